What follows belongs to an exercise in optimizing a design on an open flow for small area; a production flow would make more cautious choices.
RTL that was checked went through simulation tests only; none was proved equivalent to the original.
The runs stand in the order in which they began. Some may have run side by side, so a run need not build on the results above it, and the first need not be the original design.
Some runs may be left out. An edit can pass the tests and still lose a function that they never use.
The RTL of runs 2 to 6 and 9 to 11 was laid out without a check of its function.
The clock cells of runs 7 to 18 come from the design's own scripts or RTL, not from TritonCTS.
The clock port is modelled as an ideal driver, which makes a skipped or thinned clock tree look cheaper than it is; a real chip needs a root buffer or a tree.

==> flow/design.v <==
module game_logic (
    input wire clk,                
    input wire reset,              
    input wire up_btn,             
    input wire down_btn,           
    input wire left_btn,           
    input wire right_btn,          
    input wire select_btn,         
    output reg [3:0] cursor_pos,   
    output reg [15:0] card_values, 
    output reg [15:0] card_states, 
    output reg [7:0] move_count,   
    output reg game_won,           
    output reg card_matched        
);
    localparam CARD_HIDDEN   = 2'b00;
    localparam CARD_FLIPPED  = 2'b01;
    localparam CARD_MATCHED  = 2'b10;
    reg [3:0] first_card_pos;
    reg first_card_selected;
    reg [3:0] selected_cards_count;
    always @(posedge clk or posedge reset) begin
        if (reset) begin
            cursor_pos <= 4'b0000;
            card_states <= 16'h0000;
            card_values <= 16'h0000;
            move_count <= 8'h00;
            game_won <= 1'b0;
            card_matched <= 1'b0;
            first_card_selected <= 1'b0;
            selected_cards_count <= 4'h0;
            card_values <= 16'b0101_0101_1010_1010;
        end else begin
            card_matched <= 1'b0;
            if (up_btn && cursor_pos[3:2] > 0)
                cursor_pos[3:2] <= cursor_pos[3:2] - 1;
            else if (down_btn && cursor_pos[3:2] < 3)
                cursor_pos[3:2] <= cursor_pos[3:2] + 1;
            else if (left_btn && cursor_pos[1:0] > 0)
                cursor_pos[1:0] <= cursor_pos[1:0] - 1;
            else if (right_btn && cursor_pos[1:0] < 3)
                cursor_pos[1:0] <= cursor_pos[1:0] + 1;
            if (select_btn) begin
                if (!first_card_selected) begin
                    if (card_states[cursor_pos] == CARD_HIDDEN) begin
                        card_states[cursor_pos] <= CARD_FLIPPED;
                        first_card_pos <= cursor_pos;
                        first_card_selected <= 1'b1;
                        selected_cards_count <= selected_cards_count + 1;
                    end
                end
                else begin
                    if (card_states[cursor_pos] == CARD_HIDDEN && cursor_pos != first_card_pos) begin
                        card_states[cursor_pos] <= CARD_FLIPPED;
                        selected_cards_count <= selected_cards_count + 1;
                        move_count <= move_count + 1;
                        if (card_values[first_card_pos] == card_values[cursor_pos]) begin
                            card_states[first_card_pos] <= CARD_MATCHED;
                            card_states[cursor_pos] <= CARD_MATCHED;
                            card_matched <= 1'b1;
                        end
                        first_card_selected <= 1'b0;
                    end
                end
            end
            if (&card_states[15:0]) begin
                game_won <= 1'b1;
            end
        end
    end
endmodule
module vga_display (
    input wire clk,               
    input wire reset,              
    input wire [15:0] card_states,  
    input wire [3:0] cursor_pos,   
    output wire hsync,             
    output wire vsync,             
    output wire [3:0] red,         
    output wire [3:0] green,       
    output wire [3:0] blue         
);
    localparam H_ACTIVE = 640;
    localparam H_FRONT_PORCH = 16;
    localparam H_SYNC = 96;
    localparam H_BACK_PORCH = 48;
    localparam V_ACTIVE = 480;
    localparam V_FRONT_PORCH = 10;
    localparam V_SYNC = 2;
    localparam V_BACK_PORCH = 33;
    reg [9:0] h_count;   
    reg [9:0] v_count;   
    reg video_on;        
    assign hsync = (h_count >= (H_ACTIVE + H_FRONT_PORCH)) && 
                   (h_count < (H_ACTIVE + H_FRONT_PORCH + H_SYNC));
    assign vsync = (v_count >= (V_ACTIVE + V_FRONT_PORCH)) && 
                   (v_count < (V_ACTIVE + V_FRONT_PORCH + V_SYNC));
    always @(posedge clk or posedge reset) begin
        if (reset) begin
            h_count <= 0;
        end else begin
            if (h_count < (H_ACTIVE + H_FRONT_PORCH + H_SYNC + H_BACK_PORCH - 1)) begin
                h_count <= h_count + 1;
            end else begin
                h_count <= 0;
            end
        end
    end
    always @(posedge clk or posedge reset) begin
        if (reset) begin
            v_count <= 0;
        end else begin
            if (h_count == (H_ACTIVE + H_FRONT_PORCH + H_SYNC + H_BACK_PORCH - 1)) begin
                if (v_count < (V_ACTIVE + V_FRONT_PORCH + V_SYNC + V_BACK_PORCH - 1)) begin
                    v_count <= v_count + 1;
                end else begin
                    v_count <= 0;
                end
            end
        end
    end
    always @(posedge clk) begin
        video_on <= (h_count < H_ACTIVE) && (v_count < V_ACTIVE);
    end
    wire [3:0] card_x, card_y;
    assign card_x = h_count[9:6];   
    assign card_y = v_count[9:6];   
    reg [3:0] r, g, b;
    always @(*) begin
        if (!video_on) begin
            {r, g, b} = 12'h000;
        end else begin
            case (card_states[{card_y[1:0], card_x[1:0]}])
                2'b00: begin   
                    {r, g, b} = 12'h555;   
                end
                2'b01: begin   
                    {r, g, b} = 12'hAAA;   
                end
                2'b10: begin   
                    {r, g, b} = 12'h0F0;   
                end
                default: begin
                    {r, g, b} = 12'h000;   
                end
            endcase
            if ({card_y[1:0], card_x[1:0]} == cursor_pos) begin
                {r, g, b} = 12'hF00;   
            end
        end
    end
    assign red = r;
    assign green = g;
    assign blue = b;
endmodule
module uart_logger (
    input wire clk,                
    input wire reset,              
    input wire [3:0] card_pos,     
    input wire card_flipped,       
    input wire card_matched,       
    input wire game_won,           
    input wire [7:0] move_count,   
    output reg uart_tx,            
    output wire tx_done            
);
    localparam BAUD_RATE = 115200;
    localparam CLOCK_FREQ = 100_000_000;   
    localparam BAUD_DIV = CLOCK_FREQ / BAUD_RATE;
    reg [3:0] tx_state;
    reg [7:0] tx_data;
    reg [15:0] baud_counter;
    reg [3:0] bit_count;
    localparam IDLE = 4'b0000;
    localparam START = 4'b0001;
    localparam DATA = 4'b0010;
    localparam STOP = 4'b0011;
    always @(posedge clk or posedge reset) begin
        if (reset) begin
            uart_tx <= 1'b1;   
            tx_state <= IDLE;
            tx_data <= 8'h00;
            baud_counter <= 16'h0000;
            bit_count <= 4'h0;
        end else begin
            case (tx_state)
                IDLE: begin
                    uart_tx <= 1'b1;   
                    if (card_flipped) begin
                        tx_data <= {4'h0, card_pos};   
                        tx_state <= START;
                    end else if (card_matched) begin
                        tx_data <= 8'hAA;   
                        tx_state <= START;
                    end else if (game_won) begin
                        tx_data <= move_count;   
                        tx_state <= START;
                    end
                end
                START: begin
                    uart_tx <= 1'b0;
                    bit_count <= 4'h0;
                    if (baud_counter < BAUD_DIV) begin
                        baud_counter <= baud_counter + 1;
                    end else begin
                        baud_counter <= 16'h0000;
                        tx_state <= DATA;
                    end
                end
                DATA: begin
                    uart_tx <= tx_data[bit_count];
                    if (baud_counter < BAUD_DIV) begin
                        baud_counter <= baud_counter + 1;
                    end else begin
                        baud_counter <= 16'h0000;
                        if (bit_count < 4'd7) begin
                            bit_count <= bit_count + 1;
                        end else begin
                            tx_state <= STOP;
                        end
                    end
                end
                STOP: begin
                    uart_tx <= 1'b1;
                    if (baud_counter < BAUD_DIV) begin
                        baud_counter <= baud_counter + 1;
                    end else begin
                        baud_counter <= 16'h0000;
                        tx_state <= IDLE;
                    end
                end
                default: tx_state <= IDLE;
            endcase
        end
    end
    assign tx_done = (tx_state == IDLE);
endmodule
module card_flip_game_top (
    input wire clk,            
    input wire reset,          
    input wire up_btn,
    input wire down_btn,
    input wire left_btn,
    input wire right_btn,
    input wire select_btn,
    output wire hsync,
    output wire vsync,
    output wire [3:0] red,
    output wire [3:0] green,
    output wire [3:0] blue,
    output wire [6:0] seg_display,
    output wire [3:0] seg_select,
    output wire uart_tx
);
    wire [3:0] cursor_pos;
    wire [15:0] card_values;
    wire [15:0] card_states;
    wire [7:0] move_count;
    wire game_won;
    wire card_matched;
    game_logic game_controller (
        .clk(clk),
        .reset(reset),
        .up_btn(up_btn),
        .down_btn(down_btn),
        .left_btn(left_btn),
        .right_btn(right_btn),
        .select_btn(select_btn),
        .cursor_pos(cursor_pos),
        .card_values(card_values),
        .card_states(card_states),
        .move_count(move_count),
        .game_won(game_won),
        .card_matched(card_matched)
    );
    vga_display display (
        .clk(clk),
        .reset(reset),
        .card_states(card_states),
        .cursor_pos(cursor_pos),
        .hsync(hsync),
        .vsync(vsync),
        .red(red),
        .green(green),
        .blue(blue)
    );
    seven_segment_driver seg_driver (
        .clk(clk),
        .reset(reset),
        .move_count(move_count),
        .game_won(game_won),
        .seg_display(seg_display),
        .seg_select(seg_select)
    );
    uart_logger game_logger (
        .clk(clk),
        .reset(reset),
        .card_pos(cursor_pos),
        .card_flipped(select_btn),
        .card_matched(card_matched),
        .game_won(game_won),
        .move_count(move_count),
        .uart_tx(uart_tx)
    );
endmodule
module seven_segment_driver (
    input wire clk,
    input wire reset,
    input wire [7:0] move_count,
    input wire game_won,
    output reg [6:0] seg_display,
    output reg [3:0] seg_select
);
    always @(posedge clk or posedge reset) begin
        if (reset) begin
            seg_display <= 7'b1111111;   
            seg_select <= 4'b1110;       
        end else begin
            if (game_won) begin
                seg_display <= 7'b0010101;
            end else begin
                case (move_count[3:0])
                    4'h0: seg_display <= 7'b1000000;  
                    4'h1: seg_display <= 7'b1111001;  
                    4'h2: seg_display <= 7'b0100100;  
                    4'h3: seg_display <= 7'b0110000;  
                    4'h4: seg_display <= 7'b0011001;  
                    4'h5: seg_display <= 7'b0010010;  
                    4'h6: seg_display <= 7'b0000010;  
                    4'h7: seg_display <= 7'b1111000;  
                    4'h8: seg_display <= 7'b0000000;  
                    4'h9: seg_display <= 7'b0010000;  
                    default: seg_display <= 7'b1111111;  
                endcase
            end
        end
    end
endmodule
==> flow/run.sh <==
#!/bin/bash
# synth_recipe.tcl (not shown) runs the flow's synth.tcl, then flattens the netlist and writes it again
# the make line also repeats each setting of config.mk as NAME=value (left out here)
make -C /OpenROAD-flow-scripts/flow DESIGN_CONFIG=/design/flow/config.mk WORK_HOME=/design/flow/orfs CLKGATE_MAP_FILE= SYNTH_SCRIPT=/design/flow/synth_recipe.tcl finish
==> flow/config.mk <==
export PLATFORM = sky130hd
export DESIGN_NAME = card_flip_game_top
export DESIGN_NICKNAME = card_flip_game_top
export VERILOG_FILES = /design/flow/design.v
export SDC_FILE = /design/flow/constraint.sdc
export NUM_CORES = 4
export LEC_CHECK = 0
export CAP_MARGIN = 20
export CORE_MARGIN = 2
export CORE_UTILIZATION = 40
export SLEW_MARGIN = 20
==> flow/constraint.sdc <==
create_clock -name core_clock -period 10.0 [get_ports {clk}]
set_input_delay 2.0000 -clock core_clock [delete_from_list [all_inputs] [get_ports {clk}]]
set_output_delay 2.0000 -clock core_clock [all_outputs]
set_load 0.01 [all_outputs]
==> metrics.md, run 1 <==
| Metric | Value |
|---|---|
| Yosys warnings | 4 |
| Worst setup SP type | flop |
| Die W | 122 um |
| # rows | 43 |
| Total negative slack | 0 ns |
| Layout cells sized above 1 | 7.00% |
| CTS tree | yes |
| Status | complete, no violations |
| Setup CP Type | reg2out |
| DIE AREA | 14800 um^2 |
| HP Class | reg2reg |
| DR pass1 iterations | 4 |
| Yosys cell types | 60 |
| Crit Path Max Fanout | 9 |
| FF+latch count, synth | 94 |
| RSZ-0062 raised after global routing | no |
| Final HPWL DP | 8.41 mm |
| Least-Margin Pin Slew | 1.03 ns |
| Highest Signal Layer | met4 |
| Die height | 122 um |
| Routed WL per cell | 15.4 um |
| Flop-to-flop setup slack | 6.94 ns |
| Gr usage total | 17.3% |
| Clk Latency, worst-skew pair | 0.34 ns |
| Area Growth Syn to Fin | 11.0% |
| Count of final setup violators | 0 |
| Synthesized cell area | 5550 um^2 |
| Final Hold Vio Count | 0 |
| CTS resizes | 0 |
| Placer Congestion | 0.810 |
| FILL cells | 1306 |
| Vias per std cell | 5.56 |
| DR iter-0 viols | 406 |
| Post-synth top flop | dfrtp_1 |
| Register cell area after layout | 2380 um^2 |
| First-pass GRT wire length | 20.5 mm |
| Final period utilization | 48.7% |
| DR WL met2 | 5.81 mm |
| Async S/R FF share, synth | 94.7% |
| CP Data Arrival Time | 2.87 ns |
| Initial Util | 40.5% |
| Fin crit period | 4.87 ns |
| Grt ovf | 0 |
| Max-slew violations | 0 |
| Post-synth EDFFs | 4 |
| Antenna violations before repair | 0 |
| # IOs | 33 |
| Clock-pin slew on the worst setup and hold paths | 0.06 ns |
| Worst Skew | 0.00611 ns |
| Worst relative slew slack | 30.6% |
| # port buffers | 28 |
| DRC viols | 0 |
| Met1 Routed Length | 5.61 mm |
| WL met3 | 377 um |
| Cts bufs inserted | 9 |
| Antenna viol nets, final | 0 |
| Sequential element share of the synthesized area | 42.8% |
| Via count | 4336 |
| Highest clock rate | 0.205 GHz |
| Core area | 13700 um^2 |
| Layout Nets | 626 |
| # hold bufs at CTS | 0 |
| Postcts setup bufs | 0 |
| Clk sinks | 94 |
| Vias in the first global route | 4131 |
| Root Driver | clkbuf_16 |
| ANT cells | 0 |
| Synthesized instance count | 591 |
| Largest net degree at the start of global routing | 66 |
| H-Tree Depth | 3 |
| Critical path required time | 8.00 ns |
| Clock Tree Buf Depth | 2 |
| Syn avg cell area | 9.40 um^2 |
| Kind of end point of the critical path | primary output |
| Routed WL | 12.0 mm |
| Max cap viols | 0 |
| Multi-input gate area | 2870 um^2 |
-- final timing paths --
kind,endpoint,cells after the start,startpoint
max,blue[2],6,display.h_count[6]$_DFF_PP0_
min,game_logger.uart_tx$_DFFE_PP1P_,2,game_logger.uart_tx$_DFFE_PP1P_
max reg2reg,game_controller.card_states[13]$_DFFE_PP0P_,6,game_controller.cursor_pos[3]$_DFFE_PP0N_
min reg2reg,game_logger.uart_tx$_DFFE_PP1P_,2,game_logger.uart_tx$_DFFE_PP1P_
max in group asynchronous,game_controller.card_matched$_DFF_PP0_,3,reset
min in group asynchronous,game_controller.cursor_pos[1]$_DFFE_PP0P_,2,reset
-- state kept, by name, summed over array words and instances (netlist names), 7 cells and up --
| register | count |
|---|---|
| game_controller.move_count | 8 |
| game_logger.tx_data | 8 |
| game_logger.baud_counter | 16 |
| seg_driver.seg_display | 7 |
| game_controller.card_states | 16 |
| display.h_count | 10 |
| display.v_count | 10 |
-- layout make-up --
cell class	instances	share of cell area, %
clock buffers	13	4.22
clock inverters	3	0.710
inverters	20	1.24
multi-input cells	438	46.6
flip-flops and latches	94	38.5
well taps	180	3.65
repair buffers	32	5.03
-- synthesized netlist by cell type, types with 6 or more instances --
library cell | instances | share of area, %
dfrtp_1 | 81 | 36
nor2_1 | 64 | 4.3
nand2_1 | 52 | 3.5
nand3_1 | 32 | 2.9
o21ai_1 | 26 | 2.3
a21oi_1 | 25 | 2.3
ha_1 | 24 | 5.4
xnor2_1 | 22 | 3.5
a22o_1 | 17 | 2.7
clkbuf_1 | 16 | 1.1
inv_1 | 16 | 1.1
nor2b_1 | 15 | 1.7
a32o_1 | 14 | 2.5
buf_4 | 14 | 1.9
nand4_1 | 13 | 1.5
o21ai_0 | 13 | 1.2
and3_1 | 11 | 1.2
nor3_1 | 11 | 0.99
mux2i_1 | 9 | 1.6
o31ai_1 | 9 | 1.2
xor2_1 | 9 | 1.4
dfstp_2 | 8 | 3.8
nand2b_1 | 8 | 0.90
mux4_2 | 7 | 2.8
o22ai_1 | 6 | 0.68
-- layer usage --
metal  up-vias  global-route usage [%]
met1      2129                    23.2
met3        14                    2.95
met5         -                       0
li1       2114                       -
met4         0                    6.54
met2        79                    28.0
-- logic make-up (layout without fill, tap and decap cells) --
| family | Yosys count | in the layout | synth area share (%) |
|---|---|---|---|
| AND/OR/NAND/NOR | 226 | 226 | 19.6 |
| XOR/XNOR | 31 | 31 | 4.89 |
| adder cells (fa/ha/maj) | 24 | 24 | 5.41 |
| other | 2 | 4 | 0.135 |
| buffers and inverters | 61 | 68 | 5.59 |
| multiplexers | 19 | 19 | 5.07 |
| flip-flops | 94 | 94 | 42.8 |
| AO/OA/AOI/OAI | 134 | 134 | 16.5 |
-- cell usage in the layout (no fill, tap or decap), drive strengths merged, types with 17 or more instances in the layout --
| master | n |
|---|---|
| nand2 | 52 |
| ha | 24 |
| nand3 | 32 |
| o21ai | 39 |
| clkdlybuf4s50 | 28 |
| dfrtp | 81 |
| xnor2 | 22 |
| inv | 18 |
| a21oi | 26 |
| a22o | 17 |
| nor2 | 64 |
-- worst max-delay path: stages, from the launching register on --
cell and delay (ns):
dfrtp_1 0.59, mux4_2 0.54, nor2b_1 0.14, a211oi_1 0.22
a21oi_1 0.11, nor2_1 0.32, clkdlybuf4s50_1 0.61
-- metrics by stage --
stage          instance area [um^2]  util [%]  hold WS (ns)  instances  setup slack [ns]
2_1_floorplan                  5560         -         0.409        593              5.71
3_3_place_gp                   5860      42.7         0.453        764              5.35
3_5_place_dp                   5860      42.7         0.455        764              5.27
4_1_cts                        6170      45.0         0.464        780              5.12
5_1_grt                        6170      45.0         0.495        780              4.92
6_report                       6170      45.0         0.461        780              5.13
Power of run 1 is not shown: the default activity estimate is doubtful for this run.
==> run 2, diff against run 1 <==
==> flow/design.v (replaced) <==
module game_logic (
    input wire clk,
    input wire reset,
    input wire up_btn,
    input wire down_btn,
    input wire left_btn,
    input wire right_btn,
    input wire select_btn,
    output reg [3:0] cursor_pos,    
    output reg [15:0] card_states,  
    output reg [7:0] move_count_d,  
    output wire game_won,           
    output reg game_won_d,          
    output reg card_matched,        
    output reg first_cycle          
);
    reg [3:0] first_card_pos;
    reg first_card_selected;
    reg move_inc;
    wire [1:0] row = cursor_pos[3:2];
    wire [1:0] col = cursor_pos[1:0];
    wire cur_up = card_states[cursor_pos];
    wire same_value = (first_card_pos[0] ^ first_card_pos[3]) == (cursor_pos[0] ^ cursor_pos[3]);
    wire pick = select_btn && !cur_up;
    wire second = pick && first_card_selected;
    wire is_match = second && same_value;
    assign game_won = (&card_states) && !move_inc;
    always @(posedge clk) begin
        first_cycle <= reset;
        if (reset) begin
            cursor_pos <= 4'b0000;
            card_states <= 16'h0000;
            move_count_d <= 8'h00;
            move_inc <= 1'b0;
            game_won_d <= 1'b0;
            card_matched <= 1'b0;
            first_card_selected <= 1'b0;
        end else begin
            if (up_btn && row != 2'd0)
                cursor_pos[3:2] <= row - 2'd1;
            else if (down_btn && row != 2'd3)
                cursor_pos[3:2] <= row + 2'd1;
            else if (left_btn && col != 2'd0)
                cursor_pos[1:0] <= col - 2'd1;
            else if (right_btn && col != 2'd3)
                cursor_pos[1:0] <= col + 2'd1;
            move_count_d <= move_count_d + {7'd0, move_inc};
            move_inc <= second;
            card_matched <= is_match;
            game_won_d <= game_won;
            if (pick) begin
                first_card_selected <= !first_card_selected;
                if (is_match)
                    card_states[first_card_pos] <= 1'b0;
                else
                    card_states[cursor_pos] <= 1'b1;
            end
        end
        if (pick && !first_card_selected)
            first_card_pos <= cursor_pos;
    end
endmodule
module vga_display (
    input wire clk,
    input wire reset,
    input wire [15:0] card_states,
    input wire [3:0] cursor_pos,
    output wire hsync,
    output wire vsync,
    output wire [3:0] red,
    output wire [3:0] green,
    output wire [3:0] blue
);
    reg [9:0] h_count;   
    reg [9:0] v_count;   
    reg video_on;
    wire h_end = h_count[9] & h_count[8] & (&h_count[4:0]);            
    wire v_end = v_count[9] & v_count[3] & v_count[2];                 
    assign hsync = h_count[9] & !h_count[8] & h_count[7] &
                   (h_count[6:4] != 3'b000) & (h_count[6:4] != 3'b111);
    assign vsync = (v_count[8:1] == 8'b11110101);
    wire h_act = !(h_count[9] & (h_count[8] | h_count[7]));            
    wire v_act = !v_count[9] & !(&v_count[8:5]);                       
    always @(posedge clk) begin
        if (reset || h_end)
            h_count <= 10'd0;
        else
            h_count <= h_count + 10'd1;
        if (reset || (h_end && v_end))
            v_count <= 10'd0;
        else if (h_end)
            v_count <= v_count + 10'd1;
        video_on <= h_act && v_act;
    end
    wire [3:0] grid_cell = {v_count[7:6], h_count[7:6]};
    wire hit = (grid_cell == cursor_pos);
    wire up = card_states[grid_cell];
    wire a = video_on & (hit | up);    
    wire b = video_on & (hit | !up);   
    wire c = video_on & !hit & up;     
    wire d = video_on & !hit & !up;    
    assign red = {a, b, a, b};
    assign green = {c, d, c, d};
    assign blue = {c, d, c, d};
endmodule
module uart_logger (
    input wire clk,
    input wire reset,
    input wire [3:0] card_pos,
    input wire card_flipped,
    input wire card_matched,
    input wire game_won,
    input wire [7:0] move_count,
    output reg uart_tx
);
    reg [3:0] phase;
    reg [9:0] baud;
    reg src_pos;         
    reg src_match;       
    reg [3:0] pos;
    wire idle = !phase[3] && !phase[1] && phase[0];
    wire event_in = card_flipped || card_matched || game_won;
    wire load = idle && event_in;
    wire bit_end = baud[9] & (&baud[6:0]);
    wire [2:0] k = phase[2:0];
    wire data_bit = src_pos ? (!k[2] && pos[k[1:0]]) :
                    src_match ? k[0] : move_count[k];
    always @(posedge clk) begin
        if (reset || idle || bit_end)
            baud <= 10'd0;
        else
            baud <= {baud[8:0], !(baud[9] ^ baud[0])};
        if (reset) begin
            phase <= 4'b0001;
            uart_tx <= 1'b1;
        end else begin
            if (load)
                phase <= 4'b0111;
            else if (bit_end) begin
                phase[2:0] <= phase[2:0] + 3'd1;
                phase[3] <= phase[3] ? !(&phase[2:0]) : phase[2];
            end
            uart_tx <= phase[3] ? data_bit : !phase[2];
        end
        if (load) begin
            src_pos <= card_flipped;
            src_match <= !card_flipped && card_matched;
            pos <= card_pos;
        end
    end
endmodule
module card_flip_game_top (
    input wire clk,            
    input wire reset,          
    input wire up_btn,
    input wire down_btn,
    input wire left_btn,
    input wire right_btn,
    input wire select_btn,
    output wire hsync,
    output wire vsync,
    output wire [3:0] red,
    output wire [3:0] green,
    output wire [3:0] blue,
    output wire [6:0] seg_display,
    output wire [3:0] seg_select,
    output wire uart_tx
);
    wire [3:0] cursor_pos;
    wire [15:0] card_states;
    wire [7:0] move_count_d;
    wire game_won;
    wire game_won_d;
    wire card_matched;
    wire first_cycle;
    game_logic game_controller (
        .clk(clk),
        .reset(reset),
        .up_btn(up_btn),
        .down_btn(down_btn),
        .left_btn(left_btn),
        .right_btn(right_btn),
        .select_btn(select_btn),
        .cursor_pos(cursor_pos),
        .card_states(card_states),
        .move_count_d(move_count_d),
        .game_won(game_won),
        .game_won_d(game_won_d),
        .card_matched(card_matched),
        .first_cycle(first_cycle)
    );
    vga_display display (
        .clk(clk),
        .reset(reset),
        .card_states(card_states),
        .cursor_pos(cursor_pos),
        .hsync(hsync),
        .vsync(vsync),
        .red(red),
        .green(green),
        .blue(blue)
    );
    seven_segment_driver seg_driver (
        .move_count_d(move_count_d[3:0]),
        .game_won_d(game_won_d),
        .first_cycle(first_cycle),
        .seg_display(seg_display),
        .seg_select(seg_select)
    );
    uart_logger game_logger (
        .clk(clk),
        .reset(reset),
        .card_pos(cursor_pos),
        .card_flipped(select_btn),
        .card_matched(card_matched),
        .game_won(game_won),
        .move_count(move_count_d),
        .uart_tx(uart_tx)
    );
endmodule
module seven_segment_driver (
    input wire [3:0] move_count_d,
    input wire game_won_d,
    input wire first_cycle,
    output reg [6:0] seg_display,
    output wire [3:0] seg_select
);
    assign seg_select = 4'b1110;
    always @(*) begin
        if (first_cycle)
            seg_display = 7'b1111111;
        else if (game_won_d)
            seg_display = 7'b0010101;
        else begin
            case (move_count_d)
                4'h0: seg_display = 7'b1000000;
                4'h1: seg_display = 7'b1111001;
                4'h2: seg_display = 7'b0100100;
                4'h3: seg_display = 7'b0110000;
                4'h4: seg_display = 7'b0011001;
                4'h5: seg_display = 7'b0010010;
                4'h6: seg_display = 7'b0000010;
                4'h7: seg_display = 7'b1111000;
                4'h8: seg_display = 7'b0000000;
                4'h9: seg_display = 7'b0010000;
                default: seg_display = 7'b1111111;
            endcase
        end
    end
endmodule
==> run 2 against run 1 <==
Effect of this change:
- still clean on timing, DRC and antenna
- sequential share of layout area decreased by 3.1 points
- utilization increased by 0.27 points
- fmax increased by 1.5%
- via count decreased by 17%
- register-to-register slack improved by 0.50 ns
- non-clock buffer count decreased by 1
- wire length decreased by 18%
- die area decreased by 16%
- highest routed layer unchanged
==> metrics.md, run 2 <==
| Metric | Value |
|---|---|
| Commonest non-fill, non-tap cells in the layout | dfxtp_1 (76), nor2_1 (39), inv_1 (31), nand2_1 (28), clkdlybuf4s50_1 (28) |
| Final Hold Vio Count | 0 |
| Vias in the first global route | 3335 |
| Post-synth EDFFs | 10 |
| Top-count cell post-synth | dfxtp_1 |
| Final period utilization | 48.0% |
| FILL cells | 1111 |
| ANT cells | 0 |
| Worst Skew | 0.00316 ns |
| Placer Congestion | 0.887 |
| # hold bufs at CTS | 0 |
| Postcts setup bufs | 0 |
| Least-Margin Pin Slew | 0.901 ns |
| Synth top area share | 32.7% |
| Clock Tree Buf Depth | 2 |
| Cts bufs inserted | 9 |
| Max reg flops | 16 |
| Sequential element share of the synthesized area | 39.2% |
| Clk Latency, worst-skew pair | 0.34 ns |
| DR pass1 iterations | 5 |
| Final HPWL DP | 7.01 mm |
| Kind of end point of the critical path | primary output |
| Die height | 112 um |
| Core area | 11400 um^2 |
| Synth area leaders | dfxtp_1 (33%), edfxtp_1 (6.5%), ha_1 (5.7%), xor2_1 (4.3%), mux4_2 (3.9%) |
| H-Tree Depth | 3 |
| Synthesized cell area | 4650 um^2 |
| Crit Path Max Fanout | 8 |
| Hold Slack | 0.432 ns |
| Setup CP Type | reg2out |
| CTS resizes | 0 |
| Via count | 3581 |
| Vias per std cell | 5.54 |
| Worst setup SP type | flop |
| DR iter-0 viols | 263 |
| Hold path endpoint | game_logger.baud[9]$_SDFF_PP0_ |
| Most common cell after layout, fill and taps aside | dfxtp_1 |
| Async S/R FF share, synth | 0% |
| Highest clock rate | 0.208 GHz |
| Cells on Worst Hold Path | 1 |
| # IOs | 33 |
| Synth area leader | dfxtp_1 |
| Flop-to-flop setup slack | 7.44 ns |
| Hold path start | game_logger.baud[8]$_SDFF_PP0_ |
| Die W | 112 um |
| CTS tree | yes |
| Commonest cells in the netlist | dfxtp_1 (76), nor2_1 (39), inv_1 (31) |
| FF+latch count, synth | 86 |
| Total negative slack | 0 ns |
| Initial Util | 40.9% |
| Antenna violations before repair | 0 |
| RSZ-0062 raised after global routing | no |
| HP Class | reg2reg |
| CP Data Arrival Time | 2.80 ns |
| Critical path required time | 8.00 ns |
| Post-synth top flop | dfxtp_1 |
| Routed WL | 9.91 mm |
| Antenna viol nets, final | 0 |
| Routed WL per cell | 15.3 um |
| Area Growth Syn to Fin | 10.6% |
| Worst r2r dst | game_controller.card_states[6]$_SDFFE_PP0N_ |
| Count of final setup violators | 0 |
| Status | complete, no violations |
| Worst relative slew slack | 39.6% |
| # port buffers | 28 |
| Largest net degree at the start of global routing | 42 |
| DIE AREA | 12500 um^2 |
| FF-to-FF Start | game_controller.cursor_pos[1]$_SDFFE_PP0P_ |
| Grt ovf | 0 |
| DRC viols | 0 |
| Clock-pin slew on the worst setup and hold paths | 0.06 ns |
| # rows | 39 |
| Clk sinks | 86 |
| Area post-placement | 4870 um^2 |
| Max cap viols | 0 |
| Register-to-Register Path Depth | 7 |
| Max-slew violations | 0 |
| Fin crit period | 4.80 ns |
| First-pass GRT wire length | 16.4 mm |
| Synthesized instance count | 490 |
| Layout cells sized above 1 | 7.95% |
| Yosys warnings | 4 |
| Yosys cell types | 61 |
| Largest reg by FF count | game_controller.card_states |
| Root Driver | clkbuf_16 |
| Gr usage total | 16.2% |
| Layout Nets | 526 |
| Syn avg cell area | 9.48 um^2 |
| Design area | 5140 um^2 |
==> run 2: per-stage QoR <==
stage	util, %	setup slack [ns]	std cells
2_1_floorplan	-	5.99	492
3_3_place_gp	42.8	5.63	630
3_5_place_dp	42.8	5.54	630
4_1_cts	45.2	5.17	646
5_1_grt	45.2	5.08	646
6_report	45.2	5.20	646
==> run 2: area by class of cell <==
cell class	instances	area [um^2]	area share, %
multi-input cells	338	2440	47.6
flip-flops and latches	86	1820	35.4
repair buffers	31	303	5.89
clock buffers	10	229	4.45
well taps	143	179	3.48
inverters	32	120	2.34
clock inverters	6	43.8	0.852
==> run 2: routing by layer <==
metal  track usage, %  vias to the layer above  part of all wire (%)
li1                 -                     1751                     -
met1             21.5                     1716                    48
met2             25.1                       98                    46
met3             4.46                       16                   4.3
met4             6.50                        0                   1.7
met5                0                        -                     0
==> run 2: worst max-delay path, cell delays in order (launching register included) <==
cell	delay, ns
dfxtp_1	0.57
mux4_2	0.55
mux4_2	0.51
a21boi_0	0.24
clkdlybuf4s50_1	0.59
==> run 2: worst max path at each step <==
stage | start | to | slack, ns
final | display.h_count[6]$_SDFF_PP0_ | red[0] | 5.20
after global placement | display.h_count[6]$_SDFF_PP0_ | red[0] | 5.63
after CTS | display.h_count[6]$_SDFF_PP0_ | red[0] | 5.17
after floorplan | display.h_count[6]$_SDFF_PP0_ | red[0] | 5.99
after global routing | display.h_count[6]$_SDFF_PP0_ | red[0] | 5.08
after detailed placement | display.h_count[6]$_SDFF_PP0_ | red[0] | 5.54
==> run 2: cell families (layout without fill, tap and decap cells) <==
logic type / Yosys count / count (layout) / synth area share, %
AO/OA/AOI/OAI: 82 / 82 / 12.6
XOR/XNOR: 37 / 37 / 7.54
adder cells (fa/ha/maj): 21 / 21 / 5.65
buffers and inverters: 68 / 79 / 8.35
flip-flops: 86 / 86 / 39.2
multiplexers: 21 / 21 / 7.11
other: 2 / 4 / 0.162
AND/OR/NAND/NOR: 173 / 173 / 19.4
Power of run 2 is not shown: the default activity estimate is doubtful for this run.
==> run 3, diff against run 2 <==
--- a/flow/design.v
+++ b/flow/design.v
@@ -227,4 +227,14 @@
 );
     assign seg_select = 4'b1110;
+    localparam [15:0] SEG0 = 16'hfc12;
+    localparam [15:0] SEG1 = 16'hfc60;
+    localparam [15:0] SEG2 = 16'hfc04;
+    localparam [15:0] SEG3 = 16'hfc92;
+    localparam [15:0] SEG4 = 16'hfeba;
+    localparam [15:0] SEG5 = 16'hfc8e;
+    localparam [15:0] SEG6 = 16'hfc83;
+    wire [6:0] digit = {SEG6[move_count_d], SEG5[move_count_d], SEG4[move_count_d],
+                        SEG3[move_count_d], SEG2[move_count_d], SEG1[move_count_d],
+                        SEG0[move_count_d]};
     always @(*) begin
         if (first_cycle)
@@ -232,19 +242,6 @@
         else if (game_won_d)
             seg_display = 7'b0010101;
-        else begin
-            case (move_count_d)
-                4'h0: seg_display = 7'b1000000;
-                4'h1: seg_display = 7'b1111001;
-                4'h2: seg_display = 7'b0100100;
-                4'h3: seg_display = 7'b0110000;
-                4'h4: seg_display = 7'b0011001;
-                4'h5: seg_display = 7'b0010010;
-                4'h6: seg_display = 7'b0000010;
-                4'h7: seg_display = 7'b1111000;
-                4'h8: seg_display = 7'b0000000;
-                4'h9: seg_display = 7'b0010000;
-                default: seg_display = 7'b1111111;
-            endcase
-        end
-    end
-endmodule
+        else
+            seg_display = digit;
+    end
+endmodule
--- a/flow/config.mk
+++ b/flow/config.mk
@@ -9,3 +9,4 @@
 export CORE_MARGIN = 2
 export CORE_UTILIZATION = 40
+export CTS_BUF_LIST = sky130_fd_sc_hd__clkbuf_8
 export SLEW_MARGIN = 20
==> run 3 against run 2 <==
Effect of this change:
- still clean on timing, DRC and antenna
- fmax decreased by 1.9%
- via count decreased by 3.1%
- critical path depth unchanged
- final cell count decreased by 1.4%
- global-route usage increased by 1.5 points
- clock-buffer cell count unchanged
- clock skew increased by 0.0050 ns
- die area decreased by 5.1%
- register-to-register slack got worse by 0.35 ns
- worst hold slack improved by 0.014 ns
- critical endpoint unchanged
==> metrics.md, run 3 <==
| Metric | Value |
|---|---|
| HP Class | reg2reg |
| Kind of end point of the critical path | primary output |
| Async S/R FF share, synth | 0% |
| Final period utilization | 48.9% |
| Area Growth Syn to Fin | 10.2% |
| Grt ovf | 0 |
| Pre-CTS setup slack | 5.44 ns |
| Total negative slack | 0 ns |
| Final setup margin | 5.11 ns |
| # rows | 38 |
| Critical path's largest stage delay | 0.60 ns |
| # port buffers | 28 |
| Postcts setup bufs | 0 |
| CP Depth | 4 |
| Sequential element share of the synthesized area | 38.2% |
| Register-to-Register Path Depth | 6 |
| Multiplexer share of the synthesized area | 6.94% |
| Commonest non-fill, non-tap cells in the layout | dfxtp_1 (69), nor2_1 (46), inv_1 (30), nand2_1 (28), clkdlybuf4s50_1 (28) |
| Clock Tree Buf Depth | 2 |
| Die height | 109 um |
| Crit Path Max Fanout | 10 |
| Routed WL per cell | 15.4 um |
| Placer Congestion | 0.849 |
| Critical path required time | 8.00 ns |
| Synth top area share | 31.4% |
| DR pass1 iterations | 5 |
| Synth Area in Compound Gates | 12.0% |
| First-pass GRT wire length | 16.3 mm |
| Final Hold Vio Count | 0 |
| # IOs | 33 |
| Status | complete, no violations |
| Largest net degree at the start of global routing | 38 |
| Worst setup SP type | flop |
| RSZ-0062 raised after global routing | no |
| Post-synth top flop | dfxtp_1 |
| CP Data Arrival Time | 2.89 ns |
| Synthesized instance count | 487 |
| CP max-delay cell | clkdlybuf4s50_1 |
| ANT cells | 0 |
| Max cap viols | 0 |
| Critical path cell sequence | mux4_2 -> mux4_2 -> a21boi_0 -> clkdlybuf4s50_1 |
| Placed instance count | 621 |
| DRC viols | 0 |
| Synthesized cell area | 4400 um^2 |
| Max-slew violations | 0 |
| Largest family of logic cells by synthesized area | simple AND/OR/NAND/NOR gates |
| Final HPWL DP | 7.04 mm |
| Vias in the first global route | 3345 |
| Setup CP Type | reg2out |
| Vias per std cell | 5.45 |
| Clock-pin slew on the worst setup and hold paths | 0.08 ns |
| DIE AREA | 11900 um^2 |
| Commonest cells in the netlist | dfxtp_1 (69), nor2_1 (47), inv_1 (29) |
| Layout cells sized above 1 | 7.44% |
| Cell Count, Final, Fillers Out | 637 |
| Buf+Inv Stages, Crit Path | 1 |
| Yosys cell types | 56 |
| CTS resizes | 0 |
| Antenna violations before repair | 0 |
| Least-Margin Pin Slew | 0.740 ns |
| Cts bufs inserted | 9 |
| Post-Synth Simple-Gate Area | 22.2% |
| Largest reg by FF count | game_controller.card_states |
| Cells on Worst Hold Path | 1 |
| FF+latch count, synth | 79 |
| Via count | 3471 |
| Core area | 10800 um^2 |
| Clk Latency, worst-skew pair | 0.35 ns |
| Yosys warnings | 4 |
| DR iter-0 viols | 231 |
| Highest clock rate | 0.204 GHz |
| Post-Synth XOR/XNOR Area | 7.08% |
| Post-synth EDFFs | 10 |
| CTS tree | yes |
| Synth Area in Adders | 5.69% |
| Synth area leaders | dfxtp_1 (31%), edfxtp_1 (6.8%), ha_1 (5.7%), mux4_2 (5.1%), nor2_1 (4.0%) |
| # hold bufs at CTS | 0 |
| Antenna viol nets, final | 0 |
| Root Driver | clkbuf_8 |
| Syn avg cell area | 9.04 um^2 |
| Worst path top cell family by delay | multiplexers |
| Worst Skew | 0.00815 ns |
| Die W | 109 um |
| Count of final setup violators | 0 |
| Clk sinks | 79 |
| Synth area leader | dfxtp_1 |
| Gr usage total | 17.7% |
| Most used cell, CP | mux4_2 |
| Routed WL | 9.82 mm |
| Max reg flops | 16 |
| Worst relative slew slack | 50.6% |
| Hold Slack | 0.447 ns |
| Top-count cell post-synth | dfxtp_1 |
| Initial Util | 40.8% |
| Fin crit period | 4.89 ns |
| H-Tree Depth | 3 |
| Layout Nets | 519 |
| Most common cell after layout, fill and taps aside | dfxtp_1 |
-- run 3: cells by family (layout without fill, tap and decap cells) --
| kind of cell | after synthesis | count (layout) |
|---|---|---|
| flip-flops | 79 | 79 |
| AO/OA/AOI/OAI | 78 | 78 |
| multiplexers | 18 | 18 |
| buffers and inverters | 70 | 78 |
| AND/OR/NAND/NOR | 186 | 186 |
| other | 2 | 4 |
| XOR/XNOR | 34 | 34 |
| adder cells (fa/ha/maj) | 20 | 20 |
-- run 3: per-layer routing --
metal | track usage (%) | vias to the layer above | wire, um
met4 | 7.97 | 0 | 286
met3 | 4.00 | 27 | 506
met2 | 28.7 | 115 | 4460
met5 | 0 | - | 0
li1 | - | 1722 | -
met1 | 22.5 | 1607 | 4570
-- run 3: cell type report --
type                    count  area [um^2]
inverters                  30          113
multi-input cells         340         2390
clock inverters             6         43.8
fillers                  1012         5940
well taps                 140          175
clock buffers              10          138
flip-flops and latches     79         1680
repair buffers             32          310
-- run 3: worst register-to-register path, cell delays in order (launching register included) --
cell	delay, ns
dfxtp_1	0.41
buf_4	0.29
mux4_2	0.56
and3_4	0.20
or3_1	0.57
or3_1	0.43
inv_1	0.15
-- run 3: worst paths after layout --
path	to	slack, ns	from
max	red[0]	5.11	display.h_count[6]$_SDFF_PP0_
max reg2reg	game_controller.first_card_pos[3]$_DFFE_PP_	7.09	game_controller.cursor_pos[0]$_SDFFE_PP0P_
min reg2reg	display.h_count[0]$_SDFF_PP0_	0.45	display.h_count[0]$_SDFF_PP0_
min	display.h_count[0]$_SDFF_PP0_	0.45	display.h_count[0]$_SDFF_PP0_
-- run 3: through the flow --
| stage | util, % | cell area [um^2] |
|---|---|---|
| 2_1_floorplan | - | 4410 |
| 3_3_place_gp | 43.2 | 4670 |
| 3_5_place_dp | 43.2 | 4670 |
| 4_1_cts | 44.9 | 4850 |
| 5_1_grt | 44.9 | 4850 |
| 6_report | 44.9 | 4850 |
Power of run 3 is not shown: the default activity estimate is doubtful for this run.
==> run 4, diff against run 3 <==
--- a/flow/config.mk
+++ b/flow/config.mk
@@ -9,4 +9,5 @@
 export CORE_MARGIN = 2
 export CORE_UTILIZATION = 40
-export CTS_BUF_LIST = sky130_fd_sc_hd__clkbuf_8
+export CTS_BUF_LIST = sky130_fd_sc_hd__clkbuf_4 sky130_fd_sc_hd__clkbuf_8
+export CTS_CLUSTER_SIZE = 20
 export SLEW_MARGIN = 20
==> run 4 against run 3 <==
Effect of this change:
- worst setup slack about the same
- non-clock buffer count unchanged
- clock-buffer cell count increased by 1
- die area unchanged
- fmax about the same
- synthesized cell count unchanged
- utilization about the same
- worst hold slack unchanged
- sequential share of layout area about the same
- critical endpoint unchanged
- critical path depth unchanged
- global-route usage unchanged
- still clean on timing, DRC and antenna
==> metrics.md, run 4 <==
| Metric | Value |
|---|---|
| Commonest non-fill, non-tap cells in the layout | dfxtp_1 (69), nor2_1 (46), inv_1 (29), nand2_1 (28), clkdlybuf4s50_1 (28) |
| Critical path's largest stage delay | 0.60 ns |
| Routed WL | 9.83 mm |
| Critical path cell sequence | mux4_2 -> mux4_2 -> a21boi_0 -> clkdlybuf4s50_1 |
| Status | complete, no violations |
| Largest net degree at the start of global routing | 38 |
| Synth top area share | 31.4% |
| FF-to-FF Start | game_controller.cursor_pos[0]$_SDFFE_PP0P_ |
| Setup CP Type | reg2out |
| Synthesized cell area | 4400 um^2 |
| Antenna violations before repair | 0 |
| Max reg flops | 16 |
| Sequential element share of the synthesized area | 38.2% |
| H-Tree Depth | 3 |
| Area Growth Syn to Fin | 10.3% |
| Final Hold Vio Count | 0 |
| Die height | 109 um |
| HP Class | reg2reg |
| Async S/R FF share, synth | 0% |
| Antenna viol nets, final | 0 |
| Layout Nets | 519 |
| ANT cells | 0 |
| Postcts setup bufs | 0 |
| Placer Congestion | 0.849 |
| RSZ-0062 raised after global routing | no |
| Worst Skew | 0.00815 ns |
| Via count | 3481 |
| Die W | 109 um |
| Synthesized instance count | 487 |
| Crit Path Max Fanout | 10 |
| Cts bufs inserted | 9 |
| Clk sinks | 79 |
| Final HPWL DP | 7.04 mm |
| Total negative slack | 0 ns |
| Worst setup SP type | flop |
| Syn avg cell area | 9.04 um^2 |
| FF+latch count, synth | 79 |
| Fin crit period | 4.89 ns |
| Commonest cells in the netlist | dfxtp_1 (69), nor2_1 (47), inv_1 (29) |
| Top-count cell post-synth | dfxtp_1 |
| CP Data Arrival Time | 2.89 ns |
| Grt ovf | 0 |
| Hold Slack | 0.447 ns |
| Most common cell after layout, fill and taps aside | dfxtp_1 |
| # hold bufs at CTS | 0 |
| Yosys cell types | 56 |
| Gr usage total | 17.7% |
| Root Driver | clkbuf_8 |
| Most used cell, CP | mux4_2 |
| CP max-delay cell | clkdlybuf4s50_1 |
| First-pass GRT wire length | 16.3 mm |
| Yosys warnings | 4 |
| Core area | 10800 um^2 |
| Critical path required time | 8.00 ns |
| Worst relative slew slack | 51.5% |
| Vias in the first global route | 3345 |
| Post-synth EDFFs | 10 |
| # IOs | 33 |
| Routed WL per cell | 15.4 um |
| CTS tree | yes |
| Least-Margin Pin Slew | 0.722 ns |
| DR iter-0 viols | 231 |
| Hold path start | display.h_count[0]$_SDFF_PP0_ |
| Count of final setup violators | 0 |
| Highest clock rate | 0.204 GHz |
| Max-slew violations | 0 |
| # rows | 38 |
| Max cap viols | 0 |
| Vias per std cell | 5.46 |
| DIE AREA | 11900 um^2 |
| CP Launch Point | display.h_count[6]$_SDFF_PP0_ |
| DRC viols | 0 |
| Largest reg by FF count | game_controller.card_states |
| CTS resizes | 0 |
| Synth area leaders | dfxtp_1 (31%), edfxtp_1 (6.8%), ha_1 (5.7%), mux4_2 (5.1%), nor2_1 (4.0%) |
| # port buffers | 28 |
| DR pass1 iterations | 5 |
| Final period utilization | 48.9% |
| Post-synth top flop | dfxtp_1 |
| FILL cells | 1011 |
| Clk Latency, worst-skew pair | 0.35 ns |
| Layout cells sized above 1 | 7.65% |
| Clock-pin slew on the worst setup and hold paths | 0.08 ns |
| Clock Tree Buf Depth | 2 |
| Kind of end point of the critical path | primary output |
| Synth area leader | dfxtp_1 |
| Initial Util | 40.8% |
==> run 4: cell types whose count changed in the layout (fill, tap and decap cells not counted) <==
cell	change
clkbuf_4	+1
inv_1	-1
==> run 4: metal layers <==
layer	part of all wire (%)	vias to the layer above	global-route usage, %	wire length, um
met5	0	-	0	0
met4	3.1	0	7.97	301
met3	4.8	30	4.00	471
met2	45	115	28.7	4450
met1	47	1615	22.5	4610
li1	-	1721	-	-
==> run 4: cell type report <==
class                           count  area (um^2)  share of cell area, %
Clock buffer                       11          145                   2.99
Clock inverter                      5         40.0                  0.825
Inverter                           30          113                   2.32
Multi-Input combinational cell    340         2390                   49.2
Sequential cell                    79         1680                   34.6
Tap cell                          140          175                   3.61
Timing Repair Buffer               32          310                   6.39
==> run 4: critical path, delay by kind of cell, from the launching register on <==
kind | cells | cell delay (ns)
flip-flops | 1 | 0.59
buffers and inverters | 1 | 0.60
AO/OA/AOI/OAI | 1 | 0.30
multiplexers | 2 | 1.05
==> run 4: path summary, 6_finish.rpt <==
kind / slack (ns) / to / cells past startpoint
setup / recovery: 5.11 / red[0] / 4
hold / removal: 0.45 / display.h_count[0]$_SDFF_PP0_ / 1
setup reg to reg: 7.10 / game_controller.first_card_pos[3]$_DFFE_PP_ / 6
hold reg to reg: 0.45 / display.h_count[0]$_SDFF_PP0_ / 1
==> run 4: cells by family after synthesis <==
family | count (synthesis) | synth area share (%)
DFF | 79 | 38.2
adders and majority gates | 20 | 5.69
and+or+nand+nor | 186 | 22.2
other | 2 | 0.171
AOI/OAI and AO/OA | 78 | 12.0
buffers and inverters | 70 | 7.76
muxes | 18 | 6.94
xor gates and xnor gates | 34 | 7.08
==> run 4: through the flow <==
step | util (%) | area [um^2] | worst slack [ns] | std cells
6_report | 45.0 | 4850 | 5.11 | 637
3_5_place_dp | 43.2 | 4670 | 5.44 | 621
4_1_cts | 44.9 | 4850 | 5.04 | 637
3_3_place_gp | 43.2 | 4670 | 5.49 | 621
5_1_grt | 45.0 | 4850 | 4.94 | 637
2_1_floorplan | - | 4410 | 5.93 | 489
Power of run 4 is not shown: the default activity estimate is doubtful for this run.
==> run 5, diff against run 4 <==
--- a/flow/config.mk
+++ b/flow/config.mk
@@ -8,6 +8,7 @@
 export CAP_MARGIN = 20
 export CORE_MARGIN = 2
-export CORE_UTILIZATION = 40
-export CTS_BUF_LIST = sky130_fd_sc_hd__clkbuf_4 sky130_fd_sc_hd__clkbuf_8
-export CTS_CLUSTER_SIZE = 20
+export CORE_UTILIZATION = 60
+export CTS_BUF_LIST = sky130_fd_sc_hd__clkbuf_8
+export CTS_CLUSTER_DIAMETER = 100
+export CTS_CLUSTER_SIZE = 30
 export SLEW_MARGIN = 20
==> run 5 against run 4 <==
Effect of this change:
- still clean on timing, DRC and antenna
- fmax up 0.53%
- design area down 0.44%
- clock skew up 0.0097 ns
- via count up 0.14%
- non-clock buffer count unchanged
- utilization up 22 points
- die area down 32%
==> metrics.md, run 5 <==
| Metric | Value |
|---|---|
| Synth top area share | 31.4% |
| Highest clock rate | 0.205 GHz |
| Utilization after layout | 67.3% |
| Initial Util | 61.3% |
| Clock Tree Buf Depth | 2 |
| CP Data Arrival Time | 2.87 ns |
| HP Class | reg2reg |
| DIE AREA | 8040 um^2 |
| Synth area leader | dfxtp_1 |
| Routed WL | 9.32 mm |
| Final period utilization | 48.7% |
| # IOs | 33 |
| Largest net degree at the start of global routing | 38 |
| Clk sinks | 79 |
| Postcts setup bufs | 0 |
| Multi-input gate area | 2390 um^2 |
| Worst relative slew slack | 52.9% |
| Root Driver | clkbuf_8 |
| Most common cell after layout, fill and taps aside | dfxtp_1 |
| Status | complete, no violations |
| Die W | 89.7 um |
| Worst Skew | 0.0178 ns |
| # port buffers | 28 |
| Max reg flops | 16 |
| Hold path start | display.h_count[0]$_SDFF_PP0_ |
| Die height | 89.7 um |
| Final HPWL DP | 6.61 mm |
| Worst r2r dst | game_controller.card_states[4]$_SDFFE_PP0N_ |
| Cell Count, Final, Fillers Out | 596 |
| Via count | 3486 |
| H-Tree Depth | 3 |
| Largest reg by FF count | game_controller.card_states |
| Antenna violations before repair | 0 |
| Antenna viol nets, final | 0 |
| Fin crit period | 4.87 ns |
| ANT cells | 0 |
| First-pass GRT wire length | 15.3 mm |
| Synth area leaders | dfxtp_1 (31%), edfxtp_1 (6.8%), ha_1 (5.7%), mux4_2 (5.1%), nor2_1 (4.0%) |
| Hold path endpoint | display.h_count[0]$_SDFF_PP0_ |
| FF+latch count, synth | 79 |
| Cts bufs inserted | 9 |
| Worst setup SP type | flop |
| Placed instance count | 580 |
| Cells on Worst Hold Path | 1 |
| Kind of end point of the critical path | primary output |
| Least-Margin Pin Slew | 0.706 ns |
| Total negative slack | 0 ns |
| Vias per std cell | 5.85 |
| Grt ovf | 0 |
| Critical path required time | 8.00 ns |
| Syn avg cell area | 9.04 um^2 |
| Post-synth EDFFs | 10 |
| Register-to-Register Path Depth | 6 |
| Commonest non-fill, non-tap cells in the layout | dfxtp_1 (69), nor2_1 (47), inv_1 (30), nand2_1 (28), clkdlybuf4s50_1 (28) |
| DR pass1 iterations | 4 |
| Layout cells sized above 1 | 7.24% |
| Commonest cells in the netlist | dfxtp_1 (69), nor2_1 (47), inv_1 (29) |
| CTS resizes | 0 |
| Register cell area after layout | 1680 um^2 |
| Vias in the first global route | 3221 |
| Routed WL per cell | 15.6 um |
| Sequential element share of the synthesized area | 38.2% |
| RSZ-0062 raised after global routing | no |
| DRC viols | 0 |
| Core area | 7180 um^2 |
| Final Hold Vio Count | 0 |
| Area Growth Syn to Fin | 9.78% |
| Synthesized instance count | 487 |
| FILL cells | 599 |
| # rows | 31 |
| Synthesized cell area | 4400 um^2 |
| Crit Path Max Fanout | 10 |
| Max cap viols | 0 |
| Clock-pin slew on the worst setup and hold paths | 0.09 ns |
| DR iter-0 viols | 282 |
| Setup CP Type | reg2out |
| Max-slew violations | 0 |
| Layout Nets | 519 |
| Post-synth top flop | dfxtp_1 |
| Yosys warnings | 4 |
| FF-to-FF Start | game_controller.cursor_pos[1]$_SDFFE_PP0P_ |
| Count of final setup violators | 0 |
| Clk Latency, worst-skew pair | 0.35 ns |
| Async S/R FF share, synth | 0% |
| Top-count cell post-synth | dfxtp_1 |
| Gr usage total | 24.7% |
| Flop-to-flop setup slack | 7.07 ns |
| Placer Congestion | 0.870 |
| Yosys cell types | 56 |
| # hold bufs at CTS | 0 |
| CTS tree | yes |
==> run 5: critical path, stage by stage (launching register included) <==
cell and delay, ns:
dfxtp_1 0.62, mux4_2 0.57, mux4_2 0.52, a21boi_0 0.23, clkdlybuf4s50_1 0.58
==> run 5: kinds of logic (layout without fill, tap and decap cells) <==
| kind of cell | after synthesis | count (layout) | synth area share [%] |
|---|---|---|---|
| adder cells (fa/ha/maj) | 20 | 20 | 5.69 |
| buffers and inverters | 70 | 78 | 7.76 |
| flip-flops | 79 | 79 | 38.2 |
| multiplexers | 18 | 18 | 6.94 |
| XOR/XNOR | 34 | 34 | 7.08 |
| AND/OR/NAND/NOR | 186 | 186 | 22.2 |
| AO/OA/AOI/OAI | 78 | 78 | 12.0 |
| other | 2 | 4 | 0.171 |
==> run 5: layout make-up <==
cell class | count | area share, %
clock buffer | 9 | 2.56
clock inverter | 7 | 1.94
inverter | 30 | 2.33
multi-input combinational | 340 | 49.4
sequential | 79 | 34.8
tap | 99 | 2.56
timing repair buffer | 32 | 6.42
==> run 5: worst max path at each step <==
stage | start | to | slack [ns]
floorplan | display.h_count[6]$_SDFF_PP0_ | red[0] | 5.93
global placement | display.h_count[6]$_SDFF_PP0_ | red[0] | 5.57
detailed placement | display.h_count[6]$_SDFF_PP0_ | red[2] | 5.49
CTS | display.h_count[6]$_SDFF_PP0_ | red[2] | 5.10
global route | display.h_count[6]$_SDFF_PP0_ | red[0] | 4.92
finish | display.h_count[6]$_SDFF_PP0_ | red[2] | 5.13
==> run 5: routing by layer <==
layer	GRT usage [%]	share of wire, %	vias up
met5	0	0	-
met4	7.19	1.2	0
met3	5.21	5.9	12
met2	38.8	47	89
met1	34.7	46	1657
li1	-	-	1728
==> run 5: through the flow <==
stage	worst slack (ns)	instance area, um^2	hold WS (ns)
after floorplan	5.93	4410	0.406
after global placement	5.57	4610	0.413
after detailed placement	5.49	4610	0.438
after CTS	5.10	4830	0.453
after global routing	4.92	4830	0.476
final	5.13	4830	0.449
Power of run 5 is not shown: the default activity estimate is doubtful for this run.
==> run 6, diff against run 5 <==
==> flow/flow/run.sh (new file) <==
#!/bin/bash
# Layout flow: the standard ORFS flow, with 1x port buffers and a
# clock tree without dummy loads. Each tool's output goes to a log here.
set -euo pipefail
CTS="-sink_clustering_enable -repair_clock_nets -dont_use_dummy_load"
CTS="$CTS -buf_list ${CTS_BUFS:-sky130_fd_sc_hd__clkbuf_8}"
CTS="$CTS -sink_clustering_size ${CTS_SIZE:-30} -sink_clustering_max_diameter ${CTS_DIAM:-100}"
bash standard.sh "BUFFER_PORTS_ARGS=-buffer_cell sky130_fd_sc_hd__buf_1" "CTS_ARGS=$CTS" finish > standard_flow.log 2>&1
==> flow/standard.sh (new file) <==
#!/bin/bash
# synth_recipe.tcl (not shown) runs the flow's synth.tcl, then flattens the netlist and writes it again
# the make line also repeats each setting of config.mk as NAME=value (left out here)
make -C /OpenROAD-flow-scripts/flow DESIGN_CONFIG=/design/flow/config.mk WORK_HOME=/design/flow/orfs CLKGATE_MAP_FILE= SYNTH_SCRIPT=/design/flow/synth_recipe.tcl "${@:-finish}"
--- a/flow/config.mk
+++ b/flow/config.mk
@@ -9,6 +9,3 @@
 export CORE_MARGIN = 2
 export CORE_UTILIZATION = 60
-export CTS_BUF_LIST = sky130_fd_sc_hd__clkbuf_8
-export CTS_CLUSTER_DIAMETER = 100
-export CTS_CLUSTER_SIZE = 30
 export SLEW_MARGIN = 20
removed: flow/run.sh
==> run 6 against run 5 <==
Effect of this change:
- fmax is 10% higher
- sequential share of layout area is 2.1 points higher
- critical endpoint unchanged
- still clean
- first-iteration DRC count is 17% lower
==> metrics.md, run 6 <==
| Metric | Value |
|---|---|
| Largest family of logic cells by synthesized area | simple AND/OR/NAND/NOR gates |
| Status | complete, no violations |
| Worst setup SP type | flop |
| Highest Signal Layer | met4 |
| Met1 Routed Length | 4.37 mm |
| Die W | 89.7 um |
| DR iter-0 viols | 234 |
| Max reg flops | 16 |
| Top-count cell post-synth | dfxtp_1 |
| Register-to-Register Path Depth | 6 |
| Utilization after layout | 63.6% |
| Hold path start | game_logger.baud[8]$_SDFF_PP0_ |
| Clk sinks | 79 |
| Grt ovf | 0 |
| CP max-delay cell | dfxtp_1 |
| Cts bufs inserted | 9 |
| First-pass GRT wire length | 15.1 mm |
| Final Hold Vio Count | 0 |
| CTS tree | yes |
| Largest net degree at the start of global routing | 38 |
| Synth Area in Adders | 5.69% |
| Layout Nets | 519 |
| Max-slew violations | 0 |
| Post-synth top flop | dfxtp_1 |
| Critical path cell sequence | mux4_2 -> mux4_2 -> a21boi_0 -> buf_1 |
| Synth Area in Compound Gates | 12.0% |
| Commonest non-fill, non-tap cells in the layout | dfxtp_1 (69), nor2_1 (47), inv_1 (29), nand2_1 (28), buf_1 (28) |
| Clock Tree Buf Depth | 2 |
| Post-synth EDFFs | 10 |
| H-Tree Depth | 3 |
| Hold path endpoint | game_logger.baud[9]$_SDFF_PP0_ |
| Crit Path Max Fanout | 10 |
| # hold bufs at CTS | 0 |
| Via count | 3459 |
| CP Data Arrival Time | 2.42 ns |
| Synth top area share | 31.4% |
| Async S/R FF share, synth | 0% |
| Postcts setup bufs | 0 |
| Routed WL | 9.14 mm |
| Flop-to-flop setup slack | 7.02 ns |
| Synth area leader | dfxtp_1 |
| Synth area leaders | dfxtp_1 (31%), edfxtp_1 (6.8%), ha_1 (5.7%), mux4_2 (5.1%), nor2_1 (4.0%) |
| Kind of end point of the critical path | primary output |
| ANT cells | 0 |
| Least-Margin Pin Slew | 0.680 ns |
| # IOs | 33 |
| Clock-pin slew on the worst setup and hold paths | 0.08 ns |
| Largest reg by FF count | game_controller.card_states |
| Syn avg cell area | 9.04 um^2 |
| Highest clock rate | 0.226 GHz |
| Fin crit period | 4.42 ns |
| RSZ-0062 raised after global routing | no |
| CTS resizes | 0 |
| Most common cell after layout, fill and taps aside | dfxtp_1 |
| DIE AREA | 8040 um^2 |
| Initial Util | 61.3% |
| Yosys warnings | 4 |
| FF+latch count, synth | 79 |
| Sequential element share of the synthesized area | 38.2% |
| Max cap viols | 0 |
| Antenna viol nets, final | 0 |
| DR WL met2 | 4.21 mm |
| Total negative slack | 0 ns |
| Setup CP Type | reg2out |
| DRC viols | 0 |
| Post-Synth Simple-Gate Area | 22.2% |
| Worst Skew | 0.0280 ns |
| Synthesized instance count | 487 |
| Placer Congestion | 0.842 |
| Gr usage total | 24.4% |
| Critical path required time | 8.00 ns |
| Yosys cell types | 56 |
| Vias per std cell | 5.87 |
| Most used cell, CP | mux4_2 |
| Commonest cells in the netlist | dfxtp_1 (69), nor2_1 (47), inv_1 (29) |
| HP Class | reg2reg |
| Cells on Worst Hold Path | 1 |
| DR pass1 iterations | 5 |
| Worst relative slew slack | 54.6% |
| Clk Latency, worst-skew pair | 0.35 ns |
| Synthesized cell area | 4400 um^2 |
| Count of final setup violators | 0 |
| Multiplexer share of the synthesized area | 6.94% |
| Layout cells sized above 1 | 6.12% |
| Final HPWL DP | 6.58 mm |
| # rows | 31 |
| Worst r2r dst | game_controller.first_card_pos[2]$_DFFE_PP_ |
| Post-Synth XOR/XNOR Area | 7.08% |
| Vias in the first global route | 3062 |
| WL met3 | 434 um |
| # port buffers | 28 |
| Routed WL per cell | 15.5 um |
| Area Growth Syn to Fin | 3.67% |
| Die height | 89.7 um |
| Final period utilization | 44.2% |
| Critical path's largest stage delay | 0.61 ns |
| Core area | 7180 um^2 |
| Root Driver | clkbuf_8 |
| FF-to-FF Start | game_controller.cursor_pos[1]$_SDFFE_PP0P_ |
| Antenna violations before repair | 0 |
run 6: changes by cell type in the layout (fill, tap and decap cells not counted):
cell	delta
bufinv_16	-2
clkdlybuf4s50_1	-28
inv_4	-2
buf_1	+28
inv_1	-1
inv_6	-2
run 6: worst max-delay path by stage:
stage / start / end / slack [ns] / depth (start not counted)
2_1_floorplan: display.h_count[6]$_SDFF_PP0_ / red[0] / 5.93 / 5
6_report: display.h_count[6]$_SDFF_PP0_ / red[2] / 5.58 / 4
3_5_place_dp: display.h_count[6]$_SDFF_PP0_ / red[2] / 5.94 / 4
4_1_cts: display.h_count[6]$_SDFF_PP0_ / red[2] / 5.55 / 4
5_1_grt: display.h_count[6]$_SDFF_PP0_ / red[0] / 5.38 / 4
3_3_place_gp: display.h_count[6]$_SDFF_PP0_ / red[0] / 5.97 / 4
run 6: final cells by class:
class	count	area [um^2]
Multi-Input combinational cell	340	2390
Sequential cell	79	1680
Clock buffer	9	124
Inverter	30	113
Tap cell	99	124
Fill cell	648	2610
Timing Repair Buffer	32	135
run 6: cell families (layout without fill, tap and decap cells):
group	after synthesis	in the layout
multiplexers	18	18
flip-flops	79	79
AND/OR/NAND/NOR	186	186
XOR/XNOR	34	34
AO/OA/AOI/OAI	78	78
other	2	4
buffers and inverters	70	71
adder cells (fa/ha/maj)	20	20
run 6: layer usage:
metal | vias to the layer above | global-route usage [%]
met2 | 92 | 37.2
met4 | 0 | 8.68
met3 | 12 | 3.84
met5 | - | 0
li1 | 1716 | -
met1 | 1639 | 35.3
run 6: critical path: cells and delay by family (launching register included):
family / cells / cell delay [ns]
DFF: 1 / 0.61
muxes: 2 / 1.07
buffers and inverters: 1 / 0.18
AOI/OAI and AO/OA: 1 / 0.22
run 6: stage by stage:
stage,setup slack [ns],std cells,cell area [um^2],hold WS [ns]
after floorplan,5.93,489,4410,0.406
after global placement,5.97,579,4430,0.412
after detailed placement,5.94,580,4440,0.427
after CTS,5.55,589,4560,0.452
after global routing,5.38,589,4560,0.454
final,5.58,589,4560,0.445
Power of run 6 is not shown: the default activity estimate is doubtful for this run.
==> run 7, diff against run 6 <==
--- a/flow/design.v
+++ b/flow/design.v
@@ -12,6 +12,5 @@
     output wire game_won,           
     output reg game_won_d,          
-    output reg card_matched,        
-    output reg first_cycle          
+    output reg card_matched         
 );
     reg [3:0] first_card_pos;
@@ -26,11 +25,23 @@
     wire is_match = second && same_value;
     assign game_won = (&card_states) && !move_inc;
+    wire turn_up = pick && !is_match;
+    wire [3:0] up_row = turn_up ? (4'b0001 << cursor_pos[3:2]) : 4'b0000;
+    wire [3:0] up_col = 4'b0001 << cursor_pos[1:0];
+    wire [3:0] dn_row = is_match ? (4'b0001 << first_card_pos[3:2]) : 4'b0000;
+    wire [3:0] dn_col = 4'b0001 << first_card_pos[1:0];
+    wire [15:0] card_states_next;
+    genvar i;
+    generate
+        for (i = 0; i < 16; i = i + 1) begin : card
+            assign card_states_next[i] = !(reset || (dn_row[i / 4] && dn_col[i % 4])) &&
+                                         (card_states[i] || (up_row[i / 4] && up_col[i % 4]));
+        end
+    endgenerate
     always @(posedge clk) begin
-        first_cycle <= reset;
+        card_states <= card_states_next;
         if (reset) begin
             cursor_pos <= 4'b0000;
-            card_states <= 16'h0000;
-            move_count_d <= 8'h00;
-            move_inc <= 1'b0;
+            move_count_d <= 8'hFF;
+            move_inc <= 1'b1;
             game_won_d <= 1'b0;
             card_matched <= 1'b0;
@@ -49,11 +60,6 @@
             card_matched <= is_match;
             game_won_d <= game_won;
-            if (pick) begin
+            if (pick)
                 first_card_selected <= !first_card_selected;
-                if (is_match)
-                    card_states[first_card_pos] <= 1'b0;
-                else
-                    card_states[cursor_pos] <= 1'b1;
-            end
         end
         if (pick && !first_card_selected)
@@ -173,5 +179,4 @@
     wire game_won_d;
     wire card_matched;
-    wire first_cycle;
     game_logic game_controller (
         .clk(clk),
@@ -187,6 +192,5 @@
         .game_won(game_won),
         .game_won_d(game_won_d),
-        .card_matched(card_matched),
-        .first_cycle(first_cycle)
+        .card_matched(card_matched)
     );
     vga_display display (
@@ -204,5 +208,4 @@
         .move_count_d(move_count_d[3:0]),
         .game_won_d(game_won_d),
-        .first_cycle(first_cycle),
         .seg_display(seg_display),
         .seg_select(seg_select)
@@ -222,5 +225,4 @@
     input wire [3:0] move_count_d,
     input wire game_won_d,
-    input wire first_cycle,
     output reg [6:0] seg_display,
     output wire [3:0] seg_select
@@ -238,7 +240,5 @@
                         SEG0[move_count_d]};
     always @(*) begin
-        if (first_cycle)
-            seg_display = 7'b1111111;
-        else if (game_won_d)
+        if (game_won_d)
             seg_display = 7'b0010101;
         else
==> flow/flow/run.sh (replaced) <==
#!/bin/bash
# Layout flow: the standard ORFS flow (standard.sh) with
#  - synthesis: synth_recipe.tcl, but abc maps with an area script and no
#    adder cells (same registers, names and cell types);
#  - 1x buffers on the ports;
#  - a one-level clock tree: CTS_NBUF clock buffers fed by the clock port,
#    each driving one cluster of registers, built before global placement
#    (flow/gpl_hook.tcl, flow/clock_tree.tcl, flow/cts_hook.tcl).
# Each tool's output goes to standard_flow.log here (ORFS's own logs are
# under orfs/logs).
set -euo pipefail
F=$PWD/flow
export FLOW_ABC_SCRIPT=$F/area.script
export CTS_NBUF=${CTS_NBUF:-4}
export CTS_MASTER=${CTS_MASTER:-sky130_fd_sc_hd__clkbuf_8}
bash standard.sh \
  "SYNTH_SCRIPT=$F/synth_area.tcl" \
  "ADDER_MAP_FILE=" \
  "BUFFER_PORTS_ARGS=-buffer_cell sky130_fd_sc_hd__buf_1" \
  "PRE_GLOBAL_PLACE_TCL=$F/gpl_hook.tcl" \
  "PRE_CTS_TCL=$F/cts_hook.tcl" \
  finish > standard_flow.log 2>&1
==> flow/flow/area.script (new file) <==
strash
dch
map -a
&get -n
&st
&dch
&nf -R 1000 -p
&put
==> flow/flow/clock_tree.tcl (new file) <==
proc manual_clock_tree {nbuf master} {
  set block [ord::get_db_block]
  set clk [$block findNet clk]
  set sinks [$clk getITerms]
  set pts {}
  foreach it $sinks {
    set box [[$it getInst] getBBox]
    lappend pts [list [expr {([$box xMin] + [$box xMax]) / 2}] [expr {([$box yMin] + [$box yMax]) / 2}]]
  }
  set n [llength $pts]
  # k-means, seeded along the sinks sorted by x then y
  set order [lsort -integer -indices [lmap p $pts {expr {[lindex $p 0] * 4 + [lindex $p 1]}}]]
  set cent {}
  for {set k 0} {$k < $nbuf} {incr k} {
    lappend cent [lindex $pts [lindex $order [expr {($k * 2 + 1) * $n / (2 * $nbuf)}]]]
  }
  for {set iter 0} {$iter < 50} {incr iter} {
    set asg {}
    foreach p $pts {
      set best 0; set bd -1
      for {set k 0} {$k < $nbuf} {incr k} {
        set c [lindex $cent $k]
        set d [expr {abs([lindex $p 0] - [lindex $c 0]) + abs([lindex $p 1] - [lindex $c 1])}]
        if {$bd < 0 || $d < $bd} { set bd $d; set best $k }
      }
      lappend asg $best
    }
    set new {}
    for {set k 0} {$k < $nbuf} {incr k} {
      set sx 0; set sy 0; set m 0
      foreach p $pts a $asg { if {$a == $k} { incr sx [lindex $p 0]; incr sy [lindex $p 1]; incr m } }
      if {$m == 0} { lappend new [lindex $cent $k] } else { lappend new [list [expr {$sx / $m}] [expr {$sy / $m}]] }
    }
    set cent $new
  }
  set mst [[ord::get_db] findMaster $master]
  for {set k 0} {$k < $nbuf} {incr k} {
    set inst [odb::dbInst_create $block $mst "clkbuf_leaf_$k"]
    set onet [odb::dbNet_create $block "clknet_leaf_$k"]
    $onet setSigType CLOCK
    [$inst findITerm A] connect $clk
    [$inst findITerm X] connect $onet
    set c [lindex $cent $k]
    $inst setLocation [lindex $c 0] [lindex $c 1]
    $inst setPlacementStatus PLACED
    set cnt 0
    foreach it $sinks a $asg {
      if {$a == $k} { $it disconnect; $it connect $onet; incr cnt }
    }
    puts "manual clock tree: $master clkbuf_leaf_$k at $c drives $cnt registers"
  }
}

==> flow/flow/cts_hook.tcl (new file) <==
# PRE_CTS hook: the clock tree was built before global placement
# (flow/gpl_hook.tcl), so clock_tree_synthesis only propagates the clock.
rename clock_tree_synthesis orfs_clock_tree_synthesis
proc clock_tree_synthesis {args} {
  set_propagated_clock [all_clocks]
}
==> flow/flow/gpl_hook.tcl (new file) <==
# PRE_GLOBAL_PLACE hook: builds the clock tree (flow/clock_tree.tcl) right
# after the ports are buffered, from the positions of the placement that
# skipped the IOs, so global placement pulls each cluster to its buffer.
source [file join [file dirname [info script]] clock_tree.tcl]
rename buffer_ports orfs_buffer_ports
proc buffer_ports {args} {
  orfs_buffer_ports {*}$args
  manual_clock_tree $::env(CTS_NBUF) $::env(CTS_MASTER)
}
==> flow/flow/synth_area.tcl (new file) <==
# synth_recipe.tcl with one change: abc maps with the area script named by FLOW_ABC_SCRIPT.
proc synth {args} { yosys synth -nofsm -noshare {*}$args }
proc abc {args} {
  set i [lsearch -exact $args -script]
  if {$i >= 0 && [info exists ::env(FLOW_ABC_SCRIPT)]} { lset args [expr {$i + 1}] $::env(FLOW_ABC_SCRIPT) }
  yosys abc {*}$args
}
source $::env(SCRIPTS_DIR)/synth.tcl
# left out here: clear keep_hierarchy, flatten, clean up, hide names made inside functions, write 1_2_yosys.v
==> run 7 against run 6 <==
Effect of this change:
- utilization is 1.8 points higher
- register-to-register slack worse by 0.22 ns
- synthesized cell count is 21% lower
- still clean
- wire length is 26% lower
- die area is 20% lower
- largest cell class unchanged
- fmax is 7.9% higher
==> metrics.md, run 7 <==
| Metric | Value |
|---|---|
| Status | complete, no violations |
| FF+latch count, synth | 78 |
| Final Hold Vio Count | 0 |
| # rows | 27 |
| Largest reg by FF count | game_controller.card_states |
| Synth area leader | dfxtp_1 |
| DR iter-0 viols | 168 |
| Max-slew violations | 0 |
| Commonest non-fill, non-tap cells in the layout | dfxtp_1 (68), nor2_1 (46), a21oi_1 (42), nor3_1 (36), buf_1 (28) |
| Critical path required time | 8.00 ns |
| Kind of end point of the critical path | primary output |
| Register cell area after layout | 1660 um^2 |
| Area Growth Syn to Fin | 4.15% |
| Routed WL per cell | 14.3 um |
| CTS resizes | 0 |
| Post-synth EDFFs | 10 |
| Grt ovf | 0 |
| Clock-pin slew on the worst setup and hold paths | 0.11 ns |
| Antenna violations before repair | 0 |
| Worst Skew | 0.0240 ns |
| Synth area leaders | dfxtp_1 (39%), edfxtp_1 (8.6%), a21oi_1 (6.0%), nor3_1 (5.2%), nor2_1 (4.9%) |
| Postcts setup bufs | 0 |
| Initial Util | 62.8% |
| Yosys warnings | 4 |
| Area post-placement | 3640 um^2 |
| Die W | 80.4 um |
| Synth top area share | 38.9% |
| # hold bufs at CTS | 0 |
| HP Class | reg2reg |
| DIE AREA | 6460 um^2 |
| Vias per std cell | 5.87 |
| Flop-to-flop setup slack | 6.80 ns |
| Register-to-Register Path Depth | 10 |
| Final period utilization | 41.0% |
| Highest clock rate | 0.244 GHz |
| Clk Latency, worst-skew pair | 0.18 ns |
| First-pass GRT wire length | 11.6 mm |
| Post-synth top flop | dfxtp_1 |
| Routed WL | 6.81 mm |
| DR pass1 iterations | 5 |
| Count of final setup violators | 0 |
| Top-count cell post-synth | dfxtp_1 |
| Yosys cell types | 40 |
| Async S/R FF share, synth | 0% |
| RSZ-0062 raised after global routing | no |
| Die height | 80.4 um |
| Sequential element share of the synthesized area | 47.5% |
| Gr usage total | 21.7% |
| Max cap viols | 0 |
| # port buffers | 28 |
| FILL cells | 485 |
| Design area | 3640 um^2 |
| Most common cell after layout, fill and taps aside | dfxtp_1 |
| CP Launch Point | display.h_count[7]$_SDFF_PP0_ |
| Largest net degree at the start of global routing | 43 |
| Commonest cells in the netlist | dfxtp_1 (68), nor2_1 (46), a21oi_1 (42) |
| ANT cells | 0 |
| DRC viols | 0 |
| Layout Nets | 413 |
| Crit Path Max Fanout | 9 |
| Worst setup SP type | flop |
| Multi-input gate area | 1710 um^2 |
| CP Data Arrival Time | 2.10 ns |
| Syn avg cell area | 9.09 um^2 |
| Fin crit period | 4.10 ns |
| Synthesized cell area | 3500 um^2 |
| Via count | 2793 |
| Synthesized instance count | 385 |
| Layout cells sized above 1 | 2.72% |
| Core area | 5570 um^2 |
| Setup CP Type | reg2out |
| FF-to-FF Start | game_controller.cursor_pos[0]$_SDFFE_PP0P_ |
| Max reg flops | 16 |
| Antenna viol nets, final | 0 |
| Vias in the first global route | 2467 |
| Worst relative slew slack | 53.1% |
| Placer Congestion | 0.840 |
| CP Capture Point | green[0] |
| # IOs | 33 |
| Total negative slack | 0 ns |
| Worst r2r dst | game_controller.card_states[9]$_DFF_P_ |
| Least-Margin Pin Slew | 0.701 ns |
| Final HPWL DP | 5.03 mm |
-- run 7: cell type report --
cell class | count | area share [%]
multi-input combinational | 289 | 46.9
buffer | 4 | 1.51
timing repair buffer | 29 | 3.09
sequential | 78 | 45.6
inverter | 4 | 0.412
tap | 72 | 2.47
-- run 7: per-layer routing --
metal / vias to the layer above / global-route usage (%) / wire length, um
li1: 1412 / - / -
met1: 1285 / 31.6 / 3240
met2: 89 / 37.3 / 3150
met3: 7 / 1.12 / 362
met4: 0 / 1.53 / 55
met5: - / 0 / 0
-- run 7: stage by stage --
step	std cells	hold WS (ns)	setup slack, ns	util, %
finish	476	0.463	5.90	65.4
global route	476	0.481	5.67	65.4
CTS	476	0.468	5.89	65.4
detailed placement	476	0.446	6.10	65.4
global placement	476	0.438	6.14	65.4
floorplan	387	0.413	6.31	-
-- run 7: kinds of logic after synthesis --
| group | Yosys count | share of synthesized area, % |
|---|---|---|
| buf+inv | 20 | 3.86 |
| xor+xnor | 16 | 4.01 |
| flops | 78 | 47.5 |
| compound gates | 81 | 14.0 |
| mux | 7 | 4.15 |
| simple gates | 181 | 26.3 |
| other cells | 2 | 0.215 |
-- run 7: how the worst min path moves through the flow --
stage | startpoint | to | slack (ns) | depth (start not counted)
floorplan | display.v_count[9]$_SDFFE_PP0P_ | display.video_on$_DFF_P_ | 0.41 | 1
global placement | game_logger.baud[8]$_SDFF_PP0_ | game_logger.baud[9]$_SDFF_PP0_ | 0.44 | 1
detailed placement | display.v_count[9]$_SDFFE_PP0P_ | display.video_on$_DFF_P_ | 0.45 | 1
CTS | game_controller.first_card_selected$_SDFFE_PP0N_ | game_controller.first_card_selected$_SDFFE_PP0N_ | 0.47 | 2
global route | game_logger.baud[7]$_SDFF_PP0_ | game_logger.baud[8]$_SDFF_PP0_ | 0.48 | 1
finish | game_logger.baud[7]$_SDFF_PP0_ | game_logger.baud[8]$_SDFF_PP0_ | 0.46 | 1
-- run 7: critical path, stage by stage, from the launching register on --
cell	delay (ns)
dfxtp_1	0.59
mux4_2	0.55
mux2i_1	0.17
o211ai_1	0.17
clkinv_1	0.09
and3_1	0.19
buf_1	0.16
Power of run 7 is not shown: the default activity estimate is doubtful for this run.
==> run 8, diff against run 7 <==
--- a/flow/flow/run.sh
+++ b/flow/flow/run.sh
@@ -6,5 +6,6 @@
 #  - a one-level clock tree: CTS_NBUF clock buffers fed by the clock port,
 #    each driving one cluster of registers, built before global placement
-#    (flow/gpl_hook.tcl, flow/clock_tree.tcl, flow/cts_hook.tcl).
+#    (flow/gpl_hook.tcl, flow/clock_tree.tcl) and sized after placement
+#    (flow/cts_hook.tcl).
 # Each tool's output goes to standard_flow.log here (ORFS's own logs are
 # under orfs/logs).
@@ -14,4 +15,6 @@
 export CTS_NBUF=${CTS_NBUF:-4}
 export CTS_MASTER=${CTS_MASTER:-sky130_fd_sc_hd__clkbuf_8}
+export CTS_SIZES=${CTS_SIZES:-"sky130_fd_sc_hd__clkbuf_8 sky130_fd_sc_hd__buf_8 sky130_fd_sc_hd__buf_12 sky130_fd_sc_hd__clkbuf_16"}
+export CTS_SLEW_NS=${CTS_SLEW_NS:-0.105}
 bash standard.sh \
   "SYNTH_SCRIPT=$F/synth_area.tcl" \
==> flow/flow/cts_hook.tcl (replaced) <==
# PRE_CTS hook: the clock tree was built before global placement
# (flow/gpl_hook.tcl), so clock_tree_synthesis only propagates the clock
# and sizes each clock buffer: the smallest of CTS_SIZES whose output slew,
# estimated from the placement, is under CTS_SLEW_NS.
rename clock_tree_synthesis orfs_clock_tree_synthesis
proc clock_tree_synthesis {args} {
  set_propagated_clock [all_clocks]
  estimate_parasitics -placement
  foreach inst [get_cells clkbuf_leaf_*] {
    foreach m $::env(CTS_SIZES) {
      replace_cell $inst $m
      estimate_parasitics -placement
      set out [get_pins -of_objects $inst -filter "direction==output"]
      set s [get_property $out slew_max]
      if {$s < $::env(CTS_SLEW_NS)} { break }
    }
    puts "clock buffer [get_property $inst name]: $m, estimated slew $s"
  }
}
==> run 8 against run 7 <==
Effect of this change:
- clock skew grew 0.012 ns
- area after synthesis stayed put
- worst hold slack worse by 0.024 ns
- critical path depth unchanged
- wire length shrank 0.19%
- highest routed layer unchanged
- critical path type unchanged
- final cell count unchanged
- register-to-register slack about the same
- utilization up 0.25 points
- first-iteration DRC count fell by 3.6%
- synthesized cell count is the same
- sequential share of layout area shrank 0.17 points
==> metrics.md, run 8 <==
| Metric | Value |
|---|---|
| Most common cell after layout, fill and taps aside | dfxtp_1 |
| Grt ovf | 0 |
| Antenna viol nets, final | 0 |
| HP Class | reg2reg |
| Postcts setup bufs | 0 |
| Worst setup SP type | flop |
| Placer Congestion | 0.840 |
| Max-slew violations | 0 |
| DR pass1 iterations | 5 |
| Layout Nets | 413 |
| Final Hold Vio Count | 0 |
| CP Data Arrival Time | 2.07 ns |
| # rows | 27 |
| Post-synth top flop | dfxtp_1 |
| Clk Latency, worst-skew pair | 0.15 ns |
| Vias in the first global route | 2478 |
| Initial Util | 62.8% |
| Vias per std cell | 5.86 |
| Antenna violations before repair | 0 |
| Area Growth Syn to Fin | 4.54% |
| Fin crit period | 4.07 ns |
| Routed WL per cell | 14.3 um |
| First-pass GRT wire length | 11.6 mm |
| Count of final setup violators | 0 |
| Max cap viols | 0 |
| Commonest cells in the netlist | dfxtp_1 (68), nor2_1 (46), a21oi_1 (42) |
| Synthesized instance count | 385 |
| Routed WL | 6.79 mm |
| Layout cells sized above 1 | 2.72% |
| Critical path required time | 8.00 ns |
| Synth top area share | 38.9% |
| Worst Skew | 0.0356 ns |
| Crit Path Max Fanout | 9 |
| Least-Margin Pin Slew | 0.713 ns |
| Kind of end point of the critical path | primary output |
| Top-count cell post-synth | dfxtp_1 |
| Sequential element share of the synthesized area | 47.5% |
| Synthesized cell area | 3500 um^2 |
| Total negative slack | 0 ns |
| Largest net degree at the start of global routing | 43 |
| Status | complete, no violations |
| # IOs | 33 |
| Yosys warnings | 4 |
| Final HPWL DP | 5.03 mm |
| Synth area leaders | dfxtp_1 (39%), edfxtp_1 (8.6%), a21oi_1 (6.0%), nor3_1 (5.2%), nor2_1 (4.9%) |
| # port buffers | 28 |
| Max reg flops | 16 |
| FF+latch count, synth | 78 |
| Die W | 80.4 um |
| Clock-pin slew on the worst setup and hold paths | 0.10 ns |
| CTS resizes | 0 |
| Setup CP Type | reg2out |
| Core area | 5570 um^2 |
| DR iter-0 viols | 162 |
| Worst relative slew slack | 52.3% |
| RSZ-0062 raised after global routing | no |
| Async S/R FF share, synth | 0% |
| Yosys cell types | 40 |
| Highest clock rate | 0.246 GHz |
| Via count | 2790 |
| Hold Slack | 0.440 ns |
| Post-synth EDFFs | 10 |
| ANT cells | 0 |
| Synth area leader | dfxtp_1 |
| Die height | 80.4 um |
| # hold bufs at CTS | 0 |
| Final period utilization | 40.7% |
| DRC viols | 0 |
| Gr usage total | 21.7% |
| DIE AREA | 6460 um^2 |
| Commonest non-fill, non-tap cells in the layout | dfxtp_1 (68), nor2_1 (46), a21oi_1 (42), nor3_1 (36), buf_1 (28) |
| Syn avg cell area | 9.09 um^2 |
| Largest reg by FF count | game_controller.card_states |
run 8: through the flow:
| stage | area (um^2) | instances | utilization [%] | setup WS (ns) |
|---|---|---|---|---|
| 2_1_floorplan | 3510 | 387 | - | 6.31 |
| 3_3_place_gp | 3640 | 476 | 65.4 | 6.14 |
| 3_5_place_dp | 3640 | 476 | 65.4 | 6.10 |
| 4_1_cts | 3660 | 476 | 65.6 | 5.93 |
| 5_1_grt | 3660 | 476 | 65.6 | 5.71 |
| 6_report | 3660 | 476 | 65.6 | 5.93 |
run 8: final cells by class:
class / instances / area (um^2)
multi-input combinational: 289 / 1710
tap: 72 / 90.1
sequential: 78 / 1660
buffer: 4 / 68.8
timing repair buffer: 29 / 113
inverter: 4 / 15.0
fill: 482 / 1920
run 8: logic make-up (layout without fill, tap and decap cells):
group,after synthesis,after routing,share of synthesized area [%]
AOI/OAI and AO/OA,81,81,14.0
xor gates and xnor gates,16,16,4.01
buffers and inverters,20,37,3.86
DFF,78,78,47.5
muxes,7,7,4.15
other,2,4,0.215
and+or+nand+nor,181,181,26.3
run 8: layer usage:
layer	track usage, %	vias to the layer above	part of all wire [%]
li1	-	1409	-
met1	31.6	1302	48
met2	37.3	73	47
met3	1.12	6	4.3
met4	1.53	0	0.75
met5	0	-	0
run 8: path summary, 6_finish.rpt:
path / startpoint / endpoint / slack (ns) / cells after the start
worst max-delay path: display.h_count[7]$_SDFF_PP0_ / green[0] / 5.93 / 6
worst min-delay path: display.v_count[9]$_SDFFE_PP0P_ / display.video_on$_DFF_P_ / 0.44 / 1
worst max register to register: game_controller.cursor_pos[0]$_SDFFE_PP0P_ / game_controller.card_states[7]$_DFF_P_ / 6.80 / 10
worst min register to register: display.v_count[9]$_SDFFE_PP0P_ / display.video_on$_DFF_P_ / 0.44 / 1
run 8: critical path, stage by stage, from the launching register on:
cell and delay, ns:
dfxtp_1 0.59, mux4_2 0.55, mux2i_1 0.17, o211ai_1 0.18, clkinv_1 0.09, and3_1 0.19, buf_1 0.16
Power of run 8 is not shown: the default activity estimate is doubtful for this run.
==> run 9, diff against run 8 <==
--- a/flow/design.v
+++ b/flow/design.v
@@ -19,4 +19,8 @@
     wire [1:0] row = cursor_pos[3:2];
     wire [1:0] col = cursor_pos[1:0];
+    wire go_up = up_btn && (row != 2'd0);
+    wire go_row = go_up || (down_btn && (row != 2'd3));
+    wire go_left = !go_row && left_btn && (col != 2'd0);
+    wire go_col = go_left || (!go_row && right_btn && (col != 2'd3));
     wire cur_up = card_states[cursor_pos];
     wire same_value = (first_card_pos[0] ^ first_card_pos[3]) == (cursor_pos[0] ^ cursor_pos[3]);
@@ -48,12 +52,5 @@
             first_card_selected <= 1'b0;
         end else begin
-            if (up_btn && row != 2'd0)
-                cursor_pos[3:2] <= row - 2'd1;
-            else if (down_btn && row != 2'd3)
-                cursor_pos[3:2] <= row + 2'd1;
-            else if (left_btn && col != 2'd0)
-                cursor_pos[1:0] <= col - 2'd1;
-            else if (right_btn && col != 2'd3)
-                cursor_pos[1:0] <= col + 2'd1;
+            cursor_pos <= {row + {go_up, go_row}, col + {go_left, go_col}};
             move_count_d <= move_count_d + {7'd0, move_inc};
             move_inc <= second;
--- a/flow/config.mk
+++ b/flow/config.mk
@@ -8,4 +8,4 @@
 export CAP_MARGIN = 20
 export CORE_MARGIN = 2
-export CORE_UTILIZATION = 60
+export CORE_UTILIZATION = 80
 export SLEW_MARGIN = 20
==> run 9 against run 8 <==
Effect of this change:
- global-route usage up 7.8 points
- worst hold slack better by 0.014 ns
- clock skew grew 0.0023 ns
- worst setup slack lost 0.037 ns
- wire length grew 4.8%
- via count increased by 4.7%
- highest routed layer unchanged
- area after synthesis down 0.25%
- design area decreased by 0.96%
- critical path type unchanged
==> metrics.md, run 9 <==
| Metric | Value |
|---|---|
| Die W | 70.0 um |
| Least-Margin Pin Slew | 0.832 ns |
| Synthesized instance count | 381 |
| Design area | 3620 um^2 |
| CP max-delay cell | dfxtp_1 |
| Layout Nets | 409 |
| Synth area leader | dfxtp_1 |
| Flop-to-flop setup slack | 6.90 ns |
| Area post-placement | 3610 um^2 |
| Worst r2r dst | game_controller.card_states[11]$_DFF_P_ |
| Register-to-Register Path Depth | 9 |
| Crit Path Max Fanout | 8 |
| Largest net degree at the start of global routing | 43 |
| DR iter-0 viols | 255 |
| DIE AREA | 4910 um^2 |
| Worst Skew | 0.0379 ns |
| Highest clock rate | 0.243 GHz |
| Area Growth Syn to Fin | 3.80% |
| Async S/R FF share, synth | 0% |
| HP Class | reg2reg |
| Final period utilization | 41.1% |
| Synthesized cell area | 3490 um^2 |
| Buf+Inv Stages, Crit Path | 1 |
| Top-count cell post-synth | dfxtp_1 |
| Fin crit period | 4.11 ns |
| # port buffers | 28 |
| Grt ovf | 0 |
| DR pass1 iterations | 5 |
| Hold path start | display.v_count[9]$_SDFFE_PP0P_ |
| Critical path required time | 8.00 ns |
| Vias per std cell | 6.46 |
| First-pass GRT wire length | 12.2 mm |
| Clk Latency, worst-skew pair | 0.16 ns |
| Clock-pin slew on the worst setup and hold paths | 0.09 ns |
| Via count | 2920 |
| # hold bufs at CTS | 0 |
| Syn avg cell area | 9.16 um^2 |
| Die height | 70.0 um |
| Final HPWL DP | 5.28 mm |
| DRC viols | 0 |
| Synth area leaders | dfxtp_1 (39%), edfxtp_1 (8.6%), a21oi_1 (5.7%), nor2_1 (5.4%), nor3_1 (5.0%) |
| Placer Congestion | 0.914 |
| Yosys warnings | 4 |
| Initial Util | 81.8% |
| Cells on Worst Hold Path | 1 |
| Vias in the first global route | 2727 |
| Commonest cells in the netlist | dfxtp_1 (68), nor2_1 (50), a21oi_1 (40) |
| Routed WL | 7.12 mm |
| FF+latch count, synth | 78 |
| Setup CP Type | reg2out |
| Largest reg by FF count | game_controller.card_states |
| Status | complete, no violations |
| Most common cell after layout, fill and taps aside | dfxtp_1 |
| Total negative slack | 0 ns |
| Post-synth top flop | dfxtp_1 |
| RSZ-0062 raised after global routing | no |
| Sequential element share of the synthesized area | 47.6% |
| Critical path's largest stage delay | 0.55 ns |
| Max cap viols | 0 |
| Critical path cell sequence | mux4_2 -> nand2_1 -> nor2_1 -> a31oi_1 -> o21ai_0 -> a21boi_0 -> buf_1 |
| ANT cells | 0 |
| Count of final setup violators | 0 |
| # IOs | 33 |
| # rows | 24 |
| Post-synth EDFFs | 10 |
| Hold Slack | 0.454 ns |
| Synth top area share | 39.0% |
| Max reg flops | 16 |
| Layout cells sized above 1 | 2.75% |
| Core area | 4260 um^2 |
| Yosys cell types | 43 |
| Final Hold Vio Count | 0 |
| Postcts setup bufs | 0 |
| CTS resizes | 0 |
| CP Data Arrival Time | 2.11 ns |
| FILL cells | 246 |
| Max-slew violations | 0 |
| Gr usage total | 29.5% |
| Worst relative slew slack | 44.5% |
| Commonest non-fill, non-tap cells in the layout | dfxtp_1 (68), nor2_1 (50), a21oi_1 (40), nor3_1 (35), buf_1 (28) |
| Worst path top cell family by delay | compound AO/OA/AOI/OAI gates |
| Antenna viol nets, final | 0 |
| Worst setup SP type | flop |
| Hold path endpoint | display.video_on$_DFF_P_ |
| Kind of end point of the critical path | primary output |
| FF-to-FF Start | game_controller.cursor_pos[1]$_SDFF_PP0_ |
| Routed WL per cell | 15.8 um |
| Antenna violations before repair | 0 |
## run 9: cell count changes in the layout (fill, tap and decap cells not counted), sizes merged, moves of 3 or more
cell,before,now
and3,12,25
nor2b,17,7
nand2,25,20
nor2,46,50
a211oi,4,1
o21ai,8,5
## run 9: how the worst max path moves through the flow
stage / startpoint / to / slack, ns / cells past startpoint
5_1_grt: display.h_count[7]$_SDFF_PP0_ / red[0] / 5.70 / 7
3_3_place_gp: display.h_count[7]$_SDFF_PP0_ / green[0] / 6.10 / 8
2_1_floorplan: display.h_count[7]$_SDFF_PP0_ / blue[0] / 6.25 / 8
3_5_place_dp: display.h_count[7]$_SDFF_PP0_ / red[0] / 6.04 / 7
4_1_cts: display.h_count[7]$_SDFF_PP0_ / red[0] / 5.89 / 7
6_report: display.h_count[7]$_SDFF_PP0_ / red[0] / 5.89 / 7
## run 9: through the flow
stage,utilization [%],setup slack (ns),cells
after floorplan,-,6.25,383
after global placement,84.7,6.10,452
after detailed placement,84.7,6.04,452
after CTS,84.9,5.89,452
after global routing,84.9,5.70,452
final,84.9,5.89,452
## run 9: worst reg2reg max path, delay by kind of cell (launching register included)
kind | cells | cell delay (ns)
compound gates | 4 | 0.90
flops | 1 | 0.57
simple gates | 5 | 1.55
## run 9: layout make-up
type                    instances  area, um^2  area share [%]
flip-flops and latches         78        1660            45.9
multi-input cells             285        1700            46.9
inverters                       4        15.0           0.415
well taps                      52        65.1            1.80
plain buffers                   4        67.6            1.87
repair buffers                 29         113            3.11
## run 9: cell families (layout without fill, tap and decap cells)
| group | after synthesis | count (layout) | share of synthesized area (%) |
|---|---|---|---|
| AOI/OAI and AO/OA | 79 | 79 | 14.2 |
| xor gates and xnor gates | 17 | 17 | 4.27 |
| buffers and inverters | 20 | 37 | 3.87 |
| DFF | 78 | 78 | 47.6 |
| muxes | 7 | 7 | 4.16 |
| other | 2 | 4 | 0.215 |
| and+or+nand+nor | 178 | 178 | 25.7 |
## run 9: layer usage
layer  share of wire (%)  GRT usage, %  vias up
met4                 2.7          8.55        0
met1                  42          39.5     1366
met2                  49          51.9      117
li1                    -             -     1413
met5                   0             0        -
met3                 6.0          2.02       24
Power of run 9 is not shown: the default activity estimate is doubtful for this run.
==> run 10, diff against run 9 <==
--- a/flow/config.mk
+++ b/flow/config.mk
@@ -8,4 +8,4 @@
 export CAP_MARGIN = 20
 export CORE_MARGIN = 2
-export CORE_UTILIZATION = 80
+export CORE_UTILIZATION = 70
 export SLEW_MARGIN = 20
==> run 10 against run 9 <==
Effect of this change:
- fmax fell by 0.77%
- worst setup slack got worse by 0.032 ns
- worst hold slack got worse by 0.0023 ns
- utilization fell by 8.4 points
- critical path depth did not move
- final cell count rose by 3.3%
- largest cell class unchanged
- clock skew barely moved
- critical path type unchanged
- wire length fell by 3.5%
- still clean on timing, DRC and antenna
- area after synthesis did not move
- register-to-register slack barely moved
- die area rose by 13%
==> metrics.md, run 10 <==
| Metric | Value |
|---|---|
| Status | complete, no violations |
| Synthesized cell area | 3490 um^2 |
| Hold path start | game_logger.baud[8]$_SDFF_PP0_ |
| DRC viols | 0 |
| Final HPWL DP | 5.23 mm |
| Count of final setup violators | 0 |
| Die height | 74.6 um |
| DR iter-0 viols | 146 |
| DR pass1 iterations | 4 |
| Post-synth EDFFs | 10 |
| Vias in the first global route | 2482 |
| Synth area leader | dfxtp_1 |
| Setup CP Type | reg2out |
| Die W | 74.6 um |
| Clk Latency, worst-skew pair | 0.16 ns |
| Commonest non-fill, non-tap cells in the layout | dfxtp_1 (68), nor2_1 (50), a21oi_1 (40), nor3_1 (35), buf_1 (28) |
| Layout cells sized above 1 | 2.75% |
| RSZ-0062 raised after global routing | no |
| FF-to-FF Start | game_controller.cursor_pos[0]$_SDFF_PP0_ |
| Cells on Worst Hold Path | 1 |
| Yosys cell types | 43 |
| Core area | 4750 um^2 |
| Worst r2r dst | game_controller.card_states[11]$_DFF_P_ |
| Vias per std cell | 6.05 |
| Top-count cell post-synth | dfxtp_1 |
| DIE AREA | 5570 um^2 |
| Sequential element share of the synthesized area | 47.6% |
| Post-synth top flop | dfxtp_1 |
| # rows | 25 |
| Worst relative slew slack | 44.5% |
| Worst Skew | 0.0378 ns |
| Total negative slack | 0 ns |
| Routed WL per cell | 14.7 um |
| Synth area leaders | dfxtp_1 (39%), edfxtp_1 (8.6%), a21oi_1 (5.7%), nor2_1 (5.4%), nor3_1 (5.0%) |
| Async S/R FF share, synth | 0% |
| Commonest cells in the netlist | dfxtp_1 (68), nor2_1 (50), a21oi_1 (40) |
| Routed WL | 6.87 mm |
| Kind of end point of the critical path | primary output |
| Yosys warnings | 4 |
| Placer Congestion | 0.911 |
| # hold bufs at CTS | 0 |
| Syn avg cell area | 9.16 um^2 |
| # port buffers | 28 |
| Most common cell after layout, fill and taps aside | dfxtp_1 |
| Via count | 2827 |
| Area Growth Syn to Fin | 4.34% |
| Register-to-Register Path Depth | 9 |
| Hold Slack | 0.451 ns |
| Postcts setup bufs | 0 |
| CTS resizes | 0 |
| Final period utilization | 41.4% |
| Largest reg by FF count | game_controller.card_states |
| FILL cells | 380 |
| ANT cells | 0 |
| Initial Util | 73.4% |
| Critical path required time | 8.00 ns |
| Worst setup SP type | flop |
| Highest clock rate | 0.242 GHz |
| Largest net degree at the start of global routing | 43 |
| Max reg flops | 16 |
| Max cap viols | 0 |
| Layout Nets | 409 |
| Least-Margin Pin Slew | 0.832 ns |
| # IOs | 33 |
| Hold path endpoint | game_logger.baud[9]$_SDFF_PP0_ |
| Final Hold Vio Count | 0 |
| Synthesized instance count | 381 |
| FF+latch count, synth | 78 |
| Clock-pin slew on the worst setup and hold paths | 0.09 ns |
| First-pass GRT wire length | 11.4 mm |
| Antenna viol nets, final | 0 |
| Flop-to-flop setup slack | 6.91 ns |
| Fin crit period | 4.14 ns |
| Gr usage total | 25.4% |
| Grt ovf | 0 |
| CP Data Arrival Time | 2.14 ns |
| Crit Path Max Fanout | 8 |
| Max-slew violations | 0 |
| Antenna violations before repair | 0 |
| Synth top area share | 39.0% |
| HP Class | reg2reg |
[run 10: cell families after synthesis]
logic type                Yosys count  share of synthesized area (%)
AOI/OAI and AO/OA                  79                           14.2
xor gates and xnor gates           17                           4.27
buffers and inverters              20                           3.87
DFF                                78                           47.6
muxes                               7                           4.16
other                               2                          0.215
and+or+nand+nor                   178                           25.7
[run 10: stage by stage]
step	setup WS (ns)	std cells	area, um^2	util [%]
after detailed placement	6.02	467	3630	76.3
after global routing	5.65	467	3640	76.6
after CTS	5.86	467	3640	76.6
after floorplan	6.25	383	3500	-
after global placement	6.13	467	3630	76.3
final	5.86	467	3640	76.6
[run 10: routing by layer]
layer  vias to the layer above  share of wire [%]  GRT usage (%)
met5                         -                  0              0
met4                         0               0.96           2.98
met3                         8                3.7           1.36
met2                        77                 50           44.9
met1                      1329                 45           35.9
li1                       1413                  -              -
[run 10: worst max path at each step]
stage                                             start       to  slack [ns]  cells after the start
after CTS                 display.h_count[7]$_SDFF_PP0_   red[0]        5.86                      7
after detailed placement  display.h_count[7]$_SDFF_PP0_   red[0]        6.02                      7
final                     display.h_count[7]$_SDFF_PP0_   red[0]        5.86                      7
after global placement    display.h_count[7]$_SDFF_PP0_  blue[0]        6.13                      8
after floorplan           display.h_count[7]$_SDFF_PP0_  blue[0]        6.25                      8
after global routing      display.h_count[7]$_SDFF_PP0_   red[0]        5.65                      7
[run 10: area by class of cell]
type / count / area [um^2] / share of cell area (%)
buffer: 4 / 67.6 / 1.86
inverter: 4 / 15.0 / 0.412
multi-input combinational: 285 / 1700 / 46.7
sequential: 78 / 1660 / 45.6
tap: 67 / 83.8 / 2.30
timing repair buffer: 29 / 113 / 3.09
[run 10: worst max-delay path: stages, from the launching register on]
cell,delay [ns]
dfxtp_1,0.55
mux4_2,0.54
nand2_1,0.07
nor2_1,0.04
a31oi_1,0.13
o21ai_0,0.15
a21boi_0,0.31
buf_1,0.21
Power of run 10 is not shown: the default activity estimate is doubtful for this run.
==> run 11, diff against run 10 <==
--- a/flow/design.v
+++ b/flow/design.v
@@ -48,6 +48,4 @@
             move_count_d <= 8'hFF;
             move_inc <= 1'b1;
-            game_won_d <= 1'b0;
-            card_matched <= 1'b0;
             first_card_selected <= 1'b0;
         end else begin
@@ -55,9 +53,9 @@
             move_count_d <= move_count_d + {7'd0, move_inc};
             move_inc <= second;
-            card_matched <= is_match;
-            game_won_d <= game_won;
             if (pick)
                 first_card_selected <= !first_card_selected;
         end
+        card_matched <= is_match;
+        game_won_d <= game_won;
         if (pick && !first_card_selected)
             first_card_pos <= cursor_pos;
@@ -130,20 +128,17 @@
                     src_match ? k[0] : move_count[k];
     always @(posedge clk) begin
-        if (reset || idle || bit_end)
+        if (idle || bit_end)
             baud <= 10'd0;
         else
             baud <= {baud[8:0], !(baud[9] ^ baud[0])};
-        if (reset) begin
+        if (reset)
             phase <= 4'b0001;
-            uart_tx <= 1'b1;
-        end else begin
-            if (load)
-                phase <= 4'b0111;
-            else if (bit_end) begin
-                phase[2:0] <= phase[2:0] + 3'd1;
-                phase[3] <= phase[3] ? !(&phase[2:0]) : phase[2];
-            end
-            uart_tx <= phase[3] ? data_bit : !phase[2];
-        end
+        else if (load)
+            phase <= 4'b0111;
+        else if (bit_end) begin
+            phase[2:0] <= phase[2:0] + 3'd1;
+            phase[3] <= phase[3] ? !(&phase[2:0]) : phase[2];
+        end
+        uart_tx <= phase[3] ? data_bit : !phase[2];
         if (load) begin
             src_pos <= card_flipped;
--- a/flow/flow/run.sh
+++ b/flow/flow/run.sh
@@ -16,5 +16,5 @@
 export CTS_MASTER=${CTS_MASTER:-sky130_fd_sc_hd__clkbuf_8}
 export CTS_SIZES=${CTS_SIZES:-"sky130_fd_sc_hd__clkbuf_8 sky130_fd_sc_hd__buf_8 sky130_fd_sc_hd__buf_12 sky130_fd_sc_hd__clkbuf_16"}
-export CTS_SLEW_NS=${CTS_SLEW_NS:-0.105}
+export CTS_SLEW_NS=${CTS_SLEW_NS:-0.112}
 bash standard.sh \
   "SYNTH_SCRIPT=$F/synth_area.tcl" \
==> flow/flow/area.script (replaced) <==
strash
balance
rewrite
refactor
balance
rewrite
rewrite -z
balance
refactor -z
rewrite -z
balance
&get -n
&st
&dch
&nf -R 1000 -p
&put
==> run 11 against run 10 <==
Effect of this change:
- worst setup slack worse by 0.12 ns
- final cell count decreased by 4.5%
- wire length shrank 2.4%
- synthesized cell count is 5.5% lower
- sequential cell count unchanged
==> metrics.md, run 11 <==
| Metric | Value |
|---|---|
| Grt ovf | 0 |
| Highest Signal Layer | met4 |
| Routed WL | 6.71 mm |
| Final HPWL DP | 4.94 mm |
| Gr usage total | 24.3% |
| Final period utilization | 42.6% |
| DIE AREA | 5510 um^2 |
| Multi-input gate area | 1660 um^2 |
| WL met3 | 381 um |
| Vias per std cell | 6.21 |
| FF+latch count, synth | 78 |
| Yosys warnings | 4 |
| Synth top area share | 39.4% |
| Clk Latency, worst-skew pair | 0.16 ns |
| Synthesized cell area | 3450 um^2 |
| Initial Util | 72.6% |
| Hold path start | game_logger.baud[7]$_SDFF_PP0_ |
| Antenna violations before repair | 0 |
| CP Launch Point | display.h_count[7]$_SDFF_PP0_ |
| Setup CP Type | reg2out |
| # port buffers | 28 |
| RSZ-0062 raised after global routing | no |
| Post-synth top flop | dfxtp_1 |
| Postcts setup bufs | 0 |
| Post-synth EDFFs | 10 |
| Top-count cell post-synth | dfxtp_1 |
| Status | complete, no violations |
| Synth area leader | dfxtp_1 |
| Die W | 74.2 um |
| Critical path required time | 8.00 ns |
| Least-Margin Pin Slew | 0.952 ns |
| Clock-pin slew on the worst setup and hold paths | 0.11 ns |
| # IOs | 33 |
| Sequential element share of the synthesized area | 48.1% |
| Commonest cells in the netlist | dfxtp_1 (68), a21oi_1 (45), nor2_1 (38) |
| Routed WL per cell | 15.0 um |
| # hold bufs at CTS | 0 |
| Core area | 4750 um^2 |
| Layout Nets | 388 |
| Count of final setup violators | 0 |
| Worst setup SP type | flop |
| Register cell area after layout | 1660 um^2 |
| Placer Congestion | 0.898 |
| Syn avg cell area | 9.59 um^2 |
| Async S/R FF share, synth | 0% |
| Max reg flops | 16 |
| Final Hold Vio Count | 0 |
| Worst Skew | 0.0347 ns |
| Crit Path Max Fanout | 10 |
| Commonest non-fill, non-tap cells in the layout | dfxtp_1 (68), a21oi_1 (45), nor2_1 (38), buf_1 (28), nor2b_1 (18) |
| Hold path endpoint | game_logger.baud[8]$_SDFF_PP0_ |
| Max cap viols | 0 |
| DRC viols | 0 |
| Largest net degree at the start of global routing | 40 |
| Register-to-Register Path Depth | 10 |
| Layout cells sized above 1 | 3.17% |
| Synth area leaders | dfxtp_1 (39%), edfxtp_1 (8.7%), a21oi_1 (6.5%), mux4_2 (4.6%), nor2_1 (4.1%) |
| DR iter-0 viols | 171 |
| Most common cell after layout, fill and taps aside | dfxtp_1 |
| Yosys cell types | 43 |
| Cells on Worst Hold Path | 1 |
| # rows | 25 |
| Antenna viol nets, final | 0 |
| HP Class | reg2reg |
| Vias in the first global route | 2355 |
| FF-to-FF Start | game_controller.cursor_pos[0]$_SDFF_PP0_ |
| DR WL met2 | 3.02 mm |
| Worst relative slew slack | 35.9% |
| First-pass GRT wire length | 10.8 mm |
| Synthesized instance count | 360 |
| ANT cells | 0 |
| DR pass1 iterations | 5 |
| Total negative slack | 0 ns |
| Flop-to-flop setup slack | 6.63 ns |
| Area Growth Syn to Fin | 4.06% |
| FILL cells | 355 |
| CP Data Arrival Time | 2.26 ns |
| Fin crit period | 4.26 ns |
| Largest reg by FF count | game_controller.card_states |
| Via count | 2769 |
| Kind of end point of the critical path | primary output |
| Worst r2r dst | game_controller.card_states[11]$_DFF_P_ |
| CTS resizes | 0 |
| Die height | 74.2 um |
| Highest clock rate | 0.235 GHz |
| Max-slew violations | 0 |
| Met1 Routed Length | 3.16 mm |
==> run 11: cell types whose count changed after synthesis, sizes merged, moves of 4 or more <==
cell and delta:
nor2b +11, a222oi +4, nand2 -4, a311oi +4, a211oi +15, nor3 -19, nor2 -12, a21oi +5
o21ai +4, and3 -12
==> run 11: worst max path at each step <==
| stage | to | slack, ns | cells past startpoint |
|---|---|---|---|
| detailed placement | green[0] | 5.92 | 6 |
| global placement | green[2] | 6.05 | 6 |
| finish | green[0] | 5.74 | 6 |
| global route | blue[0] | 5.55 | 6 |
| CTS | green[0] | 5.71 | 6 |
| floorplan | blue[0] | 6.16 | 6 |
==> run 11: cells by family after synthesis <==
group	Yosys count	synth area share, %
flip-flops	78	48.1
AND/OR/NAND/NOR	136	20.6
multiplexers	7	4.57
XOR/XNOR	17	4.31
AO/OA/AOI/OAI	98	18.1
buffers and inverters	22	4.13
other	2	0.218
==> run 11: stage by stage <==
stage | util, % | instances | cell area (um^2) | hold WS, ns | worst slack [ns]
global placement | 75.5 | 446 | 3590 | 0.419 | 6.05
floorplan | - | 362 | 3460 | 0.414 | 6.16
detailed placement | 75.5 | 446 | 3590 | 0.436 | 5.92
finish | 75.6 | 446 | 3590 | 0.457 | 5.74
CTS | 75.6 | 446 | 3590 | 0.463 | 5.71
global route | 75.6 | 446 | 3590 | 0.474 | 5.55
==> run 11: layout make-up <==
type | count | area share, %
multi-input cells | 262 | 46.1
plain buffers | 4 | 1.57
repair buffers | 29 | 3.13
inverters | 6 | 0.627
flip-flops and latches | 78 | 46.3
well taps | 67 | 2.33
==> run 11: per-layer routing <==
metal / vias up / global-route usage, %
li1: 1353 / -
met1: 1291 / 37.0
met2: 111 / 39.2
met3: 14 / 0.542
met4: 0 / 5.75
met5: - / 0
==> run 11: worst max-delay path, stage by stage, from the launching register on <==
cell and delay [ns]:
dfxtp_1 0.61, mux4_2 0.57, a21oi_1 0.18, a32o_1 0.19, nor2b_1 0.16, and2_0 0.21
buf_1 0.17
Power of run 11 is not shown: the default activity estimate is doubtful for this run.
==> run 12, diff against run 11 <==
--- a/flow/design.v
+++ b/flow/design.v
@@ -118,6 +118,5 @@
     reg [9:0] baud;
     reg src_pos;         
-    reg src_match;       
-    reg [3:0] pos;
+    reg [3:0] pos;       
     wire idle = !phase[3] && !phase[1] && phase[0];
     wire event_in = card_flipped || card_matched || game_won;
@@ -126,5 +125,5 @@
     wire [2:0] k = phase[2:0];
     wire data_bit = src_pos ? (!k[2] && pos[k[1:0]]) :
-                    src_match ? k[0] : move_count[k];
+                    pos[0] ? k[0] : move_count[k];
     always @(posedge clk) begin
         if (idle || bit_end)
@@ -143,6 +142,5 @@
         if (load) begin
             src_pos <= card_flipped;
-            src_match <= !card_flipped && card_matched;
-            pos <= card_pos;
+            pos <= {card_pos[3:1], card_flipped ? card_pos[0] : card_matched};
         end
     end
==> run 12 against run 11 <==
Effect of this change:
- final cell count up 1.3%
- first-iteration DRC count unchanged
- via count down 0.58%
- worst hold slack barely moved
- register-to-register slack about the same
- utilization grew 0.24 points
- fmax rose by 3.1%
- die area shrank 0.66%
- critical path type unchanged
==> metrics.md, run 12 <==
| Metric | Value |
|---|---|
| Status | complete, no violations |
| Largest reg by FF count | game_controller.card_states |
| Kind of end point of the critical path | primary output |
| Clock-pin slew on the worst setup and hold paths | 0.08 ns |
| Worst relative slew slack | 44.0% |
| CTS resizes | 0 |
| Crit Path Max Fanout | 10 |
| # IOs | 33 |
| Clk Latency, worst-skew pair | 0.16 ns |
| Final Hold Vio Count | 0 |
| Placed instance count | 452 |
| FF+latch count, synth | 77 |
| Area post-placement | 3570 um^2 |
| Post-synth EDFFs | 9 |
| HP Class | reg2reg |
| Antenna violations before repair | 0 |
| Commonest non-fill, non-tap cells in the layout | dfxtp_1 (68), a21oi_1 (48), nor2_1 (42), buf_1 (28), a211oi_1 (17) |
| # port buffers | 28 |
| Top-count cell post-synth | dfxtp_1 |
| Gr usage total | 24.5% |
| Multi-input gate area | 1660 um^2 |
| FILL cells | 361 |
| Yosys warnings | 4 |
| Final period utilization | 41.3% |
| Worst setup SP type | flop |
| RSZ-0062 raised after global routing | no |
| Syn avg cell area | 9.37 um^2 |
| Synth top area share | 39.7% |
| Vias per std cell | 6.09 |
| Max cap viols | 0 |
| Synthesized cell area | 3430 um^2 |
| DR pass1 iterations | 4 |
| Post-synth top flop | dfxtp_1 |
| DRC viols | 0 |
| Postcts setup bufs | 0 |
| Routed WL per cell | 14.4 um |
| Worst Skew | 0.0465 ns |
| Die W | 74.0 um |
| Layout cells sized above 1 | 2.60% |
| Sequential element share of the synthesized area | 47.6% |
| Max reg flops | 16 |
| Synthesized instance count | 366 |
| # hold bufs at CTS | 0 |
| Async S/R FF share, synth | 0% |
| Initial Util | 72.6% |
| Synth area leaders | dfxtp_1 (40%), edfxtp_1 (7.9%), a21oi_1 (7.0%), nor2_1 (4.6%), a211oi_1 (3.7%) |
| Routed WL | 6.52 mm |
| Yosys cell types | 44 |
| Grt ovf | 0 |
| CP Data Arrival Time | 2.13 ns |
| Layout Nets | 394 |
| Max-slew violations | 0 |
| Die height | 74.0 um |
| Count of final setup violators | 0 |
| FF-to-FF Start | game_controller.cursor_pos[0]$_SDFF_PP0_ |
| Largest net degree at the start of global routing | 40 |
| Via count | 2753 |
| Design area | 3580 um^2 |
| Critical path required time | 8.00 ns |
| Placer Congestion | 1.00 |
| CP Launch Point | display.h_count[7]$_SDFF_PP0_ |
| Core area | 4720 um^2 |
| Setup CP Type | reg2out |
| Hold path start | game_logger.baud[7]$_SDFF_PP0_ |
| Synth area leader | dfxtp_1 |
| Area Growth Syn to Fin | 4.42% |
| Fin crit period | 4.13 ns |
| # rows | 25 |
| Most common cell after layout, fill and taps aside | dfxtp_1 |
| DR iter-0 viols | 171 |
| Least-Margin Pin Slew | 0.828 ns |
| DIE AREA | 5470 um^2 |
| Vias in the first global route | 2358 |
| Register cell area after layout | 1630 um^2 |
| First-pass GRT wire length | 10.9 mm |
| ANT cells | 0 |
| Highest clock rate | 0.242 GHz |
| Final HPWL DP | 4.89 mm |
| Total negative slack | 0 ns |
| Antenna viol nets, final | 0 |
| Cell Count, Final, Fillers Out | 452 |
| Commonest cells in the netlist | dfxtp_1 (68), a21oi_1 (48), nor2_1 (42) |
[run 12: cell types whose count changed in the layout (fill, tap and decap cells not counted), sizes merged, moves of 2 or more]
cell and change:
a21oi +3, nor2 +4, mux2i +2, mux4 -2
nor2b -2, nand2b +2
[run 12: logic make-up (layout without fill, tap and decap cells)]
logic type | Yosys count | after routing | share of synthesized area (%)
muxes | 7 | 7 | 3.87
xor gates and xnor gates | 16 | 16 | 4.09
AOI/OAI and AO/OA | 102 | 102 | 18.8
DFF | 77 | 77 | 47.6
and+or+nand+nor | 140 | 140 | 21.3
buffers and inverters | 22 | 39 | 4.16
other | 2 | 4 | 0.219
[run 12: metrics by stage]
stage | worst slack [ns] | util, % | hold WS (ns)
2_1_floorplan | 6.17 | - | 0.414
3_3_place_gp | 6.11 | 75.5 | 0.419
3_5_place_dp | 6.01 | 75.5 | 0.439
4_1_cts | 5.86 | 75.8 | 0.463
5_1_grt | 5.66 | 75.8 | 0.470
6_report | 5.87 | 75.8 | 0.457
[run 12: final timing paths]
kind	cells past startpoint	slack [ns]	to
max	8	5.87	blue[3]
min	1	0.46	game_logger.baud[8]$_SDFF_PP0_
max reg2reg	11	6.64	game_controller.card_states[9]$_DFF_P_
min reg2reg	1	0.46	game_logger.baud[8]$_SDFF_PP0_
[run 12: per-layer routing]
metal | vias to the layer above | part of all wire (%) | GRT usage (%)
met4 | 0 | 0.92 | 2.83
met1 | 1306 | 50 | 37.5
met3 | 4 | 3.2 | 0.407
met5 | - | 0 | 0
met2 | 71 | 46 | 41.0
li1 | 1372 | - | -
[run 12: layout make-up]
| class | count | share of cell area [%] |
|---|---|---|
| buffer | 4 | 1.89 |
| inverter | 6 | 0.629 |
| multi-input combinational | 269 | 46.4 |
| sequential | 77 | 45.6 |
| tap | 67 | 2.34 |
| timing repair buffer | 29 | 3.15 |
[run 12: critical path: stages, from the launching register on]
cell and delay (ns):
dfxtp_1 0.61, mux4_2 0.56, nand2_1 0.08, nand2_1 0.05
a21oi_1 0.13, a21oi_1 0.08, nor2b_1 0.15, and2_0 0.22
buf_1 0.14
Power of run 12 is not shown: the default activity estimate is doubtful for this run.
==> run 13, diff against run 12 <==
--- a/flow/flow/area.script
+++ b/flow/flow/area.script
@@ -15,2 +15,3 @@
 &nf -R 1000 -p
 &put
+mfs3 -a
==> run 13 against run 12 <==
Effect of this change:
- still clean
- register-to-register slack barely moved
- critical path type unchanged
- critical path depth unchanged
- global-route usage rose by 0.29 points
- die area shrank 0.51%
- wire length hardly changed
- area after synthesis is 0.55% lower
- highest routed layer unchanged
- design area shrank 0.66%
- worst hold slack got worse by 0.0072 ns
- clock skew down 0.0093 ns
==> metrics.md, run 13 <==
| Metric | Value |
|---|---|
| Synth area leader | dfxtp_1 |
| Highest Signal Layer | met4 |
| Setup CP Type | reg2out |
| Final period utilization | 41.3% |
| Gr usage total | 24.8% |
| Fin crit period | 4.13 ns |
| Highest clock rate | 0.242 GHz |
| Least-Margin Pin Slew | 0.776 ns |
| Most common cell after layout, fill and taps aside | dfxtp_1 |
| Worst setup SP type | flop |
| FILL cells | 344 |
| Synthesized instance count | 366 |
| DIE AREA | 5440 um^2 |
| Antenna violations before repair | 0 |
| Via count | 2735 |
| Die W | 73.8 um |
| Worst Skew | 0.0372 ns |
| Final Hold Vio Count | 0 |
| Count of final setup violators | 0 |
| Post-synth top flop | dfxtp_1 |
| CP Capture Point | blue[1] |
| Routed WL | 6.52 mm |
| Clk Latency, worst-skew pair | 0.16 ns |
| First-pass GRT wire length | 11.0 mm |
| Synth area leaders | dfxtp_1 (40%), edfxtp_1 (7.9%), a21oi_1 (6.9%), nor2_1 (4.6%), a211oi_1 (3.7%) |
| Postcts setup bufs | 0 |
| Layout cells sized above 1 | 2.60% |
| CP Depth | 8 |
| # IOs | 33 |
| Register-to-Register Path Depth | 11 |
| Sequential element share of the synthesized area | 47.9% |
| Placer Congestion | 0.927 |
| Pre-CTS setup slack | 6.04 ns |
| Vias per std cell | 6.05 |
| Largest net degree at the start of global routing | 40 |
| Antenna viol nets, final | 0 |
| Initial Util | 72.2% |
| Worst r2r dst | game_controller.card_states[3]$_DFF_P_ |
| Max-slew violations | 0 |
| Final setup margin | 5.87 ns |
| Commonest cells in the netlist | dfxtp_1 (68), a21oi_1 (47), nor2_1 (42) |
| WL met3 | 469 um |
| Status | complete, no violations |
| CP Launch Point | display.h_count[7]$_SDFF_PP0_ |
| Routed WL per cell | 14.4 um |
| FF-to-FF Start | game_controller.cursor_pos[0]$_SDFF_PP0_ |
| Max reg flops | 16 |
| Commonest non-fill, non-tap cells in the layout | dfxtp_1 (68), a21oi_1 (47), nor2_1 (42), buf_1 (28) |
| ANT cells | 0 |
| DR WL met2 | 2.87 mm |
| FF+latch count, synth | 77 |
| Kind of end point of the critical path | primary output |
| Async S/R FF share, synth | 0% |
| Die height | 73.8 um |
| CP Data Arrival Time | 2.13 ns |
| Total negative slack | 0 ns |
| # rows | 25 |
| Critical path required time | 8.00 ns |
| Yosys cell types | 41 |
| Met1 Routed Length | 3.12 mm |
| # hold bufs at CTS | 0 |
| # port buffers | 28 |
| Area Growth Syn to Fin | 4.29% |
| Core area | 4720 um^2 |
| Critical path cell sequence | mux4_2 -> nand2_1 -> nand2_1 -> a21oi_1 -> a21oi_1 -> nor2b_1 -> and2_0 -> buf_1 |
| DR iter-0 viols | 188 |
| Synthesized cell area | 3410 um^2 |
| Synth top area share | 39.9% |
| Final HPWL DP | 4.82 mm |
| Crit Path Max Fanout | 10 |
| Max cap viols | 0 |
| CP max-delay cell | dfxtp_1 |
| Clock-pin slew on the worst setup and hold paths | 0.10 ns |
| Flop-to-flop setup slack | 6.63 ns |
| Vias in the first global route | 2414 |
| Grt ovf | 0 |
| RSZ-0062 raised after global routing | no |
| Syn avg cell area | 9.32 um^2 |
| Largest reg by FF count | game_controller.card_states |
| DR pass1 iterations | 8 |
| Buf+Inv Stages, Crit Path | 1 |
| Top-count cell post-synth | dfxtp_1 |
| CTS resizes | 0 |
| Worst path top cell family by delay | flip-flops |
| Layout Nets | 394 |
| Yosys warnings | 4 |
| Post-synth EDFFs | 9 |
| HP Class | reg2reg |
| DRC viols | 0 |
| Worst relative slew slack | 47.5% |
| Critical path's largest stage delay | 0.61 ns |
[run 13: routing by layer]
metal	vias to the layer above	GRT usage [%]
met5	-	0
met4	0	3.23
met3	6	1.78
met2	119	39.6
met1	1236	38.1
li1	1374	-
[run 13: worst min path at each step]
stage	start	endpoint	slack, ns	cells past startpoint
final	game_logger.baud[8]$_SDFF_PP0_	game_logger.baud[9]$_SDFF_PP0_	0.45	1
after global routing	game_logger.baud[8]$_SDFF_PP0_	game_logger.baud[9]$_SDFF_PP0_	0.47	1
after CTS	game_logger.baud[8]$_SDFF_PP0_	game_logger.baud[9]$_SDFF_PP0_	0.45	1
after detailed placement	game_logger.baud[8]$_SDFF_PP0_	game_logger.baud[9]$_SDFF_PP0_	0.43	1
after global placement	game_logger.baud[8]$_SDFF_PP0_	game_logger.baud[9]$_SDFF_PP0_	0.42	1
after floorplan	game_logger.baud[7]$_SDFF_PP0_	game_logger.baud[8]$_SDFF_PP0_	0.41	1
[run 13: layout make-up]
type	instances	area, um^2	area share (%)
Sequential cell	77	1630	45.9
Buffer	4	62.6	1.76
Tap cell	67	83.8	2.36
Inverter	7	26.3	0.739
Multi-Input combinational cell	268	1640	46.1
Timing Repair Buffer	29	113	3.17
[run 13: cell families (layout without fill, tap and decap cells)]
| group | after synthesis | in the layout | synth area share, % |
|---|---|---|---|
| and+or+nand+nor | 138 | 138 | 20.6 |
| AOI/OAI and AO/OA | 103 | 103 | 19.0 |
| DFF | 77 | 77 | 47.9 |
| buffers and inverters | 23 | 40 | 4.29 |
| xor gates and xnor gates | 16 | 16 | 4.11 |
| muxes | 7 | 7 | 3.89 |
| other | 2 | 4 | 0.220 |
[run 13: stage by stage]
step | instance area, um^2 | std cells | hold WS, ns | utilization [%]
after detailed placement | 3550 | 452 | 0.430 | 75.1
after global placement | 3550 | 452 | 0.424 | 75.1
after CTS | 3560 | 452 | 0.454 | 75.3
final | 3560 | 452 | 0.450 | 75.3
after global routing | 3560 | 452 | 0.465 | 75.3
after floorplan | 3420 | 368 | 0.414 | -
Power of run 13 is not shown: the default activity estimate is doubtful for this run.
==> run 14, diff against run 13 <==
--- a/flow/flow/run.sh
+++ b/flow/flow/run.sh
@@ -3,5 +3,5 @@
 #  - synthesis: synth_recipe.tcl, but abc maps with an area script and no
 #    adder cells (same registers, names and cell types);
-#  - 1x buffers on the ports;
+#  - 1x buffers on the ports, and one tie cell for all constant outputs;
 #  - a one-level clock tree: CTS_NBUF clock buffers fed by the clock port,
 #    each driving one cluster of registers, built before global placement
==> flow/flow/gpl_hook.tcl (replaced) <==
# PRE_GLOBAL_PLACE hook: merges the tie cells (flow/ties.tcl) and builds the
# clock tree (flow/clock_tree.tcl) right after the ports are buffered, from the positions of the placement that
# skipped the IOs, so global placement pulls each cluster to its buffer.
source [file join [file dirname [info script]] clock_tree.tcl]
source [file join [file dirname [info script]] ties.tcl]
rename buffer_ports orfs_buffer_ports
proc buffer_ports {args} {
  orfs_buffer_ports {*}$args
  merge_tie_cells
  manual_clock_tree $::env(CTS_NBUF) $::env(CTS_MASTER)
}
==> flow/flow/ties.tcl (new file) <==
# Merge the tie cells: one conb_1 drives every constant output, its HI pin
# the outputs tied high and its LO pin those tied low.
proc merge_tie_cells {} {
  set block [ord::get_db_block]
  set ties {}
  foreach inst [$block getInsts] {
    if {[[$inst getMaster] getName] eq "sky130_fd_sc_hd__conb_1"} { lappend ties $inst }
  }
  if {[llength $ties] < 2} { return }
  set keep [lindex $ties 0]
  foreach inst [lrange $ties 1 end] {
    foreach pin {HI LO} {
      set net [[$inst findITerm $pin] getNet]
      if {$net eq "NULL"} { continue }
      set knet [[$keep findITerm $pin] getNet]
      [$inst findITerm $pin] disconnect
      if {$knet eq "NULL"} {
        [$keep findITerm $pin] connect $net
        continue
      }
      foreach bt [$net getBTerms] { $bt disconnect; $bt connect $knet }
      foreach it [$net getITerms] { $it disconnect; $it connect $knet }
      odb::dbNet_destroy $net
    }
    odb::dbInst_destroy $inst
  }
  puts "merged [llength $ties] tie cells into [$keep getName]"
}
==> run 14 against run 13 <==
Effect of this change:
- largest cell class is now sequential cells
- worst hold slack improved by 0.0078 ns
- still clean
- final cell count shrank 0.66%
- register-to-register slack worse by 0.06 ns
- highest routed layer unchanged
==> metrics.md, run 14 <==
| Metric | Value |
|---|---|
| Area post-placement | 3540 um^2 |
| Commonest non-fill, non-tap cells in the layout | dfxtp_1 (68), a21oi_1 (47), nor2_1 (42), buf_1 (28) |
| Initial Util | 72.2% |
| DIE AREA | 5440 um^2 |
| Synthesized instance count | 366 |
| RSZ-0062 raised after global routing | no |
| ANT cells | 0 |
| CTS resizes | 0 |
| CP Data Arrival Time | 2.16 ns |
| Kind of end point of the critical path | primary output |
| Final HPWL DP | 4.94 mm |
| Final Hold Vio Count | 0 |
| Largest net degree at the start of global routing | 40 |
| Count of final setup violators | 0 |
| Clock-pin slew on the worst setup and hold paths | 0.11 ns |
| Critical path required time | 8.00 ns |
| Synthesized cell area | 3410 um^2 |
| Gr usage total | 24.9% |
| Status | complete, no violations |
| Highest clock rate | 0.240 GHz |
| Placer Congestion | 0.939 |
| Max cap viols | 0 |
| Layout Nets | 392 |
| Routed WL per cell | 14.6 um |
| FF-to-FF Start | game_controller.cursor_pos[0]$_SDFF_PP0_ |
| # rows | 25 |
| Vias per std cell | 6.04 |
| CP Launch Point | display.h_count[7]$_SDFF_PP0_ |
| Design area | 3540 um^2 |
| HP Class | reg2reg |
| DRC viols | 0 |
| Most common cell after layout, fill and taps aside | dfxtp_1 |
| Via count | 2713 |
| Worst r2r dst | game_controller.card_states[3]$_DFF_P_ |
| Max reg flops | 16 |
| CP Depth | 8 |
| Yosys warnings | 4 |
| Yosys cell types | 41 |
| Vias in the first global route | 2411 |
| Synth area leader | dfxtp_1 |
| First-pass GRT wire length | 11.0 mm |
| Commonest cells in the netlist | dfxtp_1 (68), a21oi_1 (47), nor2_1 (42) |
| Flop-to-flop setup slack | 6.57 ns |
| Critical path's largest stage delay | 0.61 ns |
| Final period utilization | 41.6% |
| # hold bufs at CTS | 0 |
| Hold path start | game_logger.baud[8]$_SDFF_PP0_ |
| Core area | 4720 um^2 |
| DR pass1 iterations | 5 |
| Synth top area share | 39.9% |
| Syn avg cell area | 9.32 um^2 |
| Least-Margin Pin Slew | 0.931 ns |
| Max-slew violations | 0 |
| Worst relative slew slack | 37.3% |
| Crit Path Max Fanout | 10 |
| Routed WL | 6.57 mm |
| CP max-delay cell | dfxtp_1 |
| Die height | 73.8 um |
| Clk Latency, worst-skew pair | 0.16 ns |
| Buf+Inv Stages, Crit Path | 1 |
| CP Capture Point | blue[1] |
| # port buffers | 28 |
| Top-count cell post-synth | dfxtp_1 |
| FF+latch count, synth | 77 |
| Grt ovf | 0 |
| Die W | 73.8 um |
| Post-synth EDFFs | 9 |
| Antenna viol nets, final | 0 |
| Async S/R FF share, synth | 0% |
| Largest reg by FF count | game_controller.card_states |
| Postcts setup bufs | 0 |
| Synth area leaders | dfxtp_1 (40%), edfxtp_1 (7.9%), a21oi_1 (6.9%), nor2_1 (4.6%), a211oi_1 (3.7%) |
| Fin crit period | 4.16 ns |
| Worst setup SP type | flop |
| Worst Skew | 0.0411 ns |
| Layout cells sized above 1 | 2.62% |
| Register-to-Register Path Depth | 11 |
| Worst path top cell family by delay | flip-flops |
| Post-synth top flop | dfxtp_1 |
| Critical path cell sequence | mux4_2 -> nand2_1 -> nand2_1 -> a21oi_1 -> a21oi_1 -> nor2b_1 -> and2_0 -> buf_1 |
| DR iter-0 viols | 149 |
| Total negative slack | 0 ns |
| Antenna violations before repair | 0 |
| # IOs | 33 |
| Setup CP Type | reg2out |
| Sequential element share of the synthesized area | 47.9% |
| Area Growth Syn to Fin | 3.93% |
-- run 14: changes by cell type in the layout (fill, tap and decap cells not counted), sizes merged --
cell    change
buf         -1
clkbuf      +1
conb        -3
-- run 14: cell families (layout without fill, tap and decap cells) --
logic type | after synthesis | count (layout) | share of synthesized area [%]
other cells | 2 | 1 | 0.220
simple gates | 138 | 138 | 20.6
mux | 7 | 7 | 3.89
buf+inv | 23 | 40 | 4.29
flops | 77 | 77 | 47.9
compound gates | 103 | 103 | 19.0
xor+xnor | 16 | 16 | 4.11
-- run 14: worst min path at each step --
stage | endpoint | cells past startpoint
CTS | game_logger.baud[9]$_SDFF_PP0_ | 1
floorplan | game_logger.baud[8]$_SDFF_PP0_ | 1
global route | game_logger.baud[8]$_SDFF_PP0_ | 1
global placement | game_logger.baud[9]$_SDFF_PP0_ | 1
finish | game_logger.baud[9]$_SDFF_PP0_ | 1
detailed placement | game_logger.baud[9]$_SDFF_PP0_ | 1
-- run 14: routing by layer --
metal | global-route usage [%] | wire length [um] | vias to the layer above
met4 | 5.25 | 89 | 0
met5 | 0 | 0 | -
li1 | - | - | 1361
met3 | 1.78 | 375 | 10
met2 | 40.5 | 2960 | 99
met1 | 36.7 | 3150 | 1243
-- run 14: worst register-to-register path: cells and delay by family, from the launching register on --
family                 cells  cell delay [ns]
AND/OR/NAND/NOR            4             1.20
buffers and inverters      1             0.17
AO/OA/AOI/OAI              6             1.33
flip-flops                 1             0.61
-- run 14: stage by stage --
stage	hold slack [ns]	instances	setup slack (ns)	util, %
6_report	0.458	449	5.84	75.0
5_1_grt	0.482	449	5.63	75.0
4_1_cts	0.462	449	5.83	75.0
3_5_place_dp	0.429	449	6.02	74.9
3_3_place_gp	0.424	449	6.11	74.9
2_1_floorplan	0.414	368	6.17	-
-- run 14: cell type report --
type,count,area (um^2)
inverter,7,26.3
tap,67,83.8
multi-input combinational,265,1630
fill,359,1180
buffer,4,61.3
timing repair buffer,29,113
sequential,77,1630
Power of run 14 is not shown: the default activity estimate is doubtful for this run.
==> run 15, diff against run 14 <==
--- a/flow/flow/clock_tree.tcl
+++ b/flow/flow/clock_tree.tcl
@@ -34,4 +34,31 @@
     set cent $new
   }
+  # balance: assign registers to centres nearest first, at most
+  # ceil(n / nbuf) per centre, then move each centre to its cluster's middle
+  set cap [expr {($n + $nbuf - 1) / $nbuf}]
+  set pairs {}
+  set i 0
+  foreach p $pts {
+    for {set k 0} {$k < $nbuf} {incr k} {
+      set c [lindex $cent $k]
+      lappend pairs [list [expr {abs([lindex $p 0] - [lindex $c 0]) + abs([lindex $p 1] - [lindex $c 1])}] $i $k]
+    }
+    incr i
+  }
+  set asg [lrepeat $n -1]
+  set fill [lrepeat $nbuf 0]
+  foreach pr [lsort -integer -index 0 $pairs] {
+    lassign $pr d i k
+    if {[lindex $asg $i] >= 0 || [lindex $fill $k] >= $cap} { continue }
+    lset asg $i $k
+    lset fill $k [expr {[lindex $fill $k] + 1}]
+  }
+  set new {}
+  for {set k 0} {$k < $nbuf} {incr k} {
+    set sx 0; set sy 0; set m 0
+    foreach p $pts a $asg { if {$a == $k} { incr sx [lindex $p 0]; incr sy [lindex $p 1]; incr m } }
+    if {$m == 0} { lappend new [lindex $cent $k] } else { lappend new [list [expr {$sx / $m}] [expr {$sy / $m}]] }
+  }
+  set cent $new
   set mst [[ord::get_db] findMaster $master]
   for {set k 0} {$k < $nbuf} {incr k} {
==> run 15 against run 14 <==
Effect of this change:
- area after synthesis stayed put
- sequential share of layout area about the same
- via count increased by 1.0%
- die area did not move
- sequential cell count unchanged
- register-to-register slack improved by 0.17 ns
- first-iteration DRC count up 11%
- worst setup slack improved by 0.064 ns
- still clean on timing, DRC and antenna
==> metrics.md, run 15 <==
| Metric | Value |
|---|---|
| Max reg flops | 16 |
| Worst Skew | 0.0344 ns |
| Hold path endpoint | game_logger.baud[8]$_SDFF_PP0_ |
| Layout Nets | 393 |
| Post-Synth XOR/XNOR Area | 4.11% |
| Clock-pin slew on the worst setup and hold paths | 0.11 ns |
| Final period utilization | 41.0% |
| Synth Area in Adders | 0% |
| Max-slew violations | 0 |
| Multiplexer share of the synthesized area | 3.89% |
| Post-Synth Simple-Gate Area | 20.6% |
| Setup CP Type | reg2out |
| # rows | 25 |
| Critical path required time | 8.00 ns |
| Count of final setup violators | 0 |
| Die W | 73.8 um |
| Critical path cell sequence | mux4_2 -> nand2_1 -> nand2_1 -> a21oi_1 -> a21oi_1 -> nor2_1 -> and2_0 -> buf_1 |
| Critical path's largest stage delay | 0.60 ns |
| Worst path top cell family by delay | flip-flops |
| Vias in the first global route | 2397 |
| Kind of end point of the critical path | primary output |
| Routed WL per cell | 14.6 um |
| Final Hold Vio Count | 0 |
| Clk Latency, worst-skew pair | 0.17 ns |
| Hold path start | game_logger.baud[7]$_SDFF_PP0_ |
| Routed WL | 6.57 mm |
| Commonest non-fill, non-tap cells in the layout | dfxtp_1 (68), a21oi_1 (47), nor2_1 (42), buf_1 (28) |
| RSZ-0062 raised after global routing | no |
| Largest net degree at the start of global routing | 40 |
| Top-count cell post-synth | dfxtp_1 |
| Gr usage total | 24.5% |
| Post-synth top flop | dfxtp_1 |
| Final HPWL DP | 4.93 mm |
| Vias per std cell | 6.09 |
| Antenna viol nets, final | 0 |
| Core area | 4720 um^2 |
| Worst relative slew slack | 44.0% |
| M1 GR Usage | 35.9% |
| Synth top area share | 39.9% |
| Yosys warnings | 4 |
| ANT cells | 0 |
| Buf+Inv Stages, Crit Path | 1 |
| # IOs | 33 |
| Met2 Use GR | 40.5% |
| CP max-delay cell | dfxtp_1 |
| Syn avg cell area | 9.32 um^2 |
| # port buffers | 28 |
| Die height | 73.8 um |
| First-pass GRT wire length | 10.9 mm |
| Area Growth Syn to Fin | 3.96% |
| Total negative slack | 0 ns |
| Least-Margin Pin Slew | 0.828 ns |
| Synth Area in Compound Gates | 19.0% |
| Synth area leader | dfxtp_1 |
| # hold bufs at CTS | 0 |
| Synthesized cell area | 3410 um^2 |
| Most common cell after layout, fill and taps aside | dfxtp_1 |
| Postcts setup bufs | 0 |
| FF+latch count, synth | 77 |
| Register-to-Register Path Depth | 11 |
| Flop-to-flop setup slack | 6.74 ns |
| Via count | 2740 |
| Largest family of logic cells by synthesized area | simple AND/OR/NAND/NOR gates |
| Worst r2r dst | game_controller.card_states[3]$_DFF_P_ |
| Grt peak-use layer | met2 |
| DIE AREA | 5440 um^2 |
| Synth area leaders | dfxtp_1 (40%), edfxtp_1 (7.9%), a21oi_1 (6.9%), nor2_1 (4.6%), a211oi_1 (3.7%) |
| Highest clock rate | 0.244 GHz |
| CP Data Arrival Time | 2.10 ns |
| DR iter-0 viols | 165 |
| FF-to-FF Start | game_controller.cursor_pos[0]$_SDFF_PP0_ |
| Status | complete, no violations |
| Max cap viols | 0 |
| Fin crit period | 4.10 ns |
| CP Depth | 8 |
| GR Util met3 | 1.65% |
| Synthesized instance count | 366 |
| Cells on Worst Hold Path | 1 |
| Layout cells sized above 1 | 2.87% |
| Antenna violations before repair | 0 |
| Async S/R FF share, synth | 0% |
| Worst setup SP type | flop |
| Placer Congestion | 0.894 |
| Initial Util | 72.2% |
| Yosys cell types | 41 |
| Sequential element share of the synthesized area | 47.9% |
| Commonest cells in the netlist | dfxtp_1 (68), a21oi_1 (47), nor2_1 (42) |
| HP Class | reg2reg |
| Post-synth EDFFs | 9 |
| Largest reg by FF count | game_controller.card_states |
| DR pass1 iterations | 4 |
| DRC viols | 0 |
| Crit Path Max Fanout | 10 |
| Grt ovf | 0 |
| CTS resizes | 0 |
run 15: cell counts after synthesis:
Identical to the previous run, type by type.
run 15: metal layers:
layer	routed length (um)	vias up	part of all wire [%]
met1	3080	1270	47
met3	382	4	5.8
li1	-	1370	-
met5	0	-	0
met4	61	0	0.93
met2	3040	96	46
run 15: logic make-up after synthesis:
kind of cell | count (synthesis)
AO/OA/AOI/OAI | 103
XOR/XNOR | 16
buffers and inverters | 23
flip-flops | 77
multiplexers | 7
other | 2
AND/OR/NAND/NOR | 138
run 15: cell type report:
cell class,count,area [um^2]
buffer,4,57.6
tap,67,83.8
sequential,77,1630
inverter,7,26.3
fill,364,1180
timing repair buffer,30,118
multi-input combinational,265,1630
run 15: worst max path at each step:
stage,startpoint,to,slack (ns)
2_1_floorplan,display.h_count[7]$_SDFF_PP0_,blue[1],6.17
3_3_place_gp,display.h_count[7]$_SDFF_PP0_,blue[1],6.10
3_5_place_dp,display.h_count[7]$_SDFF_PP0_,green[0],6.06
4_1_cts,display.h_count[7]$_SDFF_PP0_,green[0],5.89
5_1_grt,display.h_count[7]$_SDFF_PP0_,green[2],5.66
6_report,display.h_count[7]$_SDFF_PP0_,green[0],5.90
run 15: stage by stage:
step	utilization, %	worst slack [ns]	area (um^2)	instances	hold slack [ns]
floorplan	-	6.17	3420	368	0.414
global placement	74.9	6.10	3540	449	0.424
detailed placement	74.9	6.06	3540	449	0.431
CTS	74.9	5.89	3540	449	0.463
global route	75.0	5.66	3540	450	0.473
finish	75.0	5.90	3540	450	0.461
Power of run 15 is not shown: the default activity estimate is doubtful for this run.
==> run 16, diff against run 15 <==
--- a/flow/design.v
+++ b/flow/design.v
@@ -32,11 +32,11 @@
     wire [3:0] up_row = turn_up ? (4'b0001 << cursor_pos[3:2]) : 4'b0000;
     wire [3:0] up_col = 4'b0001 << cursor_pos[1:0];
-    wire [3:0] dn_row = is_match ? (4'b0001 << first_card_pos[3:2]) : 4'b0000;
-    wire [3:0] dn_col = 4'b0001 << first_card_pos[1:0];
+    wire [3:0] dn_row = (is_match ? (4'b0001 << first_card_pos[3:2]) : 4'b0000) | {4{reset}};
+    wire [3:0] dn_col = (4'b0001 << first_card_pos[1:0]) | {4{reset}};
     wire [15:0] card_states_next;
     genvar i;
     generate
         for (i = 0; i < 16; i = i + 1) begin : card
-            assign card_states_next[i] = !(reset || (dn_row[i / 4] && dn_col[i % 4])) &&
+            assign card_states_next[i] = !(dn_row[i / 4] && dn_col[i % 4]) &&
                                          (card_states[i] || (up_row[i / 4] && up_col[i % 4]));
         end
--- a/flow/flow/clock_tree.tcl
+++ b/flow/flow/clock_tree.tcl
@@ -34,31 +34,4 @@
     set cent $new
   }
-  # balance: assign registers to centres nearest first, at most
-  # ceil(n / nbuf) per centre, then move each centre to its cluster's middle
-  set cap [expr {($n + $nbuf - 1) / $nbuf}]
-  set pairs {}
-  set i 0
-  foreach p $pts {
-    for {set k 0} {$k < $nbuf} {incr k} {
-      set c [lindex $cent $k]
-      lappend pairs [list [expr {abs([lindex $p 0] - [lindex $c 0]) + abs([lindex $p 1] - [lindex $c 1])}] $i $k]
-    }
-    incr i
-  }
-  set asg [lrepeat $n -1]
-  set fill [lrepeat $nbuf 0]
-  foreach pr [lsort -integer -index 0 $pairs] {
-    lassign $pr d i k
-    if {[lindex $asg $i] >= 0 || [lindex $fill $k] >= $cap} { continue }
-    lset asg $i $k
-    lset fill $k [expr {[lindex $fill $k] + 1}]
-  }
-  set new {}
-  for {set k 0} {$k < $nbuf} {incr k} {
-    set sx 0; set sy 0; set m 0
-    foreach p $pts a $asg { if {$a == $k} { incr sx [lindex $p 0]; incr sy [lindex $p 1]; incr m } }
-    if {$m == 0} { lappend new [lindex $cent $k] } else { lappend new [list [expr {$sx / $m}] [expr {$sy / $m}]] }
-  }
-  set cent $new
   set mst [[ord::get_db] findMaster $master]
   for {set k 0} {$k < $nbuf} {incr k} {
==> run 16 against run 15 <==
Effect of this change:
- final cell count fell by 2.4%
- wire length fell by 3.0%
- die area fell by 1.1%
- global-route usage fell by 0.28 points
- clock skew fell by 0.0081 ns
- worst hold slack got worse by 0.0033 ns
- first-iteration DRC count fell by 31%
- critical path depth fell by 2
- via count fell by 1.1%
- worst setup slack improved by 0.048 ns
- sequential share of layout area rose by 0.83 points
- sequential cell count did not move
==> metrics.md, run 16 <==
| Metric | Value |
|---|---|
| Final HPWL DP | 4.88 mm |
| Critical path's largest stage delay | 0.56 ns |
| Postcts setup bufs | 0 |
| Register cell area after layout | 1630 um^2 |
| Post-synth top flop | dfxtp_1 |
| RSZ-0062 raised after global routing | no |
| Pre-CTS setup slack | 6.13 ns |
| CP Data Arrival Time | 2.05 ns |
| Commonest cells in the netlist | dfxtp_1 (68), a21oi_1 (62), nor2_1 (40) |
| Area Growth Syn to Fin | 3.38% |
| Yosys cell types | 39 |
| Die W | 73.4 um |
| Gr usage total | 24.3% |
| FF+latch count, synth | 77 |
| Status | complete, no violations |
| Grt ovf | 0 |
| Crit Path Max Fanout | 9 |
| Hold path start | game_logger.baud[8]$_SDFF_PP0_ |
| Syn avg cell area | 9.13 um^2 |
| Final setup margin | 5.95 ns |
| Largest reg by FF count | game_controller.card_states |
| Vias in the first global route | 2398 |
| Antenna viol nets, final | 0 |
| Multi-input gate area | 1580 um^2 |
| Vias per std cell | 6.17 |
| Initial Util | 71.8% |
| CP Launch Point | display.h_count[7]$_SDFF_PP0_ |
| Synth top area share | 40.4% |
| Top-count cell post-synth | dfxtp_1 |
| HP Class | reg2reg |
| Critical path cell sequence | mux4_2 -> a21oi_1 -> a32oi_1 -> nor2_1 -> and2_0 -> buf_1 |
| Fin crit period | 4.05 ns |
| DIE AREA | 5380 um^2 |
| DRC viols | 0 |
| Layout cells sized above 1 | 2.60% |
| Antenna violations before repair | 0 |
| CTS resizes | 0 |
| DR pass1 iterations | 4 |
| Routed WL per cell | 14.5 um |
| Synth area leaders | dfxtp_1 (40%), a21oi_1 (9.2%), edfxtp_1 (8.0%), nor2_1 (4.5%), buf_4 (3.6%) |
| # IOs | 33 |
| ANT cells | 0 |
| Die height | 73.4 um |
| # rows | 25 |
| CP max-delay cell | dfxtp_1 |
| Worst Skew | 0.0263 ns |
| Setup CP Type | reg2out |
| Async S/R FF share, synth | 0% |
| # port buffers | 28 |
| Yosys warnings | 4 |
| Sequential element share of the synthesized area | 48.4% |
| Synthesized cell area | 3370 um^2 |
| Synthesized instance count | 369 |
| Worst setup SP type | flop |
| Utilization after layout | 74.2% |
| First-pass GRT wire length | 10.7 mm |
| Kind of end point of the critical path | primary output |
| Commonest non-fill, non-tap cells in the layout | dfxtp_1 (68), a21oi_1 (62), nor2_1 (40), buf_1 (28), nand2_1 (20) |
| Critical path required time | 8.00 ns |
| Max-slew violations | 0 |
| Max reg flops | 16 |
| Largest net degree at the start of global routing | 22 |
| Layout Nets | 395 |
| Post-synth EDFFs | 9 |
| Final period utilization | 40.5% |
| Via count | 2710 |
| Routed WL | 6.37 mm |
| FF-to-FF Start | game_controller.cursor_pos[0]$_SDFF_PP0_ |
| Most common cell after layout, fill and taps aside | dfxtp_1 |
| DR iter-0 viols | 114 |
| Final Hold Vio Count | 0 |
| Clock-pin slew on the worst setup and hold paths | 0.10 ns |
| Count of final setup violators | 0 |
| Core area | 4690 um^2 |
| # hold bufs at CTS | 0 |
| Highest clock rate | 0.247 GHz |
| FILL cells | 350 |
| Least-Margin Pin Slew | 0.993 ns |
| Placer Congestion | 0.911 |
| Max cap viols | 0 |
| Synth area leader | dfxtp_1 |
| Clk Latency, worst-skew pair | 0.15 ns |
| Total negative slack | 0 ns |
| Worst relative slew slack | 33.1% |
[run 16: cell count changes in the layout (fill, tap and decap cells not counted), sizes merged, moves of 2 or more]
| cell | previous run | this run |
|---|---|---|
| o41ai | 1 | 3 |
| nor2b | 16 | 13 |
| xnor2 | 8 | 11 |
| a311oi | 5 | 1 |
| clkinv | 7 | 10 |
| a21oi | 47 | 62 |
| o21ai | 11 | 18 |
| o21bai | 3 | 0 |
| nor2 | 42 | 40 |
| nand2 | 17 | 20 |
| a211oi | 17 | 4 |
[run 16: critical path: cells and delay by family (launching register included)]
kind                   cells  cell delay [ns]
AOI/OAI and AO/OA          2             0.25
buffers and inverters      1             0.17
and+or+nand+nor            2             0.35
muxes                      1             0.56
DFF                        1             0.56
[run 16: worst paths after layout]
check / end / slack, ns / cells past startpoint
worst min register to register: game_logger.baud[9]$_SDFF_PP0_ / 0.46 / 1
worst max register to register: game_controller.card_states[5]$_DFF_P_ / 6.86 / 10
worst min-delay path: game_logger.baud[9]$_SDFF_PP0_ / 0.46 / 1
worst max-delay path: blue[0] / 5.95 / 6
[run 16: stage by stage]
stage	instances	hold WS (ns)	instance area, um^2
finish	439	0.458	3480
global route	439	0.470	3480
CTS	439	0.462	3480
detailed placement	439	0.434	3480
global placement	439	0.420	3480
floorplan	371	0.414	3380
[run 16: layer usage]
layer	vias up	global-route usage, %	share of wire (%)
met4	0	5.25	1.5
met2	85	39.9	45
li1	1357	-	-
met3	10	1.65	5.7
met5	-	0	0
met1	1258	35.3	48
[run 16: cells by family after synthesis]
logic type                share of synthesized area [%]
and+or+nand+nor                                    19.6
AOI/OAI and AO/OA                                  18.5
DFF                                                48.4
buffers and inverters                              4.68
xor gates and xnor gates                           4.68
muxes                                              3.94
other                                             0.223
[run 16: layout make-up]
type	instances	area share (%)
Multi-Input combinational cell	265	45.2
Tap cell	54	1.94
Sequential cell	77	46.9
Timing Repair Buffer	29	3.23
Buffer	4	1.65
Inverter	10	1.08
Power of run 16 is not shown: the default activity estimate is doubtful for this run.
==> run 17, diff against run 16 <==
--- a/flow/config.mk
+++ b/flow/config.mk
@@ -9,3 +9,4 @@
 export CORE_MARGIN = 2
 export CORE_UTILIZATION = 70
+export GPL_TIMING_DRIVEN = 0
 export SLEW_MARGIN = 20
==> run 17 against run 16 <==
Effect of this change:
- still clean
- first-iteration DRC count grew 5.3%
- critical path depth grew 1
- area after synthesis is the same
- utilization grew 2.4 points
- worst hold slack lost 0.0027 ns
- global-route usage grew 0.40 points
==> metrics.md, run 17 <==
| Metric | Value |
|---|---|
| Status | complete, no violations |
| Critical path required time | 8.00 ns |
| DIE AREA | 5380 um^2 |
| Top-count cell post-synth | dfxtp_1 |
| Final period utilization | 42.1% |
| Final Hold Vio Count | 0 |
| # IOs | 33 |
| Crit Path Max Fanout | 9 |
| FF+latch count, synth | 77 |
| Multiplexer share of the synthesized area | 3.94% |
| Final HPWL DP | 4.98 mm |
| # port buffers | 28 |
| Count of final setup violators | 0 |
| Worst relative slew slack | 37.7% |
| Fin crit period | 4.21 ns |
| Synth area leader | dfxtp_1 |
| Layout cells sized above 1 | 6.25% |
| Kind of end point of the critical path | primary output |
| Yosys cell types | 39 |
| Clock-pin slew on the worst setup and hold paths | 0.10 ns |
| ANT cells | 0 |
| FILL cells | 349 |
| Max-slew violations | 0 |
| Critical path's largest stage delay | 0.60 ns |
| Routed WL per cell | 14.4 um |
| CP max-delay cell | dfxtp_1 |
| Vias in the first global route | 2383 |
| Area Growth Syn to Fin | 6.72% |
| Initial Util | 71.8% |
| Largest reg by FF count | game_controller.card_states |
| Post-Synth XOR/XNOR Area | 4.68% |
| Multi-input gate area | 1580 um^2 |
| Max cap viols | 0 |
| Die W | 73.4 um |
| Synth area leaders | dfxtp_1 (40%), a21oi_1 (9.2%), edfxtp_1 (8.0%), nor2_1 (4.5%), buf_4 (3.6%) |
| DR pass1 iterations | 5 |
| Postcts setup bufs | 0 |
| First-pass GRT wire length | 10.8 mm |
| Antenna viol nets, final | 0 |
| Synth Area in Adders | 0% |
| CTS resizes | 0 |
| Antenna violations before repair | 0 |
| Synthesized instance count | 369 |
| Critical path cell sequence | mux4_2 -> a21oi_1 -> a32oi_1 -> nor2_1 -> and2_0 -> buf_4 -> buf_1 |
| Async S/R FF share, synth | 0% |
| Total negative slack | 0 ns |
| Commonest cells in the netlist | dfxtp_1 (68), a21oi_1 (62), nor2_1 (40) |
| Highest clock rate | 0.237 GHz |
| Setup CP Type | reg2out |
| Register cell area after layout | 1630 um^2 |
| Via count | 2746 |
| Least-Margin Pin Slew | 0.925 ns |
| Gr usage total | 24.7% |
| RSZ-0062 raised after global routing | no |
| Yosys warnings | 4 |
| Worst setup SP type | flop |
| Sequential element share of the synthesized area | 48.4% |
| Clk Latency, worst-skew pair | 0.16 ns |
| Commonest non-fill, non-tap cells in the layout | dfxtp_1 (68), a21oi_1 (62), nor2_1 (40), buf_1 (28), nand2_1 (20) |
| Syn avg cell area | 9.13 um^2 |
| Grt ovf | 0 |
| DR iter-0 viols | 120 |
| # hold bufs at CTS | 0 |
| Synth Area in Compound Gates | 18.5% |
| Die height | 73.4 um |
| Largest net degree at the start of global routing | 22 |
| Max reg flops | 16 |
| DRC viols | 0 |
| # rows | 25 |
| Buf+Inv Stages, Crit Path | 2 |
| Routed WL | 6.52 mm |
| Synth top area share | 40.4% |
| Core area | 4690 um^2 |
| HP Class | reg2reg |
| Synthesized cell area | 3370 um^2 |
| Most common cell after layout, fill and taps aside | dfxtp_1 |
| Largest family of logic cells by synthesized area | simple AND/OR/NAND/NOR gates |
| CP Data Arrival Time | 2.21 ns |
| Worst Skew | 0.0279 ns |
| Placer Congestion | 0.892 |
| Post-synth EDFFs | 9 |
| Worst path top cell family by delay | flip-flops |
| Vias per std cell | 6.05 |
| Post-Synth Simple-Gate Area | 19.6% |
| Layout Nets | 410 |
| Post-synth top flop | dfxtp_1 |
[run 17: area by class of cell]
cell class,count,area share [%]
Tap cell,54,1.88
Multi-Input combinational cell,265,43.8
Inverter,10,1.04
Timing Repair Buffer,28,2.92
Buffer,20,4.94
Sequential cell,77,45.4
[run 17: final timing paths]
check,from,endpoint,slack [ns],cells after the start
worst max-delay path,display.h_count[7]$_SDFF_PP0_,blue[0],5.79,7
worst min-delay path,game_logger.baud[7]$_SDFF_PP0_,game_logger.baud[8]$_SDFF_PP0_,0.46,1
worst max register to register,game_controller.cursor_pos[0]$_SDFF_PP0_,game_controller.card_states[11]$_DFF_P_,6.81,8
worst min register to register,game_logger.baud[7]$_SDFF_PP0_,game_logger.baud[8]$_SDFF_PP0_,0.46,1
[run 17: logic make-up after synthesis]
family	count (synthesis)
compound gates	107
xor+xnor	18
buf+inv	26
flops	77
mux	7
other cells	2
simple gates	132
[run 17: routing by layer]
metal | vias up | wire [um] | GRT usage, % | part of all wire [%]
met2 | 100 | 2950 | 41.3 | 45
met4 | 0 | 59 | 2.83 | 0.90
li1 | 1391 | - | - | -
met3 | 9 | 417 | 2.06 | 6.4
met1 | 1246 | 3090 | 36.3 | 47
met5 | - | 0 | 0 | 0
[run 17: worst register-to-register path, stage by stage (launching register included)]
cell	delay [ns]
dfxtp_1	0.58
nor2b_1	0.24
a222oi_1	0.39
nand4_1	0.18
a21boi_0	0.17
a21boi_0	0.40
nand2_1	0.21
o41ai_1	0.74
a21oi_1	0.18
[run 17: through the flow]
step / util [%] / hold slack (ns) / area (um^2) / instances / setup slack [ns]
6_report: 76.6 / 0.455 / 3590 / 454 / 5.79
5_1_grt: 76.6 / 0.464 / 3590 / 454 / 5.50
4_1_cts: 76.6 / 0.460 / 3590 / 454 / 5.78
3_5_place_dp: 76.6 / 0.428 / 3590 / 454 / 5.96
3_3_place_gp: 76.6 / 0.422 / 3590 / 454 / 6.00
2_1_floorplan: - / 0.414 / 3380 / 371 / 6.28
Power of run 17 is not shown: the default activity estimate is doubtful for this run.
==> run 18, diff against run 17 <==
--- a/flow/flow/run.sh
+++ b/flow/flow/run.sh
@@ -3,4 +3,5 @@
 #  - synthesis: synth_recipe.tcl, but abc maps with an area script and no
 #    adder cells (same registers, names and cell types);
+#  - synthesis buffers removed at floorplan (REMOVE_ABC_BUFFERS);
 #  - 1x buffers on the ports, and one tie cell for all constant outputs;
 #  - a one-level clock tree: CTS_NBUF clock buffers fed by the clock port,
@@ -20,4 +21,5 @@
   "SYNTH_SCRIPT=$F/synth_area.tcl" \
   "ADDER_MAP_FILE=" \
+  "REMOVE_ABC_BUFFERS=1" \
   "BUFFER_PORTS_ARGS=-buffer_cell sky130_fd_sc_hd__buf_1" \
   "PRE_GLOBAL_PLACE_TCL=$F/gpl_hook.tcl" \
==> run 18 against run 17 <==
Effect of this change:
- critical path depth decreased by 1
- register-to-register slack got worse by 0.10 ns
- clock skew increased by 0.0047 ns
- highest routed layer unchanged
==> metrics.md, run 18 <==
| Metric | Value |
|---|---|
| Synth area leaders | dfxtp_1 (40%), a21oi_1 (9.2%), edfxtp_1 (8.0%), nor2_1 (4.5%), buf_4 (3.6%) |
| Core area | 4690 um^2 |
| Max cap viols | 0 |
| Synth top area share | 40.4% |
| Postcts setup bufs | 0 |
| Max reg flops | 16 |
| Placer Congestion | 0.915 |
| Critical path required time | 8.00 ns |
| Largest net degree at the start of global routing | 23 |
| Highest clock rate | 0.242 GHz |
| Vias in the first global route | 2281 |
| Yosys cell types | 39 |
| DR iter-0 viols | 154 |
| First-pass GRT wire length | 10.4 mm |
| Via count | 2720 |
| Commonest cells in the netlist | dfxtp_1 (68), a21oi_1 (62), nor2_1 (40) |
| Clock-pin slew on the worst setup and hold paths | 0.11 ns |
| Grt ovf | 0 |
| Routed WL per cell | 14.8 um |
| Vias per std cell | 6.21 |
| Yosys warnings | 4 |
| Async S/R FF share, synth | 0% |
| DR pass1 iterations | 6 |
| Synth area leader | dfxtp_1 |
| CTS resizes | 0 |
| Routed WL | 6.50 mm |
| DRC viols | 0 |
| # IOs | 33 |
| Fin crit period | 4.14 ns |
| Post-synth top flop | dfxtp_1 |
| Area Growth Syn to Fin | 3.12% |
| HP Class | reg2reg |
| Layout Nets | 394 |
| # hold bufs at CTS | 0 |
| Max-slew violations | 0 |
| Synthesized instance count | 369 |
| Synthesized cell area | 3370 um^2 |
| # rows | 25 |
| Worst relative slew slack | 38.3% |
| Top-count cell post-synth | dfxtp_1 |
| Final Hold Vio Count | 0 |
| Most common cell after layout, fill and taps aside | dfxtp_1 |
| Crit Path Max Fanout | 9 |
| Least-Margin Pin Slew | 0.916 ns |
| FF+latch count, synth | 77 |
| Status | complete, no violations |
| Setup CP Type | reg2out |
| ANT cells | 0 |
| CP Data Arrival Time | 2.14 ns |
| Final period utilization | 41.4% |
| Largest reg by FF count | game_controller.card_states |
| Worst setup SP type | flop |
| Die W | 73.4 um |
| RSZ-0062 raised after global routing | no |
| Initial Util | 71.8% |
| Total negative slack | 0 ns |
| Post-synth EDFFs | 9 |
| Kind of end point of the critical path | primary output |
| DIE AREA | 5380 um^2 |
| Gr usage total | 23.8% |
| Syn avg cell area | 9.13 um^2 |
| Die height | 73.4 um |
| # port buffers | 28 |
| Count of final setup violators | 0 |
| Final HPWL DP | 4.95 mm |
| Commonest non-fill, non-tap cells in the layout | dfxtp_1 (68), a21oi_1 (62), nor2_1 (40), buf_1 (28), nand2_1 (20) |
| Antenna violations before repair | 0 |
| Layout cells sized above 1 | 2.34% |
| Sequential element share of the synthesized area | 48.4% |
| Clk Latency, worst-skew pair | 0.16 ns |
| Worst Skew | 0.0326 ns |
| Antenna viol nets, final | 0 |
[run 18: cell counts after synthesis]
No cell type changed its count.
[run 18: area by class of cell]
class	count	area, um^2
fill	350	1220
sequential	77	1630
buffer	4	56.3
inverter	10	37.5
tap	54	67.6
multi-input combinational	265	1580
timing repair buffer	28	105
[run 18: kinds of logic after synthesis]
group,after synthesis,share of synthesized area (%)
buffers and inverters,26,4.68
DFF,77,48.4
other,2,0.223
muxes,7,3.94
and+or+nand+nor,132,19.6
AOI/OAI and AO/OA,107,18.5
xor gates and xnor gates,18,4.68
[run 18: worst max-delay path: stages (launching register included)]
cell	delay, ns
dfxtp_1	0.62
mux4_2	0.56
a21oi_1	0.15
a32oi_1	0.08
nor2_1	0.16
and2_0	0.22
buf_1	0.19
[run 18: through the flow]
stage	setup WS [ns]	hold WS, ns	cells	util (%)	instance area [um^2]
2_1_floorplan	6.14	0.414	355	-	3260
4_1_cts	5.84	0.463	438	74.0	3470
5_1_grt	5.64	0.470	438	74.0	3470
3_5_place_dp	5.92	0.434	438	74.0	3470
6_report	5.86	0.459	438	74.0	3470
3_3_place_gp	5.95	0.432	438	74.0	3470
[run 18: final timing paths]
path	depth (start not counted)	slack, ns	from	end
worst min register to register	1	0.46	game_logger.baud[7]$_SDFF_PP0_	game_logger.baud[8]$_SDFF_PP0_
worst max-delay path	6	5.86	display.h_count[7]$_SDFF_PP0_	green[2]
worst max register to register	8	6.71	game_controller.cursor_pos[0]$_SDFF_PP0_	game_controller.card_states[10]$_DFF_P_
worst min-delay path	1	0.46	game_logger.baud[7]$_SDFF_PP0_	game_logger.baud[8]$_SDFF_PP0_
[run 18: metal layers]
layer	global-route usage, %	vias up	wire length (um)
met3	1.10	10	318
met2	40.6	83	3070
met5	0	-	0
li1	-	1369	-
met4	4.44	0	99
met1	34.2	1258	3020
Power of run 18 is not shown: the default activity estimate is doubtful for this run.

-- afterwards: timing with drivers on the ports --
How much do the figures lean on ideal ports? The routed layouts below were timed once more, with nothing changed but the port constraints. Step 1, drivers: a clkbuf_16 drives clk and a buf_2 each remaining input, both assumed. Step 2 times the ports against the registers' clock, not the clock port: input delays grow and output delays shrink by t, the midpoint of the rising clock arrivals with the driver on. a / b / c = ideal ports / drivers / drivers and shift; a / b = the first two.
run	t, ns	setup slack, ns	latest minus earliest clock arrival (ns)
run 1	0.381	5.131 / 5.089 / 5.205	0.006 / 0.006
run 2	0.377	5.201 / 5.160 / 5.537	0.003 / 0.004
run 3	0.384	5.106 / 5.071 / 5.455	0.012 / 0.012
run 4	0.385	5.106 / 5.071 / 5.455	0.012 / 0.013
run 5	0.373	5.132 / 5.103 / 5.476	0.018 / 0.018
run 6	0.364	5.576 / 5.544 / 5.908	0.029 / 0.029
run 7	0.216	5.899 / 5.845 / 6.061	0.025 / 0.025
run 8	0.203	5.930 / 5.861 / 6.064	0.036 / 0.036
run 9	0.197	5.892 / 5.834 / 6.031	0.038 / 0.039
run 10	0.199	5.860 / 5.799 / 5.998	0.038 / 0.038
run 11	0.210	5.739 / 5.677 / 5.887	0.036 / 0.036
run 12	0.200	5.869 / 5.811 / 6.010	0.049 / 0.049
run 13	0.199	5.866 / 5.805 / 6.004	0.037 / 0.038
run 14	0.201	5.839 / 5.780 / 5.981	0.041 / 0.041
run 15	0.205	5.903 / 5.847 / 6.052	0.035 / 0.035
run 16	0.200	5.951 / 5.892 / 6.092	0.026 / 0.026
run 17	0.198	5.787 / 5.732 / 5.911	0.028 / 0.028
run 18	0.201	5.863 / 5.811 / 5.938	0.033 / 0.033
After both steps setup and hold are still met in every run listed.
